Background: an optimization exercise with open tools, aiming at small area. Do not read the settings as production practice. Where RTL was checked, it was by simulation tests only, not by an equivalence proof against the original. Runs are listed by start time; runs that overlapped did not see each other's results, and the first one shown may already differ from the original design. The series may have gaps, and a smaller design here may also do less where the tests do not look. Function not checked in runs 3 and 4: the RTL went through the layout flow alone. The clock cells of runs 10 to 14 come from the design's own scripts or RTL, not from TritonCTS. No driver is modelled on the clock port, so clock power and skew are understated where the tree is cut down; a real chip needs a root buffer or a tree. Power is estimated from default activity; no workload was simulated.

==> design/flow/design.v <==
`timescale 1ns / 1ps
module VGA(clock,sys_rst,switch,disp_RGB,hsync,vsync,up,down,left,right,middle,rst ,QC_OUT,QA_OUT);
input clock;     
input sys_rst;   
input[1:0]switch;
input rst;
output reg [7:0] QC_OUT;
output reg [3:0] QA_OUT;
input up,down,left,right,middle;
output[11:0]disp_RGB; 
output hsync; 
output vsync; 
reg [9:0]  hcount;    
reg [9:0]  vcount;    
reg [11:0]  data;
reg [11:0]  h_dat;
reg [11:0]  v_dat;
reg [11:0] x_dat;
reg [11:0] data1;
reg flag;
wire hcount_ov;
wire vcount_ov;
wire dat_act;
wire [11:0] data2=12'h652;
reg vga_clk;
reg cnt_clk; 
always@(posedge clock)
begin
if(sys_rst)begin
vga_clk<=0;
cnt_clk<=0;
end
else if(cnt_clk==1)begin
vga_clk<=~vga_clk;
cnt_clk<=0;
end
else
cnt_clk<=cnt_clk+1;
end
wire vga_en = cnt_clk & ~vga_clk;  
parameter hsync_end =10'd95,
hdat_begin=10'd143,
hdat_end=10'd783,
hpixel_end=10'd799,
vsync_end=10'd1,
vdat_begin =10'd34,
vdat_end=10'd514,
vline_end=10'd524;
always@(posedge clock)
begin
    if(sys_rst)
    hcount<=10'd0;
    else if(vga_en) begin
    if(hcount_ov)
    hcount<=10'd0;
    else
    hcount <= hcount + 10'd1;
    end
 end
assign hcount_ov =(hcount==hpixel_end);
always@(posedge clock)
begin
    if(sys_rst)
    vcount<=10'd0;
    else if(vga_en && hcount_ov)
begin
         if(vcount_ov)
           vcount<=10'd0;
        else
    vcount<=vcount+10'd1;
    end
    end
    assign vcount_ov=(vcount==vline_end);
    assign dat_act=((hcount>=hdat_begin)&&(hcount<hdat_end))&&((vcount>=vdat_begin)&&(vcount<vdat_end));
    assign hsync=(hcount>hsync_end);
    assign vsync=(vcount>vsync_end);
    assign disp_RGB=(dat_act)?data:12'h00;
reg [28:0]jishu_1s;
reg clk_1s;
 localparam tick=50000;
always @ (posedge clock)
begin
         if(sys_rst)
          begin
           jishu_1s<=0;
           clk_1s<=0;
          end
         else if(jishu_1s==tick)
          begin
           jishu_1s<=0;
           clk_1s<=~clk_1s;
          end
        else
           begin
           jishu_1s<=jishu_1s+1;
           end
end
wire en_1s = (jishu_1s==tick) & ~clk_1s;
reg clk_50ms;
    localparam DVSR=5000;
      reg [28:0] js;
always @ (posedge clock)
begin
         if(sys_rst)
          begin
           js<=0;
           clk_50ms<=0;
          end
         else if(js==DVSR)
          begin
           js<=0;
           clk_50ms<=~clk_50ms;
          end
        else
           begin
           js<=js+1;
           end
end
wire en_50ms = (js==DVSR) & ~clk_50ms;
always@(posedge clock)
begin
    if(sys_rst)
    v_dat <= 12'h000;
    else if(vga_en) begin
    if(hcount<=220||hcount>=620)
	v_dat <= 12'h000;
    else if(hcount==240 ||hcount ==360||hcount ==480||hcount==600)
      v_dat <= 12'h000;
   else
     v_dat <= 12'hfff;
    end
end
always@(posedge clock)
begin
    if(sys_rst)
    h_dat <= 12'h000;
    else if(vga_en) begin
    if(vcount<=70||vcount>=470)
	h_dat <= 12'h000;
    else if(vcount==90 ||vcount ==210||vcount ==330||vcount ==450)
      h_dat <= 12'h000;
   else
     h_dat <= 12'hfff;
    end
end
parameter  WIDTH = 60,
           HEIGHT = 60,
           DISV_TOP = 10'd120,
           DISV_DOWN =DISV_TOP+HEIGHT,
           DISH_LEFT = 10'd270,
           DISH_RIGHT = DISH_LEFT + WIDTH;
reg [9:0] topbound;
reg [9:0] downbound;
reg [9:0] leftbound;
reg [9:0] rightbound;
reg [2:0] weizhi;
always@(posedge clock)
begin
    if(sys_rst) begin
        leftbound<=DISH_LEFT;
        topbound<=DISV_TOP;
    end
    else if(en_50ms)
    case(weizhi[2:0])
         3'b000:begin
                leftbound<=10'd390;  
                topbound<=10'd120;
                end
         3'b001:begin
                leftbound<=10'd270;
                topbound<=10'd240;  
                end
         3'b010:begin
                leftbound<=10'd390;
                topbound<=10'd240;  
                end
         3'b011:begin
                leftbound<=10'd510;
                topbound<=10'd240;  
                end
         3'b100:begin
                leftbound<=10'd390;
                topbound<=10'd360;  
                end
         default:;
     endcase
end
always @(posedge clock) begin
    if(sys_rst)
        flag<=0;
    else if(en_50ms) begin
        if( up==1 && weizhi==0 )
            flag<=1;
        else if( left==1 && weizhi==1 )
            flag<=1;
        else if( middle==1 && weizhi==2 )
            flag<=1;
        else if( right==1 && weizhi==3 )
            flag<=1;
        else if( down==1 && weizhi==4 )
            flag<=1;
        else
            flag<=0;
    end
end
reg [7:0] Q1;
reg [7:0] Q2;
reg [7:0] Q3;
reg [7:0] Q4;
reg [7:0] Q;
reg [5:0] i;
reg [7:0] position_i;
always @* begin
    case(i)
    6'd0:  position_i=0;
    6'd1:  position_i=4;
    6'd2:  position_i=2;
    6'd3:  position_i=1;
    6'd4:  position_i=3;
    6'd5:  position_i=0;
    6'd6:  position_i=4;
    6'd7:  position_i=1;
    6'd8:  position_i=2;
    6'd9:  position_i=4;
    6'd10: position_i=0;
    6'd11: position_i=2;
    6'd12: position_i=1;
    6'd13: position_i=3;
    6'd14: position_i=1;
    6'd15: position_i=0;
    6'd16: position_i=3;
    6'd17: position_i=2;
    6'd18: position_i=1;
    6'd19: position_i=4;
    default: position_i=0;
    endcase
end
reg [5:0]num1;
reg [5:0]cnt_30ss;
reg flag_kaishi;
reg flag_jieshu;
always@(posedge clock)
begin
if(sys_rst) begin
i<=0;
weizhi<=0;
num1<=0;
end
else if(en_1s) begin
i<=i+1;
weizhi<=position_i[2:0];
if(i>=19)
i<=0;
if(weizhi>=5)
weizhi<=0;
if(flag==1)
num1<=num1+1;
if(num1==30)
num1<=0;
if(rst==1)
num1<=0;
end
end
always@(posedge clock)
begin
if(sys_rst || rst)
cnt_30ss<=30;
else if(en_1s) begin
if( flag_kaishi )
cnt_30ss<=cnt_30ss-1;
if(cnt_30ss==0)
cnt_30ss<=0;
end
end
always @(posedge clock) begin
    if(sys_rst)
        x_dat<=12'h000;
    else begin
        rightbound = leftbound + 10'd60 ;
        downbound = topbound + 10'd60;
        if( hcount >= leftbound &&  hcount <= rightbound &&  vcount<= downbound &&  vcount >= topbound && flag==0)
            x_dat<= 12'h0f0;
        else if( hcount >= leftbound &&  hcount <= rightbound &&  vcount<= downbound &&  vcount >= topbound && flag==1)
            x_dat<= 12'hf00;
        else
            x_dat<=12'hfff;
    end
end
reg kaishi_n;
reg jieshu_n;
always@(posedge clock)
begin
    if(sys_rst) begin
        data1<=0;
        flag_kaishi<=0;
        flag_jieshu<=0;
        data<=0;
    end
    else begin
        if(rst)
            data1<=h_dat&v_dat;
        kaishi_n = rst ? 1'b0 : flag_kaishi;
        if(!rst && up==1||down==1||left==1||right==1||middle==1)
            kaishi_n = 1'b1;
        if(!rst && kaishi_n==1 && !flag_jieshu)
            data1<=x_dat&h_dat&v_dat;
        jieshu_n = rst ? 1'b0 : flag_jieshu;
        if(cnt_30ss==0)
            jieshu_n = 1'b1;
        flag_kaishi<=kaishi_n;
        flag_jieshu<=jieshu_n;
        case(switch[1:0])
        2'd0:data<=data1;
        2'd1:data<=data1;
        2'd2:data<=data1;
        2'd3:data<=data2;
        endcase
    end
end
reg[28:0]jishu_96hz;
 localparam tick1=200;
 reg clk_96hz;
always@(posedge clock)
begin
         if(sys_rst)
          begin
           jishu_96hz<=0;
           clk_96hz<=0;
          end
         else if(jishu_96hz==tick1)
          begin
           jishu_96hz<=0;
           clk_96hz<=~clk_96hz;
          end
        else
           begin
           jishu_96hz<=jishu_96hz+1;
           end
end
wire en_96hz = (jishu_96hz==tick1) & ~clk_96hz;
 always@(posedge clock) begin
 if(sys_rst) begin
 Q1<=0; Q2<=0; Q3<=0; Q4<=0;
 end
 else begin
 Q1<=num1/10;
 Q2<=cnt_30ss%10;
 Q3<=cnt_30ss/10;
 Q4<=num1%10;
 end
end
   always @(posedge clock)
          begin
              if(sys_rst)
                  QC_OUT <= 8'b00000000;
              else if(vga_en)
              case(Q)
                  0:      QC_OUT <= 8'b11111100;
                  1:      QC_OUT <= 8'b01100000;
                  2:      QC_OUT <= 8'b11011010;
                  3:      QC_OUT <= 8'b11110010;
                  4:      QC_OUT <= 8'b01100110;
                  5:      QC_OUT <= 8'b10110110;
                  6:      QC_OUT <= 8'b10111110;
                  7:      QC_OUT <= 8'b11100000;
                  8:      QC_OUT <= 8'b11111110;
                  9:      QC_OUT <= 8'b11110110;
                 default: QC_OUT <= 8'b00000000;
              endcase
          end
    always@(posedge clock)
       if(sys_rst) begin
           Q<=0;
           QA_OUT<=4'b0000;
       end
       else if(en_96hz)
       case(QA_OUT)
           4'd1:
               begin
                    Q<=Q1;
                    QA_OUT<= 2;
               end
           4'd2:
               begin
                    Q<=Q2;
                    QA_OUT<=4;
               end
           4'd4:
               begin
                    Q<=Q3;
                    QA_OUT<=8;
               end
           4'd8:
               begin
                    Q<=Q4;
                    QA_OUT<=1;
               end
           default : begin
                QA_OUT<=4'b0001;
               end
       endcase
endmodule
==> design/flow/run.sh <==
#!/bin/bash
# synth_recipe.tcl (not shown) runs the flow's synth.tcl, then flattens the netlist and writes it again
# the make line also repeats each setting of config.mk as NAME=value (left out here)
make -C /OpenROAD-flow-scripts/flow DESIGN_CONFIG=/design/flow/config.mk WORK_HOME=/design/flow/orfs CLKGATE_MAP_FILE= SYNTH_SCRIPT=/design/flow/synth_recipe.tcl finish
==> design/flow/config.mk <==
export PLATFORM = sky130hd
export DESIGN_NAME = VGA
export DESIGN_NICKNAME = VGA
export VERILOG_FILES = /design/flow/design.v
export SDC_FILE = /design/flow/constraint.sdc
export NUM_CORES = 4
export LEC_CHECK = 0
export CAP_MARGIN = 20
export CORE_MARGIN = 2
export CORE_UTILIZATION = 40
export SLEW_MARGIN = 20
==> design/flow/constraint.sdc <==
create_clock -name core_clock -period 10.0 [get_ports {clock}]
set_input_delay 2.0000 -clock core_clock [delete_from_list [all_inputs] [get_ports {clock}]]
set_output_delay 2.0000 -clock core_clock [all_outputs]
set_load 0.01 [all_outputs]
==> notes.md, run 1 <==
HPWL after DPL = 16930 um
Post-synth EDFFs = 0
Hold Fails Final Rpt = 0
Ys Warns = 1
Int Power = 1.309 mW
vias in the first global route = 8366
Post-CTS Setup Bufs = 0
later-pin clock latency in the skew report = 500 ps
RSZ-0062 raised after global routing = false
Crit path required time = 8000 ps
average vias per placed instance = 5.453
library cells used by synthesis = 86
period utilisation layout = 0.5130
die area = 28970 um2
CP Launch Point = vcount[2]
endpoint type of the worst setup path = output pin
Starting Density = 0.4089
CTS root buf = clkbuf_16
initial antenna violation count = 0
DRT Wirelength = 23780 um
Syn Inst Count = 1321
Mean Syn Cell Area = 8.365 um2
TNS Setup = 0 ps
Clock Path Buffers = 3
Chip Width = 170.2 um
fin crit period = 5130 ps
layout cell share with drive strength beyond 1 = 0.05755
Fill cells = 2653
Peak supply drop = 96.16 uV
H-tree levels = 1
fin area = 12320 um2
clock share of power = 0.468
total grt overflow = 0
drt first-iter violations = 650
Leakage = 4.646 nW
Rows = 60
placed cell areas = 11610 um2
CTS Buf Count = 23
sw power = 372.8 uW
GRT Total Usage = 0.1654
Worst Skew = 6.031 ps
Worst R2R Start = num1[4]
post_cts resized = 0
Final setup viols = 0
Max Slew Vio Count = 0
worst hold start = jishu_1s[0]
DR DRC count = 0
cell area power density = 136.5 nW/um2
sequential share of power = 0.502
total core area = 27030 um2
CTS tree = built
top routing layer in use = met4
ANT cells = 0
utilization after layout = 0.4559
first-pass GRT wire length = 40620 um
Via Count = 9156
crit start category = flip-flop
Die Ht = 170.2 um
slew of the pin with the lowest slew margin = 1108 ps
largest net degree at the start of global routing = 54
fraction of registers with async set/reset = 0
switching part of the total = 0.2217
DRT Pass-1 Iters = 5
CTS clk-pin slew, worst paths = 60 ps
WS Path Type = reg2out
Nets = 1392
largest cells by area after synthesis = dfxtp_1 (38%), ha_1 (6.8%), nor2_1 (5.6%)
Top FF cell, synth = dfxtp_1
Slew HR = 0.2598
Max Freq = 195.0 MHz
cts hold-fix bufs = 0
Area Overhead vs Synth = 11.49%
Worst EP arrival = 3130 ps
status = timing/DRC/antenna clean
met3 routed WL = 846 um
post-synth top area cell = dfxtp_1
syn nets = 1391
clk sink count = 208
Hold WC Path Type = reg2reg
met1 wire length = 11800 um
WL met2 = 10750 um
post-synth top area share = 0.3768
Gate power share = 0.030
Placed Cells = 1638
Antenna Nets Post-Route = 0
Max-Cap Viols = 0
mapped cell area = 11050 um2
PortBufs = 34
Layout Cells excl Fill = 1679
# IOs = 36
sequential fraction of the synthesis area = 0.3768
crit-path max FO = 13
drt wl/cell = 14.16 um
gpl congestion = 0.8421
flip-flop and latch count after synthesis = 208
worst max-delay path: stages (launching register included):
cell and delay (ps):
dfxtp_1 420, or4_1 570, nor3b_1 190, a21oi_1 130, a211oi_1 530, and2_1 250
clkdlybuf4s50_1 540
power groups by stage:
| stage | clock network (mW) | registers (mW) | logic [mW] |
|---|---|---|---|
| 2_1_floorplan | 0 | 0.861 | 0.0324 |
| 3_3_place_gp | 0 | 0.863 | 0.0503 |
| 3_5_place_dp | 0 | 0.863 | 0.0509 |
| 4_1_cts | 0.813 | 0.844 | 0.0513 |
| 5_1_grt | 0.852 | 0.845 | 0.0573 |
| 6_report | 0.787 | 0.845 | 0.0504 |
layer usage:
layer,up-vias,global-route usage
li1,4705,-
met1,4274,0.2269
met2,149,0.2736
met3,28,0.02465
met4,0,0.03939
met5,-,0
per-stage QoR:
stage                     hold slack (ps)  worst slack [ps]  power [mW]
final                               456.8              4870       1.682
after detailed placement            450.1              5318      0.9138
after global placement              439.2              5355      0.9131
after CTS                           461.9              4771       1.708
after global routing                471.2              4656       1.754
after floorplan                     425.5              6076      0.8936
Yosys cell counts, drive strengths merged, types with 14 or more instances:
cell type / count
dfxtp: 208
a22oi: 14
ha: 60
nor4: 29
nor2b: 16
xor2: 68
nand4: 38
xnor2: 34
and3: 22
nand3: 63
nor3: 23
nand2: 95
o21ai: 41
nor2: 166
inv: 62
and2: 20
and4: 15
clkbuf: 57
a21oi: 78
sequential cells by signal (all words and copies together) (netlist names), 6 cells and up, named ones only:
signal      cells
Q4              8
QC_OUT          7
jishu_1s       29
i               6
Q               8
num1            6
vcount         10
Q2              8
data            6
cnt_30ss        6
jishu_96hz     29
hcount         10
js             29
cell families after synthesis:
family	share of synthesized area
simple gates	0.2637
compound gates	0.1525
flops	0.3768
buf+inv	0.04631
xor+xnor	0.08084
fa+ha+maj	0.07065
mux	0.008831
other cells	0.0003393
path summary, 6_finish.rpt:
path | endpoint | slack, ps | cells after the start
setup / recovery | disp_RGB[3] | 4870 | 6
hold / removal | jishu_1s[0] | 460 | 1
setup reg to reg | Q4[5] | 6180 | 11
hold reg to reg | jishu_1s[0] | 460 | 1
area by class of cell:
cell class,instances,area (um2),share of cell area
inverters,63,236.5,0.01919
clock inverters,10,62.56,0.005078
clock buffers,31,645.6,0.05240
well taps,341,426.7,0.03463
repair buffers,42,399.1,0.03240
flip-flops and latches,208,4164,0.3380
multi-input cells,984,6386,0.5183
placed cells by master (no fill, tap or decap), drive strengths merged, types with 5 or more instances in the layout:
| cell | count |
|---|---|
| o21ai | 41 |
| o21a | 7 |
| a21o | 5 |
| nor3 | 23 |
| or4 | 9 |
| nor2b | 16 |
| a21oi | 78 |
| or2 | 5 |
| a22oi | 14 |
| o211ai | 9 |
| nand4 | 38 |
| a211oi | 11 |
| xor2 | 68 |
| nand2b | 12 |
| nand3b | 7 |
| o31ai | 7 |
| nor4 | 29 |
| buf | 9 |
| nor2 | 166 |
| nand2 | 95 |
| or3 | 13 |
| a221o | 5 |
| ha | 60 |
| xnor2 | 34 |
| nor4b | 10 |
| o22ai | 6 |
| clkbuf | 31 |
| clkdlybuf4s50 | 33 |
| and4 | 15 |
| and2 | 20 |
| clkinvlp | 5 |
| and3 | 22 |
| inv | 62 |
| a31oi | 9 |
| dfxtp | 208 |
| clkinv | 6 |
| a2111oi | 5 |
| nand3 | 63 |
==> run 2: changes to the inputs <==
==> design/flow/design.v (replaced) <==
`timescale 1ns / 1ps
module VGA(clock,sys_rst,switch,disp_RGB,hsync,vsync,up,down,left,right,middle,rst ,QC_OUT,QA_OUT);
input clock;     
input sys_rst;   
input[1:0]switch;
input rst;
output [7:0] QC_OUT;
output [3:0] QA_OUT;
input up,down,left,right,middle;
output[11:0]disp_RGB; 
output hsync; 
output vsync; 
reg [11:0] hc;
reg [9:0]  vcount;
wire [9:0] hcount = hc[11:2];
wire vga_en = hc[1] & hc[0];
wire h_end  = hc[11] & hc[10] & (&hc[6:0]);       
wire v_end  = vcount[9] & vcount[3] & vcount[2];  
always @(posedge clock)
    if (sys_rst)    hc <= 12'd2;
    else if (h_end) hc <= 12'd0;
    else            hc <= hc + 12'd1;
always @(posedge clock)
    if (sys_rst)    vcount <= 10'd0;
    else if (h_end) vcount <= v_end ? 10'd0 : vcount + 10'd1;
wire dat_act = (hcount >= 10'd143) && (hcount < 10'd783) &&
               (vcount >= 10'd34)  && (vcount < 10'd514);
assign hsync = (hcount > 10'd95);
assign vsync = (vcount > 10'd1);
reg [16:0] l1s;
wire en_1s = ((l1s ^ 17'd74882) & 17'b11110111101111111) == 17'd0;
always @(posedge clock)
    if (sys_rst)    l1s <= 17'd111694;
    else if (en_1s) l1s <= 17'd0;
    else            l1s <= {l1s[15:0], ~(l1s[16] ^ l1s[14])};
reg [13:0] l50;
wire en_50ms = ((l50 ^ 14'd5439) & 14'b11011110111111) == 14'd0;
always @(posedge clock)
    if (sys_rst)      l50 <= 14'd1873;
    else if (en_50ms) l50 <= 14'd0;
    else              l50 <= {l50[12:0], ~(l50[13] ^ l50[0])};
reg [8:0] l96;
wire pre_96 = ((l96 ^ 9'd369) & 9'b110111110) == 9'd0;
reg en_96hz;
always @(posedge clock)
    if (sys_rst)     l96 <= 9'd296;
    else if (pre_96) l96 <= 9'd0;
    else             l96 <= {l96[7:0], ~(l96[8] ^ l96[3])};
always @(posedge clock)
    if (sys_rst) en_96hz <= 1'b0;
    else         en_96hz <= pre_96;
reg [4:0] idx;
reg [2:0] weizhi;
always @* begin
    case(idx)
    5'd0:  weizhi=0;
    5'd1:  weizhi=4;
    5'd2:  weizhi=2;
    5'd3:  weizhi=1;
    5'd4:  weizhi=3;
    5'd5:  weizhi=0;
    5'd6:  weizhi=4;
    5'd7:  weizhi=1;
    5'd8:  weizhi=2;
    5'd9:  weizhi=4;
    5'd10: weizhi=0;
    5'd11: weizhi=2;
    5'd12: weizhi=1;
    5'd13: weizhi=3;
    5'd14: weizhi=1;
    5'd15: weizhi=0;
    5'd16: weizhi=3;
    5'd17: weizhi=2;
    5'd18: weizhi=1;
    5'd19: weizhi=4;
    default: weizhi=0;
    endcase
end
reg [1:0] s_t;  reg [3:0] s_u;
reg [1:0] c_t;  reg [3:0] c_u;
reg flag, flag_kaishi, flag_jieshu;
wire s_is30 = s_t[1] & s_t[0] & (s_u == 4'd0);
wire c_is0  = (c_t == 2'd0) & (c_u == 4'd0);
always @(posedge clock)
    if (sys_rst) begin
        idx <= 5'd31;
        s_t <= 2'd0; s_u <= 4'd0;
    end
    else if (en_1s) begin
        idx <= (idx == 5'd19) ? 5'd0 : idx + 5'd1;
        if (rst || s_is30) begin
            s_t <= 2'd0; s_u <= 4'd0;
        end
        else if (flag) begin
            if (s_u == 4'd9) begin
                s_u <= 4'd0; s_t <= s_t + 2'd1;
            end
            else s_u <= s_u + 4'd1;
        end
    end
always @(posedge clock)
    if (sys_rst || rst) begin
        c_t <= 2'd3; c_u <= 4'd0;
    end
    else if (en_1s && flag_kaishi && !c_is0) begin
        if (c_u == 4'd0) begin
            c_u <= 4'd9; c_t <= c_t - 2'd1;
        end
        else c_u <= c_u - 4'd1;
    end
reg [2:0] pos;
always @(posedge clock)
    if (sys_rst) begin
        pos <= 3'd5;
        flag <= 1'b0;
    end
    else if (en_50ms) begin
        pos <= weizhi;
        case (weizhi)
        3'd0: flag <= up;
        3'd1: flag <= left;
        3'd2: flag <= middle;
        3'd3: flag <= right;
        default: flag <= down;
        endcase
    end
wire hr0 = (hcount >= 10'd270) && (hcount <= 10'd330);
wire hr1 = (hcount >= 10'd390) && (hcount <= 10'd450);
wire hr2 = (hcount >= 10'd510) && (hcount <= 10'd570);
wire vr0 = (vcount >= 10'd120) && (vcount <= 10'd180);
wire vr1 = (vcount >= 10'd240) && (vcount <= 10'd300);
wire vr2 = (vcount >= 10'd360) && (vcount <= 10'd420);
reg inblock;
always @* begin
    case (pos)
    3'd0: inblock = hr1 & vr0;    
    3'd1: inblock = hr0 & vr1;    
    3'd2: inblock = hr1 & vr1;    
    3'd3: inblock = hr2 & vr1;    
    3'd4: inblock = hr1 & vr2;    
    default: inblock = hr0 & vr0;
    endcase
end
reg xa, xb;        
always @(posedge clock) begin
    xa <= ~inblock | flag;
    xb <= ~inblock | ~flag;
end
wire v_dat = (hcount >= 10'd222) && (hcount <= 10'd620) &&
             (hcount != 10'd241) && (hcount != 10'd361) &&
             (hcount != 10'd481) && (hcount != 10'd601);
reg h_dat;
always @(posedge clock)
    if (vga_en)
        h_dat <= (vcount > 10'd70) && (vcount < 10'd470) &&
                 (vcount != 10'd90) && (vcount != 10'd210) &&
                 (vcount != 10'd330) && (vcount != 10'd450);
wire hv = h_dat & v_dat;
wire go = flag_kaishi | up | down | left | right | middle;
reg d1a, d1b;      
always @(posedge clock)
    if (sys_rst) begin
        d1a <= 1'b0; d1b <= 1'b0;
        flag_kaishi <= 1'b0;
        flag_jieshu <= 1'b0;
    end
    else begin
        if (rst) begin
            d1a <= hv; d1b <= hv;
        end
        else if (go && !flag_jieshu) begin
            d1a <= hv & xa; d1b <= hv & xb;
        end
        flag_kaishi <= (!rst && (up || flag_kaishi)) || down || left || right || middle;
        flag_jieshu <= c_is0 || (!rst && flag_jieshu);
    end
reg da, db, ds;    
always @(posedge clock) begin
    da <= d1a; db <= d1b;
    ds <= switch[1] & switch[0];
end
wire pr = dat_act & ~ds & da;
wire pg = dat_act & ~ds & db;
wire pb = dat_act & ~ds & da & db;
assign disp_RGB = {pr, pr | (dat_act & ds), pr | (dat_act & ds), pr,
                   pg, pg | (dat_act & ds), pg, pg | (dat_act & ds),
                   pb, pb, pb | (dat_act & ds), pb};
reg [3:0] qa;
assign QA_OUT = qa;
always @(posedge clock)
    if (sys_rst) qa <= 4'b0000;
    else if (en_96hz) qa <= {qa[2:0], qa[3] | (qa == 4'b0000)};
reg [3:0] q;
always @(posedge clock)
    if (sys_rst) q <= 4'd0;
    else if (pre_96)
        case (1'b1)
        qa[0]: q <= {2'b00, s_t};
        qa[1]: q <= c_u;
        qa[2]: q <= {2'b00, c_t};
        qa[3]: q <= s_u;
        default: ;
        endcase
reg [3:0] qd;
always @(posedge clock)
    if (sys_rst) qd <= 4'd15;
    else if (vga_en) qd <= q;
reg [6:0] seg;
always @* begin
    case (qd)
    4'd0: seg = 7'b1111110;
    4'd1: seg = 7'b0110000;
    4'd2: seg = 7'b1101101;
    4'd3: seg = 7'b1111001;
    4'd4: seg = 7'b0110011;
    4'd5: seg = 7'b1011011;
    4'd6: seg = 7'b1011111;
    4'd7: seg = 7'b1110000;
    4'd8: seg = 7'b1111111;
    4'd9: seg = 7'b1111011;
    default: seg = 7'b0000000;
    endcase
end
assign QC_OUT = {seg, 1'b0};
endmodule
==> run 2 against run 1 <==
Net effect:
- still clean on timing, DRC and antenna
- critical path type unchanged
- worst hold slack lost 85 ps
- global-route usage grew 0.32 points
- largest cell class unchanged
- power shrank 30%
- critical path depth is 1 higher
==> notes.md, run 2 <==
Post-CTS Setup Bufs = 0 (unchanged)
status = timing/DRC/antenna clean
commonest non-fill, non-tap cell in the layout = dfxtp_1
crit-path leading delay family = simple AND/OR/NAND/NOR gates
Nets = 674 (-52%)
vias in the first global route = 4192 (-50%)
die area = 14800 um2 (-49%)
first-pass GRT wire length = 19960 um (-51%)
Worst EP arrival = 2790 ps (-340 ps)
Die Ht = 121.7 um (-29%)
Leakage = 2.510 nW (-46%)
fraction of registers with async set/reset = 0 (unchanged)
Storage cell area = 2332 um2 (-44%)
initial antenna violation count = 0 (unchanged)
crit path cell chain = nor2_1 -> nand3b_1 -> nand2_1 -> a2bb2oi_1 -> o211ai_1 -> nor3_1 -> clkdlybuf4s50_1
Hold WC Path Type = reg2reg
worst reg2reg setup slack = 7040 ps (+860 ps)
worst hold path cell count = 0 (-1)
Via Count = 4409 (-52%)
met3 routed WL = 427 um (-50%)
commonest non-fill, non-tap cells in the layout = dfxtp_1 (115), nor2_1 (79), nand2_1 (48), clkdlybuf4s50_1 (33), a21oi_1 (27)
Placed Cells = 799 (-51%)
Peak supply drop = 116.4 uV (+21%)
Crit path required time = 8000 ps (about the same)
Final setup viols = 0 (unchanged)
Final Total Pwr = 1.178 mW (-30%)
Starting Density = 0.4134 (+0.004463)
CTS Buf Count = 17 (-26%)
library cells used by synthesis = 67 (-22%)
cts hold-fix bufs = 0 (unchanged)
total grt overflow = 0 (unchanged)
drt wl/cell = 14.28 um (+0.82%)
cell area power density = 181.3 nW/um2 (+33%)
Max Freq = 208.8 MHz (+7.1%)
WP buf/inv = 1 (unchanged)
layout cell share with drive strength beyond 1 = 0.1023 (+0.04474)
Fill cells = 1298 (-51%)
WS Path Type = reg2out
drt first-iter violations = 401 (-38%)
DRT Pass-1 Iters = 4 (-1)
Layout Cells excl Fill = 831 (-51%)
reg2reg path depth = 8 (-3)
slew of the pin with the lowest slew margin = 794.8 ps (-312.8 ps)
WL met2 = 5662 um (-47%)
Mean Syn Cell Area = 8.709 um2 (+4.1%)
ANT cells = 0 (unchanged)
crit-path max FO = 15 (+2)
Final WS setup = 5211 ps (+340.3 ps)
Post-synth EDFFs = 1 (+1)
largest net degree at the start of global routing = 60 (+11%)
top routing layer in use = met4
CTS root buf = clkbuf_16
post-synth top area cell = dfxtp_1
post-synth top area share = 0.4156 (+0.03882)
CP max-delay cell = dfxtp_1
H-tree levels = 4 (+3)
Antenna Nets Post-Route = 0 (unchanged)
Area Overhead vs Synth = 17.33%
Setup WS pre-CTS = 5590 ps (+272.4 ps)
endpoint type of the worst setup path = output pin
max reg flops = 17
CTS clk-pin slew, worst paths = 60 ps (about the same)
RSZ-0062 raised after global routing = false
syn nets = 668 (-52%)
met1 wire length = 5598 um (-53%)
Syn Inst Count = 636 (-52%)
CTS tree = built
Chip Width = 121.7 um (-29%)
gpl congestion = 0.9145 (+8.6%)
later-pin clock latency in the skew report = 410 ps (-90 ps)
HPWL after DPL = 8092 um (-52%)
clk sink count = 116 (-44%)
Hold Fails Final Rpt = 0 (unchanged)
Ys Warns = 1 (unchanged)
total core area = 13400 um2 (-50%)
Rows = 42 (-30%)
DR DRC count = 0 (unchanged)
Top FF cell, synth = dfxtp_1
Largest regs = l1s (17), l50 (14), hc (12)
slowest stage delay, CP = 620 ps (+50 ps)
Max-Cap Viols = 0 (unchanged)
worst reg2reg endpoint = weizhi[0]
count leader, synth = dfxtp_1
DRT Wirelength = 11870 um (-50%)
worst hold start = d1a
period utilisation layout = 0.4789 (-0.03403)
sequential fraction of the synthesis area = 0.4211 (+0.04424)
average vias per placed instance = 5.306 (-2.7%)
fin crit period = 4789 ps (-340.3 ps)
Worst R2R Start = l1s[6]
Hold Crit Endpoint = da
Slew HR = 0.4696 (+0.2098)
crit start category = flip-flop
PortBufs = 34 (unchanged)
Clock Path Buffers = 2 (-1)
Reg with most FFs = l1s
GRT Total Usage = 0.1686 (+0.003203)
Commonest cells post-synth = dfxtp_1 (115), nor2_1 (79), nand2_1 (48), clkbuf_1 (28), a21oi_1 (27)
TNS Setup = 0 ps (unchanged)
largest cells by area after synthesis = dfxtp_1 (42%), nor2_1 (5.4%), ha_1 (5.0%)
post_cts resized = 0 (unchanged)
mapped cell area = 5539 um2 (-50%)
# IOs = 36 (unchanged)
Worst Skew = 5.722 ps (-0.3097 ps)
Max Slew Vio Count = 0 (unchanged)
area of the multi-input gates = 2898 um2 (-55%)
flip-flop and latch count after synthesis = 116 (-44%)
## run 2: changes by cell type in the layout (fill, tap and decap cells not counted), moves of 30 or more
cell     delta
dfxtp_1    -93
nor2_1     -87
xor2_1     -54
a21oi_1    -50
nand2_1    -47
nand3_1    -44
inv_1      -40
ha_1       -38
nand4_1    -30
## run 2: cell families (layout without fill, tap and decap cells)
logic type,count (synthesis),in the layout,synth area share
and+or+nand+nor,270,270,0.2528
DFF,116,116,0.4211
AOI/OAI and AO/OA,111,111,0.1380
buffers and inverters,70,89,0.05715
xor gates and xnor gates,24,24,0.03795
adders and majority gates,22,22,0.04969
muxes,22,22,0.04269
other,1,1,0.0006770
## run 2: worst max-delay path by stage
stage          startpoint      endpoint  slack [ps]  cells after the start
2_1_floorplan   vcount[4]  disp_RGB[10]        6270                      7
3_3_place_gp      sys_rst     weizhi[0]        5690                      9
3_5_place_dp      sys_rst     weizhi[0]        5590                      9
4_1_cts             hc[6]   disp_RGB[3]        5200                      7
5_1_grt             hc[6]   disp_RGB[3]        4960                      7
6_report            hc[6]   disp_RGB[3]        5210                      7
## run 2: report_power, final
group	switching [mW]	internal [mW]	total (mW)
Sequential	0.00948	0.480	0.490
Combinational	0.0281	0.0241	0.0522
Clock	0.237	0.399	0.636
## run 2: routing by layer
| layer | GRT usage | vias to the layer above |
|---|---|---|
| li1 | - | 2226 |
| met1 | 0.2106 | 2069 |
| met2 | 0.2774 | 95 |
| met3 | 0.04307 | 19 |
| met4 | 0.06968 | 0 |
| met5 | 0 | - |
## run 2: through the flow
| stage | hold WS [ps] | util | cell area (um2) |
|---|---|---|---|
| after floorplan | 330.6 | - | 5539 |
| after global placement | 370.5 | 0.4382 | 5872 |
| after detailed placement | 358.6 | 0.4382 | 5872 |
| after CTS | 368.8 | 0.4844 | 6491 |
| after global routing | 376.7 | 0.4850 | 6499 |
| final | 372.1 | 0.4850 | 6499 |
## run 2: final cells by class
class / count / share of cell area
multi-input cells: 450 / 0.4459
flip-flops and latches: 116 / 0.3589
clock buffers: 17 / 0.06546
repair buffers: 36 / 0.05391
well taps: 176 / 0.03389
clock inverters: 15 / 0.02984
inverters: 21 / 0.01213
==> run 3: changes to the inputs <==
--- a/design/flow/design.v
+++ b/design/flow/design.v
@@ -12,41 +12,68 @@
 output vsync; 
-reg [11:0] hc;
-reg [9:0]  vcount;
-wire [9:0] hcount = hc[11:2];
-wire vga_en = hc[1] & hc[0];
-wire h_end  = hc[11] & hc[10] & (&hc[6:0]);       
-wire v_end  = vcount[9] & vcount[3] & vcount[2];  
-always @(posedge clock)
-    if (sys_rst)    hc <= 12'd2;
-    else if (h_end) hc <= 12'd0;
-    else            hc <= hc + 12'd1;
-always @(posedge clock)
-    if (sys_rst)    vcount <= 10'd0;
-    else if (h_end) vcount <= v_end ? 10'd0 : vcount + 10'd1;
-wire dat_act = (hcount >= 10'd143) && (hcount < 10'd783) &&
-               (vcount >= 10'd34)  && (vcount < 10'd514);
-assign hsync = (hcount > 10'd95);
-assign vsync = (vcount > 10'd1);
-reg [16:0] l1s;
-wire en_1s = ((l1s ^ 17'd74882) & 17'b11110111101111111) == 17'd0;
-always @(posedge clock)
-    if (sys_rst)    l1s <= 17'd111694;
-    else if (en_1s) l1s <= 17'd0;
-    else            l1s <= {l1s[15:0], ~(l1s[16] ^ l1s[14])};
-reg [13:0] l50;
-wire en_50ms = ((l50 ^ 14'd5439) & 14'b11011110111111) == 14'd0;
-always @(posedge clock)
-    if (sys_rst)      l50 <= 14'd1873;
-    else if (en_50ms) l50 <= 14'd0;
-    else              l50 <= {l50[12:0], ~(l50[13] ^ l50[0])};
-reg [8:0] l96;
-wire pre_96 = ((l96 ^ 9'd369) & 9'b110111110) == 9'd0;
-reg en_96hz;
-always @(posedge clock)
-    if (sys_rst)     l96 <= 9'd296;
-    else if (pre_96) l96 <= 9'd0;
-    else             l96 <= {l96[7:0], ~(l96[8] ^ l96[3])};
-always @(posedge clock)
-    if (sys_rst) en_96hz <= 1'b0;
-    else         en_96hz <= pre_96;
+reg [8:0] hbp;
+reg [2:0] ha;
+reg [6:0] vd;
+reg [2:0] vc;
+wire [6:0] hb = hbp[8:2];
+wire vga_en = hbp[1] & hbp[0];
+wire hb_end   = hbp[8] & hbp[7] & hbp[6] & (&hbp[4:0]);     
+wire line_end = ha[2] & ha[1] & hbp[8] & (&hbp[5:0]);       
+wire vd_end   = vd[6] & vd[5] & vd[4] & vd[2] & vd[1] & vd[0];  
+wire frame_end = vc[2] & vd[5] & vd[3] & vd[2];               
+always @(posedge clock)
+    if (sys_rst) begin
+        hbp <= 9'd2; ha <= 3'd0;
+    end
+    else if (line_end) begin
+        hbp <= 9'd0; ha <= 3'd0;
+    end
+    else if (hb_end) begin
+        hbp <= 9'd0; ha <= ha + 3'd1;
+    end
+    else hbp <= hbp + 9'd1;
+always @(posedge clock)
+    if (sys_rst) begin
+        vd <= 7'd0; vc <= 3'd0;
+    end
+    else if (line_end) begin
+        if (frame_end) begin
+            vd <= 7'd0; vc <= 3'd0;
+        end
+        else if (vd_end) begin
+            vd <= 7'd0; vc <= vc + 3'd1;
+        end
+        else vd <= vd + 7'd1;
+    end
+wire ha0 = (ha == 3'd0), ha1 = (ha == 3'd1), ha2 = (ha == 3'd2), ha3 = (ha == 3'd3),
+     ha4 = (ha == 3'd4), ha5 = (ha == 3'd5), ha6 = (ha == 3'd6);
+wire vc0 = (vc == 3'd0), vc1 = (vc == 3'd1), vc2 = (vc == 3'd2), vc3 = (vc == 3'd3),
+     vc4 = (vc == 3'd4);
+wire dat_act = ((ha1 & (hb >= 7'd23)) | ha2 | ha3 | ha4 | ha5 | (ha6 & (hb <= 7'd62))) &
+               ((vc0 & (vd >= 7'd34)) | vc1 | vc2 | vc3 | (vc4 & (vd <= 7'd33)));
+assign hsync = ~ha0 | (hb >= 7'd96);
+assign vsync = ~vc0 | (vd >= 7'd2);
+reg [1:0] m;
+always @(posedge clock) begin
+    m[0] <= ~(sys_rst | m[0] | m[1]);
+    m[1] <= ~sys_rst & m[0];
+end
+wire t6_2 = ~hbp[0] & m[1];    
+wire t6_1 =  hbp[0] & m[0];    
+reg [14:0] l1s;               
+wire l1s_end = ((l1s ^ 15'b010010110101100) & 15'b011111111101111) == 15'd0;
+always @(posedge clock)
+    l1s <= (sys_rst | l1s_end) ? 15'd0 : {~l1s[13:0], ~(l1s[14] ^ l1s[0])};
+wire en_1s = l1s_end & t6_2;
+reg [10:0] l50;               
+wire l50_end = ((l50 ^ 11'b00110100111) & 11'b10110111111) == 11'd0;
+always @(posedge clock)
+    l50 <= (sys_rst | l50_end) ? 11'd0 : {~l50[9:0], l50[10] ^ l50[7]};
+wire en_50ms = l50_end & t6_2;
+reg [6:0] l96;                
+wire l96_end = ((l96 ^ 7'b1000010) & 7'b1111010) == 7'd0;    
+wire l96_65  = ((l96 ^ 7'b0011100) & 7'b0111101) == 7'd0;    
+always @(posedge clock)
+    l96 <= (sys_rst | l96_end) ? 7'd0 : {~l96[5:0], ~(l96[6] ^ l96[5])};
+wire en_96hz = l96_end & t6_2;    
+wire pre_96  = l96_65 & t6_1;     
 reg [4:0] idx;
@@ -126,8 +153,4 @@
     end
-wire hr0 = (hcount >= 10'd270) && (hcount <= 10'd330);
-wire hr1 = (hcount >= 10'd390) && (hcount <= 10'd450);
-wire hr2 = (hcount >= 10'd510) && (hcount <= 10'd570);
-wire vr0 = (vcount >= 10'd120) && (vcount <= 10'd180);
-wire vr1 = (vcount >= 10'd240) && (vcount <= 10'd300);
-wire vr2 = (vcount >= 10'd360) && (vcount <= 10'd420);
+wire hin = (hb >= 7'd30) && (hb <= 7'd90);
+wire vin = (vd <= 7'd60);
 reg inblock;
@@ -135,9 +158,10 @@
     case (pos)
-    3'd0: inblock = hr1 & vr0;    
-    3'd1: inblock = hr0 & vr1;    
-    3'd2: inblock = hr1 & vr1;    
-    3'd3: inblock = hr2 & vr1;    
-    3'd4: inblock = hr1 & vr2;    
-    default: inblock = hr0 & vr0;
+    3'd0: inblock = ha3 & vc1;    
+    3'd1: inblock = ha2 & vc2;    
+    3'd2: inblock = ha3 & vc2;    
+    3'd3: inblock = ha4 & vc2;    
+    3'd4: inblock = ha3 & vc3;    
+    default: inblock = ha2 & vc1;
     endcase
+    inblock = inblock & hin & vin;
 end
@@ -148,5 +172,4 @@
 end
-wire v_dat = (hcount >= 10'd222) && (hcount <= 10'd620) &&
-             (hcount != 10'd241) && (hcount != 10'd361) &&
-             (hcount != 10'd481) && (hcount != 10'd601);
+wire v_dat = (ha1 & (hb >= 7'd102)) | ((ha2 | ha3 | ha4) & (hb != 7'd1)) |
+             (ha5 & (hb <= 7'd20) & (hb != 7'd1));
 reg h_dat;
@@ -154,5 +177,4 @@
     if (vga_en)
-        h_dat <= (vcount > 10'd70) && (vcount < 10'd470) &&
-                 (vcount != 10'd90) && (vcount != 10'd210) &&
-                 (vcount != 10'd330) && (vcount != 10'd450);
+        h_dat <= (vd != 7'd90) &
+                 ((vc0 & (vd >= 7'd71)) | vc1 | vc2 | (vc3 & (vd <= 7'd109)));
 wire hv = h_dat & v_dat;
==> design/flow/flow/run.sh (new file) <==
#!/bin/bash
# Standard layout, with buf_1 port buffers and a smaller clock tree
# (clkbuf_8, large sink clusters, no dummy loads).
set -euo pipefail
bash standard.sh \
  "BUFFER_PORTS_ARGS=-buffer_cell sky130_fd_sc_hd__buf_1" \
  "CTS_ARGS=-sink_clustering_enable -repair_clock_nets -dont_use_dummy_load -buf_list sky130_fd_sc_hd__clkbuf_8 -sink_clustering_size 60 -sink_clustering_max_diameter 200" \
  finish > standard.log 2>&1
==> design/flow/standard.sh (new file) <==
#!/bin/bash
# synth_recipe.tcl (not shown) runs the flow's synth.tcl, then flattens the netlist and writes it again
# the make line also repeats each setting of config.mk as NAME=value (left out here)
make -C /OpenROAD-flow-scripts/flow DESIGN_CONFIG=/design/flow/config.mk WORK_HOME=/design/flow/orfs CLKGATE_MAP_FILE= SYNTH_SCRIPT=/design/flow/synth_recipe.tcl "${@:-finish}"
removed: design/flow/run.sh
==> run 3 against run 2 <==
Net effect:
- sequential power down 4.9%
- clock-buffer cell count down 8
- die area down 6.5%
- sequential share of layout area up 4.4 points
- synthesized cell count down 5.8%
- fmax up 9.9%
==> notes.md, run 3 <==
HPWL after DPL = 7750 um (-4.2%)
Hold Fails Final Rpt = 0 (unchanged)
library cells used by synthesis = 63 (-6.0%)
commonest non-fill, non-tap cell in the layout = dfxtp_1
Fill cells = 1250 (-3.7%)
syn nets = 640 (-4.2%)
post-synthesis xor/xnor area fraction = 0.03389 (-0.004059)
WS Path Type = in2reg
Slew HR = 0.2615 (-0.2080)
count leader, synth = dfxtp_1
clk sink count = 110 (-5.2%)
H-tree levels = 3 (-1)
Worst Skew = 36.67 ps (+30.95 ps)
sequential share of power = 0.649 (+0.233)
post-synth top area share = 0.4222 (+0.006542)
crit-path max FO = 51 (+36)
switching part of the total = 0.2313 (-0.001787)
ANT cells = 0 (unchanged)
largest net degree at the start of global routing = 52 (-13%)
Synth Area in Compound Gates = 0.1198 (-0.01819)
Largest regs = l1s (15), l50 (11), hbp (9)
CTS tree = built
Hold WC Path Type = reg2reg
drt first-iter violations = 304 (-24%)
multiplexer share of the synthesized area = 0.04527 (+0.002575)
RSZ-0062 raised after global routing = false
commonest non-fill, non-tap cells in the layout = dfxtp_1 (109), nor2_1 (104), nand2_1 (45), buf_1 (33)
TNS Setup = 0 ps (unchanged)
Mean Syn Cell Area = 8.629 um2 (-0.92%)
mapped cell area = 5169 um2 (-6.7%)
Max Slew Vio Count = 0 (unchanged)
fin crit period = 4357 ps (-431.8 ps)
Top FF cell, synth = dfxtp_1
drt wl/cell = 13.48 um (-5.6%)
period utilisation layout = 0.4357 (-0.04318)
Via Count = 4092 (-7.2%)
layout cell share with drive strength beyond 1 = 0.04105 (-0.06124)
Commonest cells post-synth = dfxtp_1 (109), nor2_1 (104), nand2_1 (45)
Rows = 41 (-2.4%)
Antenna Nets Post-Route = 0 (unchanged)
later-pin clock latency in the skew report = 380 ps (-30 ps)
Syn Inst Count = 599 (-5.8%)
initial antenna violation count = 0 (unchanged)
fraction of registers with async set/reset = 0 (unchanged)
post_cts resized = 0 (unchanged)
Leakage = 2.048 nW (-18%)
CTS Buf Count = 9 (-8)
Post-synth EDFFs = 1 (unchanged)
die area = 13850 um2 (-6.5%)
Nets = 652 (-3.3%)
largest cells by area after synthesis = dfxtp_1 (42%), nor2_1 (7.6%), ha_1 (7.5%)
Area Overhead vs Synth = 6.246%
Post-CTS Setup Bufs = 0 (unchanged)
total grt overflow = 0 (unchanged)
total core area = 12620 um2 (-5.8%)
DRT Wirelength = 10520 um (-11%)
Final setup viols = 0 (unchanged)
CTS root buf = clkbuf_8
average vias per placed instance = 5.239 (-1.2%)
cell area power density = 130.6 nW/um2 (-28%)
largest family of logic cells by synthesized area = simple AND/OR/NAND/NOR gates
Placed Cells = 772 (-3.4%)
cts hold-fix bufs = 0 (unchanged)
Layout Cells excl Fill = 781 (-6.0%)
DR DRC count = 0 (unchanged)
DRT Pass-1 Iters = 4 (unchanged)
sw power = 165.9 uW (-40%)
Gate power share = 0.056 (+0.012)
endpoint type of the worst setup path = flip-flop
Chip Width = 117.7 um (-3.3%)
Starting Density = 0.4096 (-0.003774)
CTS clk-pin slew, worst paths = 80 ps (+20 ps)
flip-flop and latch count after synthesis = 110 (-5.2%)
Worst EP arrival = 4570 ps (+1780 ps)
Int Power = 551.4 uW (-39%)
Crit path required time = 10220 ps (+2220 ps)
slew of the pin with the lowest slew margin = 1105 ps (+310.6 ps)
worst hold slack = 355.4 ps (-16.70 ps)
vias in the first global route = 3772 (-10%)
gpl congestion = 0.8324 (-9.0%)
fin area = 5492 um2 (-15%)
first-pass GRT wire length = 17840 um (-11%)
clock share of power = 0.295 (-0.245)
crit start category = primary input
Max Freq = 229.5 MHz (+9.9%)
GRT Total Usage = 0.1567 (-0.01194)
Peak supply drop = 58.63 uV (-50%)
Die Ht = 117.7 um (-3.3%)
Simple-Gate Fraction of Synth Area = 0.2392 (-0.01360)
status = timing/DRC/antenna clean
max reg flops = 15 (-2)
Post-Synth Adder-Cell Area = 0.07504 (+0.02535)
placed cell areas = 5361 um2 (-8.7%)
post-synth top area cell = dfxtp_1
PortBufs = 34 (unchanged)
Ys Warns = 1 (unchanged)
sequential fraction of the synthesis area = 0.4280 (+0.006931)
# IOs = 36 (unchanged)
Reg with most FFs = l1s
Clock Path Buffers = 2 (unchanged)
Max-Cap Viols = 0 (unchanged)
run 3: stage by stage:
step | setup WS, ps | total power [mW] | util
floorplan | 6235 | 0.5030 | -
finish | 5643 | 0.7173 | 0.4352
detailed placement | 5283 | 0.5163 | 0.4248
global placement | 5405 | 0.5142 | 0.4243
CTS | 5641 | 0.7274 | 0.4347
global route | 5300 | 0.7486 | 0.4352
run 3: cell families (layout without fill, tap and decap cells):
logic type,Yosys count,count (layout)
compound gates,97,97
xor+xnor,20,20
fa+ha+maj,31,31
buf+inv,67,77
flops,110,110
mux,22,22
other cells,1,1
simple gates,251,251
run 3: power by group through the flow:
stage | clock network, mW | logic, mW | registers, mW
5_1_grt | 0.234 | 0.0467 | 0.468
3_5_place_dp | 0 | 0.0402 | 0.476
3_3_place_gp | 0 | 0.0390 | 0.475
6_report | 0.212 | 0.0399 | 0.466
4_1_cts | 0.221 | 0.0405 | 0.466
2_1_floorplan | 0 | 0.0287 | 0.474
run 3: critical path, stage by stage:
cell	delay, ps
clkbuf_2	70
buf_4	470
clkinv_1	680
nand3_1	400
inv_1	100
ha_1	220
nor4_1	280
a311oi_1	90
nand4bb_1	130
o221ai_1	110
run 3: area by class of cell:
cell class                      instances  area (um2)  share of cell area
Inverter                               32       120.1             0.02187
Sequential cell                       110        2212              0.4028
Clock buffer                            9       123.9             0.02256
Multi-Input combinational cell        422        2676              0.4874
Timing Repair Buffer                   36       143.9             0.02620
Tap cell                              172       215.2             0.03919
run 3: path summary, 6_finish.rpt:
path,from,endpoint,slack [ps],cells past startpoint
worst max-delay path,sys_rst,weizhi[1],5640,10
worst min-delay path,d1b,db,360,0
worst max register to register,l1s[12],weizhi[1],6840,10
worst min register to register,d1b,db,360,0
run 3: routing by layer:
layer / wire [um] / vias to the layer above / part of all wire / global-route usage
met5: 0 / - / 0 / 0
met1: 4925 / 1929 / 0.47 / 0.1941
met2: 5077 / 71 / 0.48 / 0.2693
met3: 355 / 16 / 0.034 / 0.03246
met4: 165 / 0 / 0.016 / 0.05497
li1: - / 2076 / - / -
==> run 4: changes to the inputs <==
==> design/flow/flow/run.sh (replaced) <==
#!/bin/bash
# Standard layout, with buf_1 port buffers and a smaller clock tree
# (clkbuf_16, large sink clusters, no dummy loads).
set -euo pipefail
bash standard.sh \
  "BUFFER_PORTS_ARGS=-buffer_cell sky130_fd_sc_hd__buf_1" \
  "CTS_ARGS=-sink_clustering_enable -repair_clock_nets -dont_use_dummy_load -buf_list sky130_fd_sc_hd__clkbuf_16 -sink_clustering_size 100 -sink_clustering_max_diameter 500" \
  finish > standard.log 2>&1
==> run 4 against run 3 <==
Net effect:
- still clean
- highest routed layer unchanged
- largest power group unchanged
- die area stayed put
- clock skew down 13 ps
- synthesized cell count is the same
- register-to-register slack better by 20 ps
==> notes.md, run 4 <==
post-synth top area cell = dfxtp_1
worst hold start = d1b
drt first-iter violations = 322 (+5.9%)
reg2reg path depth = 10 (unchanged)
Nets = 652 (unchanged)
GRT Total Usage = 0.1573 (+0.0006168)
crit-path max FO = 51 (unchanged)
Leakage = 2.095 nW (+2.3%)
fraction of registers with async set/reset = 0 (unchanged)
Worst Skew = 23.66 ps (-13.01 ps)
Max Slew Vio Count = 0 (unchanged)
Largest regs = l1s (15), l50 (11), hbp (9)
Starting Density = 0.4096 (unchanged)
commonest non-fill, non-tap cell in the layout = dfxtp_1
Post-synth EDFFs = 1 (unchanged)
syn nets = 640 (unchanged)
die area = 13850 um2 (unchanged)
initial antenna violation count = 0 (unchanged)
Chip Width = 117.7 um (unchanged)
Fill cells = 1237 (-1.0%)
crit start category = primary input
DRT Wirelength = 10560 um (+0.29%)
worst reg2reg setup slack = 6860 ps (+20 ps)
CTS root buf = clkbuf_16
first-pass GRT wire length = 17910 um (+0.39%)
Ys Warns = 1 (unchanged)
Hold Crit Endpoint = db
WS Path Type = in2reg
placed cell areas = 5361 um2 (unchanged)
total core area = 12620 um2 (unchanged)
fin area = 5593 um2 (+1.8%)
HPWL after DPL = 7750 um (unchanged)
CTS Buf Count = 9 (unchanged)
H-tree levels = 3 (unchanged)
commonest non-fill, non-tap cells in the layout = dfxtp_1 (109), nor2_1 (104), nand2_1 (45), buf_1 (33)
sequential fraction of the synthesis area = 0.4280 (unchanged)
Commonest cells post-synth = dfxtp_1 (109), nor2_1 (104), nand2_1 (45)
CTS tree = built
Max-Cap Viols = 0 (unchanged)
RSZ-0062 raised after global routing = false
# IOs = 36 (unchanged)
Hold WC Path Type = reg2reg
clk sink count = 110 (unchanged)
gpl congestion = 0.8324 (unchanged)
Via Count = 4083 (-0.22%)
ANT cells = 0 (unchanged)
Worst R2R Start = l1s[12]
Die Ht = 117.7 um (unchanged)
Hold Fails Final Rpt = 0 (unchanged)
TNS Setup = 0 ps (unchanged)
cell area power density = 143.9 nW/um2 (+10%)
Worst EP arrival = 4620 ps (+50 ps)
Final setup viols = 0 (unchanged)
Reg with most FFs = l1s
post-synth top area share = 0.4222 (unchanged)
Crit path required time = 10200 ps (-20 ps)
Area Overhead vs Synth = 8.206%
Top FF cell, synth = dfxtp_1
max reg flops = 15 (unchanged)
CTS clk-pin slew, worst paths = 60 ps (-20 ps)
slew of the pin with the lowest slew margin = 1098 ps (-7.370 ps)
total grt overflow = 0 (unchanged)
flip-flop and latch count after synthesis = 110 (unchanged)
DRT Pass-1 Iters = 4 (unchanged)
fin crit period = 4420 ps (+62.76 ps)
later-pin clock latency in the skew report = 350 ps (-30 ps)
DR DRC count = 0 (unchanged)
Rows = 41 (unchanged)
Max Freq = 226.2 MHz (-1.4%)
Post-CTS Setup Bufs = 0 (unchanged)
Mean Syn Cell Area = 8.629 um2 (unchanged)
library cells used by synthesis = 63 (unchanged)
period utilisation layout = 0.4420 (+0.006276)
average vias per placed instance = 5.228 (-0.22%)
post_cts resized = 0 (unchanged)
cts hold-fix bufs = 0 (unchanged)
layout cell share with drive strength beyond 1 = 0.04105 (unchanged)
status = timing/DRC/antenna clean
PortBufs = 34 (unchanged)
worst hold path cell count = 0 (unchanged)
vias in the first global route = 3790 (+0.48%)
worst reg2reg endpoint = weizhi[1]
count leader, synth = dfxtp_1
Antenna Nets Post-Route = 0 (unchanged)
Clock Path Buffers = 2 (unchanged)
endpoint type of the worst setup path = flip-flop
Syn Inst Count = 599 (unchanged)
drt wl/cell = 13.51 um (+0.29%)
Final WS setup = 5580 ps (-62.76 ps)
Setup WS pre-CTS = 5283 ps (unchanged)
largest cells by area after synthesis = dfxtp_1 (42%), nor2_1 (7.6%), ha_1 (7.5%)
Slew HR = 0.2665 (+0.004924)
Peak supply drop = 74.73 uV (+27%)
largest net degree at the start of global routing = 52 (unchanged)
mapped cell area = 5169 um2 (unchanged)
run 4: cell counts after synthesis:
Identical to the previous run, type by type.
run 4: stage by stage:
| step | power [mW] | utilization | hold WS [ps] | instances |
|---|---|---|---|---|
| floorplan | 0.5030 | - | 331.1 | 599 |
| global placement | 0.5142 | 0.4243 | 338.5 | 772 |
| detailed placement | 0.5163 | 0.4248 | 342.0 | 772 |
| CTS | 0.8160 | 0.4427 | 352.2 | 781 |
| global route | 0.8396 | 0.4432 | 355.5 | 781 |
| finish | 0.8046 | 0.4432 | 352.3 | 781 |
run 4: cell families (layout without fill, tap and decap cells):
group / count (synthesis) / after routing / synth area share
AO/OA/AOI/OAI: 97 / 97 / 0.1198
AND/OR/NAND/NOR: 251 / 251 / 0.2392
multiplexers: 22 / 22 / 0.04527
adder cells (fa/ha/maj): 31 / 31 / 0.07504
other: 1 / 1 / 0.0007255
flip-flops: 110 / 110 / 0.4280
XOR/XNOR: 20 / 20 / 0.03389
buffers and inverters: 67 / 77 / 0.05810
run 4: layout make-up:
type	instances	area, um2	share of cell area
Clock buffer	9	225.2	0.04027
Timing Repair Buffer	36	143.9	0.02573
Sequential cell	110	2212	0.3955
Multi-Input combinational cell	422	2676	0.4785
Inverter	32	120.1	0.02148
Tap cell	172	215.2	0.03848
run 4: per-layer routing:
metal	share of wire	vias to the layer above	GRT usage	wire length [um]
li1	-	2081	-	-
met1	0.47	1918	0.1960	4969
met2	0.48	71	0.2693	5055
met3	0.035	13	0.03537	371
met4	0.015	0	0.05045	159
met5	0	-	0	0
run 4: how the worst max path moves through the flow:
stage | slack, ps | depth (start not counted) | to | from
floorplan | 6230 | 8 | disp_RGB[0] | hbp[3]
global placement | 5410 | 10 | weizhi[1] | sys_rst
detailed placement | 5280 | 10 | weizhi[1] | sys_rst
CTS | 5620 | 10 | weizhi[1] | sys_rst
global route | 5280 | 10 | weizhi[1] | sys_rst
finish | 5580 | 10 | weizhi[1] | sys_rst
run 4: worst max-delay path, stage by stage:
cell,delay [ps]
clkbuf_2,70
buf_4,480
clkinv_1,700
nand3_1,410
inv_1,100
ha_1,230
nor4_1,280
a311oi_1,90
nand4bb_1,130
o221ai_1,110
run 4: power by group:
group	leakage, nW	total, mW	switching, mW	internal, mW
combinational	1.08	0.0401	0.0254	0.0147
sequential	0.903	0.466	0.0103	0.456
clock	0.111	0.298	0.139	0.159
total	2.09	0.805	0.175	0.630
==> run 5: changes to the inputs <==
--- a/design/flow/design.v
+++ b/design/flow/design.v
@@ -79,28 +79,24 @@
 reg [4:0] idx;
-reg [2:0] weizhi;
-always @* begin
-    case(idx)
-    5'd0:  weizhi=0;
-    5'd1:  weizhi=4;
-    5'd2:  weizhi=2;
-    5'd3:  weizhi=1;
-    5'd4:  weizhi=3;
-    5'd5:  weizhi=0;
-    5'd6:  weizhi=4;
-    5'd7:  weizhi=1;
-    5'd8:  weizhi=2;
-    5'd9:  weizhi=4;
-    5'd10: weizhi=0;
-    5'd11: weizhi=2;
-    5'd12: weizhi=1;
-    5'd13: weizhi=3;
-    5'd14: weizhi=1;
-    5'd15: weizhi=0;
-    5'd16: weizhi=3;
-    5'd17: weizhi=2;
-    5'd18: weizhi=1;
-    5'd19: weizhi=4;
-    default: weizhi=0;
-    endcase
-end
+wire [2:0] weizhi =
+    (idx == 5'd0) ? 3'd0 :
+    (idx == 5'd1) ? 3'd4 :
+    (idx == 5'd2) ? 3'd2 :
+    (idx == 5'd3) ? 3'd1 :
+    (idx == 5'd4) ? 3'd3 :
+    (idx == 5'd5) ? 3'd0 :
+    (idx == 5'd6) ? 3'd4 :
+    (idx == 5'd7) ? 3'd1 :
+    (idx == 5'd8) ? 3'd2 :
+    (idx == 5'd9) ? 3'd4 :
+    (idx == 5'd10) ? 3'd0 :
+    (idx == 5'd11) ? 3'd2 :
+    (idx == 5'd12) ? 3'd1 :
+    (idx == 5'd13) ? 3'd3 :
+    (idx == 5'd14) ? 3'd1 :
+    (idx == 5'd15) ? 3'd0 :
+    (idx == 5'd16) ? 3'd3 :
+    (idx == 5'd17) ? 3'd2 :
+    (idx == 5'd18) ? 3'd1 :
+    (idx == 5'd19) ? 3'd4 :
+    3'd0;
 reg [1:0] s_t;  reg [3:0] s_u;
@@ -229,18 +225,14 @@
     else if (vga_en) qd <= q;
-reg [6:0] seg;
-always @* begin
-    case (qd)
-    4'd0: seg = 7'b1111110;
-    4'd1: seg = 7'b0110000;
-    4'd2: seg = 7'b1101101;
-    4'd3: seg = 7'b1111001;
-    4'd4: seg = 7'b0110011;
-    4'd5: seg = 7'b1011011;
-    4'd6: seg = 7'b1011111;
-    4'd7: seg = 7'b1110000;
-    4'd8: seg = 7'b1111111;
-    4'd9: seg = 7'b1111011;
-    default: seg = 7'b0000000;
-    endcase
-end
+wire [6:0] seg =
+    (qd == 4'd0) ? 7'b1111110 :
+    (qd == 4'd1) ? 7'b0110000 :
+    (qd == 4'd2) ? 7'b1101101 :
+    (qd == 4'd3) ? 7'b1111001 :
+    (qd == 4'd4) ? 7'b0110011 :
+    (qd == 4'd5) ? 7'b1011011 :
+    (qd == 4'd6) ? 7'b1011111 :
+    (qd == 4'd7) ? 7'b1110000 :
+    (qd == 4'd8) ? 7'b1111111 :
+    (qd == 4'd9) ? 7'b1111011 :
+    7'b0000000;
 assign QC_OUT = {seg, 1'b0};
==> design/flow/flow/run.sh (replaced) <==
#!/bin/bash
# Standard layout, with buf_1 port buffers and a smaller clock tree
# (clkbuf_8, large sink clusters, no dummy loads).
set -euo pipefail
bash standard.sh \
  "BUFFER_PORTS_ARGS=-buffer_cell sky130_fd_sc_hd__buf_1" \
  "CTS_ARGS=-sink_clustering_enable -repair_clock_nets -dont_use_dummy_load -buf_list sky130_fd_sc_hd__clkbuf_8 -sink_clustering_size 60 -sink_clustering_max_diameter 200" \
  finish > standard.log 2>&1
==> run 5 against run 4 <==
Net effect:
- still clean on timing, DRC and antenna
- first-iteration DRC count decreased by 18%
- clock power decreased by 32%
- synthesized cell count decreased by 2.8%
- cell count decreased by 6.7%
- via count decreased by 3.7%
- combinational power decreased by 13%
- worst hold slack improved by 17 ps
- clock skew about the same
- highest routed layer unchanged
==> notes.md, run 5 <==
Fill cells = 1206 (-2.5%)
Post-CTS Setup Bufs = 0 (unchanged)
Area Overhead vs Synth = 4.842%
CP Launch Point = ha[1]
worst hold slack = 369.8 ps (+17.46 ps)
cell area power density = 129.3 nW/um2 (-10%)
DRT Wirelength = 10060 um (-4.7%)
CTS clk-pin slew, worst paths = 80 ps (+20 ps)
period utilisation layout = 0.4449 (+0.002924)
drt first-iter violations = 264 (-18%)
die area = 13110 um2 (-5.3%)
Clock Path Buffers = 2 (unchanged)
Max Slew Vio Count = 0 (unchanged)
Peak supply drop = 77.15 uV (+3.2%)
commonest non-fill, non-tap cell in the layout = dfxtp_1
Antenna Nets Post-Route = 0 (unchanged)
drt wl/cell = 13.80 um (+2.1%)
Hold Fails Final Rpt = 0 (unchanged)
Ys Warns = 1 (unchanged)
sequential fraction of the synthesis area = 0.4120 (-0.01599)
Worst R2R Start = idx[0]
max reg flops = 15 (unchanged)
placed cell areas = 4990 um2 (-6.9%)
CTS root buf = clkbuf_8
fin crit period = 4449 ps (+29.24 ps)
Nets = 619 (-5.1%)
Crit path required time = 8000 ps (-2200 ps)
WS Path Type = reg2out
fraction of registers with async set/reset = 0 (unchanged)
Final setup viols = 0 (unchanged)
count leader, synth = dfxtp_1
fin area = 5120 um2 (-8.5%)
first-pass GRT wire length = 16880 um (-5.7%)
slew of the pin with the lowest slew margin = 940.6 ps (-157.4 ps)
Largest regs = l1s (15), l50 (11), hbp (9)
CP max-delay cell = or3b_2
later-pin clock latency in the skew report = 360 ps (about the same)
clk sink count = 100 (-9.1%)
worst reg2reg setup slack = 7200 ps (+340 ps)
DRT Pass-1 Iters = 4 (unchanged)
commonest non-fill, non-tap cells in the layout = dfxtp_1 (99), nor2_1 (97), nand2_1 (53), buf_1 (33), a21oi_1 (31)
Hold WC Path Type = reg2reg
WP buf/inv = 2 (-2)
Max Freq = 224.8 MHz (-0.66%)
crit path cell chain = inv_1 -> ha_1 -> or3b_2 -> a21oi_1 -> o31ai_1 -> a31oi_1 -> a21oi_1 -> and4b_1 -> buf_1
worst reg2reg endpoint = flag
post-synth top area cell = dfxtp_1
endpoint type of the worst setup path = output pin
total core area = 11960 um2 (-5.2%)
RSZ-0062 raised after global routing = false
post_cts resized = 0 (unchanged)
Commonest cells post-synth = dfxtp_1 (99), nor2_1 (97), nand2_1 (53), a21oi_1 (31), clkbuf_1 (29)
Via Count = 3932 (-3.7%)
Crit path depth = 9 (-1)
TNS Setup = 0 ps (unchanged)
status = timing/DRC/antenna clean
post-synth top area share = 0.4058 (-0.01633)
ANT cells = 0 (unchanged)
Critical Path End = disp_RGB[0]
mapped cell area = 4883 um2 (-5.5%)
average vias per placed instance = 5.394 (+3.2%)
largest net degree at the start of global routing = 46 (-12%)
flip-flop and latch count after synthesis = 100 (-9.1%)
HPWL after DPL = 7339 um (-5.3%)
Post-synth EDFFs = 1 (unchanged)
Reg with most FFs = l1s
reg2reg path depth = 9 (-1)
Chip Width = 114.5 um (-2.7%)
Starting Density = 0.4083 (-0.001314)
CTS Buf Count = 9 (unchanged)
gpl congestion = 0.8178 (-1.8%)
cell mode on critical path = a21oi_1
layout cell share with drive strength beyond 1 = 0.04296 (+0.001904)
DR DRC count = 0 (unchanged)
vias in the first global route = 3661 (-3.4%)
Die Ht = 114.5 um (-2.7%)
Layout Cells excl Fill = 729 (-6.7%)
slowest stage delay, CP = 470 ps (-230 ps)
Syn Inst Count = 582 (-2.8%)
initial antenna violation count = 0 (unchanged)
total grt overflow = 0 (unchanged)
CTS tree = built
Placed Cells = 720 (-6.7%)
H-tree levels = 3 (unchanged)
Leakage = 1.958 nW (-6.5%)
Mean Syn Cell Area = 8.391 um2 (-2.8%)
Max-Cap Viols = 0 (unchanged)
GRT Total Usage = 0.1597 (+0.002440)
Top FF cell, synth = dfxtp_1
Rows = 40 (-2.4%)
crit-path max FO = 6 (-88%)
# IOs = 36 (unchanged)
largest cells by area after synthesis = dfxtp_1 (41%), nor2_1 (7.5%), ha_1 (6.4%)
syn nets = 617 (-3.6%)
crit start category = flip-flop
PortBufs = 34 (unchanged)
Slew HR = 0.3730 (+0.1065)
Worst Skew = 23.61 ps (-0.04270 ps)
cts hold-fix bufs = 0 (unchanged)
crit-path leading delay family = simple AND/OR/NAND/NOR gates
library cells used by synthesis = 63 (unchanged)
Worst EP arrival = 2450 ps (-2170 ps)
## run 5: logic make-up (layout without fill, tap and decap cells)
logic type                 count (synthesis)  after routing  share of synthesized area
buffers and inverters                     63             63                    0.05765
adders and majority gates                 25             25                    0.06405
xor gates and xnor gates                  21             21                    0.03766
muxes                                     18             18                    0.03971
and+or+nand+nor                          258            258                     0.2642
other                                      1              1                  0.0007679
AOI/OAI and AO/OA                         96             96                     0.1240
DFF                                      100            100                     0.4120
## run 5: stage by stage
stage	total power, mW	utilization	setup WS [ps]
3_3_place_gp	0.4680	0.4172	5995
6_report	0.6619	0.4280	5551
3_5_place_dp	0.4693	0.4172	5912
4_1_cts	0.6727	0.4275	5514
5_1_grt	0.6945	0.4280	5296
2_1_floorplan	0.4586	-	6058
## run 5: metal layers
metal / part of all wire / vias up / global-route usage / wire, um
li1: - / 2001 / - / -
met1: 0.48 / 1826 / 0.2031 / 4830
met2: 0.46 / 85 / 0.2611 / 4649
met3: 0.038 / 20 / 0.04341 / 379
met4: 0.020 / 0 / 0.05528 / 197
met5: 0 / - / 0 / 0
## run 5: final cells by class
class,instances,area (um2),share of cell area
well taps,147,183.9,0.03592
inverters,20,75.07,0.01466
multi-input cells,419,2596,0.5071
flip-flops and latches,100,2012,0.3930
repair buffers,34,128.9,0.02517
clock buffers,9,123.9,0.02419
## run 5: power breakdown
part | internal (mW) | switching [mW] | leakage [nW]
Sequential | 0.413 | 0.0119 | 0.821
Clock | 0.0810 | 0.121 | 0.0647
Combinational | 0.0141 | 0.0209 | 1.07
Total | 0.508 | 0.154 | 1.96
## run 5: how the worst min path moves through the flow
| stage | start | end | slack (ps) | cells after the start |
|---|---|---|---|---|
| 2_1_floorplan | d1a | da | 330 | 0 |
| 3_3_place_gp | d1b | db | 370 | 0 |
| 3_5_place_dp | d1b | db | 350 | 0 |
| 4_1_cts | d1b | db | 380 | 0 |
| 5_1_grt | d1b | db | 380 | 0 |
| 6_report | d1b | db | 370 | 0 |
==> run 6: changes to the inputs <==
--- a/design/flow/design.v
+++ b/design/flow/design.v
@@ -80,14 +80,14 @@
 wire [2:0] weizhi =
-    (idx == 5'd0) ? 3'd0 :
-    (idx == 5'd1) ? 3'd4 :
-    (idx == 5'd2) ? 3'd2 :
+    (idx == 5'd0) ? 3'd4 :
+    (idx == 5'd1) ? 3'd2 :
+    (idx == 5'd2) ? 3'd0 :
     (idx == 5'd3) ? 3'd1 :
     (idx == 5'd4) ? 3'd3 :
-    (idx == 5'd5) ? 3'd0 :
-    (idx == 5'd6) ? 3'd4 :
+    (idx == 5'd5) ? 3'd4 :
+    (idx == 5'd6) ? 3'd2 :
     (idx == 5'd7) ? 3'd1 :
-    (idx == 5'd8) ? 3'd2 :
-    (idx == 5'd9) ? 3'd4 :
-    (idx == 5'd10) ? 3'd0 :
-    (idx == 5'd11) ? 3'd2 :
+    (idx == 5'd8) ? 3'd0 :
+    (idx == 5'd9) ? 3'd2 :
+    (idx == 5'd10) ? 3'd4 :
+    (idx == 5'd11) ? 3'd0 :
     (idx == 5'd12) ? 3'd1 :
@@ -95,8 +95,8 @@
     (idx == 5'd14) ? 3'd1 :
-    (idx == 5'd15) ? 3'd0 :
+    (idx == 5'd15) ? 3'd4 :
     (idx == 5'd16) ? 3'd3 :
-    (idx == 5'd17) ? 3'd2 :
+    (idx == 5'd17) ? 3'd0 :
     (idx == 5'd18) ? 3'd1 :
-    (idx == 5'd19) ? 3'd4 :
-    3'd0;
+    (idx == 5'd19) ? 3'd2 :
+    3'd4;
 reg [1:0] s_t;  reg [3:0] s_u;
@@ -135,12 +135,8 @@
 always @(posedge clock)
-    if (sys_rst) begin
-        pos <= 3'd5;
-        flag <= 1'b0;
-    end
-    else if (en_50ms) begin
+    if (en_50ms) begin
         pos <= weizhi;
         case (weizhi)
-        3'd0: flag <= up;
+        3'd4: flag <= up;
         3'd1: flag <= left;
-        3'd2: flag <= middle;
+        3'd0: flag <= middle;
         3'd3: flag <= right;
@@ -154,8 +150,7 @@
     case (pos)
-    3'd0: inblock = ha3 & vc1;    
+    3'd4: inblock = ha3 & vc1;    
     3'd1: inblock = ha2 & vc2;    
-    3'd2: inblock = ha3 & vc2;    
+    3'd0: inblock = ha3 & vc2;    
     3'd3: inblock = ha4 & vc2;    
-    3'd4: inblock = ha3 & vc3;    
-    default: inblock = ha2 & vc1;
+    default: inblock = ha3 & vc3;    
     endcase
==> run 6 against run 5 <==
Net effect:
- combinational power is 4% lower
- highest routed layer unchanged
- fmax is 4.5% higher
- critical path depth is 2 lower
- utilization is 0.65 points higher
- clock skew is 12 ps lower
- register-to-register slack worse by 20 ps
- routed wire length is 0.78% higher
- clock-buffer cell count stayed put
- die area is 2.3% higher
- area after synthesis is 2.3% higher
==> notes.md, run 6 <==
status = timing/DRC/antenna clean
period utilisation layout = 0.4259 (-0.01902)
post-synth top area cell = dfxtp_1
crit-path max FO = 8 (+2)
worst reg2reg endpoint = flag
flip-flop and latch count after synthesis = 100 (unchanged)
Via Count = 3979 (+1.2%)
cts hold-fix bufs = 0 (unchanged)
Slew HR = 0.5700 (+0.1971)
initial antenna violation count = 0 (unchanged)
Crit path required time = 8000 ps (about the same)
DRT Wirelength = 10140 um (+0.78%)
crit start category = flip-flop
Max Freq = 234.8 MHz (+4.5%)
CTS tree = built
H-tree levels = 3 (unchanged)
Worst R2R Start = idx[0]
Fill cells = 1243 (+3.1%)
Final setup viols = 0 (unchanged)
CTS Buf Count = 9 (unchanged)
TNS Setup = 0 ps (unchanged)
Clock Path Buffers = 2 (unchanged)
GRT Total Usage = 0.1609 (+0.001228)
Largest regs = l1s (15), l50 (11), hbp (9)
Setup WS pre-CTS = 6141 ps (+229.1 ps)
Rows = 40 (unchanged)
commonest non-fill, non-tap cells in the layout = nor2_1 (106), dfxtp_1 (95), nand2_1 (44), a21oi_1 (35), buf_1 (33)
reg2reg path depth = 9 (unchanged)
cell area power density = 125.8 nW/um2 (-2.7%)
worst hold slack = 364.6 ps (-5.117 ps)
Antenna Nets Post-Route = 0 (unchanged)
slew of the pin with the lowest slew margin = 639.6 ps (-300.9 ps)
syn nets = 633 (+2.6%)
Leakage = 1.994 nW (+1.8%)
Final Total Pwr = 662.1 uW (about the same)
Area Overhead vs Synth = 5.308%
Max-Cap Viols = 0 (unchanged)
max reg flops = 15 (unchanged)
worst hold start = d1b
count leader, synth = nor2_1
vias in the first global route = 3785 (+3.4%)
PortBufs = 34 (unchanged)
Worst EP arrival = 2260 ps (-190 ps)
mapped cell area = 4997 um2 (+2.3%)
drt first-iter violations = 343 (+30%)
total core area = 12110 um2 (+1.3%)
Reg with most FFs = l1s
fin crit period = 4259 ps (-190.2 ps)
clk sink count = 100 (unchanged)
fraction of registers with async set/reset = 0 (unchanged)
Hold Fails Final Rpt = 0 (unchanged)
DR DRC count = 0 (unchanged)
# IOs = 36 (unchanged)
Worst Skew = 12.04 ps (-11.58 ps)
Post-synth EDFFs = 5 (+4)
Chip Width = 115.8 um (+1.1%)
later-pin clock latency in the skew report = 360 ps (about the same)
Starting Density = 0.4126 (+0.004340)
largest cells by area after synthesis = dfxtp_1 (38%), nor2_1 (8.0%), ha_1 (6.3%)
Hold Crit Endpoint = db
Die Ht = 115.8 um (+1.1%)
drt wl/cell = 13.23 um (-4.1%)
worst reg2reg setup slack = 7180 ps (-20 ps)
Peak supply drop = 87.65 uV (+14%)
commonest non-fill, non-tap cell in the layout = nor2_1
Gate power share = 0.051 (-0.002)
library cells used by synthesis = 69 (+9.5%)
gpl congestion = 0.8176 (about the same)
layout cell share with drive strength beyond 1 = 0.04682 (+0.003867)
sequential share of power = 0.645 (+0.003)
Final WS setup = 5741 ps (+190.2 ps)
Ys Warns = 1 (unchanged)
post_cts resized = 0 (unchanged)
largest net degree at the start of global routing = 45 (-2.2%)
Hold WC Path Type = reg2reg
Max Slew Vio Count = 0 (unchanged)
sw power = 152.2 uW (-0.86%)
endpoint type of the worst setup path = output pin
RSZ-0062 raised after global routing = false
switching part of the total = 0.2299 (-0.002062)
total grt overflow = 0 (unchanged)
HPWL after DPL = 7356 um (+0.24%)
clock share of power = 0.304 (about the same)
Post-CTS Setup Bufs = 0 (unchanged)
sequential fraction of the synthesis area = 0.4106 (-0.001375)
Top FF cell, synth = dfxtp_1
worst hold path cell count = 0 (unchanged)
post-synth top area share = 0.3806 (-0.02527)
Commonest cells post-synth = nor2_1 (106), dfxtp_1 (95), nand2_1 (44), a21oi_1 (35), clkbuf_1 (28)
Int Power = 509.9 uW (+0.30%)
first-pass GRT wire length = 17340 um (+2.7%)
ANT cells = 0 (unchanged)
average vias per placed instance = 5.195 (-3.7%)
Nets = 635 (+2.6%)
die area = 13400 um2 (+2.3%)
WS Path Type = reg2out
Syn Inst Count = 598 (+2.7%)
CTS root buf = clkbuf_8
Mean Syn Cell Area = 8.357 um2 (-0.41%)
CTS clk-pin slew, worst paths = 80 ps (about the same)
DRT Pass-1 Iters = 4 (unchanged)
run 6: kinds of logic (layout without fill, tap and decap cells):
kind of cell | after synthesis | after routing | share of synthesized area
adder cells (fa/ha/maj) | 25 | 25 | 0.06259
multiplexers | 20 | 20 | 0.04081
buffers and inverters | 67 | 67 | 0.05959
other | 1 | 1 | 0.0007504
AND/OR/NAND/NOR | 269 | 269 | 0.2737
flip-flops | 100 | 100 | 0.4106
AO/OA/AOI/OAI | 100 | 100 | 0.1239
XOR/XNOR | 16 | 16 | 0.02804
run 6: metal layers:
metal,track usage,share of wire
met1,0.1959,0.45
met2,0.2823,0.49
met3,0.03504,0.038
met4,0.05397,0.014
met5,0,0
run 6: power groups by stage:
stage | logic (mW) | clock network [mW] | registers (mW)
floorplan | 0.0283 | 0 | 0.431
global placement | 0.0331 | 0 | 0.436
detailed placement | 0.0340 | 0 | 0.436
CTS | 0.0341 | 0.212 | 0.427
global route | 0.0388 | 0.225 | 0.430
finish | 0.0336 | 0.201 | 0.427
run 6: area by class of cell:
cell class,instances,area [um2],share of cell area
repair buffers,35,136.4,0.02592
multi-input cells,431,2654,0.5043
inverters,23,86.33,0.01641
flip-flops and latches,100,2052,0.3899
well taps,168,210.2,0.03994
clock buffers,9,123.9,0.02354
run 6: worst max-delay path: stages (launching register included):
cell and delay (ps):
dfxtp_1 460, and3_1 300, nand2_1 80, o31ai_1 230, nand2_1 80, a31o_2 280, nor3_1 280, buf_1 190
run 6: worst max-delay path by stage:
| stage | from | to | slack, ps | depth (start not counted) |
|---|---|---|---|---|
| CTS | hbp[3] | disp_RGB[0] | 5730 | 7 |
| detailed placement | vd[1] | disp_RGB[0] | 6140 | 8 |
| global route | hbp[3] | disp_RGB[0] | 5580 | 7 |
| finish | hbp[3] | disp_RGB[0] | 5740 | 7 |
| global placement | vd[2] | disp_RGB[2] | 6190 | 6 |
| floorplan | vd[2] | disp_RGB[0] | 6230 | 7 |
run 6: stage by stage:
step	cell area, um2	util	instances
after floorplan	4997	-	598
after global placement	5132	0.4238	757
after detailed placement	5132	0.4238	757
after CTS	5256	0.4340	766
after global routing	5263	0.4345	766
final	5263	0.4345	766
==> run 7: changes to the inputs <==
--- a/design/flow/flow/run.sh
+++ b/design/flow/flow/run.sh
@@ -1,5 +1,27 @@
 #!/bin/bash
-# Standard layout, with buf_1 port buffers and a smaller clock tree
-# (clkbuf_8, large sink clusters, no dummy loads).
+# 1. standard synthesis (the standard flow's own, unchanged);
+# 2. its combinational logic re-mapped by ABC with an area-oriented script
+#    (deepsyn + area mapping); flip-flops are untouched (same cells, names, nets);
+# 3. the standard layout from that netlist, with buf_1 port buffers and a
+#    smaller clock tree (clkbuf_8, large sink clusters, no dummy loads).
+# Every tool writes its full output to a log file here.
 set -euo pipefail
+F=$(cd "$(dirname "$0")" && pwd)
+W=$(pwd)
+R=$W/orfs/results/$FLOW_PLATFORM/VGA/base
+LIB=$FLOW_HOME/platforms/$FLOW_PLATFORM/lib/sky130_fd_sc_hd__tt_025C_1v80.lib
+
+bash standard.sh synth > synth.log 2>&1
+cp $R/1_2_yosys.v $W/std_1_2_yosys.v
+
+python3 $F/mkmodels.py $LIB $W/std_1_2_yosys.v $W/models.v > models.log 2>&1
+DU=""
+for c in $(sed -n '/DONT_USE_CELLS/,/^$/p' $FLOW_HOME/platforms/$FLOW_PLATFORM/config.mk | grep -o "sky130_fd_sc_hd__[a-z0-9_]*"); do
+  DU="$DU -dont_use $c"
+done
+echo "strash; &get -n; &deepsyn -T 90; &put; dch -f; amap; topo" > $W/area.abc
+sed -e "s|@WORK@|$W|g" -e "s|@LIB@|$LIB|g" -e "s|@DONTUSE@|$DU|g" $F/remap.ys.in > $W/remap.ys
+yosys -s $W/remap.ys > remap.log 2>&1
+cp $W/remap_1_2_yosys.v $R/1_2_yosys.v
+
 bash standard.sh \
==> design/flow/flow/mkmodels.py (new file) <==
# Write Verilog models of the sky130hd cells a netlist uses: combinational cells
# as assigns (from the liberty functions), flip-flops as blackboxes.
import re, sys
lib=open(sys.argv[1]).read(); net=open(sys.argv[2]).read()
used=sorted(set(re.findall(r'^\s*(sky130_fd_sc_hd__\w+)\s',net,re.M)))
def cellbody(name):
    i=lib.index('cell ("%s")'%name); depth=0; j=lib.index('{',i)
    k=j
    while True:
        if lib[k]=='{': depth+=1
        elif lib[k]=='}':
            depth-=1
            if depth==0: break
        k+=1
    return lib[j:k]
def vexpr(f):
    f=f.replace('!','~').replace('*','&').replace('+','|')
    f=re.sub(r'\)\s*\(',') & (',f)
    f=re.sub(r'(\w)\s+(\w)',r'\1 & \2',f)
    f=re.sub(r'(\w)\s+(\w)',r'\1 & \2',f)
    f=re.sub(r'\)\s+(\w|~|\()',r') & \1',f)
    f=re.sub(r'(\w)\s+(\(|~)',r'\1 & \2',f)
    return f
out=[]
for c in used:
    b=cellbody(c)
    locs=[(m.start(),m.group(1)) for m in re.finditer(r'(?<!pg_)pin \("(\w+)"\)',b)]
    pins=[(p,b[st:st+400]) for st,p in locs]
    ins=[];outs=[]
    for p,body in pins:
        d=re.search(r'direction\s*:\s*"(\w+)"',body).group(1)
        if d=='input': ins.append(p)
        else:
            fm=re.search(r'function\s*:\s*"([^"]*)"',body)
            outs.append((p,fm.group(1) if fm else None))
    seq=('ff (' in b) or ('latch (' in b) or any(f is None for _,f in outs)
    ports=ins+[o for o,_ in outs]
    if seq:
        out.append('(* blackbox *)\nmodule %s(%s);\n'%(c,', '.join(ports))+''.join('  input %s;\n'%p for p in ins)+''.join('  output %s;\n'%o for o,_ in outs)+'endmodule\n')
    else:
        out.append('module %s(%s);\n'%(c,', '.join(ports))+''.join('  input %s;\n'%p for p in ins)+''.join('  output %s;\n  assign %s = %s;\n'%(o,o,vexpr(f)) for o,f in outs)+'endmodule\n')
open(sys.argv[3],'w').write('\n'.join(out))
==> design/flow/flow/remap.ys.in (new file) <==
# Re-map the combinational logic of the standard synthesis for area.
# Flip-flops are blackboxes here, so they keep their cells, names and nets.
read_verilog @WORK@/models.v
read_verilog @WORK@/std_1_2_yosys.v
hierarchy -top VGA
flatten
hierarchy -top VGA
read_liberty -lib -overwrite @LIB@
proc
techmap
opt -fast
opt_clean -purge
abc -liberty @LIB@ @DONTUSE@ -script @WORK@/area.abc
splitnets
opt_clean -purge
hilomap -singleton -hicell sky130_fd_sc_hd__conb_1 HI -locell sky130_fd_sc_hd__conb_1 LO
insbuf -buf sky130_fd_sc_hd__buf_1 A X
rename -hide w:*.*
opt_clean -purge
rename -enumerate -pattern rmp_%
hierarchy -top VGA
tee -o @WORK@/remap_stat.txt stat -liberty @LIB@
check -assert
write_verilog -noattr -nohex -nodec @WORK@/remap_1_2_yosys.v
==> run 7 against run 6 <==
Net effect:
- setup slack lost 530 ps
- global-route usage fell by 0.24 points
- area after synthesis fell by 19%
- largest cell class is now flip-flops and latches
==> notes.md, run 7 <==
status = timing/DRC/antenna clean
worst hold slack = 360.7 ps (-3.971 ps)
cts hold-fix bufs = 0 (unchanged)
post_cts resized = 0 (unchanged)
mapped cell area = 4028 um2 (-19%)
WS Path Type = reg2out
die area = 10890 um2 (-19%)
Rows = 36 (-10%)
# IOs = 36 (unchanged)
H-tree levels = 3 (unchanged)
slowest stage delay, CP = 350 ps (-110 ps)
endpoint type of the worst setup path = output pin
drt wl/cell = 12.59 um (-4.9%)
Hold WC Path Type = reg2reg
CTS clk-pin slew, worst paths = 90 ps (about the same)
drt first-iter violations = 152 (-56%)
GRT Total Usage = 0.1586 (-0.002380)
Nets = 538 (-15%)
first-pass GRT wire length = 14080 um (-19%)
Hold Fails Final Rpt = 0 (unchanged)
Final setup viols = 0 (unchanged)
Via Count = 3412 (-14%)
Mean Syn Cell Area = 7.975 um2 (-4.6%)
CP max-delay cell = dfxtp_1
Max Slew Vio Count = 0 (unchanged)
Starting Density = 0.4121 (-0.0005449)
slew of the pin with the lowest slew margin = 529.9 ps (-109.7 ps)
largest net degree at the start of global routing = 32 (-29%)
DR DRC count = 0 (unchanged)
worst hold start = d1b
clk sink count = 100 (unchanged)
Max-Cap Viols = 0 (unchanged)
Die Ht = 104.3 um (-9.9%)
total core area = 9774 um2 (-19%)
Post-CTS Setup Bufs = 0 (unchanged)
crit start category = flip-flop
Leakage = 1.497 nW (-25%)
total grt overflow = 0 (unchanged)
Largest regs = l1s (15), l50 (11), hbp (9)
Worst R2R Start = hbp[0]
DRT Pass-1 Iters = 4 (unchanged)
crit-path max FO = 5 (-3)
Fill cells = 1011 (-19%)
commonest non-fill, non-tap cells in the layout = nor2_1 (107), dfxtp_1 (95), clkinv_1 (71), buf_1 (34), nand2_1 (29)
Crit path required time = 8000 ps (about the same)
syn nets = 515 (-19%)
Worst EP arrival = 2790 ps (+530 ps)
commonest non-fill, non-tap cell in the layout = nor2_1
vias in the first global route = 3094 (-18%)
Antenna Nets Post-Route = 0 (unchanged)
later-pin clock latency in the skew report = 360 ps (about the same)
crit path cell chain = clkinv_1 -> a21oi_1 -> nor2_1 -> nor4_1 -> o21a_1 -> nor2_1 -> a221o_1 -> or2_0 -> nor2b_1 -> nor2b_1 -> buf_1
ANT cells = 0 (unchanged)
max reg flops = 15 (unchanged)
HPWL after DPL = 6254 um (-15%)
fin crit period = 4786 ps (+526.4 ps)
Chip Width = 104.3 um (-9.9%)
DRT Wirelength = 8294 um (-18%)
average vias per placed instance = 5.178 (-0.33%)
layout cell share with drive strength beyond 1 = 0.02091 (-0.02591)
Peak supply drop = 94.22 uV (+7.5%)
Ys Warns = 1 (unchanged)
Slew HR = 0.6467 (+0.07670)
Reg with most FFs = l1s
CTS Buf Count = 9 (unchanged)
Clock Path Buffers = 2 (unchanged)
CTS tree = built
Syn Inst Count = 505 (-16%)
CTS root buf = clkbuf_8
period utilisation layout = 0.4786 (+0.05264)
cell area power density = 153.4 nW/um2 (+22%)
TNS Setup = 0 ps (unchanged)
PortBufs = 34 (unchanged)
initial antenna violation count = 0 (unchanged)
Worst Skew = 29.02 ps (+16.98 ps)
gpl congestion = 0.8377 (+2.5%)
Max Freq = 209.0 MHz (-11%)
RSZ-0062 raised after global routing = false
Area Overhead vs Synth = 8.512%
CP Launch Point = hbp[3]
## run 7: area by class of cell
type                    count  area [um2]  share of cell area
flip-flops and latches    100        2052              0.4695
well taps                 133       166.4             0.03808
multi-input cells         310        1619              0.3705
repair buffers             36       142.6             0.03264
clock buffers               9       123.9             0.02834
inverters                  71       266.5             0.06098
## run 7: path summary, 6_finish.rpt
| check | to | slack (ps) | cells after the start |
|---|---|---|---|
| worst max-delay path | disp_RGB[0] | 5210 | 11 |
| worst min-delay path | db | 360 | 0 |
| worst max register to register | vc[2] | 6930 | 14 |
| worst min register to register | db | 360 | 0 |
## run 7: where the power goes
| part | leakage (nW) | switching, mW | internal (mW) |
|---|---|---|---|
| clock network | 0.0647 | 0.116 | 0.0809 |
| registers | 0.834 | 0.0101 | 0.418 |
| logic | 0.599 | 0.0293 | 0.0162 |
## run 7: stage by stage
stage	power [mW]	std cells	util	setup WS, ps	cell area [um2]
after global placement	0.4826	650	0.4345	5738	4247
after global routing	0.7049	659	0.4471	4993	4370
after floorplan	0.4698	505	-	5890	4028
after CTS	0.6815	659	0.4471	5257	4370
after detailed placement	0.4833	650	0.4345	5657	4247
final	0.6704	659	0.4471	5214	4370
## run 7: worst max-delay path: cells and delay by family, from the launching register on
| kind | cells | cell delay, ps |
|---|---|---|
| AOI/OAI and AO/OA | 3 | 680 |
| buffers and inverters | 2 | 300 |
| DFF | 1 | 350 |
| and+or+nand+nor | 6 | 1080 |
## run 7: routing by layer
metal	wire length [um]	share of wire	global-route usage	vias to the layer above
met3	346	0.042	0.04323	6
met4	80	0.0096	0.04440	0
met1	3957	0.48	0.2007	1566
met5	0	0	0	-
li1	-	-	-	1768
met2	3909	0.47	0.2652	72
==> run 8: changes to the inputs <==
--- a/design/flow/flow/run.sh
+++ b/design/flow/flow/run.sh
@@ -2,4 +2,5 @@
 # 1. standard synthesis (the standard flow's own, unchanged);
-# 2. its combinational logic re-mapped by ABC with an area-oriented script
-#    (deepsyn + area mapping); flip-flops are untouched (same cells, names, nets);
+# 2. its combinational logic re-mapped by ABC for area: several scripts
+#    (deepsyn, then area-oriented mapping) run in parallel and the smallest
+#    netlist is kept; flip-flops are untouched (same cells, names, nets);
 # 3. the standard layout from that netlist, with buf_1 port buffers and a
@@ -21,5 +22,3 @@
 done
-echo "strash; &get -n; &deepsyn -T 90; &put; dch -f; amap; topo" > $W/area.abc
-sed -e "s|@WORK@|$W|g" -e "s|@LIB@|$LIB|g" -e "s|@DONTUSE@|$DU|g" $F/remap.ys.in > $W/remap.ys
-yosys -s $W/remap.ys > remap.log 2>&1
+python3 $F/remap.py $W $LIB "$DU" ${NUM_CORES:-4} > remap.log 2>&1
 cp $W/remap_1_2_yosys.v $R/1_2_yosys.v
==> design/flow/flow/remap.py (new file) <==
#!/usr/bin/env python3
"""Re-map the combinational logic of the standard synthesis for area.

Runs yosys (remap.ys.in) with several ABC scripts in parallel, each in its own
folder with its own log, and copies the smallest result to remap_1_2_yosys.v.
Flip-flops are blackboxes in every run, so they keep their cells, names and nets.
usage: remap.py WORK LIB DONTUSE_ARGS JOBS
"""
import os, re, subprocess, sys, shutil
from concurrent.futures import ThreadPoolExecutor
work, lib, dontuse, jobs = sys.argv[1], sys.argv[2], sys.argv[3], int(sys.argv[4])
here = os.path.dirname(os.path.abspath(__file__))
tmpl = open(os.path.join(here, 'remap.ys.in')).read()
pre = 'strash; &get -n; &deepsyn -J %d -S %d; &put; dch -f'
maps = ['amap', '&get -n; &nf -p -R 1000 -E 10 -a; &put', '&get -n; &nf -p -R 1000 -E 20 -a; &put']
scripts = []
for seed in (0, 1, 2):
    for m in maps:
        scripts.append('%s; %s; topo' % (pre % (100, seed), m))
def run(i):
    d = os.path.join(work, 'remap_%02d' % i)
    os.makedirs(d, exist_ok=True)
    open(os.path.join(d, 'area.abc'), 'w').write(scripts[i] + '\n')
    ys = tmpl.replace('@IN@', os.path.join(work, 'std_1_2_yosys.v')).replace('@MODELS@', os.path.join(work, 'models.v'))
    ys = ys.replace('@WORK@', d).replace('@LIB@', lib).replace('@DONTUSE@', dontuse)
    open(os.path.join(d, 'remap.ys'), 'w').write(ys)
    with open(os.path.join(d, 'remap.log'), 'w') as log:
        r = subprocess.run(['yosys', '-s', os.path.join(d, 'remap.ys')], stdout=log, stderr=subprocess.STDOUT)
    try:
        area = float(re.search(r'Chip area for module .*?: ([\d.]+)', open(os.path.join(d, 'remap_stat.txt')).read()).group(1))
    except Exception:
        area = None
    return i, r.returncode, area
with ThreadPoolExecutor(jobs) as ex:
    res = list(ex.map(run, range(len(scripts))))
ok = [(a, i) for i, rc, a in res if rc == 0 and a is not None]
for i, rc, a in res:
    print('run %02d rc %d area %s script: %s' % (i, rc, a, scripts[i]))
best = min(ok)
print('best run %02d area %.3f' % (best[1], best[0]))
shutil.copy(os.path.join(work, 'remap_%02d' % best[1], 'remap_1_2_yosys.v'), os.path.join(work, 'remap_1_2_yosys.v'))
--- a/design/flow/flow/remap.ys.in
+++ b/design/flow/flow/remap.ys.in
@@ -2,4 +2,4 @@
 # Flip-flops are blackboxes here, so they keep their cells, names and nets.
-read_verilog @WORK@/models.v
-read_verilog @WORK@/std_1_2_yosys.v
+read_verilog @MODELS@
+read_verilog @IN@
 hierarchy -top VGA
==> run 8 against run 7 <==
Net effect:
- utilization shrank 0.19 points
- setup slack gained 640 ps
- worst hold slack lost 4.9 ps
- clock-buffer cell count is the same
- flip-flop and latch count is the same
- clock skew shrank 6.5 ps
- clock power is essentially flat
- routed wire length shrank 2.1%
- synthesized cell count shrank 8.3%
- sequential power is essentially flat
==> notes.md, run 8 <==
status = timing/DRC/antenna clean
crit-path max FO = 5 (unchanged)
Peak supply drop = 117.0 uV (+24%)
Reg with most FFs = l1s
max reg flops = 15 (unchanged)
Worst Skew = 22.54 ps (-6.483 ps)
GR Util met1 = 0.2046 (+0.003856)
Hold WC Path Type = reg2reg
layout cell share with drive strength beyond 1 = 0.02277 (+0.001862)
Layout Cells excl Fill = 616 (-6.5%)
Placed Cells = 607 (-6.6%)
Clock Path Buffers = 2 (unchanged)
Ys Warns = 1 (unchanged)
RSZ-0062 raised after global routing = false
Max-Cap Viols = 0 (unchanged)
met3 GRT Util = 0.05075 (+0.007519)
drt first-iter violations = 205 (+35%)
syn nets = 473 (-8.2%)
endpoint type of the worst setup path = output pin
Final setup viols = 0 (unchanged)
largest net degree at the start of global routing = 34 (+6.3%)
post_cts resized = 0 (unchanged)
Post-CTS Setup Bufs = 0 (unchanged)
CTS Buf Count = 9 (unchanged)
Chip Width = 104.0 um (-0.37%)
PortBufs = 34 (unchanged)
Syn Inst Count = 463 (-8.3%)
GR Util met2 = 0.2345 (-0.03068)
WS Path Type = reg2out
fin crit period = 4142 ps (-643.1 ps)
Antenna Nets Post-Route = 0 (unchanged)
Worst EP arrival = 2140 ps (-650 ps)
Slew HR = 0.4505 (-0.1962)
Rows = 36 (unchanged)
mapped cell area = 3996 um2 (-0.78%)
Fill cells = 973 (-3.8%)
Storage cell area = 2052 um2 (unchanged)
commonest non-fill, non-tap cell in the layout = dfxtp_1
clk sink count = 100 (unchanged)
cts hold-fix bufs = 0 (unchanged)
# IOs = 36 (unchanged)
Max Slew Vio Count = 0 (unchanged)
ANT cells = 0 (unchanged)
Starting Density = 0.4108 (-0.001307)
Largest regs = l1s (15), l50 (11), hbp (9)
DR DRC count = 0 (unchanged)
commonest non-fill, non-tap cells in the layout = dfxtp_1 (95), nor2_1 (80), nand2_1 (39), buf_1 (34), nor3_1 (31)
area of the multi-input gates = 1813 um2 (+12%)
H-tree levels = 3 (unchanged)
CTS tree = built
sequential share of power = 0.648 (+0.009)
first-pass GRT wire length = 13570 um (-3.6%)
die area = 10810 um2 (-0.75%)
DRT Wirelength = 8123 um (-2.1%)
Crit path required time = 8000 ps (about the same)
initial antenna violation count = 0 (unchanged)
Area Overhead vs Synth = 8.391%
TNS Setup = 0 ps (unchanged)
Via Count = 3305 (-3.1%)
slew of the pin with the lowest slew margin = 816.7 ps (+286.7 ps)
cell area power density = 152.0 nW/um2 (-0.89%)
GRT Total Usage = 0.1547 (-0.003880)
Gate power share = 0.051 (-0.017)
HPWL after DPL = 5890 um (-5.8%)
total core area = 9729 um2 (-0.46%)
later-pin clock latency in the skew report = 350 ps (about the same)
busiest grt layer = met2
Leakage = 1.538 nW (+2.7%)
CTS root buf = clkbuf_8
CTS clk-pin slew, worst paths = 70 ps (-20 ps)
Nets = 495 (-8.0%)
Die Ht = 104.0 um (-0.37%)
period utilisation layout = 0.4142 (-0.06431)
Int Power = 510.2 uW (-0.99%)
average vias per placed instance = 5.365 (+3.6%)
DRT Pass-1 Iters = 5 (+1)
Mean Syn Cell Area = 8.631 um2 (+8.2%)
drt wl/cell = 13.19 um (+4.8%)
clock share of power = 0.301 (+0.008)
vias in the first global route = 2864 (-7.4%)
total grt overflow = 0 (unchanged)
sw power = 148.3 uW (-4.4%)
switching part of the total = 0.2252 (-0.006091)
Hold Fails Final Rpt = 0 (unchanged)
gpl congestion = 0.8916 (+6.4%)
Max Freq = 241.4 MHz (+16%)
crit start category = flip-flop
==> run 8: final timing paths <==
kind	start	end	slack, ps	cells after the start
worst max-delay path	ha[0]	disp_RGB[3]	5860	7
worst min-delay path	d1a	da	360	0
worst max register to register	hbp[0]	vd[4]	7610	8
worst min register to register	d1a	da	360	0
==> run 8: power groups by stage <==
stage               Combinational [mW]  Sequential (mW)  Clock (mW)
floorplan                       0.0248            0.433           0
global placement                0.0332            0.436           0
detailed placement              0.0341            0.436           0
CTS                             0.0343            0.427       0.209
global route                    0.0387            0.429       0.222
finish                          0.0338            0.427       0.198
==> run 8: per-layer routing <==
layer	vias up	share of wire
met4	0	0.020
li1	1692	-
met5	-	0
met2	86	0.44
met1	1511	0.47
met3	16	0.065
==> run 8: critical path, stage by stage, from the launching register on <==
cell and delay, ps:
dfxtp_1 390, clkinv_1 180, a311oi_1 370, a21boi_0 210
o31ai_1 140, nor2_1 150, and3_1 200, buf_1 160
==> run 8: layout make-up <==
class | instances | share of cell area
Sequential cell | 100 | 0.4737
Multi-Input combinational cell | 328 | 0.4185
Tap cell | 133 | 0.03842
Timing Repair Buffer | 35 | 0.03120
Clock buffer | 9 | 0.02860
Inverter | 11 | 0.009532
==> run 8: metrics by stage <==
step / power [mW] / setup slack (ps) / utilization / instance area, um2 / hold WS [ps]
after floorplan: 0.4580 / 6458 / - / 3996 / 330.6
after global placement: 0.4689 / 6292 / 0.4325 / 4208 / 339.9
after detailed placement: 0.4700 / 6200 / 0.4325 / 4208 / 344.3
after CTS: 0.6703 / 5854 / 0.4452 / 4332 / 357.6
after global routing: 0.6896 / 5660 / 0.4452 / 4332 / 364.9
final: 0.6585 / 5858 / 0.4452 / 4332 / 355.8
==> run 9: changes to the inputs <==
--- a/design/flow/flow/run.sh
+++ b/design/flow/flow/run.sh
@@ -27,2 +27,3 @@
   "BUFFER_PORTS_ARGS=-buffer_cell sky130_fd_sc_hd__buf_1" \
+  "PRE_CTS_TCL=$F/pre_cts.tcl" \
   "CTS_ARGS=-sink_clustering_enable -repair_clock_nets -dont_use_dummy_load -buf_list sky130_fd_sc_hd__clkbuf_8 -sink_clustering_size 60 -sink_clustering_max_diameter 200" \
==> design/flow/flow/pre_cts.tcl (new file) <==
set_max_fanout 30 [current_design]
==> run 9 against run 8 <==
Net effect:
- combinational power grew 4%
- via count is essentially flat
- register-to-register slack worse by 30 ps
- cell count grew 0.32%
- clock-buffer cell count stayed put
- non-clock buffer count is 2 higher
- design area grew 0.58%
- critical endpoint is now vd[4]
==> notes.md, run 9 <==
status = timing/DRC/antenna clean
Setup WS pre-CTS = 6200 ps (unchanged)
layout cell share with drive strength beyond 1 = 0.02474 (+0.001968)
Storage cell area = 2052 um2 (unchanged)
# IOs = 36 (unchanged)
die area = 10810 um2 (unchanged)
Max Freq = 234.2 MHz (-3.0%)
Nets = 497 (+0.40%)
Hold WC Path Type = reg2reg
Leakage = 1.549 nW (+0.74%)
Max Slew Vio Count = 0 (unchanged)
Rows = 36 (unchanged)
Slew HR = 0.4432 (-0.007361)
largest net degree at the start of global routing = 34 (unchanged)
Hold Fails Final Rpt = 0 (unchanged)
fin crit period = 4270 ps (+127.6 ps)
Peak supply drop = 117.9 uV (+0.81%)
worst reg2reg setup slack = 7580 ps (-30 ps)
later-pin clock latency in the skew report = 350 ps (about the same)
Max-Cap Viols = 0 (unchanged)
Chip Width = 104.0 um (unchanged)
cts hold-fix bufs = 0 (unchanged)
Final WS setup = 5730 ps (-127.6 ps)
HPWL after DPL = 5890 um (unchanged)
Via Count = 3302 (-0.091%)
cell area power density = 151.5 nW/um2 (-0.35%)
PortBufs = 34 (unchanged)
worst reg2reg endpoint = vd[4]
worst hold slack = 354.9 ps (-0.8560 ps)
max reg flops = 15 (unchanged)
RSZ-0062 raised after global routing = false
Crit path required time = 10220 ps (+2220 ps)
Hold Crit Endpoint = da
total grt overflow = 0 (unchanged)
commonest non-fill, non-tap cells in the layout = dfxtp_1 (95), nor2_1 (80), nand2_1 (39), buf_1 (34), nor3_1 (31)
crit-path max FO = 17 (+12)
Worst EP arrival = 4490 ps (+2350 ps)
WS Path Type = in2reg
mapped cell area = 3996 um2 (unchanged)
Post-CTS Setup Bufs = 0 (unchanged)
drt wl/cell = 13.41 um (+1.7%)
worst hold start = d1a
Mean Syn Cell Area = 8.631 um2 (unchanged)
clk sink count = 100 (unchanged)
Worst Skew = 23.08 ps (+0.5398 ps)
period utilisation layout = 0.4270 (+0.01276)
Starting Density = 0.4108 (unchanged)
utilization after layout = 0.4478 (+0.002572)
reg2reg path depth = 8 (unchanged)
slowest stage delay, CP = 870 ps (+480 ps)
Die Ht = 104.0 um (unchanged)
gpl congestion = 0.8916 (unchanged)
syn nets = 473 (unchanged)
Area Overhead vs Synth = 9.017%
slew of the pin with the lowest slew margin = 827.6 ps (+10.94 ps)
Syn Inst Count = 463 (unchanged)
DRT Pass-1 Iters = 5 (unchanged)
Ys Warns = 1 (unchanged)
CP max-delay cell = clkdlybuf4s50_1
drt first-iter violations = 233 (+14%)
area of the multi-input gates = 1813 um2 (unchanged)
CTS clk-pin slew, worst paths = 70 ps (about the same)
GRT Total Usage = 0.1547 (unchanged)
endpoint type of the worst setup path = flip-flop
initial antenna violation count = 0 (unchanged)
Reg with most FFs = l1s
CTS tree = built
Fill cells = 970 (-0.31%)
TNS Setup = 0 ps (unchanged)
total core area = 9729 um2 (unchanged)
worst hold path cell count = 0 (unchanged)
Largest regs = l1s (15), l50 (11), hbp (9)
Antenna Nets Post-Route = 0 (unchanged)
crit start category = primary input
commonest non-fill, non-tap cell in the layout = dfxtp_1
DRT Wirelength = 8287 um (+2.0%)
average vias per placed instance = 5.343 (-0.41%)
vias in the first global route = 2864 (unchanged)
ANT cells = 0 (unchanged)
Final setup viols = 0 (unchanged)
crit path cell chain = buf_1 -> buf_4 -> clkdlybuf4s50_1 -> buf_8 -> clkinv_1 -> nand2_1 -> or2_0 -> a21oi_1 -> o21a_1
CTS Buf Count = 9 (unchanged)
Worst R2R Start = hbp[0]
post_cts resized = 0 (unchanged)
DR DRC count = 0 (unchanged)
first-pass GRT wire length = 13570 um (unchanged)
-- run 9: area by class of cell --
class,count,area share
sequential,100,0.4710
multi-input combinational,328,0.4161
tap,133,0.03820
timing repair buffer,37,0.03676
clock buffer,9,0.02843
inverter,11,0.009477
-- run 9: layer usage --
layer / wire length [um] / share of wire / GRT usage
met1: 4108 / 0.50 / 0.2046
met2: 3597 / 0.43 / 0.2345
met4: 161 / 0.019 / 0.05985
met3: 420 / 0.051 / 0.05075
met5: 0 / 0 / 0
-- run 9: how the worst max path moves through the flow --
stage             from          end  slack (ps)  depth (start not counted)
3_5_place_dp   sys_rst        vd[4]        6200                          7
2_1_floorplan   hbp[6]  disp_RGB[0]        6460                          7
4_1_cts          vd[1]  disp_RGB[3]        5850                          7
3_3_place_gp    hbp[6]  disp_RGB[3]        6290                          7
5_1_grt        sys_rst        vd[4]        5570                          9
6_report       sys_rst        vd[4]        5730                          9
-- run 9: report_power, final --
part	switching (mW)	internal (mW)	total, mW
sequential	0.0108	0.416	0.427
clock	0.117	0.0809	0.198
combinational	0.0211	0.0141	0.0352
-- run 9: through the flow --
step           power (mW)  area [um2]  cells
6_report           0.6600        4357    618
5_1_grt            0.6910        4357    618
4_1_cts            0.6703        4332    616
3_5_place_dp       0.4700        4208    607
3_3_place_gp       0.4689        4208    607
2_1_floorplan      0.4580        3996    463
-- run 9: worst max-delay path, delay by kind of cell --
| kind | cells | cell delay, ps |
|---|---|---|
| AO/OA/AOI/OAI | 2 | 180 |
| buffers and inverters | 5 | 1680 |
| AND/OR/NAND/NOR | 2 | 610 |
==> run 10: changes to the inputs <==
--- a/design/flow/flow/run.sh
+++ b/design/flow/flow/run.sh
@@ -6,3 +6,5 @@
 # 3. the standard layout from that netlist, with buf_1 port buffers and a
-#    smaller clock tree (clkbuf_8, large sink clusters, no dummy loads).
+#    small two-level clock tree built by pre_cts.tcl in place of TritonCTS
+#    (one clkbuf_2 root, four clkbuf_16 leaves of a quarter of the
+#    flip-flops each).
 # Every tool writes its full output to a log file here.
@@ -28,3 +30,2 @@
   "PRE_CTS_TCL=$F/pre_cts.tcl" \
-  "CTS_ARGS=-sink_clustering_enable -repair_clock_nets -dont_use_dummy_load -buf_list sky130_fd_sc_hd__clkbuf_8 -sink_clustering_size 60 -sink_clustering_max_diameter 200" \
   finish > standard.log 2>&1
==> design/flow/flow/pre_cts.tcl (replaced) <==
# Manual clock tree, built in place of TritonCTS (whose H-tree puts at most 15
# sinks on a leaf): the clock port drives one root clkbuf_2, which drives
# nx*ny clkbuf_16 leaf buffers, each clocking one group of flip-flops: the
# flip-flops are cut into nx columns by x, and each column into ny groups by y.
# Every flip-flop is one root and one leaf buffer from the port.
set nx 2
set ny 2
set block [ord::get_db_block]
set db [ord::get_db]
set clk_net [$block findNet clock]
set sinks {}
foreach it [$clk_net getITerms] {
  set inst [$it getInst]
  set loc [$inst getLocation]
  set w [[$inst getMaster] getWidth]
  set h [[$inst getMaster] getHeight]
  lappend sinks [list [expr {[lindex $loc 0] + $w / 2}] [expr {[lindex $loc 1] + $h / 2}] $it]
}
puts "manual clock tree: [llength $sinks] sinks"
set groups {}
set sinks [lsort -integer -index 0 $sinks]
set n [llength $sinks]
for {set i 0} {$i < $nx} {incr i} {
  set col [lsort -integer -index 1 [lrange $sinks [expr {$i * $n / $nx}] [expr {($i + 1) * $n / $nx - 1}]]]
  set m [llength $col]
  for {set j 0} {$j < $ny} {incr j} {
    lappend groups [lrange $col [expr {$j * $m / $ny}] [expr {($j + 1) * $m / $ny - 1}]]
  }
}
set nleaf [llength $groups]
set leaf_master [$db findMaster sky130_fd_sc_hd__clkbuf_16]
set root_master [$db findMaster sky130_fd_sc_hd__clkbuf_2]
set root_net [odb::dbNet_create $block clknet_root]
$root_net setSigType CLOCK
set sx 0; set sy 0
for {set g 0} {$g < $nleaf} {incr g} {
  set grp [lindex $groups $g]
  set cx 0; set cy 0
  foreach s $grp { incr cx [lindex $s 0]; incr cy [lindex $s 1] }
  set cx [expr {$cx / [llength $grp]}]; set cy [expr {$cy / [llength $grp]}]
  set buf [odb::dbInst_create $block $leaf_master clkbuf_leaf_$g]
  set net [odb::dbNet_create $block clknet_leaf_$g]
  $net setSigType CLOCK
  [$buf findITerm A] connect $root_net
  [$buf findITerm X] connect $net
  foreach s $grp {
    set it [lindex $s 2]
    $it disconnect
    $it connect $net
  }
  $buf setLocation $cx $cy
  $buf setPlacementStatus PLACED
  incr sx $cx; incr sy $cy
  puts "manual clock tree: leaf $g with [llength $grp] sinks at $cx $cy"
}
set root [odb::dbInst_create $block $root_master clkbuf_root]
[$root findITerm A] connect $clk_net
[$root findITerm X] connect $root_net
$root setLocation [expr {$sx / $nleaf}] [expr {$sy / $nleaf}]
$root setPlacementStatus PLACED
global_connect
set_propagated_clock [all_clocks]
# TritonCTS is not run: the tree above is the clock tree.
rename clock_tree_synthesis tritoncts_clock_tree_synthesis
proc clock_tree_synthesis { args } {
  puts "manual clock tree in place; clock_tree_synthesis $args skipped"
}
==> run 10 against run 9 <==
Net effect:
- clock skew decreased by 12 ps
- clock power decreased by 5%
- sequential share of layout area increased by 0.48 points
- largest power group unchanged
- flip-flop and latch count unchanged
- critical endpoint is now disp_RGB[3]
- fmax decreased by 1.4%
- largest cell class unchanged
- setup slack got worse by 60 ps
- first-iteration DRC count increased by 1.3%
- cell count decreased by 0.97%
==> notes.md, run 10 <==
sw power = 146.5 uW (-1.6%)
WP buf/inv = 2 (-3)
slew of the pin with the lowest slew margin = 802.6 ps (-24.97 ps)
DR DRC count = 0 (unchanged)
worst hold slack = 358.5 ps (+3.574 ps)
DRT Pass-1 Iters = 6 (+1)
crit path cell chain = clkinv_1 -> a311oi_1 -> a21boi_0 -> o31ai_1 -> nor2_1 -> and3_1 -> buf_1
ANT cells = 0 (unchanged)
Die Ht = 104.0 um (unchanged)
WS Path Type = reg2out
Reg with most FFs = l1s
gpl congestion = 0.8916 (unchanged)
Peak supply drop = 115.5 uV (-2.1%)
Placed Cells = 607 (unchanged)
slowest stage delay, CP = 400 ps (-470 ps)
crit start category = flip-flop
met3 GRT Util = 0.02068 (-0.03008)
Gate power share = 0.052 (about the same)
Slew HR = 0.4600 (+0.01680)
placed cell areas = 4208 um2 (unchanged)
cell area power density = 150.5 nW/um2 (-0.67%)
GR Util met2 = 0.2303 (-0.004229)
HPWL after DPL = 5890 um (unchanged)
TNS Setup = 0 ps (unchanged)
Final setup viols = 0 (unchanged)
fin crit period = 4330 ps (+59.51 ps)
Worst EP arrival = 2330 ps (-2160 ps)
Area Overhead vs Synth = 7.921%
Mean Syn Cell Area = 8.631 um2 (unchanged)
Setup WS pre-CTS = 6200 ps (unchanged)
area of the multi-input gates = 1813 um2 (unchanged)
Nets = 491 (-1.2%)
post_cts resized = 0 (unchanged)
Rows = 36 (unchanged)
CTS clk-pin slew, worst paths = 100 ps (+30 ps)
Leakage = 1.526 nW (-1.5%)
GR Util met1 = 0.2055 (+0.0009376)
switching part of the total = 0.2258 (about the same)
total core area = 9729 um2 (unchanged)
die area = 10810 um2 (unchanged)
crit-path leading delay family = compound AO/OA/AOI/OAI gates
Post-CTS Setup Bufs = 0 (unchanged)
initial antenna violation count = 0 (unchanged)
drt wl/cell = 13.29 um (-0.92%)
period utilisation layout = 0.4330 (+0.005951)
crit-path max FO = 5 (-12)
Worst Skew = 10.76 ps (-12.32 ps)
average vias per placed instance = 5.343 (about the same)
Chip Width = 104.0 um (unchanged)
Fill cells = 959 (-1.1%)
DRT Wirelength = 8131 um (-1.9%)
RSZ-0062 raised after global routing = false
Final WS setup = 5670 ps (-59.51 ps)
drt first-iter violations = 236 (+1.3%)
Hold Fails Final Rpt = 0 (unchanged)
vias in the first global route = 2834 (-1.0%)
mapped cell area = 3996 um2 (unchanged)
status = timing/DRC/antenna clean
fin area = 4313 um2 (-1.0%)
Storage cell area = 2052 um2 (unchanged)
Crit path required time = 8000 ps (-2220 ps)
Final Total Pwr = 649.0 uW (-1.7%)
Starting Density = 0.4108 (unchanged)
Syn Inst Count = 463 (unchanged)
cts hold-fix bufs = 0 (unchanged)
largest net degree at the start of global routing = 34 (unchanged)
CP max-delay cell = dfxtp_1
Antenna Nets Post-Route = 0 (unchanged)
commonest non-fill, non-tap cell in the layout = dfxtp_1
syn nets = 473 (unchanged)
later-pin clock latency in the skew report = 520 ps (+170 ps)
Via Count = 3270 (-0.97%)
Max Slew Vio Count = 0 (unchanged)
Max Freq = 231.0 MHz (-1.4%)
layout cell share with drive strength beyond 1 = 0.01461 (-0.01013)
Largest regs = l1s (15), l50 (11), hbp (9)
max reg flops = 15 (unchanged)
Int Power = 502.4 uW (-1.7%)
sequential share of power = 0.658 (+0.011)
Hold WC Path Type = reg2reg
first-pass GRT wire length = 13420 um (-1.1%)
Max-Cap Viols = 0 (unchanged)
PortBufs = 34 (unchanged)
GRT Total Usage = 0.1432 (-0.01151)
clock share of power = 0.290 (-0.010)
Ys Warns = 1 (unchanged)
Layout Cells excl Fill = 612 (-0.97%)
endpoint type of the worst setup path = output pin
total grt overflow = 0 (unchanged)
commonest non-fill, non-tap cells in the layout = dfxtp_1 (95), nor2_1 (80), nand2_1 (39), buf_1 (34), nor3_1 (31)
# IOs = 36 (unchanged)
busiest grt layer = met2
utilization after layout = 0.4433 (-0.004501)
-- run 10: power by group through the flow --
stage                     Clock [mW]  Combinational [mW]  Sequential [mW]
after detailed placement           0              0.0341            0.436
after CTS                      0.196              0.0343            0.427
after global routing           0.207              0.0388            0.429
after global placement             0              0.0332            0.436
final                          0.188              0.0339            0.427
after floorplan                    0              0.0248            0.433
-- run 10: worst paths after layout --
check / startpoint / endpoint / slack (ps) / cells after the start
max reg2reg: hbp[0] / vd[4] / 7600 / 8
min reg2reg: d1b / db / 360 / 0
max: ha[0] / disp_RGB[3] / 5670 / 7
min: d1b / db / 360 / 0
-- run 10: area by class of cell --
| cell class | instances | share of cell area |
|---|---|---|
| buffer | 5 | 0.02437 |
| inverter | 11 | 0.009574 |
| multi-input combinational | 328 | 0.4204 |
| sequential | 100 | 0.4758 |
| tap | 133 | 0.03858 |
| timing repair buffer | 35 | 0.03133 |
-- run 10: metal layers --
layer | up-vias | wire length, um
met1 | 1505 | 3956
met2 | 67 | 3574
met5 | - | 0
met4 | 0 | 178
met3 | 15 | 421
li1 | 1683 | -
==> run 11: changes to the inputs <==
--- a/design/flow/flow/run.sh
+++ b/design/flow/flow/run.sh
@@ -7,3 +7,3 @@
 #    small two-level clock tree built by pre_cts.tcl in place of TritonCTS
-#    (one clkbuf_2 root, four clkbuf_16 leaves of a quarter of the
+#    (one clkbuf_2 root, four buf_12 leaves of a quarter of the
 #    flip-flops each).
--- a/design/flow/flow/pre_cts.tcl
+++ b/design/flow/flow/pre_cts.tcl
@@ -2,3 +2,3 @@
 # sinks on a leaf): the clock port drives one root clkbuf_2, which drives
-# nx*ny clkbuf_16 leaf buffers, each clocking one group of flip-flops: the
+# nx*ny buf_12 leaf buffers, each clocking one group of flip-flops: the
 # flip-flops are cut into nx columns by x, and each column into ny groups by y.
@@ -30,3 +30,3 @@
 set nleaf [llength $groups]
-set leaf_master [$db findMaster sky130_fd_sc_hd__clkbuf_16]
+set leaf_master [$db findMaster sky130_fd_sc_hd__buf_12]
 set root_master [$db findMaster sky130_fd_sc_hd__clkbuf_2]
==> run 11 against run 10 <==
Net effect:
- cell count stayed put
- synthesized cell count is the same
- power decreased by 1.0%
- worst hold slack improved by 1.3 ps
- setup slack gained 10 ps
- design area is 0.46% lower
- routed wire length about the same
- critical endpoint unchanged
- largest power group unchanged
- highest routed layer unchanged
==> notes.md, run 11 <==
DRT Pass-1 Iters = 7 (+1)
area of the multi-input gates = 1813 um2 (unchanged)
cell area power density = 149.6 nW/um2 (-0.59%)
Hold WC Path Type = reg2reg
Hold Fails Final Rpt = 0 (unchanged)
drt wl/cell = 13.28 um (about the same)
WS Path Type = reg2out
Post-CTS Setup Bufs = 0 (unchanged)
status = timing/DRC/antenna clean
Worst Skew = 9.871 ps (-0.8888 ps)
Leakage = 1.515 nW (-0.77%)
WP buf/inv = 1 (-1)
DR DRC count = 0 (unchanged)
Area Overhead vs Synth = 7.420%
Nets = 491 (unchanged)
largest net degree at the start of global routing = 34 (unchanged)
Max Slew Vio Count = 0 (unchanged)
# IOs = 36 (unchanged)
commonest non-fill, non-tap cells in the layout = dfxtp_1 (95), nor2_1 (80), nand2_1 (39), buf_1 (34), nor3_1 (31)
total core area = 9729 um2 (unchanged)
drt first-iter violations = 208 (-12%)
Die Ht = 104.0 um (unchanged)
Reg with most FFs = l1s
slowest stage delay, CP = 430 ps (+30 ps)
later-pin clock latency in the skew report = 500 ps (-20 ps)
average vias per placed instance = 5.400 (+1.1%)
period utilisation layout = 0.4319 (-0.001025)
endpoint type of the worst setup path = output pin
Max Freq = 231.5 MHz (+0.24%)
Largest regs = l1s (15), l50 (11), hbp (9)
ANT cells = 0 (unchanged)
DRT Wirelength = 8126 um (about the same)
Peak supply drop = 113.3 uV (-1.9%)
Antenna Nets Post-Route = 0 (unchanged)
PortBufs = 34 (unchanged)
TNS Setup = 0 ps (unchanged)
initial antenna violation count = 0 (unchanged)
max reg flops = 15 (unchanged)
crit-path max FO = 9 (+4)
layout cell share with drive strength beyond 1 = 0.01461 (unchanged)
die area = 10810 um2 (unchanged)
vias in the first global route = 2832 (-0.071%)
syn nets = 473 (unchanged)
CP max-delay cell = nor4_1
RSZ-0062 raised after global routing = false
Via Count = 3305 (+1.1%)
slew of the pin with the lowest slew margin = 804.3 ps (+1.618 ps)
Chip Width = 104.0 um (unchanged)
CTS clk-pin slew, worst paths = 100 ps (about the same)
post_cts resized = 0 (unchanged)
gpl congestion = 0.8916 (unchanged)
crit path cell chain = nor4_1 -> o21a_1 -> xnor2_1 -> o31ai_1 -> nor2_1 -> and3_1 -> buf_1
Fill cells = 962 (+0.31%)
mapped cell area = 3996 um2 (unchanged)
crit-path leading delay family = simple AND/OR/NAND/NOR gates
Max-Cap Viols = 0 (unchanged)
Slew HR = 0.4589 (-0.001089)
utilization after layout = 0.4412 (-0.002058)
Worst EP arrival = 2320 ps (about the same)
Mean Syn Cell Area = 8.631 um2 (unchanged)
HPWL after DPL = 5890 um (unchanged)
Crit path required time = 8000 ps (about the same)
Final Total Pwr = 642.2 uW (-1.0%)
commonest non-fill, non-tap cell in the layout = dfxtp_1
cts hold-fix bufs = 0 (unchanged)
first-pass GRT wire length = 13420 um (unchanged)
crit start category = flip-flop
fin crit period = 4319 ps (-10.25 ps)
Syn Inst Count = 463 (unchanged)
total grt overflow = 0 (unchanged)
Starting Density = 0.4108 (unchanged)
Final setup viols = 0 (unchanged)
Storage cell area = 2052 um2 (unchanged)
Rows = 36 (unchanged)
GRT Total Usage = 0.1434 (+0.0002661)
Ys Warns = 1 (unchanged)
-- run 11: cell type report --
type	count	area share
Timing Repair Buffer	35	0.03148
Buffer	5	0.01982
Multi-Input combinational cell	328	0.4223
Inverter	11	0.009618
Tap cell	133	0.03876
Sequential cell	100	0.4780
-- run 11: worst paths after layout --
check	cells after the start	to	startpoint	slack (ps)
setup / recovery	7	disp_RGB[3]	vd[4]	5680
hold / removal	0	db	d1b	360
setup reg to reg	8	vd[4]	hbp[0]	7590
hold reg to reg	0	db	d1b	360
-- run 11: metal layers --
| layer | share of wire | track usage | vias to the layer above | routed length [um] |
|---|---|---|---|---|
| met5 | 0 | 0 | - | 0 |
| met4 | 0.022 | 0.02896 | 0 | 178 |
| met3 | 0.048 | 0.02068 | 16 | 386 |
| met2 | 0.44 | 0.2298 | 68 | 3599 |
| met1 | 0.49 | 0.2067 | 1534 | 3962 |
| li1 | - | - | 1687 | - |
-- run 11: stage by stage --
stage                     setup slack [ps]  cell area, um2  hold slack, ps  cells
after floorplan                       6458            3996           330.6    463
after global placement                6292            4208           339.9    607
after detailed placement              6200            4208           344.3    607
after CTS                             5672            4293           362.0    612
after global routing                  5494            4293           369.6    612
final                                 5681            4293           359.8    612
-- run 11: report_power, final --
part,switching (mW),leakage [nW],internal (mW)
Sequential,0.0108,0.829,0.416
Clock,0.117,0.0417,0.0640
Combinational,0.0206,0.644,0.0132
Total,0.149,1.51,0.493
-- run 11: worst reg2reg max path: cells and delay by family, from the launching register on --
family / cells / cell delay (ps)
compound gates: 2 / 180
flops: 1 / 460
simple gates: 6 / 1670
==> run 12: changes to the inputs <==
--- a/design/flow/flow/remap.py
+++ b/design/flow/flow/remap.py
@@ -16,3 +16,3 @@
 scripts = []
-for seed in (0, 1, 2):
+for seed in (0, 1, 2, 3, 4):
     for m in maps:
==> run 12 against run 11 <==
Net effect:
- still clean
- clock skew is the same
- design area is the same
- first-iteration DRC count is the same
- via count is the same
- critical path depth is the same
- power is the same
- setup slack is the same
- die area is the same
- utilization is the same
- critical endpoint unchanged
==> notes.md, run 12 <==
fin crit period = 4319 ps (unchanged)
Via Count = 3305 (unchanged)
max reg flops = 15 (unchanged)
syn nets = 473 (unchanged)
drt first-iter violations = 208 (unchanged)
PortBufs = 34 (unchanged)
Worst EP arrival = 2320 ps (about the same)
HPWL after DPL = 5890 um (unchanged)
endpoint type of the worst setup path = output pin
slowest stage delay, CP = 430 ps (about the same)
crit-path leading delay family = simple AND/OR/NAND/NOR gates
Chip Width = 104.0 um (unchanged)
DR DRC count = 0 (unchanged)
Mean Syn Cell Area = 8.631 um2 (unchanged)
drt wl/cell = 13.28 um (unchanged)
Largest regs = l1s (15), l50 (11), hbp (9)
Rows = 36 (unchanged)
Post-CTS Setup Bufs = 0 (unchanged)
Hold Fails Final Rpt = 0 (unchanged)
reg2reg path depth = 8 (unchanged)
Peak supply drop = 113.3 uV (unchanged)
DRT Pass-1 Iters = 7 (unchanged)
Area Overhead vs Synth = 7.420% (unchanged)
cell area power density = 149.6 nW/um2 (unchanged)
total grt overflow = 0 (unchanged)
Placed Cells = 607 (unchanged)
mapped cell area = 3996 um2 (unchanged)
gpl congestion = 0.8916 (unchanged)
Die Ht = 104.0 um (unchanged)
met1 wire length = 3962 um (unchanged)
Reg with most FFs = l1s
RSZ-0062 raised after global routing = false
first-pass GRT wire length = 13420 um (unchanged)
Hold WC Path Type = reg2reg
cts hold-fix bufs = 0 (unchanged)
Ys Warns = 1 (unchanged)
status = timing/DRC/antenna clean
crit-path max FO = 9 (unchanged)
layout cell share with drive strength beyond 1 = 0.01461 (unchanged)
Max Slew Vio Count = 0 (unchanged)
CP max-delay cell = nor4_1
later-pin clock latency in the skew report = 500 ps (about the same)
CTS clk-pin slew, worst paths = 100 ps (about the same)
crit path cell chain = nor4_1 -> o21a_1 -> xnor2_1 -> o31ai_1 -> nor2_1 -> and3_1 -> buf_1
Max Freq = 231.5 MHz (unchanged)
vias in the first global route = 2832 (unchanged)
WL met2 = 3599 um (unchanged)
initial antenna violation count = 0 (unchanged)
# IOs = 36 (unchanged)
commonest non-fill, non-tap cell in the layout = dfxtp_1
Nets = 491 (unchanged)
Slew HR = 0.4589 (unchanged)
Worst Skew = 9.871 ps (unchanged)
Crit path depth = 7 (unchanged)
Leakage = 1.515 nW (unchanged)
ANT cells = 0 (unchanged)
Antenna Nets Post-Route = 0 (unchanged)
WP buf/inv = 1 (unchanged)
Layout Cells excl Fill = 612 (unchanged)
top routing layer in use = met4
worst hold path cell count = 0 (unchanged)
DRT Wirelength = 8126 um (unchanged)
total core area = 9729 um2 (unchanged)
commonest non-fill, non-tap cells in the layout = dfxtp_1 (95), nor2_1 (80), nand2_1 (39), buf_1 (34), nor3_1 (31)
post_cts resized = 0 (unchanged)
period utilisation layout = 0.4319 (unchanged)
Final setup viols = 0 (unchanged)
Syn Inst Count = 463 (unchanged)
Max-Cap Viols = 0 (unchanged)
crit start category = flip-flop
met3 routed WL = 386 um (unchanged)
largest net degree at the start of global routing = 34 (unchanged)
TNS Setup = 0 ps (unchanged)
Starting Density = 0.4108 (unchanged)
die area = 10810 um2 (unchanged)
Crit path required time = 8000 ps (about the same)
WS Path Type = reg2out
Fill cells = 962 (unchanged)
average vias per placed instance = 5.400 (unchanged)
GRT Total Usage = 0.1434 (unchanged)
slew of the pin with the lowest slew margin = 804.3 ps (unchanged)
[run 12: layer usage]
metal / vias up / track usage
met5: - / 0
met4: 0 / 0.02896
met3: 16 / 0.02068
met2: 68 / 0.2298
met1: 1534 / 0.2067
li1: 1687 / -
[run 12: path summary, 6_finish.rpt]
check / startpoint / to / slack [ps]
worst max-delay path: vd[4] / disp_RGB[3] / 5680
worst min-delay path: d1b / db / 360
worst max register to register: hbp[0] / vd[4] / 7590
worst min register to register: d1b / db / 360
[run 12: through the flow]
step             util  instance area, um2  setup slack (ps)  power (mW)  hold WS [ps]
6_report       0.4412                4293              5681      0.6422         359.8
5_1_grt        0.4412                4293              5494      0.6682         369.6
4_1_cts        0.4412                4293              5672      0.6506         362.0
3_5_place_dp   0.4325                4208              6200      0.4700         344.3
3_3_place_gp   0.4325                4208              6292      0.4689         339.9
2_1_floorplan       -                3996              6458      0.4580         330.6
[run 12: area by class of cell]
type                       count  area [um2]  share of cell area
buffer                         5       85.08             0.01982
multi-input combinational    328        1813              0.4223
tap                          133       166.4             0.03876
inverter                      11       41.29            0.009618
timing repair buffer          35       135.1             0.03148
sequential                   100        2052              0.4780
[run 12: power by group]
group          internal, mW  switching (mW)
registers             0.416          0.0108
clock network        0.0640           0.117
logic                0.0132          0.0206
total                 0.493           0.149
==> run 13: changes to the inputs <==
--- a/design/flow/design.v
+++ b/design/flow/design.v
@@ -79,24 +79,6 @@
 reg [4:0] idx;
-wire [2:0] weizhi =
-    (idx == 5'd0) ? 3'd4 :
-    (idx == 5'd1) ? 3'd2 :
-    (idx == 5'd2) ? 3'd0 :
-    (idx == 5'd3) ? 3'd1 :
-    (idx == 5'd4) ? 3'd3 :
-    (idx == 5'd5) ? 3'd4 :
-    (idx == 5'd6) ? 3'd2 :
-    (idx == 5'd7) ? 3'd1 :
-    (idx == 5'd8) ? 3'd0 :
-    (idx == 5'd9) ? 3'd2 :
-    (idx == 5'd10) ? 3'd4 :
-    (idx == 5'd11) ? 3'd0 :
-    (idx == 5'd12) ? 3'd1 :
-    (idx == 5'd13) ? 3'd3 :
-    (idx == 5'd14) ? 3'd1 :
-    (idx == 5'd15) ? 3'd4 :
-    (idx == 5'd16) ? 3'd3 :
-    (idx == 5'd17) ? 3'd0 :
-    (idx == 5'd18) ? 3'd1 :
-    (idx == 5'd19) ? 3'd2 :
-    3'd4;
+wire [2:0] weizhi;
+assign weizhi[0] = (idx[3] & idx[2] & ~idx[1]) | (~idx[4] & ~idx[3] & idx[1] & idx[0]) | (idx[2] & ~idx[1] & ~idx[0]) | (idx[4] & ~idx[0]) | (idx[3] & idx[2] & ~idx[0]);
+assign weizhi[1] = (idx[4] & ~idx[2] & idx[1] & idx[0]) | (~idx[4] & ~idx[2] & ~idx[1] & idx[0]) | (idx[4] & ~idx[1] & ~idx[0]) | (~idx[3] & idx[2] & ~idx[0]) | (idx[3] & ~idx[1] & idx[0]);
+assign weizhi[2] = (idx[3] & idx[2] & idx[1] & idx[0]) | (idx[3] & ~idx[2] & idx[1] & ~idx[0]) | (~idx[3] & idx[2] & ~idx[1] & idx[0]) | (~idx[4] & ~idx[3] & ~idx[2] & ~idx[1] & ~idx[0]);
 reg [1:0] s_t;  reg [3:0] s_u;
@@ -112,3 +94,3 @@
     else if (en_1s) begin
-        idx <= (idx == 5'd19) ? 5'd0 : idx + 5'd1;
+        idx <= (idx[4] & idx[1] & idx[0]) ? 5'd0 : idx + 5'd1;
         if (rst || s_is30) begin
@@ -117,3 +99,3 @@
         else if (flag) begin
-            if (s_u == 4'd9) begin
+            if (s_u[3] & s_u[0]) begin       
                 s_u <= 4'd0; s_t <= s_t + 2'd1;
@@ -209,9 +191,4 @@
     else if (pre_96)
-        case (1'b1)
-        qa[0]: q <= {2'b00, s_t};
-        qa[1]: q <= c_u;
-        qa[2]: q <= {2'b00, c_t};
-        qa[3]: q <= s_u;
-        default: ;
-        endcase
+        q <= ({4{qa[0]}} & {2'b00, s_t}) | ({4{qa[1]}} & c_u) |
+             ({4{qa[2]}} & {2'b00, c_t}) | ({4{qa[3]}} & s_u);
 reg [3:0] qd;
@@ -220,15 +197,10 @@
     else if (vga_en) qd <= q;
-wire [6:0] seg =
-    (qd == 4'd0) ? 7'b1111110 :
-    (qd == 4'd1) ? 7'b0110000 :
-    (qd == 4'd2) ? 7'b1101101 :
-    (qd == 4'd3) ? 7'b1111001 :
-    (qd == 4'd4) ? 7'b0110011 :
-    (qd == 4'd5) ? 7'b1011011 :
-    (qd == 4'd6) ? 7'b1011111 :
-    (qd == 4'd7) ? 7'b1110000 :
-    (qd == 4'd8) ? 7'b1111111 :
-    (qd == 4'd9) ? 7'b1111011 :
-    7'b0000000;
-assign QC_OUT = {seg, 1'b0};
+assign QC_OUT[7] = (~qd[2] & ~qd[0]) | (qd[2] & ~qd[1] & qd[0]) | (qd[3] & ~qd[2]) | (~qd[3] & qd[1]);
+assign QC_OUT[6] = (~qd[1] & ~qd[0]) | (~qd[3] & qd[1] & qd[0]) | (~qd[2]);
+assign QC_OUT[5] = (qd[2] & ~qd[0]) | (~qd[3] & qd[0]) | (~qd[1]);
+assign QC_OUT[4] = (~qd[2] & qd[1]) | (qd[3] & ~qd[2]) | (~qd[2] & ~qd[0]) | (qd[1] & ~qd[0]) | (qd[2] & ~qd[1] & qd[0]);
+assign QC_OUT[3] = (~qd[2] & ~qd[0]) | (qd[1] & ~qd[0]);
+assign QC_OUT[2] = (~qd[1] & ~qd[0]) | (qd[2] & ~qd[0]) | (qd[3] & ~qd[2]) | (qd[2] & ~qd[1]);
+assign QC_OUT[1] = (qd[2] & ~qd[0]) | (~qd[2] & qd[1]) | (qd[3] & ~qd[2]) | (qd[2] & ~qd[1]);
+assign QC_OUT[0] = 1'b0;
 endmodule
--- a/design/flow/flow/remap.py
+++ b/design/flow/flow/remap.py
@@ -16,3 +16,3 @@
 scripts = []
-for seed in (0, 1, 2, 3, 4):
+for seed in (0, 1, 2):
     for m in maps:
==> run 13 against run 12 <==
Net effect:
- via count down 2.0%
- design area down 0.41%
- still clean on timing, DRC and antenna
- clock power about the same
- area after synthesis down 0.44%
- cell count up 0.33%
==> notes.md, run 13 <==
Critical Path End = disp_RGB[0]
Worst EP arrival = 2670 ps (+350 ps)
gpl congestion = 0.8353 (-6.3%)
drt first-iter violations = 133 (-36%)
worst reg2reg setup slack = 7230 ps (-360 ps)
Ys Warns = 1 (unchanged)
period utilisation layout = 0.4673 (+0.03536)
Crit path depth = 8 (+1)
Post-CTS Setup Bufs = 0 (unchanged)
Crit path required time = 8000 ps (about the same)
Max Freq = 214.0 MHz (-7.6%)
average vias per placed instance = 5.274 (-2.3%)
Hold WC Path Type = reg2reg
Leakage = 1.496 nW (-1.2%)
Fill cells = 984 (+2.3%)
crit start category = flip-flop
CP Launch Point = vd[1]
commonest non-fill, non-tap cells in the layout = dfxtp_1 (95), nor2_1 (75), nand2_1 (48), buf_1 (34), a21oi_1 (28)
Largest regs = l1s (15), l50 (11), hbp (9)
Area Overhead vs Synth = 7.453% (about the same)
fin area = 4275 um2 (-0.41%)
DRT Wirelength = 7953 um (-2.1%)
cell area power density = 156.1 nW/um2 (+4.3%)
crit path cell chain = nor4_1 -> o21a_1 -> xor2_1 -> a311o_1 -> or2_0 -> nor2b_1 -> and2_0 -> buf_1
crit-path max FO = 7 (-2)
slew of the pin with the lowest slew margin = 885.8 ps (+81.59 ps)
die area = 10760 um2 (-0.42%)
WP buf/inv = 1 (unchanged)
vias in the first global route = 2924 (+3.2%)
slowest stage delay, CP = 410 ps (-20 ps)
endpoint type of the worst setup path = output pin
drt wl/cell = 12.95 um (-2.4%)
Final Total Pwr = 667.3 uW (+3.9%)
cts hold-fix bufs = 0 (unchanged)
Die Ht = 103.7 um (-0.21%)
crit-path leading delay family = simple AND/OR/NAND/NOR gates
DRT Pass-1 Iters = 4 (-3)
HPWL after DPL = 5784 um (-1.8%)
total core area = 9729 um2 (unchanged)
TNS Setup = 0 ps (unchanged)
initial antenna violation count = 0 (unchanged)
Starting Density = 0.4090 (-0.001800)
mapped cell area = 3979 um2 (-0.44%)
Peak supply drop = 118.4 uV (+4.5%)
CP max-delay cell = nor4_1
RSZ-0062 raised after global routing = false
total grt overflow = 0 (unchanged)
WS Path Type = reg2out
DR DRC count = 0 (unchanged)
Hold Fails Final Rpt = 0 (unchanged)
max reg flops = 15 (unchanged)
syn nets = 475 (+0.42%)
Worst Skew = 7.223 ps (-2.648 ps)
Final setup viols = 0 (unchanged)
Mean Syn Cell Area = 8.557 um2 (-0.87%)
commonest non-fill, non-tap cell in the layout = dfxtp_1
Max Slew Vio Count = 0 (unchanged)
reg2reg path depth = 10 (+2)
Syn Inst Count = 465 (+0.43%)
Slew HR = 0.4040 (-0.05489)
Worst R2R Start = hbp[0]
first-pass GRT wire length = 13590 um (+1.2%)
GRT Total Usage = 0.1442 (+0.0007663)
largest net degree at the start of global routing = 31 (-8.8%)
utilization after layout = 0.4394 (-0.001800)
Nets = 493 (+0.41%)
later-pin clock latency in the skew report = 500 ps (about the same)
Storage cell area = 2052 um2 (unchanged)
PortBufs = 34 (unchanged)
# IOs = 36 (unchanged)
placed cell areas = 4190 um2 (-0.42%)
post_cts resized = 0 (unchanged)
status = timing/DRC/antenna clean
Chip Width = 103.7 um (-0.21%)
Rows = 36 (unchanged)
Max-Cap Viols = 0 (unchanged)
area of the multi-input gates = 1795 um2 (-0.97%)
Reg with most FFs = l1s
Via Count = 3238 (-2.0%)
fin crit period = 4673 ps (+353.6 ps)
Antenna Nets Post-Route = 0 (unchanged)
layout cell share with drive strength beyond 1 = 0.01247 (-0.002140)
worst hold slack = 363.2 ps (+3.401 ps)
ANT cells = 0 (unchanged)
worst reg2reg endpoint = vc[2]
CTS clk-pin slew, worst paths = 100 ps (about the same)
==> run 13: metrics by stage <==
step,std cells,worst slack (ps)
3_3_place_gp,609,5676
3_5_place_dp,609,5590
5_1_grt,614,5142
6_report,614,5327
2_1_floorplan,465,6108
4_1_cts,614,5310
==> run 13: where the power goes <==
| group | internal (mW) | total (mW) | switching [mW] |
|---|---|---|---|
| sequential | 0.419 | 0.434 | 0.0152 |
| clock | 0.0640 | 0.183 | 0.119 |
| combinational | 0.0203 | 0.0502 | 0.0299 |
==> run 13: layer usage <==
layer,GRT usage,wire (um),up-vias,part of all wire
met5,0,0,-,0
met2,0.2370,3480,72,0.44
met3,0.01385,392,7,0.049
met4,0.01448,76,0,0.0096
li1,-,-,1660,-
met1,0.2136,4003,1499,0.50
==> run 13: worst min path at each step <==
stage	from	to	slack, ps	cells past startpoint
6_report	d1b	db	360	0
3_3_place_gp	d1a	da	340	0
2_1_floorplan	d1a	da	330	0
3_5_place_dp	d1a	da	350	0
5_1_grt	d1a	da	370	0
4_1_cts	d1a	da	360	0
==> run 13: layout make-up <==
class                           instances  area share
Tap cell                              133     0.03892
Timing Repair Buffer                   35     0.03161
Multi-Input combinational cell        330      0.4200
Sequential cell                       100      0.4800
Inverter                               11    0.009658
Buffer                                  5     0.01990
==> run 14: changes to the inputs <==
--- a/design/flow/flow/remap.py
+++ b/design/flow/flow/remap.py
@@ -14,3 +14,4 @@
 pre = 'strash; &get -n; &deepsyn -J %d -S %d; &put; dch -f'
-maps = ['amap', '&get -n; &nf -p -R 1000 -E 10 -a; &put', '&get -n; &nf -p -R 1000 -E 20 -a; &put']
+maps = ['amap', '&get -n; &nf -p -R 1000 -E 10 -a; &put', '&get -n; &nf -p -R 1000 -E 20 -a; &put',
+        '&get -n; &nf -p -R 1000 -E 10 -a -F 8 -A 8; &put']
 scripts = []
==> run 14 against run 13 <==
Net effect:
- cell count shrank 0.33%
- first-iteration DRC count rose by 28%
- sequential share of layout area up 0.13 points
- routed wire length decreased by 3.9%
- combinational power shrank 25%
- sequential power is 1% lower
- critical endpoint unchanged
- critical path depth fell by 1
==> notes.md, run 14 <==
status = timing/DRC/antenna clean
Worst Skew = 5.313 ps (-1.910 ps)
Worst EP arrival = 2340 ps (-330 ps)
Peak supply drop = 74.74 uV (-37%)
average vias per placed instance = 5.221 (-1.0%)
Reg with most FFs = l1s
period utilisation layout = 0.4344 (-0.03289)
area of the multi-input gates = 1762 um2 (-1.9%)
GRT Total Usage = 0.1375 (-0.006711)
Rows = 36 (unchanged)
crit start category = flip-flop
commonest non-fill, non-tap cell in the layout = dfxtp_1
# IOs = 36 (unchanged)
Syn Inst Count = 463 (-0.43%)
Max-Cap Viols = 0 (unchanged)
drt first-iter violations = 170 (+28%)
crit-path max FO = 8 (+1)
DR DRC count = 0 (unchanged)
layout cell share with drive strength beyond 1 = 0.01253 (+0.00005208)
fin crit period = 4344 ps (-328.9 ps)
mapped cell area = 3968 um2 (-0.28%)
commonest non-fill, non-tap cells in the layout = dfxtp_1 (95), nor2_1 (76), nand2_1 (43), buf_1 (34), nor3_1 (27)
largest net degree at the start of global routing = 34 (+9.7%)
Fill cells = 961 (-2.3%)
slew of the pin with the lowest slew margin = 788.0 ps (-97.84 ps)
worst hold slack = 361.8 ps (-1.389 ps)
Max Freq = 230.2 MHz (+7.6%)
Slew HR = 0.4698 (+0.06583)
die area = 10730 um2 (-0.27%)
ANT cells = 0 (unchanged)
Max Slew Vio Count = 0 (unchanged)
post_cts resized = 0 (unchanged)
HPWL after DPL = 5702 um (-1.4%)
cts hold-fix bufs = 0 (unchanged)
Post-CTS Setup Bufs = 0 (unchanged)
Hold Crit Endpoint = da
Hold WC Path Type = reg2reg
Final WS setup = 5656 ps (+328.9 ps)
TNS Setup = 0 ps (unchanged)
first-pass GRT wire length = 13080 um (-3.8%)
Crit path required time = 8000 ps (about the same)
total grt overflow = 0 (unchanged)
Via Count = 3195 (-1.3%)
Largest regs = l1s (15), l50 (11), hbp (9)
Ys Warns = 1 (unchanged)
Storage cell area = 2052 um2 (unchanged)
later-pin clock latency in the skew report = 500 ps (about the same)
Antenna Nets Post-Route = 0 (unchanged)
Final setup viols = 0 (unchanged)
CTS clk-pin slew, worst paths = 100 ps (about the same)
Area Overhead vs Synth = 7.474% (about the same)
worst reg2reg setup slack = 7360 ps (+130 ps)
worst hold path cell count = 0 (unchanged)
gpl congestion = 0.7726 (-7.5%)
Mean Syn Cell Area = 8.569 um2 (+0.15%)
DRT Pass-1 Iters = 5 (+1)
total core area = 9684 um2 (-0.46%)
Starting Density = 0.4097 (+0.0007393)
cell area power density = 151.3 nW/um2 (-3.0%)
PortBufs = 34 (unchanged)
Hold Fails Final Rpt = 0 (unchanged)
vias in the first global route = 2910 (-0.48%)
worst hold start = d1a
Worst R2R Start = hbp[2]
drt wl/cell = 12.48 um (-3.6%)
WS Path Type = reg2out
Setup WS pre-CTS = 6189 ps (+599.3 ps)
RSZ-0062 raised after global routing = false
Chip Width = 103.6 um (-0.13%)
initial antenna violation count = 0 (unchanged)
max reg flops = 15 (unchanged)
DRT Wirelength = 7639 um (-3.9%)
syn nets = 473 (-0.42%)
endpoint type of the worst setup path = output pin
worst reg2reg endpoint = vc[2]
reg2reg path depth = 9 (-1)
Leakage = 1.495 nW (about the same)
Die Ht = 103.6 um (-0.13%)
Nets = 491 (-0.41%)
## run 14: stage by stage
step	utilization	power, mW	std cells	cell area (um2)
after floorplan	-	0.4626	463	3968
after global placement	0.4315	0.4742	607	4179
after detailed placement	0.4315	0.4752	607	4179
after CTS	0.4403	0.6535	612	4264
after global routing	0.4403	0.6723	612	4264
final	0.4403	0.6453	612	4264
## run 14: worst max-delay path by stage
stage	from	end	slack, ps	depth (start not counted)
finish	vd[4]	disp_RGB[0]	5660	7
global route	vd[1]	disp_RGB[3]	5470	7
CTS	vd[4]	disp_RGB[0]	5620	7
detailed placement	vd[4]	disp_RGB[0]	6190	7
global placement	vd[4]	disp_RGB[0]	6260	7
floorplan	vd[4]	disp_RGB[0]	6480	7
## run 14: per-layer routing
metal,share of wire,track usage,vias to the layer above
li1,-,-,1656
met1,0.48,0.1849,1484
met2,0.47,0.2488,47
met3,0.035,0.01133,8
met4,0.013,0.01641,0
met5,0,0,-
## run 14: area by class of cell
class / count / area share
flip-flops and latches: 100 / 0.4812
repair buffers: 35 / 0.03169
inverters: 17 / 0.01496
plain buffers: 5 / 0.01995
multi-input cells: 322 / 0.4131
well taps: 133 / 0.03903
## run 14: power by group
part,switching (mW),leakage [nW],internal [mW],total [mW]
clock network,0.115,0.0417,0.0640,0.179
logic,0.0231,0.628,0.0149,0.0379
registers,0.0114,0.826,0.417,0.428
## run 14: critical path: stages, from the launching register on
cell and delay (ps):
dfxtp_1 380, nor4_1 400, o21ai_0 160, xor2_1 180, o211ai_1 190, nor2_1 180
and3_1 200, buf_1 150

separate check: timing with driven ports:
How much do the figures lean on ideal ports? The routed layouts below were timed once more, with nothing changed but the port constraints.
Step 1 (the two cells are an assumption about what drives the block):
set clk [get_ports {clock}]
set_driving_cell -lib_cell sky130_fd_sc_hd__clkbuf_16 $clk
set_driving_cell -lib_cell sky130_fd_sc_hd__buf_2 [delete_from_list [all_inputs] $clk]
Step 2, shift: input delay + t, output delay - t, t = (earliest + latest rising clock arrival at the registers) / 2. This alone moves slack from input paths to output paths.
Slacks: no drivers / after step 1 / after step 2; pairs: no drivers / after step 1.
run | t, ns | setup WS [ns] | clock arrival spread, ns | slew at the worst register clock pin (ns) | worst slew at a driven data input, ns
run 1 | 0.550 | 4.870 / 4.821 / 5.370 | 0.009 / 0.009 | 0.06 / 0.06 | 0.05
run 2 | 0.446 | 5.211 / 5.174 / 5.571 | 0.006 / 0.007 | 0.06 / 0.06 | 0.04
run 3 | 0.395 | 5.643 / 5.625 / 5.259 | 0.036 / 0.037 | 0.11 / 0.11 | 0.03
run 4 | 0.375 | 5.580 / 5.596 / 5.221 | 0.023 / 0.024 | 0.08 / 0.08 | 0.03
run 5 | 0.386 | 5.551 / 5.517 / 5.903 | 0.026 / 0.026 | 0.10 / 0.10 | 0.04
run 6 | 0.385 | 5.741 / 5.707 / 6.092 | 0.019 / 0.019 | 0.09 / 0.09 | 0.06
run 7 | 0.378 | 5.214 / 5.181 / 5.559 | 0.030 / 0.030 | 0.09 / 0.09 | 0.03
run 8 | 0.379 | 5.858 / 5.825 / 6.188 | 0.034 / 0.033 | 0.10 / 0.10 | 0.06
run 9 | 0.376 | 5.730 / 5.740 / 5.364 | 0.030 / 0.030 | 0.09 / 0.09 | 0.05
run 10 | 0.545 | 5.670 / 5.641 / 6.186 | 0.011 / 0.012 | 0.10 / 0.10 | 0.05
run 11 | 0.522 | 5.681 / 5.652 / 6.174 | 0.010 / 0.011 | 0.10 / 0.10 | 0.05
run 12 | 0.522 | 5.681 / 5.652 / 6.174 | 0.010 / 0.011 | 0.10 / 0.10 | 0.05
run 13 | 0.528 | 5.327 / 5.300 / 5.628 | 0.007 / 0.007 | 0.10 / 0.10 | 0.04
run 14 | 0.526 | 5.656 / 5.627 / 6.153 | 0.006 / 0.005 | 0.10 / 0.10 | 0.03
After both steps every run listed still meets setup and hold. The setup slack of run 3, which loses most, moves by -0.018 ns with the drivers and by -0.384 ns with both steps.
